Context: an optimization exercise on an open-source flow, tuned for small area and a short achievable clock period. The choices shown serve that exercise and are no tape-out recipe.
At most, simulation tests tie the RTL to the original design; equivalence was not proved.
The runs stand in the order in which they began. Some may have run side by side, so a run need not build on the results above it, and the first need not be the original design.
Some runs may be left out. An edit can pass the tests and still lose a function that they never use.
Only the layout flow was run in runs 1, 3, 4, 7, 8 and 13; the RTL was not checked for function there.

[flow/config.mk]
export PLATFORM = sky130hd
export DESIGN_NAME = mac
export DESIGN_NICKNAME = mac
export VERILOG_FILES = /design/flow/design.v
export SDC_FILE = /design/flow/constraint.sdc
export NUM_CORES = 4
export LEC_CHECK = 0
export CAP_MARGIN = 20
export CORE_MARGIN = 2
export CORE_UTILIZATION = 40
export SLEW_MARGIN = 20
[flow/constraint.sdc]
create_clock -name core_clock -period 16.5 [get_ports {clk}]
set_input_delay 3.3000 -clock core_clock [delete_from_list [all_inputs] [get_ports {clk}]]
set_output_delay 3.3000 -clock core_clock [all_outputs]
set_load 0.01 [all_outputs]
[flow/design.v]
`timescale 1ns/1ps
module mac #(
    parameter N = 32
  )(
    input  wire                clk,
    input  wire                arst_n,
    input  wire                ce,
    input  wire                sload,
    input  wire signed [N-1:0] A,
    input  wire signed [N-1:0] B,
    output wire                pvalid,
    output wire signed [N-1:0] P
  );
  reg signed [N-1:0]   a_reg;
  reg signed [N-1:0]   b_reg;
  reg signed [N-1:0]   p_reg;
  reg signed [2*N-1:0] mult_reg;
  reg signed [2*N-1:0] acc_reg;
  reg                  sload_reg;
  reg                  qpvalid;
  always @(posedge clk or negedge arst_n) begin : init
    if (arst_n == 1'b0) begin
      sload_reg <= 1'b1;
      a_reg    <= {N{1'b0}};
      b_reg    <= {N{1'b0}};
    end else if (ce == 1'b1) begin
      sload_reg <= sload;
      a_reg <= A;
      b_reg <= B;
    end
  end
  always @(negedge clk or negedge arst_n) begin : mult
    if (arst_n == 1'b0) begin
      mult_reg <= {2*N{1'b0}};
    end else if (ce == 1'b1) begin
      mult_reg <= a_reg * b_reg;
    end
  end
  always @(posedge clk or negedge arst_n) begin : accum
    if (arst_n == 1'b0) begin
      acc_reg  <= {2*N{1'b0}};
    end else if (ce == 1'b1) begin
      if (sload_reg == 1'b0) begin
        acc_reg <= acc_reg + mult_reg;
      end else begin
        acc_reg[2*N-1:N] <= {N{1'b0}};
      end
    end
  end
  always @(negedge clk or negedge arst_n) begin : result_extract
    if (arst_n == 1'b0) begin
      qpvalid <= 1'b0;
      p_reg   <= {N{1'b0}};
    end else if (ce == 1'b1) begin
      if (sload_reg == 1'b0) begin
        qpvalid <= 1'b0;
        p_reg   <= {N{1'b0}};
      end else begin
        qpvalid <= 1'b1;
        p_reg   <= acc_reg[2*N-1:N];
      end
    end
  end
  assign P = p_reg;
  assign pvalid = qpvalid;
endmodule
[flow/run.sh]
#!/bin/bash
# synth_recipe.tcl (not shown) runs the flow's synth.tcl, then flattens the netlist and writes it again
# the make line also repeats each setting of config.mk as NAME=value (left out here)
make -C /OpenROAD-flow-scripts/flow DESIGN_CONFIG=/design/flow/config.mk WORK_HOME=/design/flow/orfs CLKGATE_MAP_FILE= SYNTH_SCRIPT=/design/flow/synth_recipe.tcl finish
==> results.yml, run 1 <==
status:
  status: "timing/DRC/antenna clean"
global_routing:
  grt_max_degree: 165
  antenna_found_initial: 1
  grt_pass1_wl_um: 208000
  grt_overflow_total: 0
  grt_pass1_vias: 38425
  grtUsageTotal_pct: 21.5
logic_synthesis:
  synth.distinct_cells: 80
  synth_top_cell_by_area: "fa_1"
  post_synth.cell_area_avg_um2: 9.53
  ys_ff_latch: 226
  synth-async-reset-ratio_pct: 100
  synthCells: 5055
  ys.flop_type: "dfrtp_1"
  synth_edf_count: 0
  ys_seq_area_share_pct: 11.7
  syn-cell-area_mm2: 0.0482
  synth_top_area_share_pct: 45.0
  synthTopCellsByArea: "fa_1 (45%), inv_1 (8.0%), and2_1 (6.8%)"
  yosysWarnings: 1
sta:
  slew_viol_final: 0
  hold_violations: 0
  worst_pin_slew_ps: 921
  setup_tns_ps: 0
  slew_headroom_pct: 38.6
  finalWorstSetupSlack_ps: 371
  finalSetupViolations: 0
  skew_ps: 58.6
  rsz0062_at_grt: "no"
run:
  max_cap_viol_count: 0
clocking:
  hold_buffers: 0
  cts_tree: "yes"
  cts_setup_buffers: 0
  cts_root_buffer: "clkbuf_16"
  clkSlewWorstSetupHoldPaths_ps: 50
  clockBufferDepth: 3
  worstSkewPairLatency_ps: 620
  cts_resized: 0
  cts_sinks: 226
  cts_buffers: 34
  htreeDepth: 2
critical_path:
  cp_top_family: "adder cells"
  path_class: "flop to flop"
  worstPathCellList: "buf_4, nand2_1, fa_1, inv_1, fa_1, fa_1, fa_1, fa_1, fa_1, fa_1, inv_1, fa_1, inv_1, ha_1, nand4_1, nor3_1, buf_4, o31ai_2, o21ai_1, a211oi_2, o31ai_1, xnor2_1, mux2_2"
  crit_top_cell: "fa_1"
  cp.buffers_inverters: 5
  cp_slowest_cell: "dfrtp_1"
  crit_fanout: 23
  path_depth: 23
  cp-start-kind: "flop"
  arrival_ps: 8330
  r2r_cells: 23
  max_stage_delay_ps: 620
  crit_required_ps: 8700
  timing.reg2reg.setup_slack_ps: 370
  cp-end-kind: "flop"
cells_and_area:
  fill_cells: 11555
  syn_to_final_growth_pct: 10.5
  seq_area_mm2: 0.00569
  multi_input_area_mm2: 0.0377
  finalNonFillerCells: 6758
  nets: 6518
  drive_gt1_share_pct: 8.26
  insertedDiodeCount: 0
die:
  fp.dieW_um: 351
  fp-row-count: 127
  start_util_pct: 40.3
  fp.dieArea_mm2: 0.123
  coreArea_mm2: 0.120
  ios: 101
  die_h_um: 351
drt:
  wirelength_um: 124000
  vias: 34210
  remaining_drc_errors: 0
  first_pass_iters: 6
  antenna_left: 0
  wl_per_cell_um: 18.4
  drt-initial-drc-count: 1931
  via_per_inst: 5.06
place:
  port_buffers: 100
  post-dp-hpwl_um: 105000
  place_inst: 6696
  dp_slack_ps: 146
  globalplace.congestion: 0.883
min_path:
  hp-class: "flop to flop"
  whs_path_depth: 1
worst paths after layout:
kind | to | start
hold / removal | p_reg[31] | p_reg[31]
hold reg to reg | p_reg[31] | p_reg[31]
min in group asynchronous | b_reg[12] | arst_n
setup reg to reg | mult_reg[60] | b_reg[23]
setup / recovery | mult_reg[60] | b_reg[23]
max in group asynchronous | mult_reg[11] | arst_n
synthesized netlist by cell type, types with 73 or more instances:
master / count
o21ai_0: 139
and2_1: 521
a21oi_1: 139
a21o_1: 73
mux2_2: 110
inv_1: 1021
nor2_1: 111
dfrtp_1: 128
ha_1: 247
fa_1: 1083
clkbuf_1: 264
dfrtn_1: 97
xnor2_1: 74
nand2_1: 622
cell families (layout without fill, tap and decap cells):
group | after synthesis | after routing | synth area share, %
and+or+nand+nor | 1423 | 1423 | 14.5
xor gates and xnor gates | 119 | 119 | 2.16
muxes | 115 | 115 | 2.68
buffers and inverters | 1299 | 1390 | 10.1
AOI/OAI and AO/OA | 543 | 543 | 7.31
adders and majority gates | 1330 | 1330 | 51.4
DFF | 226 | 226 | 11.7
area by class of cell:
cell class              count  share of cell area [%]
multi-input cells        3530                    70.8
repair buffers            305                    5.30
inverters                1023                    7.22
well taps                1612                    3.79
clock buffers              51                    1.85
flip-flops and latches    226                    10.7
clock inverters            11                   0.383
metrics by stage:
stage	util (%)	hold WS, ps	area, um^2
6_report	44.5	441	53200
5_1_grt	44.5	477	53200
4_1_cts	44.4	440	53200
3_5_place_dp	43.4	439	52000
3_3_place_gp	43.4	435	52000
2_1_floorplan	-	418	48200
placed cells by master (no fill, tap or decap), types with 34 or more instances in the layout:
cell / Yosys / layout
nand3_1: 60 / 60
xnor2_1: 74 / 74
buf_4: 0 / 183
a21oi_1: 139 / 138
o21ai_0: 139 / 139
clkbuf_16: 0 / 34
nand2_1: 622 / 622
fa_1: 1083 / 1082
mux2_2: 110 / 110
ha_1: 247 / 247
nor2_1: 111 / 110
clkdlybuf4s50_1: 0 / 98
inv_1: 1021 / 1019
dfrtp_1: 128 / 103
a21o_1: 73 / 73
and2_1: 521 / 521
dfrtn_1: 97 / 97
xor2_1: 45 / 45
metal layers:
metal	up-vias	GRT usage [%]	wire [um]
li1	15427	-	-
met3	203	1.93	3470
met5	-	0	0
met1	17982	26.0	50200
met4	0	6.82	4250
met2	598	40.2	66400
Power of run 1 is not shown: default switching activity piles up to over one toggle a cycle in this logic, so the estimate is an artifact.
==> run 2: too many edits to list; what changed since run 1 <==
flow/design.v: 66 -> 2250 lines; modules unchanged: 0
  mac: edited, 65 -> 2249 lines, shown in part
==> module mac, changes in run 2, first 63 of 2282 lines <==
@@ -12,16 +12,16 @@
   );
-  reg signed [N-1:0]   a_reg;
-  reg signed [N-1:0]   b_reg;
-  reg signed [N-1:0]   p_reg;
-  reg signed [2*N-1:0] mult_reg;
-  reg signed [2*N-1:0] acc_reg;
-  reg                  sload_reg;
-  reg                  qpvalid;
-  always @(posedge clk or negedge arst_n) begin : init
-    if (arst_n == 1'b0) begin
-      sload_reg <= 1'b1;
-      a_reg    <= {N{1'b0}};
-      b_reg    <= {N{1'b0}};
-    end else if (ce == 1'b1) begin
-      sload_reg <= sload;
+  reg  [31:0] a_reg;
+  reg  [31:0] b_reg;
+  reg  [31:0] acc_hi;
+  reg  [31:0] acc_lo;
+  reg         sl;
+  reg         hz;
+  reg         pv;
+  reg         v;
+  wire [63:0] acc_in = {acc_hi & {32{~hz}}, acc_lo};
+  wire [63:0] row0;
+  wire [63:0] row1;
+  wire [63:0] sum = row0 + row1;
+  always @(posedge clk) begin
+    if (ce) begin
       a_reg <= A;
@@ -30,36 +30,2220 @@
   end
-  always @(negedge clk or negedge arst_n) begin : mult
-    if (arst_n == 1'b0) begin
-      mult_reg <= {2*N{1'b0}};
-    end else if (ce == 1'b1) begin
-      mult_reg <= a_reg * b_reg;
-    end
+  always @(posedge clk) begin
+    if (ce && !sl)
+      acc_hi <= sum[63:32];
   end
-  always @(posedge clk or negedge arst_n) begin : accum
-    if (arst_n == 1'b0) begin
-      acc_reg  <= {2*N{1'b0}};
-    end else if (ce == 1'b1) begin
-      if (sload_reg == 1'b0) begin
-        acc_reg <= acc_reg + mult_reg;
-      end else begin
-        acc_reg[2*N-1:N] <= {N{1'b0}};
-      end
-    end
+  always @(posedge clk or negedge arst_n) begin
+    if (!arst_n)
+      acc_lo <= 32'd0;
+    else if (ce && !sl)
+      acc_lo <= sum[31:0];
   end
-  always @(negedge clk or negedge arst_n) begin : result_extract
-    if (arst_n == 1'b0) begin
-      qpvalid <= 1'b0;
-      p_reg   <= {N{1'b0}};
==> results.yml, run 2 <==
die:
  ios: 101
  fp.dieW_um: 316
  fp.dieArea_mm2: 0.100
  start_util_pct: 40.3
  coreArea_mm2: 0.0967
  fp-row-count: 114
  die_h_um: 316
drt:
  antenna_left: 0
  vias: 40167
  drt-initial-drc-count: 6630
  via_per_inst: 6.48
  wirelength_um: 173000
  wl_per_cell_um: 27.9
  first_pass_iters: 10
  remaining_drc_errors: 0
sta:
  finalSetupViolations: 0
  hold_violations: 0
  skew_ps: 28.2
  fin_crit_sh_pct: 58.9
  setup_tns_ps: 0
  fmax_mhz: 103
  min_period_ps: 9730
  worst_pin_slew_ps: 1170
  slew_headroom_pct: 21.4
  holdWs_ps: 490
  rsz0062_at_grt: "no"
  slew_viol_final: 0
logic_synthesis:
  ys_ff_latch: 132
  synthCells: 5315
  synth-async-reset-ratio_pct: 27.3
  ys_seq_area_share_pct: 9.71
  synth_edf_count: 96
  synth_top_cell_by_area: "fa_1"
  syn-cell-area_mm2: 0.0390
  ys.flop_type: "edfxtp_1"
  yosysMostFrequentCell: "nand2_1"
  synth_commonest_cells: "nand2_1 (737), clkbuf_1 (535), inv_1 (533)"
  synth_top_area_share_pct: 24.7
  post_synth.cell_area_avg_um2: 7.34
  synthTopCellsByArea: "fa_1 (25%), edfxtp_1 (7.4%), nand2_1 (7.1%)"
  synth.distinct_cells: 71
  yosysWarnings: 1
global_routing:
  grt_pass1_vias: 36146
  grtUsageTotal_pct: 34.2
  grt_max_degree: 120
  grt_overflow_total: 0
  antenna_found_initial: 7
  grt_pass1_wl_um: 253000
place:
  port_buffers: 100
  globalplace.congestion: 1.06
  post-dp-hpwl_um: 122000
  place_area_mm2: 0.0402
clocking:
  cts_setup_buffers: 0
  worstSkewPairLatency_ps: 520
  cts_buffers: 17
  clkSlewWorstSetupHoldPaths_ps: 70
  htreeDepth: 4
  clockBufferDepth: 2
  cts_root_buffer: "clkbuf_16"
  hold_buffers: 0
  cts_tree: "yes"
  cts_sinks: 132
  cts_resized: 0
cells_and_area:
  final_util_pct: 42.2
  fill_cells: 9970
  drive_gt1_share_pct: 4.14
  mostFrequentLayoutCells: "nand2_1 (736), inv_1 (532), a21oi_1 (516)"
  final_common_cell: "nand2_1"
  seq_area_mm2: 0.00379
  design_area_mm2: 0.0408
  nets: 5585
  syn_to_final_growth_pct: 4.54
  multi_input_area_mm2: 0.0308
critical_path:
  crit_fanout: 25
  cp-start-kind: "flop"
  max_stage_delay_ps: 1080
  crit_required_ps: 16760
  cp-end-kind: "flop"
  crit_top_cell: "fa_1"
  cp_slowest_cell: "nor2_1"
  arrival_ps: 9990
  timing.reg2reg.setup_slack_ps: 6770
  path_class: "flop to flop"
min_path:
  hp-class: "flop to flop"
status:
  status: "timing/DRC/antenna clean"
run:
  max_cap_viol_count: 0
## run 2: routing by layer
| layer | part of all wire, % | track usage, % |
|---|---|---|
| met1 | 39 | 46.3 |
| met2 | 40 | 48.5 |
| met3 | 15 | 11.6 |
| met4 | 6.1 | 17.0 |
| met5 | 0.12 | 0.900 |
## run 2: final timing paths
check / startpoint / to / depth (start not counted)
setup reg to reg: b_reg[16] / acc_hi[31] / 25
hold / removal: acc_lo[27] / acc_lo[27] / 2
min in group asynchronous: arst_n / v / 2
max in group asynchronous: arst_n / acc_lo[11] / 2
hold reg to reg: acc_lo[27] / acc_lo[27] / 2
setup / recovery: b_reg[16] / acc_hi[31] / 25
## run 2: area by class of cell
| type | count | area share, % |
|---|---|---|
| clock inverter | 12 | 0.295 |
| tap | 1276 | 3.91 |
| timing repair buffer | 234 | 4.93 |
| multi-input combinational | 3984 | 75.5 |
| antenna | 1 | 0.00614 |
| sequential | 132 | 9.28 |
| clock buffer | 20 | 1.10 |
| inverter | 541 | 4.98 |
## run 2: worst max-delay path, delay by kind of cell (launching register included)
| family | cells | cell delay [ps] |
|---|---|---|
| flip-flops | 1 | 1010 |
| adder cells (fa/ha/maj) | 8 | 3090 |
| XOR/XNOR | 1 | 110 |
| buffers and inverters | 6 | 1170 |
| AO/OA/AOI/OAI | 5 | 1980 |
| AND/OR/NAND/NOR | 5 | 2090 |
## run 2: stage by stage
stage | worst slack (ps) | std cells
3_5_place_dp | 7180 | 6167
2_1_floorplan | 8900 | 5315
4_1_cts | 7110 | 6199
3_3_place_gp | 7210 | 6167
6_report | 6770 | 6200
5_1_grt | 6310 | 6199
## run 2: logic make-up after synthesis
kind of cell | count (synthesis) | synth area share (%)
flip-flops | 132 | 9.71
adder cells (fa/ha/maj) | 744 | 32.2
buffers and inverters | 1199 | 11.6
AO/OA/AOI/OAI | 1823 | 29.8
AND/OR/NAND/NOR | 1293 | 13.9
multiplexers | 4 | 0.112
XOR/XNOR | 120 | 2.69
Power of run 2 is left out for the same reason.
--- run 3: outline of the changes from run 2 ---
flow/design.v: 2250 -> 2973 lines; modules unchanged: 0
  mac: edited, 2249 -> 2246 lines, shown in part
  mac_bsel: new, 12 lines
  mac_aoi22: new, 9 lines
  mac_xnor: new, 7 lines
  mac_bsel32: new, 8 lines
  mac_fa: new, 9 lines
  mac_fa1: new, 9 lines
  mac_ha: new, 8 lines
  mac_cpa: new, 648 lines
  mac_ga: new, 8 lines
  mac_gb: new, 8 lines
==> module mac, changes in run 3, first 50 of 2454 lines <==
@@ -23,3 +23,4 @@
   wire [63:0] row1;
-  wire [63:0] sum = row0 + row1;
+  wire [63:0] sum;
+  mac_cpa u_cpa (.x(row0), .y(row1), .s(sum));
   always @(posedge clk) begin
@@ -57,17 +58,556 @@
   wire [32:0] bx = {b_reg, 1'b0};
-  wire [32:0] ax = {a_reg[31], a_reg};
-  wire [15:0] neg;
-  genvar j;
+  wire [15:0] one, two, nz, neg;
+  genvar j, i;
   generate
-    for (j = 0; j < 16; j = j + 1) begin : booth
-      wire b2 = bx[2*j+2];
-      wire b1 = bx[2*j+1];
-      wire b0 = bx[2*j];
-      wire one = b1 ^ b0;
-      wire two = (b2 & ~b1 & ~b0) | (~b2 & b1 & b0);
-      assign neg[j] = b2;
-      wire [32:0] sel = ({33{one}} & ax) | ({33{two}} & {ax[31:0], 1'b0});
-      wire [32:0] pp = sel ^ {33{b2}};
+    for (j = 0; j < 16; j = j + 1) begin : enc
+      assign one[j] = bx[2*j+1] ^ bx[2*j];
+      assign two[j] = (bx[2*j+2] & ~bx[2*j+1] & ~bx[2*j]) | (~bx[2*j+2] & bx[2*j+1] & bx[2*j]);
+      assign nz[j]  = one[j] | two[j];
+      assign neg[j] = bx[2*j+2];
     end
   endgenerate
+  wire [32:0] pp0;
+  wire [32:0] pp1;
+  wire [32:0] pp2;
+  wire [32:0] pp3;
+  wire [32:0] pp4;
+  wire [32:0] pp5;
+  wire [32:0] pp6;
+  wire [32:0] pp7;
+  wire [32:0] pp8;
+  wire [32:0] pp9;
+  wire [32:0] pp10;
+  wire [32:0] pp11;
+  wire [32:0] pp12;
+  wire [32:0] pp13;
+  wire [32:0] pp14;
+  wire [32:0] pp15;
+  mac_bsel u_bs0_0 (.a1(a_reg[0]), .a0(1'b0), .one(one[0]), .two(two[0]), .neg(neg[0]), .pp(pp0[0]));
+  mac_bsel u_bs0_1 (.a1(a_reg[1]), .a0(a_reg[0]), .one(one[0]), .two(two[0]), .neg(neg[0]), .pp(pp0[1]));
+  mac_bsel u_bs0_2 (.a1(a_reg[2]), .a0(a_reg[1]), .one(one[0]), .two(two[0]), .neg(neg[0]), .pp(pp0[2]));
+  mac_bsel u_bs0_3 (.a1(a_reg[3]), .a0(a_reg[2]), .one(one[0]), .two(two[0]), .neg(neg[0]), .pp(pp0[3]));
==> module mac_bsel as of run 3 <==
module mac_bsel (
    input  wire a1,
    input  wire a0,
    input  wire one,
    input  wire two,
    input  wire neg,
    output wire pp
  );
  wire n;
  mac_aoi22 u_ao (.a1(a1), .a0(a0), .one(one), .two(two), .y(n));
  mac_xnor u_x (.a(n), .b(neg), .y(pp));
endmodule
==> module mac_aoi22 as of run 3 <==
module mac_aoi22 (
    input  wire a1,
    input  wire a0,
    input  wire one,
    input  wire two,
    output wire y
  );
  assign y = ~((one & a1) | (two & a0));
endmodule
==> module mac_xnor as of run 3 <==
module mac_xnor (
    input  wire a,
    input  wire b,
    output wire y
  );
  assign y = ~(a ^ b);
endmodule
==> module mac_bsel32 as of run 3 <==
module mac_bsel32 (
    input  wire a,
    input  wire nz,
    input  wire neg,
    output wire ppn
  );
  assign ppn = ~((nz & a) ^ neg);
endmodule
==> module mac_fa as of run 3 <==
module mac_fa (
    input  wire x,
    input  wire y,
    input  wire z,
    output wire s,
    output wire c
  );
  assign {c, s} = x + y + z;
endmodule
==> module mac_fa1 as of run 3 <==
module mac_fa1 (
    input  wire x,
    input  wire y,
    output wire s,
    output wire c
  );
  assign s = ~(x ^ y);
  assign c = x | y;
endmodule
==> module mac_ha as of run 3 <==
module mac_ha (
    input  wire x,
    input  wire y,
    output wire s,
    output wire c
  );
  assign {c, s} = x + y;
endmodule
==> module mac_cpa as of run 3 <==
module mac_cpa (
    input  wire [63:0] x,
    input  wire [63:0] y,
    output wire [63:0] s
  );
  wire p0_0;
  wire g0_0;
  wire p0_1;
  wire g0_1;
  wire p0_2;
  wire g0_2;
  wire p0_3;
  wire g0_3;
  wire p0_4;
  wire g0_4;
  wire p0_5;
  wire g0_5;
  wire p0_6;
  wire g0_6;
  wire p0_7;
  wire g0_7;
  wire p0_8;
  wire g0_8;
  wire p0_9;
  wire g0_9;
  wire p0_10;
  wire g0_10;
  wire p0_11;
  wire g0_11;
  wire p0_12;
  wire g0_12;
  wire p0_13;
  wire g0_13;
  wire p0_14;
  wire g0_14;
  wire p0_15;
  wire g0_15;
  wire p0_16;
  wire g0_16;
  wire p0_17;
  wire g0_17;
  wire p0_18;
  wire g0_18;
  wire p0_19;
  wire g0_19;
  wire p0_20;
  wire g0_20;
  wire p0_21;
  wire g0_21;
  wire p0_22;
  wire g0_22;
  wire p0_23;
  wire g0_23;
  wire p0_24;
  wire g0_24;
  wire p0_25;
  wire g0_25;
  wire p0_26;
  wire g0_26;
  wire p0_27;
  wire g0_27;
  wire p0_28;
  wire g0_28;
  wire p0_29;
  wire g0_29;
  wire p0_30;
  wire g0_30;
  wire p0_31;
  wire g0_31;
  wire p0_32;
  wire g0_32;
  wire p0_33;
  wire g0_33;
  wire p0_34;
  wire g0_34;
  wire p0_35;
  wire g0_35;
  wire p0_36;
  wire g0_36;
  wire p0_37;
  wire g0_37;
  wire p0_38;
  wire g0_38;
  wire p0_39;
  wire g0_39;
  wire p0_40;
  wire g0_40;
  wire p0_41;
  wire g0_41;
  wire p0_42;
  wire g0_42;
  wire p0_43;
  wire g0_43;
  wire p0_44;
  wire g0_44;
  wire p0_45;
  wire g0_45;
  wire p0_46;
  wire g0_46;
  wire p0_47;
  wire g0_47;
  wire p0_48;
  wire g0_48;
  wire p0_49;
  wire g0_49;
  wire p0_50;
  wire g0_50;
  wire p0_51;
  wire g0_51;
  wire p0_52;
  wire g0_52;
  wire p0_53;
  wire g0_53;
  wire p0_54;
  wire g0_54;
  wire p0_55;
  wire g0_55;
  wire p0_56;
  wire g0_56;
  wire p0_57;
  wire g0_57;
  wire p0_58;
  wire g0_58;
  wire p0_59;
  wire g0_59;
  wire p0_60;
  wire g0_60;
  wire p0_61;
  wire g0_61;
  wire p0_62;
  wire g0_62;
  wire p0_63;
  wire g0_63;
  wire g1_1;
  wire g1_3;
  wire p1_3;
  wire g1_5;
  wire p1_5;
  wire g1_7;
  wire p1_7;
  wire g1_9;
  wire p1_9;
  wire g1_11;
  wire p1_11;
  wire g1_13;
  wire p1_13;
  wire g1_15;
  wire p1_15;
  wire g1_17;
  wire p1_17;
  wire g1_19;
  wire p1_19;
  wire g1_21;
  wire p1_21;
  wire g1_23;
  wire p1_23;
  wire g1_25;
  wire p1_25;
  wire g1_27;
  wire p1_27;
  wire g1_29;
  wire p1_29;
  wire g1_31;
  wire p1_31;
  wire g1_33;
  wire p1_33;
  wire g1_35;
  wire p1_35;
  wire g1_37;
  wire p1_37;
  wire g1_39;
  wire p1_39;
  wire g1_41;
  wire p1_41;
  wire g1_43;
  wire p1_43;
  wire g1_45;
  wire p1_45;
  wire g1_47;
  wire p1_47;
  wire g1_49;
  wire p1_49;
  wire g1_51;
  wire p1_51;
  wire g1_53;
  wire p1_53;
  wire g1_55;
  wire p1_55;
  wire g1_57;
  wire p1_57;
  wire g1_59;
  wire p1_59;
  wire g1_61;
  wire p1_61;
  wire g1_63;
  wire p1_63;
  wire g2_3;
  wire g2_7;
  wire p2_7;
  wire g2_11;
  wire p2_11;
  wire g2_15;
  wire p2_15;
  wire g2_19;
  wire p2_19;
  wire g2_23;
  wire p2_23;
  wire g2_27;
  wire p2_27;
  wire g2_31;
  wire p2_31;
  wire g2_35;
  wire p2_35;
  wire g2_39;
  wire p2_39;
  wire g2_43;
  wire p2_43;
  wire g2_47;
  wire p2_47;
  wire g2_51;
  wire p2_51;
  wire g2_55;
  wire p2_55;
  wire g2_59;
  wire p2_59;
  wire g2_63;
  wire p2_63;
  wire g3_7;
  wire g3_15;
  wire p3_15;
  wire g3_23;
  wire p3_23;
  wire g3_31;
  wire p3_31;
  wire g3_39;
  wire p3_39;
  wire g3_47;
  wire p3_47;
  wire g3_55;
  wire p3_55;
  wire g3_63;
  wire p3_63;
  wire g4_15;
  wire g4_31;
  wire p4_31;
  wire g4_47;
  wire p4_47;
  wire g4_63;
  wire p4_63;
  wire g5_31;
  wire g5_63;
  wire p5_63;
  wire g6_63;
  wire ni0;
  wire g7_47;
  wire ni1;
  wire g8_23;
  wire g8_39;
  wire g8_55;
  wire ni2;
  wire g9_11;
  wire g9_19;
  wire g9_27;
  wire g9_35;
  wire g9_43;
  wire ni3;
  wire g9_51;
  wire g9_59;
  wire ni4;
  wire g10_5;
  wire g10_9;
  wire g10_13;
  wire g10_17;
  wire g10_21;
  wire ni5;
  wire g10_25;
  wire g10_29;
  wire g10_33;
  wire g10_37;
  wire ni6;
  wire g10_41;
  wire g10_45;
  wire g10_49;
  wire g10_53;
  wire ni7;
  wire g10_57;
  wire g10_61;
  wire ni8;
  wire g11_2;
  wire g11_4;
  wire g11_6;
  wire g11_8;
  wire g11_10;
  wire ni9;
  wire g11_12;
  wire g11_14;
  wire g11_16;
  wire g11_18;
  wire ni10;
  wire g11_20;
  wire g11_22;
  wire g11_24;
  wire g11_26;
  wire ni11;
  wire g11_28;
  wire g11_30;
  wire g11_32;
  wire g11_34;
  wire ni12;
  wire g11_36;
  wire g11_38;
  wire g11_40;
  wire g11_42;
  wire ni13;
  wire g11_44;
  wire g11_46;
  wire g11_48;
  wire g11_50;
  wire ni14;
  wire g11_52;
  wire g11_54;
  wire g11_56;
  wire g11_58;
  wire ni15;
  wire g11_60;
  wire g11_62;
  mac_ha u_pg0 (.x(x[0]), .y(y[0]), .s(p0_0), .c(g0_0));
  mac_ha u_pg1 (.x(x[1]), .y(y[1]), .s(p0_1), .c(g0_1));
  mac_ha u_pg2 (.x(x[2]), .y(y[2]), .s(p0_2), .c(g0_2));
  mac_ha u_pg3 (.x(x[3]), .y(y[3]), .s(p0_3), .c(g0_3));
  mac_ha u_pg4 (.x(x[4]), .y(y[4]), .s(p0_4), .c(g0_4));
  mac_ha u_pg5 (.x(x[5]), .y(y[5]), .s(p0_5), .c(g0_5));
  mac_ha u_pg6 (.x(x[6]), .y(y[6]), .s(p0_6), .c(g0_6));
  mac_ha u_pg7 (.x(x[7]), .y(y[7]), .s(p0_7), .c(g0_7));
  mac_ha u_pg8 (.x(x[8]), .y(y[8]), .s(p0_8), .c(g0_8));
  mac_ha u_pg9 (.x(x[9]), .y(y[9]), .s(p0_9), .c(g0_9));
  mac_ha u_pg10 (.x(x[10]), .y(y[10]), .s(p0_10), .c(g0_10));
  mac_ha u_pg11 (.x(x[11]), .y(y[11]), .s(p0_11), .c(g0_11));
  mac_ha u_pg12 (.x(x[12]), .y(y[12]), .s(p0_12), .c(g0_12));
  mac_ha u_pg13 (.x(x[13]), .y(y[13]), .s(p0_13), .c(g0_13));
  mac_ha u_pg14 (.x(x[14]), .y(y[14]), .s(p0_14), .c(g0_14));
  mac_ha u_pg15 (.x(x[15]), .y(y[15]), .s(p0_15), .c(g0_15));
  mac_ha u_pg16 (.x(x[16]), .y(y[16]), .s(p0_16), .c(g0_16));
  mac_ha u_pg17 (.x(x[17]), .y(y[17]), .s(p0_17), .c(g0_17));
  mac_ha u_pg18 (.x(x[18]), .y(y[18]), .s(p0_18), .c(g0_18));
  mac_ha u_pg19 (.x(x[19]), .y(y[19]), .s(p0_19), .c(g0_19));
  mac_ha u_pg20 (.x(x[20]), .y(y[20]), .s(p0_20), .c(g0_20));
  mac_ha u_pg21 (.x(x[21]), .y(y[21]), .s(p0_21), .c(g0_21));
  mac_ha u_pg22 (.x(x[22]), .y(y[22]), .s(p0_22), .c(g0_22));
  mac_ha u_pg23 (.x(x[23]), .y(y[23]), .s(p0_23), .c(g0_23));
  mac_ha u_pg24 (.x(x[24]), .y(y[24]), .s(p0_24), .c(g0_24));
  mac_ha u_pg25 (.x(x[25]), .y(y[25]), .s(p0_25), .c(g0_25));
  mac_ha u_pg26 (.x(x[26]), .y(y[26]), .s(p0_26), .c(g0_26));
  mac_ha u_pg27 (.x(x[27]), .y(y[27]), .s(p0_27), .c(g0_27));
  mac_ha u_pg28 (.x(x[28]), .y(y[28]), .s(p0_28), .c(g0_28));
  mac_ha u_pg29 (.x(x[29]), .y(y[29]), .s(p0_29), .c(g0_29));
  mac_ha u_pg30 (.x(x[30]), .y(y[30]), .s(p0_30), .c(g0_30));
  mac_ha u_pg31 (.x(x[31]), .y(y[31]), .s(p0_31), .c(g0_31));
  mac_ha u_pg32 (.x(x[32]), .y(y[32]), .s(p0_32), .c(g0_32));
  mac_ha u_pg33 (.x(x[33]), .y(y[33]), .s(p0_33), .c(g0_33));
  mac_ha u_pg34 (.x(x[34]), .y(y[34]), .s(p0_34), .c(g0_34));
  mac_ha u_pg35 (.x(x[35]), .y(y[35]), .s(p0_35), .c(g0_35));
  mac_ha u_pg36 (.x(x[36]), .y(y[36]), .s(p0_36), .c(g0_36));
  mac_ha u_pg37 (.x(x[37]), .y(y[37]), .s(p0_37), .c(g0_37));
  mac_ha u_pg38 (.x(x[38]), .y(y[38]), .s(p0_38), .c(g0_38));
  mac_ha u_pg39 (.x(x[39]), .y(y[39]), .s(p0_39), .c(g0_39));
  mac_ha u_pg40 (.x(x[40]), .y(y[40]), .s(p0_40), .c(g0_40));
  mac_ha u_pg41 (.x(x[41]), .y(y[41]), .s(p0_41), .c(g0_41));
  mac_ha u_pg42 (.x(x[42]), .y(y[42]), .s(p0_42), .c(g0_42));
  mac_ha u_pg43 (.x(x[43]), .y(y[43]), .s(p0_43), .c(g0_43));
  mac_ha u_pg44 (.x(x[44]), .y(y[44]), .s(p0_44), .c(g0_44));
  mac_ha u_pg45 (.x(x[45]), .y(y[45]), .s(p0_45), .c(g0_45));
  mac_ha u_pg46 (.x(x[46]), .y(y[46]), .s(p0_46), .c(g0_46));
  mac_ha u_pg47 (.x(x[47]), .y(y[47]), .s(p0_47), .c(g0_47));
  mac_ha u_pg48 (.x(x[48]), .y(y[48]), .s(p0_48), .c(g0_48));
  mac_ha u_pg49 (.x(x[49]), .y(y[49]), .s(p0_49), .c(g0_49));
  mac_ha u_pg50 (.x(x[50]), .y(y[50]), .s(p0_50), .c(g0_50));
  mac_ha u_pg51 (.x(x[51]), .y(y[51]), .s(p0_51), .c(g0_51));
  mac_ha u_pg52 (.x(x[52]), .y(y[52]), .s(p0_52), .c(g0_52));
  mac_ha u_pg53 (.x(x[53]), .y(y[53]), .s(p0_53), .c(g0_53));
  mac_ha u_pg54 (.x(x[54]), .y(y[54]), .s(p0_54), .c(g0_54));
  mac_ha u_pg55 (.x(x[55]), .y(y[55]), .s(p0_55), .c(g0_55));
  mac_ha u_pg56 (.x(x[56]), .y(y[56]), .s(p0_56), .c(g0_56));
  mac_ha u_pg57 (.x(x[57]), .y(y[57]), .s(p0_57), .c(g0_57));
  mac_ha u_pg58 (.x(x[58]), .y(y[58]), .s(p0_58), .c(g0_58));
  mac_ha u_pg59 (.x(x[59]), .y(y[59]), .s(p0_59), .c(g0_59));
  mac_ha u_pg60 (.x(x[60]), .y(y[60]), .s(p0_60), .c(g0_60));
  mac_ha u_pg61 (.x(x[61]), .y(y[61]), .s(p0_61), .c(g0_61));
  mac_ha u_pg62 (.x(x[62]), .y(y[62]), .s(p0_62), .c(g0_62));
  mac_ha u_pg63 (.x(x[63]), .y(y[63]), .s(p0_63), .c(g0_63));
  mac_ga u_g1_1 (.gh(g0_1), .ph(p0_1), .gl(g0_0), .gn(g1_1));
  mac_ga u_g1_3 (.gh(g0_3), .ph(p0_3), .gl(g0_2), .gn(g1_3));
  assign p1_3 = ~(p0_3 & p0_2);
  mac_ga u_g1_5 (.gh(g0_5), .ph(p0_5), .gl(g0_4), .gn(g1_5));
  assign p1_5 = ~(p0_5 & p0_4);
  mac_ga u_g1_7 (.gh(g0_7), .ph(p0_7), .gl(g0_6), .gn(g1_7));
  assign p1_7 = ~(p0_7 & p0_6);
  mac_ga u_g1_9 (.gh(g0_9), .ph(p0_9), .gl(g0_8), .gn(g1_9));
  assign p1_9 = ~(p0_9 & p0_8);
  mac_ga u_g1_11 (.gh(g0_11), .ph(p0_11), .gl(g0_10), .gn(g1_11));
  assign p1_11 = ~(p0_11 & p0_10);
  mac_ga u_g1_13 (.gh(g0_13), .ph(p0_13), .gl(g0_12), .gn(g1_13));
  assign p1_13 = ~(p0_13 & p0_12);
  mac_ga u_g1_15 (.gh(g0_15), .ph(p0_15), .gl(g0_14), .gn(g1_15));
  assign p1_15 = ~(p0_15 & p0_14);
  mac_ga u_g1_17 (.gh(g0_17), .ph(p0_17), .gl(g0_16), .gn(g1_17));
  assign p1_17 = ~(p0_17 & p0_16);
  mac_ga u_g1_19 (.gh(g0_19), .ph(p0_19), .gl(g0_18), .gn(g1_19));
  assign p1_19 = ~(p0_19 & p0_18);
  mac_ga u_g1_21 (.gh(g0_21), .ph(p0_21), .gl(g0_20), .gn(g1_21));
  assign p1_21 = ~(p0_21 & p0_20);
  mac_ga u_g1_23 (.gh(g0_23), .ph(p0_23), .gl(g0_22), .gn(g1_23));
  assign p1_23 = ~(p0_23 & p0_22);
  mac_ga u_g1_25 (.gh(g0_25), .ph(p0_25), .gl(g0_24), .gn(g1_25));
  assign p1_25 = ~(p0_25 & p0_24);
  mac_ga u_g1_27 (.gh(g0_27), .ph(p0_27), .gl(g0_26), .gn(g1_27));
  assign p1_27 = ~(p0_27 & p0_26);
  mac_ga u_g1_29 (.gh(g0_29), .ph(p0_29), .gl(g0_28), .gn(g1_29));
  assign p1_29 = ~(p0_29 & p0_28);
  mac_ga u_g1_31 (.gh(g0_31), .ph(p0_31), .gl(g0_30), .gn(g1_31));
  assign p1_31 = ~(p0_31 & p0_30);
  mac_ga u_g1_33 (.gh(g0_33), .ph(p0_33), .gl(g0_32), .gn(g1_33));
  assign p1_33 = ~(p0_33 & p0_32);
  mac_ga u_g1_35 (.gh(g0_35), .ph(p0_35), .gl(g0_34), .gn(g1_35));
  assign p1_35 = ~(p0_35 & p0_34);
  mac_ga u_g1_37 (.gh(g0_37), .ph(p0_37), .gl(g0_36), .gn(g1_37));
  assign p1_37 = ~(p0_37 & p0_36);
  mac_ga u_g1_39 (.gh(g0_39), .ph(p0_39), .gl(g0_38), .gn(g1_39));
  assign p1_39 = ~(p0_39 & p0_38);
  mac_ga u_g1_41 (.gh(g0_41), .ph(p0_41), .gl(g0_40), .gn(g1_41));
  assign p1_41 = ~(p0_41 & p0_40);
  mac_ga u_g1_43 (.gh(g0_43), .ph(p0_43), .gl(g0_42), .gn(g1_43));
  assign p1_43 = ~(p0_43 & p0_42);
  mac_ga u_g1_45 (.gh(g0_45), .ph(p0_45), .gl(g0_44), .gn(g1_45));
  assign p1_45 = ~(p0_45 & p0_44);
  mac_ga u_g1_47 (.gh(g0_47), .ph(p0_47), .gl(g0_46), .gn(g1_47));
  assign p1_47 = ~(p0_47 & p0_46);
  mac_ga u_g1_49 (.gh(g0_49), .ph(p0_49), .gl(g0_48), .gn(g1_49));
  assign p1_49 = ~(p0_49 & p0_48);
  mac_ga u_g1_51 (.gh(g0_51), .ph(p0_51), .gl(g0_50), .gn(g1_51));
  assign p1_51 = ~(p0_51 & p0_50);
  mac_ga u_g1_53 (.gh(g0_53), .ph(p0_53), .gl(g0_52), .gn(g1_53));
  assign p1_53 = ~(p0_53 & p0_52);
  mac_ga u_g1_55 (.gh(g0_55), .ph(p0_55), .gl(g0_54), .gn(g1_55));
  assign p1_55 = ~(p0_55 & p0_54);
  mac_ga u_g1_57 (.gh(g0_57), .ph(p0_57), .gl(g0_56), .gn(g1_57));
  assign p1_57 = ~(p0_57 & p0_56);
  mac_ga u_g1_59 (.gh(g0_59), .ph(p0_59), .gl(g0_58), .gn(g1_59));
  assign p1_59 = ~(p0_59 & p0_58);
  mac_ga u_g1_61 (.gh(g0_61), .ph(p0_61), .gl(g0_60), .gn(g1_61));
  assign p1_61 = ~(p0_61 & p0_60);
  mac_ga u_g1_63 (.gh(g0_63), .ph(p0_63), .gl(g0_62), .gn(g1_63));
  assign p1_63 = ~(p0_63 & p0_62);
  mac_gb u_g2_3 (.gnh(g1_3), .pnh(p1_3), .gnl(g1_1), .g(g2_3));
  mac_gb u_g2_7 (.gnh(g1_7), .pnh(p1_7), .gnl(g1_5), .g(g2_7));
  assign p2_7 = ~(p1_7 | p1_5);
  mac_gb u_g2_11 (.gnh(g1_11), .pnh(p1_11), .gnl(g1_9), .g(g2_11));
  assign p2_11 = ~(p1_11 | p1_9);
  mac_gb u_g2_15 (.gnh(g1_15), .pnh(p1_15), .gnl(g1_13), .g(g2_15));
  assign p2_15 = ~(p1_15 | p1_13);
  mac_gb u_g2_19 (.gnh(g1_19), .pnh(p1_19), .gnl(g1_17), .g(g2_19));
  assign p2_19 = ~(p1_19 | p1_17);
  mac_gb u_g2_23 (.gnh(g1_23), .pnh(p1_23), .gnl(g1_21), .g(g2_23));
  assign p2_23 = ~(p1_23 | p1_21);
  mac_gb u_g2_27 (.gnh(g1_27), .pnh(p1_27), .gnl(g1_25), .g(g2_27));
  assign p2_27 = ~(p1_27 | p1_25);
  mac_gb u_g2_31 (.gnh(g1_31), .pnh(p1_31), .gnl(g1_29), .g(g2_31));
  assign p2_31 = ~(p1_31 | p1_29);
  mac_gb u_g2_35 (.gnh(g1_35), .pnh(p1_35), .gnl(g1_33), .g(g2_35));
  assign p2_35 = ~(p1_35 | p1_33);
  mac_gb u_g2_39 (.gnh(g1_39), .pnh(p1_39), .gnl(g1_37), .g(g2_39));
  assign p2_39 = ~(p1_39 | p1_37);
  mac_gb u_g2_43 (.gnh(g1_43), .pnh(p1_43), .gnl(g1_41), .g(g2_43));
  assign p2_43 = ~(p1_43 | p1_41);
  mac_gb u_g2_47 (.gnh(g1_47), .pnh(p1_47), .gnl(g1_45), .g(g2_47));
  assign p2_47 = ~(p1_47 | p1_45);
  mac_gb u_g2_51 (.gnh(g1_51), .pnh(p1_51), .gnl(g1_49), .g(g2_51));
  assign p2_51 = ~(p1_51 | p1_49);
  mac_gb u_g2_55 (.gnh(g1_55), .pnh(p1_55), .gnl(g1_53), .g(g2_55));
  assign p2_55 = ~(p1_55 | p1_53);
  mac_gb u_g2_59 (.gnh(g1_59), .pnh(p1_59), .gnl(g1_57), .g(g2_59));
  assign p2_59 = ~(p1_59 | p1_57);
  mac_gb u_g2_63 (.gnh(g1_63), .pnh(p1_63), .gnl(g1_61), .g(g2_63));
  assign p2_63 = ~(p1_63 | p1_61);
  mac_ga u_g3_7 (.gh(g2_7), .ph(p2_7), .gl(g2_3), .gn(g3_7));
  mac_ga u_g3_15 (.gh(g2_15), .ph(p2_15), .gl(g2_11), .gn(g3_15));
  assign p3_15 = ~(p2_15 & p2_11);
  mac_ga u_g3_23 (.gh(g2_23), .ph(p2_23), .gl(g2_19), .gn(g3_23));
  assign p3_23 = ~(p2_23 & p2_19);
  mac_ga u_g3_31 (.gh(g2_31), .ph(p2_31), .gl(g2_27), .gn(g3_31));
  assign p3_31 = ~(p2_31 & p2_27);
  mac_ga u_g3_39 (.gh(g2_39), .ph(p2_39), .gl(g2_35), .gn(g3_39));
  assign p3_39 = ~(p2_39 & p2_35);
  mac_ga u_g3_47 (.gh(g2_47), .ph(p2_47), .gl(g2_43), .gn(g3_47));
  assign p3_47 = ~(p2_47 & p2_43);
  mac_ga u_g3_55 (.gh(g2_55), .ph(p2_55), .gl(g2_51), .gn(g3_55));
  assign p3_55 = ~(p2_55 & p2_51);
  mac_ga u_g3_63 (.gh(g2_63), .ph(p2_63), .gl(g2_59), .gn(g3_63));
  assign p3_63 = ~(p2_63 & p2_59);
  mac_gb u_g4_15 (.gnh(g3_15), .pnh(p3_15), .gnl(g3_7), .g(g4_15));
  mac_gb u_g4_31 (.gnh(g3_31), .pnh(p3_31), .gnl(g3_23), .g(g4_31));
  assign p4_31 = ~(p3_31 | p3_23);
  mac_gb u_g4_47 (.gnh(g3_47), .pnh(p3_47), .gnl(g3_39), .g(g4_47));
  assign p4_47 = ~(p3_47 | p3_39);
  mac_gb u_g4_63 (.gnh(g3_63), .pnh(p3_63), .gnl(g3_55), .g(g4_63));
  assign p4_63 = ~(p3_63 | p3_55);
  mac_ga u_g5_31 (.gh(g4_31), .ph(p4_31), .gl(g4_15), .gn(g5_31));
  mac_ga u_g5_63 (.gh(g4_63), .ph(p4_63), .gl(g4_47), .gn(g5_63));
  assign p5_63 = ~(p4_63 & p4_47);
  mac_gb u_g6_63 (.gnh(g5_63), .pnh(p5_63), .gnl(g5_31), .g(g6_63));
  assign ni0 = ~g5_31;
  mac_ga u_g7_47 (.gh(g4_47), .ph(p4_47), .gl(ni0), .gn(g7_47));
  assign ni1 = ~g4_15;
  mac_gb u_g8_23 (.gnh(g3_23), .pnh(p3_23), .gnl(ni1), .g(g8_23));
  mac_gb u_g8_39 (.gnh(g3_39), .pnh(p3_39), .gnl(g5_31), .g(g8_39));
  mac_gb u_g8_55 (.gnh(g3_55), .pnh(p3_55), .gnl(g7_47), .g(g8_55));
  assign ni2 = ~g3_7;
  mac_ga u_g9_11 (.gh(g2_11), .ph(p2_11), .gl(ni2), .gn(g9_11));
  mac_ga u_g9_19 (.gh(g2_19), .ph(p2_19), .gl(g4_15), .gn(g9_19));
  mac_ga u_g9_27 (.gh(g2_27), .ph(p2_27), .gl(g8_23), .gn(g9_27));
  mac_ga u_g9_35 (.gh(g2_35), .ph(p2_35), .gl(ni0), .gn(g9_35));
  mac_ga u_g9_43 (.gh(g2_43), .ph(p2_43), .gl(g8_39), .gn(g9_43));
  assign ni3 = ~g7_47;
  mac_ga u_g9_51 (.gh(g2_51), .ph(p2_51), .gl(ni3), .gn(g9_51));
  mac_ga u_g9_59 (.gh(g2_59), .ph(p2_59), .gl(g8_55), .gn(g9_59));
  assign ni4 = ~g2_3;
  mac_gb u_g10_5 (.gnh(g1_5), .pnh(p1_5), .gnl(ni4), .g(g10_5));
  mac_gb u_g10_9 (.gnh(g1_9), .pnh(p1_9), .gnl(g3_7), .g(g10_9));
  mac_gb u_g10_13 (.gnh(g1_13), .pnh(p1_13), .gnl(g9_11), .g(g10_13));
  mac_gb u_g10_17 (.gnh(g1_17), .pnh(p1_17), .gnl(ni1), .g(g10_17));
  mac_gb u_g10_21 (.gnh(g1_21), .pnh(p1_21), .gnl(g9_19), .g(g10_21));
  assign ni5 = ~g8_23;
  mac_gb u_g10_25 (.gnh(g1_25), .pnh(p1_25), .gnl(ni5), .g(g10_25));
  mac_gb u_g10_29 (.gnh(g1_29), .pnh(p1_29), .gnl(g9_27), .g(g10_29));
  mac_gb u_g10_33 (.gnh(g1_33), .pnh(p1_33), .gnl(g5_31), .g(g10_33));
  mac_gb u_g10_37 (.gnh(g1_37), .pnh(p1_37), .gnl(g9_35), .g(g10_37));
  assign ni6 = ~g8_39;
  mac_gb u_g10_41 (.gnh(g1_41), .pnh(p1_41), .gnl(ni6), .g(g10_41));
  mac_gb u_g10_45 (.gnh(g1_45), .pnh(p1_45), .gnl(g9_43), .g(g10_45));
  mac_gb u_g10_49 (.gnh(g1_49), .pnh(p1_49), .gnl(g7_47), .g(g10_49));
  mac_gb u_g10_53 (.gnh(g1_53), .pnh(p1_53), .gnl(g9_51), .g(g10_53));
  assign ni7 = ~g8_55;
  mac_gb u_g10_57 (.gnh(g1_57), .pnh(p1_57), .gnl(ni7), .g(g10_57));
  mac_gb u_g10_61 (.gnh(g1_61), .pnh(p1_61), .gnl(g9_59), .g(g10_61));
  assign ni8 = ~g1_1;
  mac_ga u_g11_2 (.gh(g0_2), .ph(p0_2), .gl(ni8), .gn(g11_2));
  mac_ga u_g11_4 (.gh(g0_4), .ph(p0_4), .gl(g2_3), .gn(g11_4));
  mac_ga u_g11_6 (.gh(g0_6), .ph(p0_6), .gl(g10_5), .gn(g11_6));
  mac_ga u_g11_8 (.gh(g0_8), .ph(p0_8), .gl(ni2), .gn(g11_8));
  mac_ga u_g11_10 (.gh(g0_10), .ph(p0_10), .gl(g10_9), .gn(g11_10));
  assign ni9 = ~g9_11;
  mac_ga u_g11_12 (.gh(g0_12), .ph(p0_12), .gl(ni9), .gn(g11_12));
  mac_ga u_g11_14 (.gh(g0_14), .ph(p0_14), .gl(g10_13), .gn(g11_14));
  mac_ga u_g11_16 (.gh(g0_16), .ph(p0_16), .gl(g4_15), .gn(g11_16));
  mac_ga u_g11_18 (.gh(g0_18), .ph(p0_18), .gl(g10_17), .gn(g11_18));
  assign ni10 = ~g9_19;
  mac_ga u_g11_20 (.gh(g0_20), .ph(p0_20), .gl(ni10), .gn(g11_20));
  mac_ga u_g11_22 (.gh(g0_22), .ph(p0_22), .gl(g10_21), .gn(g11_22));
  mac_ga u_g11_24 (.gh(g0_24), .ph(p0_24), .gl(g8_23), .gn(g11_24));
  mac_ga u_g11_26 (.gh(g0_26), .ph(p0_26), .gl(g10_25), .gn(g11_26));
  assign ni11 = ~g9_27;
  mac_ga u_g11_28 (.gh(g0_28), .ph(p0_28), .gl(ni11), .gn(g11_28));
  mac_ga u_g11_30 (.gh(g0_30), .ph(p0_30), .gl(g10_29), .gn(g11_30));
  mac_ga u_g11_32 (.gh(g0_32), .ph(p0_32), .gl(ni0), .gn(g11_32));
  mac_ga u_g11_34 (.gh(g0_34), .ph(p0_34), .gl(g10_33), .gn(g11_34));
  assign ni12 = ~g9_35;
  mac_ga u_g11_36 (.gh(g0_36), .ph(p0_36), .gl(ni12), .gn(g11_36));
  mac_ga u_g11_38 (.gh(g0_38), .ph(p0_38), .gl(g10_37), .gn(g11_38));
  mac_ga u_g11_40 (.gh(g0_40), .ph(p0_40), .gl(g8_39), .gn(g11_40));
  mac_ga u_g11_42 (.gh(g0_42), .ph(p0_42), .gl(g10_41), .gn(g11_42));
  assign ni13 = ~g9_43;
  mac_ga u_g11_44 (.gh(g0_44), .ph(p0_44), .gl(ni13), .gn(g11_44));
  mac_ga u_g11_46 (.gh(g0_46), .ph(p0_46), .gl(g10_45), .gn(g11_46));
  mac_ga u_g11_48 (.gh(g0_48), .ph(p0_48), .gl(ni3), .gn(g11_48));
  mac_ga u_g11_50 (.gh(g0_50), .ph(p0_50), .gl(g10_49), .gn(g11_50));
  assign ni14 = ~g9_51;
  mac_ga u_g11_52 (.gh(g0_52), .ph(p0_52), .gl(ni14), .gn(g11_52));
  mac_ga u_g11_54 (.gh(g0_54), .ph(p0_54), .gl(g10_53), .gn(g11_54));
  mac_ga u_g11_56 (.gh(g0_56), .ph(p0_56), .gl(g8_55), .gn(g11_56));
  mac_ga u_g11_58 (.gh(g0_58), .ph(p0_58), .gl(g10_57), .gn(g11_58));
  assign ni15 = ~g9_59;
  mac_ga u_g11_60 (.gh(g0_60), .ph(p0_60), .gl(ni15), .gn(g11_60));
  mac_ga u_g11_62 (.gh(g0_62), .ph(p0_62), .gl(g10_61), .gn(g11_62));
  assign s[0] = p0_0;
  assign s[1] = p0_1 ^ g0_0;
  assign s[2] = ~(p0_2 ^ g1_1);
  assign s[3] = ~(p0_3 ^ g11_2);
  assign s[4] = p0_4 ^ g2_3;
  assign s[5] = ~(p0_5 ^ g11_4);
  assign s[6] = p0_6 ^ g10_5;
  assign s[7] = ~(p0_7 ^ g11_6);
  assign s[8] = ~(p0_8 ^ g3_7);
  assign s[9] = ~(p0_9 ^ g11_8);
  assign s[10] = p0_10 ^ g10_9;
  assign s[11] = ~(p0_11 ^ g11_10);
  assign s[12] = ~(p0_12 ^ g9_11);
  assign s[13] = ~(p0_13 ^ g11_12);
  assign s[14] = p0_14 ^ g10_13;
  assign s[15] = ~(p0_15 ^ g11_14);
  assign s[16] = p0_16 ^ g4_15;
  assign s[17] = ~(p0_17 ^ g11_16);
  assign s[18] = p0_18 ^ g10_17;
  assign s[19] = ~(p0_19 ^ g11_18);
  assign s[20] = ~(p0_20 ^ g9_19);
  assign s[21] = ~(p0_21 ^ g11_20);
  assign s[22] = p0_22 ^ g10_21;
  assign s[23] = ~(p0_23 ^ g11_22);
  assign s[24] = p0_24 ^ g8_23;
  assign s[25] = ~(p0_25 ^ g11_24);
  assign s[26] = p0_26 ^ g10_25;
  assign s[27] = ~(p0_27 ^ g11_26);
  assign s[28] = ~(p0_28 ^ g9_27);
  assign s[29] = ~(p0_29 ^ g11_28);
  assign s[30] = p0_30 ^ g10_29;
  assign s[31] = ~(p0_31 ^ g11_30);
  assign s[32] = ~(p0_32 ^ g5_31);
  assign s[33] = ~(p0_33 ^ g11_32);
  assign s[34] = p0_34 ^ g10_33;
  assign s[35] = ~(p0_35 ^ g11_34);
  assign s[36] = ~(p0_36 ^ g9_35);
  assign s[37] = ~(p0_37 ^ g11_36);
  assign s[38] = p0_38 ^ g10_37;
  assign s[39] = ~(p0_39 ^ g11_38);
  assign s[40] = p0_40 ^ g8_39;
  assign s[41] = ~(p0_41 ^ g11_40);
  assign s[42] = p0_42 ^ g10_41;
  assign s[43] = ~(p0_43 ^ g11_42);
  assign s[44] = ~(p0_44 ^ g9_43);
  assign s[45] = ~(p0_45 ^ g11_44);
  assign s[46] = p0_46 ^ g10_45;
  assign s[47] = ~(p0_47 ^ g11_46);
  assign s[48] = ~(p0_48 ^ g7_47);
  assign s[49] = ~(p0_49 ^ g11_48);
  assign s[50] = p0_50 ^ g10_49;
  assign s[51] = ~(p0_51 ^ g11_50);
  assign s[52] = ~(p0_52 ^ g9_51);
  assign s[53] = ~(p0_53 ^ g11_52);
  assign s[54] = p0_54 ^ g10_53;
  assign s[55] = ~(p0_55 ^ g11_54);
  assign s[56] = p0_56 ^ g8_55;
  assign s[57] = ~(p0_57 ^ g11_56);
  assign s[58] = p0_58 ^ g10_57;
  assign s[59] = ~(p0_59 ^ g11_58);
  assign s[60] = ~(p0_60 ^ g9_59);
  assign s[61] = ~(p0_61 ^ g11_60);
  assign s[62] = p0_62 ^ g10_61;
  assign s[63] = ~(p0_63 ^ g11_62);
endmodule
==> module mac_ga as of run 3 <==
module mac_ga (
    input  wire gh,
    input  wire ph,
    input  wire gl,
    output wire gn
  );
  assign gn = ~(gh | (ph & gl));
endmodule
==> module mac_gb as of run 3 <==
module mac_gb (
    input  wire gnh,
    input  wire pnh,
    input  wire gnl,
    output wire g
  );
  assign g = ~(gnh & (pnh | gnl));
endmodule
--- a/flow/config.mk
+++ b/flow/config.mk
@@ -7,5 +7,7 @@
 export LEC_CHECK = 0
-export CAP_MARGIN = 20
+export CAP_MARGIN = 60
 export CORE_MARGIN = 2
 export CORE_UTILIZATION = 40
-export SLEW_MARGIN = 20
+export SETUP_SLACK_MARGIN = 5
+export SLEW_MARGIN = 60
+export SYNTH_HIERARCHICAL = 1
==> results.yml, run 3 <==
status:
  status: "timing/DRC/antenna clean"
sta:
  slew_headroom_pct: 59.5
  slew_viol_final: 0
  setup_tns_ps: 0
  hold_violations: 0
  fin_crit_sh_pct: 51.4
  finalSetupViolations: 0
  min_period_ps: 8470
  fmax_mhz: 118
  worst_pin_slew_ps: 608
  holdWs_ps: 489
  finalWorstSetupSlack_ps: 8030
  skew_ps: 18.5
  rsz0062_at_grt: "no"
drt:
  wirelength_um: 104000
  wl_per_cell_um: 29.0
  remaining_drc_errors: 0
  via_per_inst: 6.16
  first_pass_iters: 5
  antenna_left: 0
  drt-initial-drc-count: 1947
  vias: 22068
logic_synthesis:
  synthCells: 2387
  yosysWarnings: 7
  synthTopCellsByArea: "fa_1 (32%), a22oi_2 (21%), xnor2_1 (16%)"
  ys_seq_area_share_pct: 12.5
  post_synth.cell_area_avg_um2: 12.7
  synth_top_area_share_pct: 31.8
  ys_ff_latch: 132
  synth.distinct_cells: 36
  synth-async-reset-ratio_pct: 27.3
  synth_top_cell_by_area: "fa_1"
  ys.flop_type: "edfxtp_1"
  synth_edf_count: 96
  yosysMostFrequentCell: "xnor2_1"
  syn-cell-area_mm2: 0.0303
  synth_commonest_cells: "xnor2_1 (554), a22oi_2 (512), fa_1 (480)"
global_routing:
  grt_overflow_total: 0
  grt_pass1_vias: 24838
  grtUsageTotal_pct: 27.2
  grt_pass1_wl_um: 158000
  antenna_found_initial: 0
  grt_max_degree: 69
critical_path:
  r2r-start: "b_reg[11]"
  cp-end-kind: "flop"
  cp-startpoint: "b_reg[11]"
  crit_required_ps: 16760
  crit_fanout: 36
  path_class: "flop to flop"
  cp-start-kind: "flop"
  arrival_ps: 8730
clocking:
  clockBufferDepth: 2
  cts_tree: "yes"
  htreeDepth: 4
  cts_setup_buffers: 0
  worstSkewPairLatency_ps: 500
  cts_buffers: 17
  hold_buffers: 0
  cts_resized: 0
  cts_root_buffer: "clkbuf_16"
  cts_sinks: 132
  clkSlewWorstSetupHoldPaths_ps: 80
place:
  post-dp-hpwl_um: 67500
  port_buffers: 100
  dp_slack_ps: 8010
  globalplace.congestion: 0.903
cells_and_area:
  fill_cells: 6737
  syn_to_final_growth_pct: 14.4
  mostFrequentLayoutCells: "xnor2_1 (554), a22oi_2 (512), fa_1 (480)"
  final_util_pct: 46.3
  nets: 3272
  drive_gt1_share_pct: 32.4
  final_common_cell: "xnor2_1"
die:
  die_h_um: 279
  fp.dieW_um: 279
  fp.dieArea_mm2: 0.0778
  start_util_pct: 40.5
  coreArea_mm2: 0.0747
  ios: 101
  fp-row-count: 100
run:
  max_cap_viol_count: 0
min_path:
  hp-start: "v"
  hp-class: "flop to flop"
[run 3: cell count changes after synthesis, sizes merged, moves of 109 or more]
| cell | before | now |
|---|---|---|
| a22oi | 283 | 512 |
| maj3 | 137 | 0 |
| clkbuf | 537 | 24 |
| o21ai | 394 | 52 |
| xnor2 | 58 | 554 |
| a21oi | 517 | 78 |
| buf | 121 | 12 |
| a221oi | 118 | 0 |
| a211oi | 120 | 0 |
| nor2 | 321 | 17 |
| inv | 534 | 81 |
| o22ai | 137 | 0 |
| nand2 | 738 | 56 |
[run 3: final timing paths]
kind	endpoint	slack, ps	depth (start not counted)
setup / recovery	acc_hi[31]	8030	23
hold / removal	v	490	2
setup reg to reg	acc_hi[31]	8030	23
hold reg to reg	v	490	2
max in group asynchronous	acc_lo[30]	13030	2
min in group asynchronous	acc_lo[3]	2740	1
[run 3: metrics by stage]
step                cells  cell area (um^2)
floorplan            2402             30300
global placement     3531             33500
detailed placement   3543             33900
CTS                  3575             34500
global route         3579             34600
finish               3580             34600
[run 3: cell type report]
type                       count  area (um^2)  area share, %
tap                          969         1210           3.50
clock inverter                15          183          0.528
antenna                        1         2.50        0.00723
inverter                      81          304          0.879
sequential                   132         3790           10.9
multi-input combinational   2153        26500           76.5
timing repair buffer         212         2220           6.41
clock buffer                  17          425           1.23
[run 3: per-layer routing]
metal | global-route usage [%] | share of wire (%) | vias to the layer above
met4 | 11.9 | 3.9 | 0
met3 | 4.60 | 7.3 | 248
li1 | - | - | 9073
met2 | 45.1 | 48 | 1133
met5 | 0 | 0 | -
met1 | 35.0 | 41 | 11614
[run 3: Yosys stat by module (local to each module, per instance), a selection]
| module | cells inside | flip-flops and latches | copies in the design |
|---|---|---|---|
| mac_ha | 1 | 0 | 111 |
| mac_xnor | 1 | 0 | 512 |
| mac | 414 | 132 | 1 |
| mac_fa1 | 5 | 0 | 16 |
| mac_fa | 1 | 0 | 480 |
| mac_ga | 1 | 0 | 78 |
| mac_aoi22 | 1 | 0 | 512 |
| mac_bsel32 | 2 | 0 | 16 |
| mac_gb | 1 | 0 | 36 |
| mac_cpa | 132 | 0 | 1 |
[run 3: logic make-up after synthesis]
family / after synthesis / synth area share (%)
compound gates: 674 / 25.2
other cells: 1 / 0.0124
buf+inv: 117 / 1.75
fa+ha+maj: 607 / 37.0
simple gates: 216 / 4.31
mux: 34 / 1.63
flops: 132 / 12.5
xor+xnor: 606 / 17.5
[run 3: worst max-delay path, cell delays in order (launching register included)]
cell      delay [ps]
edfxtp_1         520
buf_6            520
xor2_4           400
buf_4            520
a22oi_2          180
xnor2_1          310
fa_1             470
fa_1             510
fa_1             430
fa_1             430
fa_1             550
fa_1             430
ha_1             320
ha_1             370
and4_4           210
and4_1           210
a21oi_2          360
inv_1            170
a21oi_2          440
o21ai_2          210
a21oi_2          240
o21ai_1          150
a21oi_2          160
xnor2_1           80
Power of run 3 is left out for the same reason.
## Run 4: large edit since run 3, in outline
flow/design.v: 2973 -> 3354 lines; modules unchanged: 5
  mac: edited, 2246 -> 2258 lines, shown in part
  mac_mux: new, 8 lines
  mac_bsel: edited, 12 -> 10 lines
  mac_bsel0: new, 8 lines
  mac_bsel32: edited, 8 -> 9 lines
  mac_cpa: edited, 648 -> 1018 lines, not shown
  removed: mac_aoi22, mac_xnor
==> module mac, changes in run 4, first 62 of 1128 lines <==
@@ -12,4 +12,6 @@
   );
-  reg  [31:0] a_reg;
-  reg  [31:0] b_reg;
+  reg  [31:0] a_n;
+  reg  [15:0] one_n;
+  reg  [15:0] two_n;
+  reg  [15:0] neg;
   reg  [31:0] acc_hi;
@@ -24,11 +26,25 @@
   wire [63:0] sum;
-  mac_cpa u_cpa (.x(row0), .y(row1), .s(sum));
+  wire [32:0] bx = {B, 1'b0};
+  wire [15:0] b_one;
+  wire [15:0] b_two;
+  genvar j;
+  generate
+    for (j = 0; j < 16; j = j + 1) begin : enc
+      assign b_one[j] = bx[2*j+1] ^ bx[2*j];
+      assign b_two[j] = (bx[2*j+2] & ~bx[2*j+1] & ~bx[2*j]) | (~bx[2*j+2] & bx[2*j+1] & bx[2*j]);
+    end
+  endgenerate
+  wire ld_ab = ce & ~sload;
   always @(posedge clk) begin
-    if (ce) begin
-      a_reg <= A;
-      b_reg <= B;
+    if (ld_ab) begin
+      a_n   <= ~A;
+      one_n <= ~b_one;
+      two_n <= ~b_two;
+      neg   <= {B[31], B[29], B[27], B[25], B[23], B[21], B[19], B[17],
+                B[15], B[13], B[11], B[9], B[7], B[5], B[3], B[1]};
     end
   end
+  wire ld_acc = ce & ~sl;
   always @(posedge clk) begin
-    if (ce && !sl)
+    if (ld_acc)
       acc_hi <= sum[63:32];
@@ -38,3 +54,3 @@
       acc_lo <= 32'd0;
-    else if (ce && !sl)
+    else if (ld_acc)
       acc_lo <= sum[31:0];
@@ -54,16 +70,12 @@
   end
-  wire pshow = ce ? (sl & ~hz) : pv;
-  assign P      = acc_hi & {32{pshow}};
-  assign pvalid = ce ? (sl & arst_n) : v;
-  wire [32:0] bx = {b_reg, 1'b0};
-  wire [15:0] one, two, nz, neg;
-  genvar j, i;
+  wire       show = sl & ~hz;
+  wire [3:0] pshow;
   generate
-    for (j = 0; j < 16; j = j + 1) begin : enc
-      assign one[j] = bx[2*j+1] ^ bx[2*j];
-      assign two[j] = (bx[2*j+2] & ~bx[2*j+1] & ~bx[2*j]) | (~bx[2*j+2] & bx[2*j+1] & bx[2*j]);
-      assign nz[j]  = one[j] | two[j];
-      assign neg[j] = bx[2*j+2];
+    for (j = 0; j < 4; j = j + 1) begin : psel
==> module mac_mux as of run 4 <==
module mac_mux (
    input  wire s,
    input  wire a1,
    input  wire a0,
    output wire y
  );
  assign y = s ? a1 : a0;
endmodule
==> module mac_bsel as of run 4 <==
module mac_bsel (
    input  wire a1n,
    input  wire a0n,
    input  wire onen,
    input  wire twon,
    input  wire neg,
    output wire pp
  );
  assign pp = ~((onen | a1n) & (twon | a0n)) ^ neg;
endmodule
==> module mac_bsel0 as of run 4 <==
module mac_bsel0 (
    input  wire a1n,
    input  wire onen,
    input  wire neg,
    output wire pp
  );
  assign pp = ~(onen | a1n) ^ neg;
endmodule
==> module mac_bsel32 as of run 4 <==
module mac_bsel32 (
    input  wire a31n,
    input  wire onen,
    input  wire twon,
    input  wire neg,
    output wire ppn
  );
  assign ppn = ~(~((onen & twon) | a31n) ^ neg);
endmodule
==> results.yml, run 4 <==
status:
  status: "timing/DRC/antenna clean"
place:
  port_buffers: 100
  post-dp-hpwl_um: 67700
  globalplace.congestion: 0.893
  place_area_mm2: 0.0343
logic_synthesis:
  synth_simple_gate_area_share_pct: 4.20
  synth_top_cell_by_area: "fa_1"
  post_synth.cell_area_avg_um2: 12.4
  synth_xor_area_share_pct: 17.1
  synthMuxAreaShare_pct: 1.78
  syn-cell-area_mm2: 0.0310
  synth_compound_area_share_pct: 25.0
  synth-async-reset-ratio_pct: 24.3
  yosysMostFrequentCell: "xor2_1"
  synthCells: 2506
  ys_ff_latch: 148
  synth_top_family_by_area: "adder cells"
  synthAdderAreaFrac_pct: 36.1
  yosysWarnings: 7
  ys_seq_area_share_pct: 13.7
  synthTopCellsByArea: "fa_1 (31%), o22ai_2 (20%), xor2_1 (15%)"
  synth.distinct_cells: 40
  synth_top_area_share_pct: 31.0
  synth_edf_count: 112
  ys.flop_type: "edfxtp_1"
  synth_commonest_cells: "xor2_1 (543), o22ai_2 (496), fa_1 (480)"
drt:
  wirelength_um: 107000
  dr_wl_met2_um: 51600
  drt-initial-drc-count: 1883
  vias: 22882
  top_layer_used: "met4"
  remaining_drc_errors: 0
  met3_wirelength_um: 8780
  drt-met1-wl_um: 42000
  via_per_inst: 6.06
  antenna_left: 0
  wl_per_cell_um: 28.4
  first_pass_iters: 5
critical_path:
  cp_slowest_cell: "clkdlybuf4s50_1"
  cp-start-kind: "input port"
  crit_required_ps: 13200
  timing.reg2reg.setup_slack_ps: 9340
  r2r_cells: 21
  cp-endpoint: "P[14]"
  arrival_ps: 4640
  timing.rr.end: "acc_hi[28]"
  path_depth: 4
  crit_fanout: 12
  path_class: "input port to primary output"
  r2r-start: "a_n[22]"
  cp-end-kind: "primary output"
  cp.buffers_inverters: 2
  worstPathCellList: "buf_2, mux2_4, and2_1, clkdlybuf4s50_1"
  cp-startpoint: "ce"
  max_stage_delay_ps: 480
  cp_top_family: "buffers and inverters"
global_routing:
  antenna_found_initial: 0
  grt_pass1_wl_um: 160000
  grt_pass1_vias: 25175
  grtUsageTotal_pct: 27.1
  grt_overflow_total: 0
  grt_max_degree: 78
sta:
  slew_viol_final: 0
  min_period_ps: 7940
  slew_headroom_pct: 58.5
  rsz0062_at_grt: "no"
  fin_crit_sh_pct: 48.1
  worst_pin_slew_ps: 623
  fmax_mhz: 126
  hold_violations: 0
  finalSetupViolations: 0
  setup_tns_ps: 0
  skew_ps: 28.1
die:
  fp.dieW_um: 283
  fp-row-count: 102
  ios: 101
  coreArea_mm2: 0.0771
  start_util_pct: 40.3
  fp.dieArea_mm2: 0.0798
  die_h_um: 283
run:
  max_cap_viol_count: 0
clocking:
  cts_setup_buffers: 0
  htreeDepth: 4
  clockBufferDepth: 2
  hold_buffers: 0
  cts_tree: "yes"
  cts_root_buffer: "clkbuf_16"
  worstSkewPairLatency_ps: 520
  cts_sinks: 148
  cts_resized: 0
  clkSlewWorstSetupHoldPaths_ps: 90
  cts_buffers: 17
cells_and_area:
  mostFrequentLayoutCells: "xor2_1 (543), o22ai_2 (496), fa_1 (480)"
  final_common_cell: "xor2_1"
  syn_to_final_growth_pct: 12.5
  nets: 3396
  final_util_pct: 45.3
  design_area_mm2: 0.0349
  insertedDiodeCount: 0
  drive_gt1_share_pct: 29.7
min_path:
  hp-class: "flop to flop"
## run 4: cell types whose count changed in the layout (fill, tap and decap cells not counted), moves of 47 or more
cell and change:
a21oi_2 +47, a22oi_2 -512, inv_1 +55, o22ai_2 +496, xnor2_1 -491, xor2_1 +506
## run 4: layout make-up
class	instances	area, um^2
tap	1040	1300
timing repair buffer	207	2090
clock inverter	15	185
fill	7091	42100
sequential	148	4270
multi-input combinational	2208	26100
inverter	139	529
clock buffer	17	425
## run 4: per-layer routing
metal	vias up	global-route usage [%]
li1	9411	-
met1	11891	33.9
met2	1253	45.3
met3	327	5.76
met4	0	11.6
met5	-	0
## run 4: worst min-delay path by stage
stage / to / start / slack [ps] / depth (start not counted)
global placement: v / v / 480 / 2
global route: acc_lo[1] / acc_lo[1] / 540 / 1
floorplan: v / v / 440 / 2
detailed placement: v / v / 500 / 2
finish: v / v / 510 / 2
CTS: v / v / 520 / 2
## run 4: stage by stage
step           hold WS, ps  worst slack, ps  std cells
2_1_floorplan          442             9000       2506
5_1_grt                543             8500       3774
4_1_cts                523             7970       3773
3_3_place_gp           477             7990       3738
3_5_place_dp           503             7980       3741
6_report               508             8560       3774
## run 4: tightest hold or removal path: stages (launching register included)
cell and delay, ps:
dfrtp_1 340, nand2b_1 70, nand2_1 70
## run 4: cell families (layout without fill, tap and decap cells)
family	Yosys count	after routing
buf+inv	150	378
mux	38	38
compound gates	714	714
fa+ha+maj	607	607
flops	148	148
xor+xnor	606	606
simple gates	243	243
## run 4: modules after synthesis, one instance, submodules excluded
module      flip-flops and latches  cells inside  area, um^2  copies in the design
mac_gb                           0             1        5.00                    77
mac_cpa                          0           231        1340                     1
mac                            148           358        5830                     1
mac_bsel0                        0             2        12.5                    16
mac_fa1                          0             5        27.5                    16
mac_bsel32                       0             2        17.5                    16
mac_bsel                         0             2        21.3                   496
mac_mux                          0             1        15.0                     4
mac_ha                           0             1        12.5                   111
mac_ga                           0             1        8.76                   109
mac_fa                           0             1        20.0                   480
Power of run 4 is left out for the same reason.
==> run 5, diff against run 4 <==
--- a/flow/design.v
+++ b/flow/design.v
@@ -2516,317 +2516,132 @@
   wire p1_63;
-  wire ni0;
-  wire g2_2;
   wire g2_3;
-  wire ni1;
-  wire ni2;
-  wire g2_6;
-  wire p2_6;
   wire g2_7;
   wire p2_7;
-  wire ni3;
-  wire ni4;
-  wire g2_10;
-  wire p2_10;
   wire g2_11;
   wire p2_11;
-  wire ni5;
-  wire ni6;
-  wire g2_14;
-  wire p2_14;
   wire g2_15;
   wire p2_15;
-  wire ni7;
-  wire ni8;
-  wire g2_18;
-  wire p2_18;
   wire g2_19;
   wire p2_19;
-  wire ni9;
-  wire ni10;
-  wire g2_22;
-  wire p2_22;
   wire g2_23;
   wire p2_23;
-  wire ni11;
-  wire ni12;
-  wire g2_26;
-  wire p2_26;
   wire g2_27;
   wire p2_27;
-  wire ni13;
-  wire ni14;
-  wire g2_30;
-  wire p2_30;
   wire g2_31;
   wire p2_31;
-  wire ni15;
-  wire ni16;
-  wire g2_34;
-  wire p2_34;
   wire g2_35;
   wire p2_35;
-  wire ni17;
-  wire ni18;
-  wire g2_38;
-  wire p2_38;
   wire g2_39;
   wire p2_39;
-  wire ni19;
-  wire ni20;
-  wire g2_42;
-  wire p2_42;
   wire g2_43;
   wire p2_43;
-  wire ni21;
-  wire ni22;
-  wire g2_46;
-  wire p2_46;
   wire g2_47;
   wire p2_47;
-  wire ni23;
-  wire ni24;
-  wire g2_50;
-  wire p2_50;
   wire g2_51;
   wire p2_51;
-  wire ni25;
-  wire ni26;
-  wire g2_54;
-  wire p2_54;
   wire g2_55;
   wire p2_55;
-  wire ni27;
-  wire ni28;
-  wire g2_58;
-  wire p2_58;
   wire g2_59;
   wire p2_59;
-  wire ni29;
-  wire ni30;
-  wire g2_62;
-  wire p2_62;
   wire g2_63;
   wire p2_63;
-  wire g3_4;
-  wire ni31;
-  wire g3_5;
-  wire g3_6;
   wire g3_7;
-  wire g3_12;
-  wire p3_12;
-  wire ni32;
-  wire ni33;
-  wire g3_13;
-  wire p3_13;
-  wire g3_14;
-  wire p3_14;
   wire g3_15;
   wire p3_15;
-  wire g3_20;
-  wire p3_20;
-  wire ni34;
-  wire ni35;
-  wire g3_21;
-  wire p3_21;
-  wire g3_22;
-  wire p3_22;
   wire g3_23;
   wire p3_23;
-  wire g3_28;
-  wire p3_28;
-  wire ni36;
-  wire ni37;
-  wire g3_29;
-  wire p3_29;
-  wire g3_30;
-  wire p3_30;
   wire g3_31;
   wire p3_31;
-  wire g3_36;
-  wire p3_36;
-  wire ni38;
-  wire ni39;
-  wire g3_37;
-  wire p3_37;
-  wire g3_38;
-  wire p3_38;
   wire g3_39;
   wire p3_39;
-  wire g3_44;
-  wire p3_44;
-  wire ni40;
-  wire ni41;
-  wire g3_45;
-  wire p3_45;
-  wire g3_46;
-  wire p3_46;
   wire g3_47;
   wire p3_47;
-  wire g3_52;
-  wire p3_52;
-  wire ni42;
-  wire ni43;
-  wire g3_53;
-  wire p3_53;
-  wire g3_54;
-  wire p3_54;
   wire g3_55;
   wire p3_55;
-  wire g3_60;
-  wire p3_60;
-  wire ni44;
-  wire ni45;
-  wire g3_61;
-  wire p3_61;
-  wire g3_62;
-  wire p3_62;
   wire g3_63;
   wire p3_63;
-  wire ni46;
-  wire g4_8;
-  wire g4_9;
-  wire g4_10;
-  wire g4_11;
-  wire g4_12;
-  wire g4_13;
-  wire g4_14;
   wire g4_15;
-  wire ni47;
-  wire ni48;
-  wire g4_24;
-  wire p4_24;
-  wire g4_25;
-  wire p4_25;
-  wire g4_26;
-  wire p4_26;
-  wire g4_27;
-  wire p4_27;
-  wire g4_28;
-  wire p4_28;
-  wire g4_29;
-  wire p4_29;
-  wire g4_30;
-  wire p4_30;
   wire g4_31;
   wire p4_31;
-  wire ni49;
-  wire ni50;
-  wire g4_40;
-  wire p4_40;
-  wire g4_41;
-  wire p4_41;
-  wire g4_42;
-  wire p4_42;
-  wire g4_43;
-  wire p4_43;
-  wire g4_44;
-  wire p4_44;
-  wire g4_45;
-  wire p4_45;
-  wire g4_46;
-  wire p4_46;
   wire g4_47;
   wire p4_47;
-  wire ni51;
-  wire ni52;
-  wire g4_56;
-  wire p4_56;
-  wire g4_57;
-  wire p4_57;
-  wire g4_58;
-  wire p4_58;
-  wire g4_59;
-  wire p4_59;
-  wire g4_60;
-  wire p4_60;
-  wire g4_61;
-  wire p4_61;
-  wire g4_62;
-  wire p4_62;
   wire g4_63;
   wire p4_63;
-  wire g5_16;
-  wire ni53;
-  wire g5_17;
-  wire g5_18;
-  wire g5_19;
-  wire g5_20;
-  wire g5_21;
-  wire g5_22;
-  wire g5_23;
-  wire g5_24;
-  wire g5_25;
-  wire g5_26;
-  wire g5_27;
-  wire g5_28;
-  wire g5_29;
-  wire g5_30;
   wire g5_31;
-  wire g5_48;
-  wire p5_48;
-  wire ni54;
-  wire ni55;
-  wire g5_49;
-  wire p5_49;
-  wire g5_50;
-  wire p5_50;
-  wire g5_51;
-  wire p5_51;
-  wire g5_52;
-  wire p5_52;
-  wire g5_53;
-  wire p5_53;
-  wire g5_54;
-  wire p5_54;
-  wire g5_55;
-  wire p5_55;
-  wire g5_56;
-  wire p5_56;
-  wire g5_57;
-  wire p5_57;
-  wire g5_58;
-  wire p5_58;
-  wire g5_59;
-  wire p5_59;
-  wire g5_60;
-  wire p5_60;
-  wire g5_61;
-  wire p5_61;
-  wire g5_62;
-  wire p5_62;
   wire g5_63;
   wire p5_63;
-  wire ni56;
-  wire g6_32;
-  wire g6_33;
-  wire g6_34;
-  wire g6_35;
-  wire g6_36;
-  wire g6_37;
-  wire g6_38;
-  wire g6_39;
-  wire g6_40;
-  wire g6_41;
-  wire g6_42;
-  wire g6_43;
-  wire g6_44;
-  wire g6_45;
-  wire g6_46;
-  wire g6_47;
-  wire g6_48;
-  wire g6_49;
-  wire g6_50;
-  wire g6_51;
-  wire g6_52;
-  wire g6_53;
-  wire g6_54;
-  wire g6_55;
-  wire g6_56;
-  wire g6_57;
-  wire g6_58;
-  wire g6_59;
-  wire g6_60;
-  wire g6_61;
-  wire g6_62;
   wire g6_63;
+  wire ni0;
+  wire g7_47;
+  wire ni1;
+  wire g8_23;
+  wire g8_39;
+  wire g8_55;
+  wire ni2;
+  wire g9_11;
+  wire g9_19;
+  wire g9_27;
+  wire g9_35;
+  wire g9_43;
+  wire ni3;
+  wire g9_51;
+  wire g9_59;
+  wire ni4;
+  wire g10_5;
+  wire g10_9;
+  wire g10_13;
+  wire g10_17;
+  wire g10_21;
+  wire ni5;
+  wire g10_25;
+  wire g10_29;
+  wire g10_33;
+  wire g10_37;
+  wire ni6;
+  wire g10_41;
+  wire g10_45;
+  wire g10_49;
+  wire g10_53;
+  wire ni7;
+  wire g10_57;
+  wire g10_61;
+  wire ni8;
+  wire g11_2;
+  wire g11_4;
+  wire g11_6;
+  wire g11_8;
+  wire g11_10;
+  wire ni9;
+  wire g11_12;
+  wire g11_14;
+  wire g11_16;
+  wire g11_18;
+  wire ni10;
+  wire g11_20;
+  wire g11_22;
+  wire g11_24;
+  wire g11_26;
+  wire ni11;
+  wire g11_28;
+  wire g11_30;
+  wire g11_32;
+  wire g11_34;
+  wire ni12;
+  wire g11_36;
+  wire g11_38;
+  wire g11_40;
+  wire g11_42;
+  wire ni13;
+  wire g11_44;
+  wire g11_46;
+  wire g11_48;
+  wire g11_50;
+  wire ni14;
+  wire g11_52;
+  wire g11_54;
+  wire g11_56;
+  wire g11_58;
+  wire ni15;
+  wire g11_60;
+  wire g11_62;
   mac_ha u_pg0 (.x(x[0]), .y(y[0]), .s(p0_0), .c(g0_0));
@@ -2958,317 +2773,132 @@
   assign p1_63 = ~(p0_63 & p0_62);
-  assign ni0 = ~g1_1;
-  mac_ga u_g2_2 (.gh(g0_2), .ph(p0_2), .gl(ni0), .gn(g2_2));
   mac_gb u_g2_3 (.gnh(g1_3), .pnh(p1_3), .gnl(g1_1), .g(g2_3));
-  assign ni1 = ~g1_5;
-  assign ni2 = ~p1_5;
-  mac_ga u_g2_6 (.gh(g0_6), .ph(p0_6), .gl(ni1), .gn(g2_6));
-  assign p2_6 = ~(p0_6 & ni2);
   mac_gb u_g2_7 (.gnh(g1_7), .pnh(p1_7), .gnl(g1_5), .g(g2_7));
   assign p2_7 = ~(p1_7 | p1_5);
-  assign ni3 = ~g1_9;
-  assign ni4 = ~p1_9;
-  mac_ga u_g2_10 (.gh(g0_10), .ph(p0_10), .gl(ni3), .gn(g2_10));
-  assign p2_10 = ~(p0_10 & ni4);
   mac_gb u_g2_11 (.gnh(g1_11), .pnh(p1_11), .gnl(g1_9), .g(g2_11));
   assign p2_11 = ~(p1_11 | p1_9);
-  assign ni5 = ~g1_13;
-  assign ni6 = ~p1_13;
-  mac_ga u_g2_14 (.gh(g0_14), .ph(p0_14), .gl(ni5), .gn(g2_14));
-  assign p2_14 = ~(p0_14 & ni6);
   mac_gb u_g2_15 (.gnh(g1_15), .pnh(p1_15), .gnl(g1_13), .g(g2_15));
   assign p2_15 = ~(p1_15 | p1_13);
-  assign ni7 = ~g1_17;
-  assign ni8 = ~p1_17;
-  mac_ga u_g2_18 (.gh(g0_18), .ph(p0_18), .gl(ni7), .gn(g2_18));
-  assign p2_18 = ~(p0_18 & ni8);
   mac_gb u_g2_19 (.gnh(g1_19), .pnh(p1_19), .gnl(g1_17), .g(g2_19));
   assign p2_19 = ~(p1_19 | p1_17);
-  assign ni9 = ~g1_21;
-  assign ni10 = ~p1_21;
-  mac_ga u_g2_22 (.gh(g0_22), .ph(p0_22), .gl(ni9), .gn(g2_22));
-  assign p2_22 = ~(p0_22 & ni10);
   mac_gb u_g2_23 (.gnh(g1_23), .pnh(p1_23), .gnl(g1_21), .g(g2_23));
   assign p2_23 = ~(p1_23 | p1_21);
-  assign ni11 = ~g1_25;
-  assign ni12 = ~p1_25;
-  mac_ga u_g2_26 (.gh(g0_26), .ph(p0_26), .gl(ni11), .gn(g2_26));
-  assign p2_26 = ~(p0_26 & ni12);
   mac_gb u_g2_27 (.gnh(g1_27), .pnh(p1_27), .gnl(g1_25), .g(g2_27));
   assign p2_27 = ~(p1_27 | p1_25);
-  assign ni13 = ~g1_29;
-  assign ni14 = ~p1_29;
-  mac_ga u_g2_30 (.gh(g0_30), .ph(p0_30), .gl(ni13), .gn(g2_30));
-  assign p2_30 = ~(p0_30 & ni14);
   mac_gb u_g2_31 (.gnh(g1_31), .pnh(p1_31), .gnl(g1_29), .g(g2_31));
   assign p2_31 = ~(p1_31 | p1_29);
-  assign ni15 = ~g1_33;
-  assign ni16 = ~p1_33;
-  mac_ga u_g2_34 (.gh(g0_34), .ph(p0_34), .gl(ni15), .gn(g2_34));
-  assign p2_34 = ~(p0_34 & ni16);
   mac_gb u_g2_35 (.gnh(g1_35), .pnh(p1_35), .gnl(g1_33), .g(g2_35));
   assign p2_35 = ~(p1_35 | p1_33);
-  assign ni17 = ~g1_37;
-  assign ni18 = ~p1_37;
-  mac_ga u_g2_38 (.gh(g0_38), .ph(p0_38), .gl(ni17), .gn(g2_38));
-  assign p2_38 = ~(p0_38 & ni18);
   mac_gb u_g2_39 (.gnh(g1_39), .pnh(p1_39), .gnl(g1_37), .g(g2_39));
   assign p2_39 = ~(p1_39 | p1_37);
-  assign ni19 = ~g1_41;
-  assign ni20 = ~p1_41;
-  mac_ga u_g2_42 (.gh(g0_42), .ph(p0_42), .gl(ni19), .gn(g2_42));
-  assign p2_42 = ~(p0_42 & ni20);
   mac_gb u_g2_43 (.gnh(g1_43), .pnh(p1_43), .gnl(g1_41), .g(g2_43));
   assign p2_43 = ~(p1_43 | p1_41);
-  assign ni21 = ~g1_45;
-  assign ni22 = ~p1_45;
-  mac_ga u_g2_46 (.gh(g0_46), .ph(p0_46), .gl(ni21), .gn(g2_46));
-  assign p2_46 = ~(p0_46 & ni22);
   mac_gb u_g2_47 (.gnh(g1_47), .pnh(p1_47), .gnl(g1_45), .g(g2_47));
   assign p2_47 = ~(p1_47 | p1_45);
-  assign ni23 = ~g1_49;
-  assign ni24 = ~p1_49;
-  mac_ga u_g2_50 (.gh(g0_50), .ph(p0_50), .gl(ni23), .gn(g2_50));
-  assign p2_50 = ~(p0_50 & ni24);
   mac_gb u_g2_51 (.gnh(g1_51), .pnh(p1_51), .gnl(g1_49), .g(g2_51));
   assign p2_51 = ~(p1_51 | p1_49);
-  assign ni25 = ~g1_53;
-  assign ni26 = ~p1_53;
-  mac_ga u_g2_54 (.gh(g0_54), .ph(p0_54), .gl(ni25), .gn(g2_54));
-  assign p2_54 = ~(p0_54 & ni26);
   mac_gb u_g2_55 (.gnh(g1_55), .pnh(p1_55), .gnl(g1_53), .g(g2_55));
   assign p2_55 = ~(p1_55 | p1_53);
-  assign ni27 = ~g1_57;
-  assign ni28 = ~p1_57;
-  mac_ga u_g2_58 (.gh(g0_58), .ph(p0_58), .gl(ni27), .gn(g2_58));
-  assign p2_58 = ~(p0_58 & ni28);
   mac_gb u_g2_59 (.gnh(g1_59), .pnh(p1_59), .gnl(g1_57), .g(g2_59));
   assign p2_59 = ~(p1_59 | p1_57);
-  assign ni29 = ~g1_61;
-  assign ni30 = ~p1_61;
-  mac_ga u_g2_62 (.gh(g0_62), .ph(p0_62), .gl(ni29), .gn(g2_62));
-  assign p2_62 = ~(p0_62 & ni30);
   mac_gb u_g2_63 (.gnh(g1_63), .pnh(p1_63), .gnl(g1_61), .g(g2_63));
   assign p2_63 = ~(p1_63 | p1_61);
-  mac_ga u_g3_4 (.gh(g0_4), .ph(p0_4), .gl(g2_3), .gn(g3_4));
-  assign ni31 = ~g2_3;
-  mac_gb u_g3_5 (.gnh(g1_5), .pnh(p1_5), .gnl(ni31), .g(g3_5));
-  mac_gb u_g3_6 (.gnh(g2_6), .pnh(p2_6), .gnl(ni31), .g(g3_6));
   mac_ga u_g3_7 (.gh(g2_7), .ph(p2_7), .gl(g2_3), .gn(g3_7));
-  mac_ga u_g3_12 (.gh(g0_12), .ph(p0_12), .gl(g2_11), .gn(g3_12));
-  assign p3_12 = ~(p0_12 & p2_11);
-  assign ni32 = ~g2_11;
-  assign ni33 = ~p2_11;
-  mac_gb u_g3_13 (.gnh(g1_13), .pnh(p1_13), .gnl(ni32), .g(g3_13));
-  assign p3_13 = ~(p1_13 | ni33);
-  mac_gb u_g3_14 (.gnh(g2_14), .pnh(p2_14), .gnl(ni32), .g(g3_14));
-  assign p3_14 = ~(p2_14 | ni33);
   mac_ga u_g3_15 (.gh(g2_15), .ph(p2_15), .gl(g2_11), .gn(g3_15));
   assign p3_15 = ~(p2_15 & p2_11);
-  mac_ga u_g3_20 (.gh(g0_20), .ph(p0_20), .gl(g2_19), .gn(g3_20));
-  assign p3_20 = ~(p0_20 & p2_19);
-  assign ni34 = ~g2_19;
-  assign ni35 = ~p2_19;
-  mac_gb u_g3_21 (.gnh(g1_21), .pnh(p1_21), .gnl(ni34), .g(g3_21));
-  assign p3_21 = ~(p1_21 | ni35);
-  mac_gb u_g3_22 (.gnh(g2_22), .pnh(p2_22), .gnl(ni34), .g(g3_22));
-  assign p3_22 = ~(p2_22 | ni35);
   mac_ga u_g3_23 (.gh(g2_23), .ph(p2_23), .gl(g2_19), .gn(g3_23));
   assign p3_23 = ~(p2_23 & p2_19);
-  mac_ga u_g3_28 (.gh(g0_28), .ph(p0_28), .gl(g2_27), .gn(g3_28));
-  assign p3_28 = ~(p0_28 & p2_27);
-  assign ni36 = ~g2_27;
-  assign ni37 = ~p2_27;
-  mac_gb u_g3_29 (.gnh(g1_29), .pnh(p1_29), .gnl(ni36), .g(g3_29));
-  assign p3_29 = ~(p1_29 | ni37);
-  mac_gb u_g3_30 (.gnh(g2_30), .pnh(p2_30), .gnl(ni36), .g(g3_30));
-  assign p3_30 = ~(p2_30 | ni37);
   mac_ga u_g3_31 (.gh(g2_31), .ph(p2_31), .gl(g2_27), .gn(g3_31));
   assign p3_31 = ~(p2_31 & p2_27);
-  mac_ga u_g3_36 (.gh(g0_36), .ph(p0_36), .gl(g2_35), .gn(g3_36));
-  assign p3_36 = ~(p0_36 & p2_35);
-  assign ni38 = ~g2_35;
-  assign ni39 = ~p2_35;
-  mac_gb u_g3_37 (.gnh(g1_37), .pnh(p1_37), .gnl(ni38), .g(g3_37));
-  assign p3_37 = ~(p1_37 | ni39);
-  mac_gb u_g3_38 (.gnh(g2_38), .pnh(p2_38), .gnl(ni38), .g(g3_38));
-  assign p3_38 = ~(p2_38 | ni39);
   mac_ga u_g3_39 (.gh(g2_39), .ph(p2_39), .gl(g2_35), .gn(g3_39));
   assign p3_39 = ~(p2_39 & p2_35);
-  mac_ga u_g3_44 (.gh(g0_44), .ph(p0_44), .gl(g2_43), .gn(g3_44));
-  assign p3_44 = ~(p0_44 & p2_43);
-  assign ni40 = ~g2_43;
-  assign ni41 = ~p2_43;
-  mac_gb u_g3_45 (.gnh(g1_45), .pnh(p1_45), .gnl(ni40), .g(g3_45));
-  assign p3_45 = ~(p1_45 | ni41);
-  mac_gb u_g3_46 (.gnh(g2_46), .pnh(p2_46), .gnl(ni40), .g(g3_46));
-  assign p3_46 = ~(p2_46 | ni41);
   mac_ga u_g3_47 (.gh(g2_47), .ph(p2_47), .gl(g2_43), .gn(g3_47));
   assign p3_47 = ~(p2_47 & p2_43);
-  mac_ga u_g3_52 (.gh(g0_52), .ph(p0_52), .gl(g2_51), .gn(g3_52));
-  assign p3_52 = ~(p0_52 & p2_51);
-  assign ni42 = ~g2_51;
-  assign ni43 = ~p2_51;
-  mac_gb u_g3_53 (.gnh(g1_53), .pnh(p1_53), .gnl(ni42), .g(g3_53));
-  assign p3_53 = ~(p1_53 | ni43);
-  mac_gb u_g3_54 (.gnh(g2_54), .pnh(p2_54), .gnl(ni42), .g(g3_54));
-  assign p3_54 = ~(p2_54 | ni43);
   mac_ga u_g3_55 (.gh(g2_55), .ph(p2_55), .gl(g2_51), .gn(g3_55));
   assign p3_55 = ~(p2_55 & p2_51);
-  mac_ga u_g3_60 (.gh(g0_60), .ph(p0_60), .gl(g2_59), .gn(g3_60));
-  assign p3_60 = ~(p0_60 & p2_59);
-  assign ni44 = ~g2_59;
-  assign ni45 = ~p2_59;
-  mac_gb u_g3_61 (.gnh(g1_61), .pnh(p1_61), .gnl(ni44), .g(g3_61));
-  assign p3_61 = ~(p1_61 | ni45);
-  mac_gb u_g3_62 (.gnh(g2_62), .pnh(p2_62), .gnl(ni44), .g(g3_62));
-  assign p3_62 = ~(p2_62 | ni45);
   mac_ga u_g3_63 (.gh(g2_63), .ph(p2_63), .gl(g2_59), .gn(g3_63));
   assign p3_63 = ~(p2_63 & p2_59);
-  assign ni46 = ~g3_7;
-  mac_ga u_g4_8 (.gh(g0_8), .ph(p0_8), .gl(ni46), .gn(g4_8));
-  mac_gb u_g4_9 (.gnh(g1_9), .pnh(p1_9), .gnl(g3_7), .g(g4_9));
-  mac_gb u_g4_10 (.gnh(g2_10), .pnh(p2_10), .gnl(g3_7), .g(g4_10));
-  mac_ga u_g4_11 (.gh(g2_11), .ph(p2_11), .gl(ni46), .gn(g4_11));
-  mac_gb u_g4_12 (.gnh(g3_12), .pnh(p3_12), .gnl(g3_7), .g(g4_12));
-  mac_ga u_g4_13 (.gh(g3_13), .ph(p3_13), .gl(ni46), .gn(g4_13));
-  mac_ga u_g4_14 (.gh(g3_14), .ph(p3_14), .gl(ni46), .gn(g4_14));
   mac_gb u_g4_15 (.gnh(g3_15), .pnh(p3_15), .gnl(g3_7), .g(g4_15));
-  assign ni47 = ~g3_23;
-  assign ni48 = ~p3_23;
-  mac_ga u_g4_24 (.gh(g0_24), .ph(p0_24), .gl(ni47), .gn(g4_24));
-  assign p4_24 = ~(p0_24 & ni48);
-  mac_gb u_g4_25 (.gnh(g1_25), .pnh(p1_25), .gnl(g3_23), .g(g4_25));
-  assign p4_25 = ~(p1_25 | p3_23);
-  mac_gb u_g4_26 (.gnh(g2_26), .pnh(p2_26), .gnl(g3_23), .g(g4_26));
-  assign p4_26 = ~(p2_26 | p3_23);
-  mac_ga u_g4_27 (.gh(g2_27), .ph(p2_27), .gl(ni47), .gn(g4_27));
-  assign p4_27 = ~(p2_27 & ni48);
-  mac_gb u_g4_28 (.gnh(g3_28), .pnh(p3_28), .gnl(g3_23), .g(g4_28));
-  assign p4_28 = ~(p3_28 | p3_23);
-  mac_ga u_g4_29 (.gh(g3_29), .ph(p3_29), .gl(ni47), .gn(g4_29));
-  assign p4_29 = ~(p3_29 & ni48);
-  mac_ga u_g4_30 (.gh(g3_30), .ph(p3_30), .gl(ni47), .gn(g4_30));
-  assign p4_30 = ~(p3_30 & ni48);
   mac_gb u_g4_31 (.gnh(g3_31), .pnh(p3_31), .gnl(g3_23), .g(g4_31));
   assign p4_31 = ~(p3_31 | p3_23);
-  assign ni49 = ~g3_39;
-  assign ni50 = ~p3_39;
-  mac_ga u_g4_40 (.gh(g0_40), .ph(p0_40), .gl(ni49), .gn(g4_40));
-  assign p4_40 = ~(p0_40 & ni50);
-  mac_gb u_g4_41 (.gnh(g1_41), .pnh(p1_41), .gnl(g3_39), .g(g4_41));
-  assign p4_41 = ~(p1_41 | p3_39);
-  mac_gb u_g4_42 (.gnh(g2_42), .pnh(p2_42), .gnl(g3_39), .g(g4_42));
-  assign p4_42 = ~(p2_42 | p3_39);
-  mac_ga u_g4_43 (.gh(g2_43), .ph(p2_43), .gl(ni49), .gn(g4_43));
-  assign p4_43 = ~(p2_43 & ni50);
-  mac_gb u_g4_44 (.gnh(g3_44), .pnh(p3_44), .gnl(g3_39), .g(g4_44));
-  assign p4_44 = ~(p3_44 | p3_39);
-  mac_ga u_g4_45 (.gh(g3_45), .ph(p3_45), .gl(ni49), .gn(g4_45));
-  assign p4_45 = ~(p3_45 & ni50);
-  mac_ga u_g4_46 (.gh(g3_46), .ph(p3_46), .gl(ni49), .gn(g4_46));
-  assign p4_46 = ~(p3_46 & ni50);
   mac_gb u_g4_47 (.gnh(g3_47), .pnh(p3_47), .gnl(g3_39), .g(g4_47));
   assign p4_47 = ~(p3_47 | p3_39);
-  assign ni51 = ~g3_55;
-  assign ni52 = ~p3_55;
-  mac_ga u_g4_56 (.gh(g0_56), .ph(p0_56), .gl(ni51), .gn(g4_56));
-  assign p4_56 = ~(p0_56 & ni52);
-  mac_gb u_g4_57 (.gnh(g1_57), .pnh(p1_57), .gnl(g3_55), .g(g4_57));
-  assign p4_57 = ~(p1_57 | p3_55);
-  mac_gb u_g4_58 (.gnh(g2_58), .pnh(p2_58), .gnl(g3_55), .g(g4_58));
-  assign p4_58 = ~(p2_58 | p3_55);
-  mac_ga u_g4_59 (.gh(g2_59), .ph(p2_59), .gl(ni51), .gn(g4_59));
-  assign p4_59 = ~(p2_59 & ni52);
-  mac_gb u_g4_60 (.gnh(g3_60), .pnh(p3_60), .gnl(g3_55), .g(g4_60));
-  assign p4_60 = ~(p3_60 | p3_55);
-  mac_ga u_g4_61 (.gh(g3_61), .ph(p3_61), .gl(ni51), .gn(g4_61));
-  assign p4_61 = ~(p3_61 & ni52);
-  mac_ga u_g4_62 (.gh(g3_62), .ph(p3_62), .gl(ni51), .gn(g4_62));
-  assign p4_62 = ~(p3_62 & ni52);
   mac_gb u_g4_63 (.gnh(g3_63), .pnh(p3_63), .gnl(g3_55), .g(g4_63));
   assign p4_63 = ~(p3_63 | p3_55);
-  mac_ga u_g5_16 (.gh(g0_16), .ph(p0_16), .gl(g4_15), .gn(g5_16));
-  assign ni53 = ~g4_15;
-  mac_gb u_g5_17 (.gnh(g1_17), .pnh(p1_17), .gnl(ni53), .g(g5_17));
-  mac_gb u_g5_18 (.gnh(g2_18), .pnh(p2_18), .gnl(ni53), .g(g5_18));
-  mac_ga u_g5_19 (.gh(g2_19), .ph(p2_19), .gl(g4_15), .gn(g5_19));
-  mac_gb u_g5_20 (.gnh(g3_20), .pnh(p3_20), .gnl(ni53), .g(g5_20));
-  mac_ga u_g5_21 (.gh(g3_21), .ph(p3_21), .gl(g4_15), .gn(g5_21));
-  mac_ga u_g5_22 (.gh(g3_22), .ph(p3_22), .gl(g4_15), .gn(g5_22));
-  mac_gb u_g5_23 (.gnh(g3_23), .pnh(p3_23), .gnl(ni53), .g(g5_23));
-  mac_gb u_g5_24 (.gnh(g4_24), .pnh(p4_24), .gnl(ni53), .g(g5_24));
-  mac_ga u_g5_25 (.gh(g4_25), .ph(p4_25), .gl(g4_15), .gn(g5_25));
-  mac_ga u_g5_26 (.gh(g4_26), .ph(p4_26), .gl(g4_15), .gn(g5_26));
-  mac_gb u_g5_27 (.gnh(g4_27), .pnh(p4_27), .gnl(ni53), .g(g5_27));
-  mac_ga u_g5_28 (.gh(g4_28), .ph(p4_28), .gl(g4_15), .gn(g5_28));
-  mac_gb u_g5_29 (.gnh(g4_29), .pnh(p4_29), .gnl(ni53), .g(g5_29));
-  mac_gb u_g5_30 (.gnh(g4_30), .pnh(p4_30), .gnl(ni53), .g(g5_30));
   mac_ga u_g5_31 (.gh(g4_31), .ph(p4_31), .gl(g4_15), .gn(g5_31));
-  mac_ga u_g5_48 (.gh(g0_48), .ph(p0_48), .gl(g4_47), .gn(g5_48));
-  assign p5_48 = ~(p0_48 & p4_47);
-  assign ni54 = ~g4_47;
-  assign ni55 = ~p4_47;
-  mac_gb u_g5_49 (.gnh(g1_49), .pnh(p1_49), .gnl(ni54), .g(g5_49));
-  assign p5_49 = ~(p1_49 | ni55);
-  mac_gb u_g5_50 (.gnh(g2_50), .pnh(p2_50), .gnl(ni54), .g(g5_50));
-  assign p5_50 = ~(p2_50 | ni55);
-  mac_ga u_g5_51 (.gh(g2_51), .ph(p2_51), .gl(g4_47), .gn(g5_51));
-  assign p5_51 = ~(p2_51 & p4_47);
-  mac_gb u_g5_52 (.gnh(g3_52), .pnh(p3_52), .gnl(ni54), .g(g5_52));
-  assign p5_52 = ~(p3_52 | ni55);
-  mac_ga u_g5_53 (.gh(g3_53), .ph(p3_53), .gl(g4_47), .gn(g5_53));
-  assign p5_53 = ~(p3_53 & p4_47);
-  mac_ga u_g5_54 (.gh(g3_54), .ph(p3_54), .gl(g4_47), .gn(g5_54));
-  assign p5_54 = ~(p3_54 & p4_47);
-  mac_gb u_g5_55 (.gnh(g3_55), .pnh(p3_55), .gnl(ni54), .g(g5_55));
-  assign p5_55 = ~(p3_55 | ni55);
-  mac_gb u_g5_56 (.gnh(g4_56), .pnh(p4_56), .gnl(ni54), .g(g5_56));
-  assign p5_56 = ~(p4_56 | ni55);
-  mac_ga u_g5_57 (.gh(g4_57), .ph(p4_57), .gl(g4_47), .gn(g5_57));
-  assign p5_57 = ~(p4_57 & p4_47);
-  mac_ga u_g5_58 (.gh(g4_58), .ph(p4_58), .gl(g4_47), .gn(g5_58));
-  assign p5_58 = ~(p4_58 & p4_47);
-  mac_gb u_g5_59 (.gnh(g4_59), .pnh(p4_59), .gnl(ni54), .g(g5_59));
-  assign p5_59 = ~(p4_59 | ni55);
-  mac_ga u_g5_60 (.gh(g4_60), .ph(p4_60), .gl(g4_47), .gn(g5_60));
-  assign p5_60 = ~(p4_60 & p4_47);
-  mac_gb u_g5_61 (.gnh(g4_61), .pnh(p4_61), .gnl(ni54), .g(g5_61));
-  assign p5_61 = ~(p4_61 | ni55);
-  mac_gb u_g5_62 (.gnh(g4_62), .pnh(p4_62), .gnl(ni54), .g(g5_62));
-  assign p5_62 = ~(p4_62 | ni55);
   mac_ga u_g5_63 (.gh(g4_63), .ph(p4_63), .gl(g4_47), .gn(g5_63));
   assign p5_63 = ~(p4_63 & p4_47);
-  assign ni56 = ~g5_31;
-  mac_ga u_g6_32 (.gh(g0_32), .ph(p0_32), .gl(ni56), .gn(g6_32));
-  mac_gb u_g6_33 (.gnh(g1_33), .pnh(p1_33), .gnl(g5_31), .g(g6_33));
-  mac_gb u_g6_34 (.gnh(g2_34), .pnh(p2_34), .gnl(g5_31), .g(g6_34));
-  mac_ga u_g6_35 (.gh(g2_35), .ph(p2_35), .gl(ni56), .gn(g6_35));
-  mac_gb u_g6_36 (.gnh(g3_36), .pnh(p3_36), .gnl(g5_31), .g(g6_36));
-  mac_ga u_g6_37 (.gh(g3_37), .ph(p3_37), .gl(ni56), .gn(g6_37));
-  mac_ga u_g6_38 (.gh(g3_38), .ph(p3_38), .gl(ni56), .gn(g6_38));
-  mac_gb u_g6_39 (.gnh(g3_39), .pnh(p3_39), .gnl(g5_31), .g(g6_39));
-  mac_gb u_g6_40 (.gnh(g4_40), .pnh(p4_40), .gnl(g5_31), .g(g6_40));
-  mac_ga u_g6_41 (.gh(g4_41), .ph(p4_41), .gl(ni56), .gn(g6_41));
-  mac_ga u_g6_42 (.gh(g4_42), .ph(p4_42), .gl(ni56), .gn(g6_42));
-  mac_gb u_g6_43 (.gnh(g4_43), .pnh(p4_43), .gnl(g5_31), .g(g6_43));
-  mac_ga u_g6_44 (.gh(g4_44), .ph(p4_44), .gl(ni56), .gn(g6_44));
-  mac_gb u_g6_45 (.gnh(g4_45), .pnh(p4_45), .gnl(g5_31), .g(g6_45));
-  mac_gb u_g6_46 (.gnh(g4_46), .pnh(p4_46), .gnl(g5_31), .g(g6_46));
-  mac_ga u_g6_47 (.gh(g4_47), .ph(p4_47), .gl(ni56), .gn(g6_47));
-  mac_gb u_g6_48 (.gnh(g5_48), .pnh(p5_48), .gnl(g5_31), .g(g6_48));
-  mac_ga u_g6_49 (.gh(g5_49), .ph(p5_49), .gl(ni56), .gn(g6_49));
-  mac_ga u_g6_50 (.gh(g5_50), .ph(p5_50), .gl(ni56), .gn(g6_50));
-  mac_gb u_g6_51 (.gnh(g5_51), .pnh(p5_51), .gnl(g5_31), .g(g6_51));
-  mac_ga u_g6_52 (.gh(g5_52), .ph(p5_52), .gl(ni56), .gn(g6_52));
-  mac_gb u_g6_53 (.gnh(g5_53), .pnh(p5_53), .gnl(g5_31), .g(g6_53));
-  mac_gb u_g6_54 (.gnh(g5_54), .pnh(p5_54), .gnl(g5_31), .g(g6_54));
-  mac_ga u_g6_55 (.gh(g5_55), .ph(p5_55), .gl(ni56), .gn(g6_55));
-  mac_ga u_g6_56 (.gh(g5_56), .ph(p5_56), .gl(ni56), .gn(g6_56));
-  mac_gb u_g6_57 (.gnh(g5_57), .pnh(p5_57), .gnl(g5_31), .g(g6_57));
-  mac_gb u_g6_58 (.gnh(g5_58), .pnh(p5_58), .gnl(g5_31), .g(g6_58));
-  mac_ga u_g6_59 (.gh(g5_59), .ph(p5_59), .gl(ni56), .gn(g6_59));
-  mac_gb u_g6_60 (.gnh(g5_60), .pnh(p5_60), .gnl(g5_31), .g(g6_60));
-  mac_ga u_g6_61 (.gh(g5_61), .ph(p5_61), .gl(ni56), .gn(g6_61));
-  mac_ga u_g6_62 (.gh(g5_62), .ph(p5_62), .gl(ni56), .gn(g6_62));
   mac_gb u_g6_63 (.gnh(g5_63), .pnh(p5_63), .gnl(g5_31), .g(g6_63));
+  assign ni0 = ~g5_31;
+  mac_ga u_g7_47 (.gh(g4_47), .ph(p4_47), .gl(ni0), .gn(g7_47));
+  assign ni1 = ~g4_15;
+  mac_gb u_g8_23 (.gnh(g3_23), .pnh(p3_23), .gnl(ni1), .g(g8_23));
+  mac_gb u_g8_39 (.gnh(g3_39), .pnh(p3_39), .gnl(g5_31), .g(g8_39));
+  mac_gb u_g8_55 (.gnh(g3_55), .pnh(p3_55), .gnl(g7_47), .g(g8_55));
+  assign ni2 = ~g3_7;
+  mac_ga u_g9_11 (.gh(g2_11), .ph(p2_11), .gl(ni2), .gn(g9_11));
+  mac_ga u_g9_19 (.gh(g2_19), .ph(p2_19), .gl(g4_15), .gn(g9_19));
+  mac_ga u_g9_27 (.gh(g2_27), .ph(p2_27), .gl(g8_23), .gn(g9_27));
+  mac_ga u_g9_35 (.gh(g2_35), .ph(p2_35), .gl(ni0), .gn(g9_35));
+  mac_ga u_g9_43 (.gh(g2_43), .ph(p2_43), .gl(g8_39), .gn(g9_43));
+  assign ni3 = ~g7_47;
+  mac_ga u_g9_51 (.gh(g2_51), .ph(p2_51), .gl(ni3), .gn(g9_51));
+  mac_ga u_g9_59 (.gh(g2_59), .ph(p2_59), .gl(g8_55), .gn(g9_59));
+  assign ni4 = ~g2_3;
+  mac_gb u_g10_5 (.gnh(g1_5), .pnh(p1_5), .gnl(ni4), .g(g10_5));
+  mac_gb u_g10_9 (.gnh(g1_9), .pnh(p1_9), .gnl(g3_7), .g(g10_9));
+  mac_gb u_g10_13 (.gnh(g1_13), .pnh(p1_13), .gnl(g9_11), .g(g10_13));
+  mac_gb u_g10_17 (.gnh(g1_17), .pnh(p1_17), .gnl(ni1), .g(g10_17));
+  mac_gb u_g10_21 (.gnh(g1_21), .pnh(p1_21), .gnl(g9_19), .g(g10_21));
+  assign ni5 = ~g8_23;
+  mac_gb u_g10_25 (.gnh(g1_25), .pnh(p1_25), .gnl(ni5), .g(g10_25));
+  mac_gb u_g10_29 (.gnh(g1_29), .pnh(p1_29), .gnl(g9_27), .g(g10_29));
+  mac_gb u_g10_33 (.gnh(g1_33), .pnh(p1_33), .gnl(g5_31), .g(g10_33));
+  mac_gb u_g10_37 (.gnh(g1_37), .pnh(p1_37), .gnl(g9_35), .g(g10_37));
+  assign ni6 = ~g8_39;
+  mac_gb u_g10_41 (.gnh(g1_41), .pnh(p1_41), .gnl(ni6), .g(g10_41));
+  mac_gb u_g10_45 (.gnh(g1_45), .pnh(p1_45), .gnl(g9_43), .g(g10_45));
+  mac_gb u_g10_49 (.gnh(g1_49), .pnh(p1_49), .gnl(g7_47), .g(g10_49));
+  mac_gb u_g10_53 (.gnh(g1_53), .pnh(p1_53), .gnl(g9_51), .g(g10_53));
+  assign ni7 = ~g8_55;
+  mac_gb u_g10_57 (.gnh(g1_57), .pnh(p1_57), .gnl(ni7), .g(g10_57));
+  mac_gb u_g10_61 (.gnh(g1_61), .pnh(p1_61), .gnl(g9_59), .g(g10_61));
+  assign ni8 = ~g1_1;
+  mac_ga u_g11_2 (.gh(g0_2), .ph(p0_2), .gl(ni8), .gn(g11_2));
+  mac_ga u_g11_4 (.gh(g0_4), .ph(p0_4), .gl(g2_3), .gn(g11_4));
+  mac_ga u_g11_6 (.gh(g0_6), .ph(p0_6), .gl(g10_5), .gn(g11_6));
+  mac_ga u_g11_8 (.gh(g0_8), .ph(p0_8), .gl(ni2), .gn(g11_8));
+  mac_ga u_g11_10 (.gh(g0_10), .ph(p0_10), .gl(g10_9), .gn(g11_10));
+  assign ni9 = ~g9_11;
+  mac_ga u_g11_12 (.gh(g0_12), .ph(p0_12), .gl(ni9), .gn(g11_12));
+  mac_ga u_g11_14 (.gh(g0_14), .ph(p0_14), .gl(g10_13), .gn(g11_14));
+  mac_ga u_g11_16 (.gh(g0_16), .ph(p0_16), .gl(g4_15), .gn(g11_16));
+  mac_ga u_g11_18 (.gh(g0_18), .ph(p0_18), .gl(g10_17), .gn(g11_18));
+  assign ni10 = ~g9_19;
+  mac_ga u_g11_20 (.gh(g0_20), .ph(p0_20), .gl(ni10), .gn(g11_20));
+  mac_ga u_g11_22 (.gh(g0_22), .ph(p0_22), .gl(g10_21), .gn(g11_22));
+  mac_ga u_g11_24 (.gh(g0_24), .ph(p0_24), .gl(g8_23), .gn(g11_24));
+  mac_ga u_g11_26 (.gh(g0_26), .ph(p0_26), .gl(g10_25), .gn(g11_26));
+  assign ni11 = ~g9_27;
+  mac_ga u_g11_28 (.gh(g0_28), .ph(p0_28), .gl(ni11), .gn(g11_28));
+  mac_ga u_g11_30 (.gh(g0_30), .ph(p0_30), .gl(g10_29), .gn(g11_30));
+  mac_ga u_g11_32 (.gh(g0_32), .ph(p0_32), .gl(ni0), .gn(g11_32));
+  mac_ga u_g11_34 (.gh(g0_34), .ph(p0_34), .gl(g10_33), .gn(g11_34));
+  assign ni12 = ~g9_35;
+  mac_ga u_g11_36 (.gh(g0_36), .ph(p0_36), .gl(ni12), .gn(g11_36));
+  mac_ga u_g11_38 (.gh(g0_38), .ph(p0_38), .gl(g10_37), .gn(g11_38));
+  mac_ga u_g11_40 (.gh(g0_40), .ph(p0_40), .gl(g8_39), .gn(g11_40));
+  mac_ga u_g11_42 (.gh(g0_42), .ph(p0_42), .gl(g10_41), .gn(g11_42));
+  assign ni13 = ~g9_43;
+  mac_ga u_g11_44 (.gh(g0_44), .ph(p0_44), .gl(ni13), .gn(g11_44));
+  mac_ga u_g11_46 (.gh(g0_46), .ph(p0_46), .gl(g10_45), .gn(g11_46));
+  mac_ga u_g11_48 (.gh(g0_48), .ph(p0_48), .gl(ni3), .gn(g11_48));
+  mac_ga u_g11_50 (.gh(g0_50), .ph(p0_50), .gl(g10_49), .gn(g11_50));
+  assign ni14 = ~g9_51;
+  mac_ga u_g11_52 (.gh(g0_52), .ph(p0_52), .gl(ni14), .gn(g11_52));
+  mac_ga u_g11_54 (.gh(g0_54), .ph(p0_54), .gl(g10_53), .gn(g11_54));
+  mac_ga u_g11_56 (.gh(g0_56), .ph(p0_56), .gl(g8_55), .gn(g11_56));
+  mac_ga u_g11_58 (.gh(g0_58), .ph(p0_58), .gl(g10_57), .gn(g11_58));
+  assign ni15 = ~g9_59;
+  mac_ga u_g11_60 (.gh(g0_60), .ph(p0_60), .gl(ni15), .gn(g11_60));
+  mac_ga u_g11_62 (.gh(g0_62), .ph(p0_62), .gl(g10_61), .gn(g11_62));
   assign s[0] = p0_0;
@@ -3276,63 +2906,63 @@
   assign s[2] = ~(p0_2 ^ g1_1);
-  assign s[3] = ~(p0_3 ^ g2_2);
+  assign s[3] = ~(p0_3 ^ g11_2);
   assign s[4] = p0_4 ^ g2_3;
-  assign s[5] = ~(p0_5 ^ g3_4);
-  assign s[6] = p0_6 ^ g3_5;
-  assign s[7] = p0_7 ^ g3_6;
+  assign s[5] = ~(p0_5 ^ g11_4);
+  assign s[6] = p0_6 ^ g10_5;
+  assign s[7] = ~(p0_7 ^ g11_6);
   assign s[8] = ~(p0_8 ^ g3_7);
-  assign s[9] = ~(p0_9 ^ g4_8);
-  assign s[10] = p0_10 ^ g4_9;
-  assign s[11] = p0_11 ^ g4_10;
-  assign s[12] = ~(p0_12 ^ g4_11);
-  assign s[13] = p0_13 ^ g4_12;
-  assign s[14] = ~(p0_14 ^ g4_13);
-  assign s[15] = ~(p0_15 ^ g4_14);
+  assign s[9] = ~(p0_9 ^ g11_8);
+  assign s[10] = p0_10 ^ g10_9;
+  assign s[11] = ~(p0_11 ^ g11_10);
+  assign s[12] = ~(p0_12 ^ g9_11);
+  assign s[13] = ~(p0_13 ^ g11_12);
+  assign s[14] = p0_14 ^ g10_13;
+  assign s[15] = ~(p0_15 ^ g11_14);
   assign s[16] = p0_16 ^ g4_15;
-  assign s[17] = ~(p0_17 ^ g5_16);
-  assign s[18] = p0_18 ^ g5_17;
-  assign s[19] = p0_19 ^ g5_18;
-  assign s[20] = ~(p0_20 ^ g5_19);
-  assign s[21] = p0_21 ^ g5_20;
-  assign s[22] = ~(p0_22 ^ g5_21);
-  assign s[23] = ~(p0_23 ^ g5_22);
-  assign s[24] = p0_24 ^ g5_23;
-  assign s[25] = p0_25 ^ g5_24;
-  assign s[26] = ~(p0_26 ^ g5_25);
-  assign s[27] = ~(p0_27 ^ g5_26);
-  assign s[28] = p0_28 ^ g5_27;
-  assign s[29] = ~(p0_29 ^ g5_28);
-  assign s[30] = p0_30 ^ g5_29;
-  assign s[31] = p0_31 ^ g5_30;
+  assign s[17] = ~(p0_17 ^ g11_16);
+  assign s[18] = p0_18 ^ g10_17;
+  assign s[19] = ~(p0_19 ^ g11_18);
+  assign s[20] = ~(p0_20 ^ g9_19);
+  assign s[21] = ~(p0_21 ^ g11_20);
+  assign s[22] = p0_22 ^ g10_21;
+  assign s[23] = ~(p0_23 ^ g11_22);
+  assign s[24] = p0_24 ^ g8_23;
+  assign s[25] = ~(p0_25 ^ g11_24);
+  assign s[26] = p0_26 ^ g10_25;
+  assign s[27] = ~(p0_27 ^ g11_26);
+  assign s[28] = ~(p0_28 ^ g9_27);
+  assign s[29] = ~(p0_29 ^ g11_28);
+  assign s[30] = p0_30 ^ g10_29;
+  assign s[31] = ~(p0_31 ^ g11_30);
   assign s[32] = ~(p0_32 ^ g5_31);
-  assign s[33] = ~(p0_33 ^ g6_32);
-  assign s[34] = p0_34 ^ g6_33;
-  assign s[35] = p0_35 ^ g6_34;
-  assign s[36] = ~(p0_36 ^ g6_35);
-  assign s[37] = p0_37 ^ g6_36;
-  assign s[38] = ~(p0_38 ^ g6_37);
-  assign s[39] = ~(p0_39 ^ g6_38);
-  assign s[40] = p0_40 ^ g6_39;
-  assign s[41] = p0_41 ^ g6_40;
-  assign s[42] = ~(p0_42 ^ g6_41);
-  assign s[43] = ~(p0_43 ^ g6_42);
-  assign s[44] = p0_44 ^ g6_43;
-  assign s[45] = ~(p0_45 ^ g6_44);
-  assign s[46] = p0_46 ^ g6_45;
-  assign s[47] = p0_47 ^ g6_46;
-  assign s[48] = ~(p0_48 ^ g6_47);
-  assign s[49] = p0_49 ^ g6_48;
-  assign s[50] = ~(p0_50 ^ g6_49);
-  assign s[51] = ~(p0_51 ^ g6_50);
-  assign s[52] = p0_52 ^ g6_51;
-  assign s[53] = ~(p0_53 ^ g6_52);
-  assign s[54] = p0_54 ^ g6_53;
-  assign s[55] = p0_55 ^ g6_54;
-  assign s[56] = ~(p0_56 ^ g6_55);
-  assign s[57] = ~(p0_57 ^ g6_56);
-  assign s[58] = p0_58 ^ g6_57;
-  assign s[59] = p0_59 ^ g6_58;
-  assign s[60] = ~(p0_60 ^ g6_59);
-  assign s[61] = p0_61 ^ g6_60;
-  assign s[62] = ~(p0_62 ^ g6_61);
-  assign s[63] = ~(p0_63 ^ g6_62);
+  assign s[33] = ~(p0_33 ^ g11_32);
+  assign s[34] = p0_34 ^ g10_33;
+  assign s[35] = ~(p0_35 ^ g11_34);
+  assign s[36] = ~(p0_36 ^ g9_35);
+  assign s[37] = ~(p0_37 ^ g11_36);
+  assign s[38] = p0_38 ^ g10_37;
+  assign s[39] = ~(p0_39 ^ g11_38);
+  assign s[40] = p0_40 ^ g8_39;
+  assign s[41] = ~(p0_41 ^ g11_40);
+  assign s[42] = p0_42 ^ g10_41;
+  assign s[43] = ~(p0_43 ^ g11_42);
+  assign s[44] = ~(p0_44 ^ g9_43);
+  assign s[45] = ~(p0_45 ^ g11_44);
+  assign s[46] = p0_46 ^ g10_45;
+  assign s[47] = ~(p0_47 ^ g11_46);
+  assign s[48] = ~(p0_48 ^ g7_47);
+  assign s[49] = ~(p0_49 ^ g11_48);
+  assign s[50] = p0_50 ^ g10_49;
+  assign s[51] = ~(p0_51 ^ g11_50);
+  assign s[52] = ~(p0_52 ^ g9_51);
+  assign s[53] = ~(p0_53 ^ g11_52);
+  assign s[54] = p0_54 ^ g10_53;
+  assign s[55] = ~(p0_55 ^ g11_54);
+  assign s[56] = p0_56 ^ g8_55;
+  assign s[57] = ~(p0_57 ^ g11_56);
+  assign s[58] = p0_58 ^ g10_57;
+  assign s[59] = ~(p0_59 ^ g11_58);
+  assign s[60] = ~(p0_60 ^ g9_59);
+  assign s[61] = ~(p0_61 ^ g11_60);
+  assign s[62] = p0_62 ^ g10_61;
+  assign s[63] = ~(p0_63 ^ g11_62);
 endmodule
==> results.yml, run 5 <==
clocking:
  htreeDepth: 4
  clkSlewWorstSetupHoldPaths_ps: 80
  cts_tree: "yes"
  clockBufferDepth: 2
  cts_resized: 0
  cts_sinks: 148
  worstSkewPairLatency_ps: 520
  cts_root_buffer: "clkbuf_16"
  hold_buffers: 0
  cts_setup_buffers: 0
  cts_buffers: 17
sta:
  setup_tns_ps: 0
  worst_pin_slew_ps: 636
  skew_ps: 32.3
  fmax_mhz: 126
  slew_viol_final: 0
  hold_violations: 0
  min_period_ps: 7910
  fin_crit_sh_pct: 48.0
  rsz0062_at_grt: "no"
  finalSetupViolations: 0
  slew_headroom_pct: 57.6
cells_and_area:
  nets: 3225
  final_common_cell: "xor2_1"
  insertedDiodeCount: 0
  drive_gt1_share_pct: 30.4
  syn_to_final_growth_pct: 12.8
  mostFrequentLayoutCells: "xor2_1 (533), o22ai_2 (496), fa_1 (480)"
place:
  port_buffers: 100
  post-dp-hpwl_um: 64800
  globalplace.congestion: 0.876
critical_path:
  cp_slowest_cell: "edfxtp_1"
  crit_top_cell: "fa_1"
  cp-start-kind: "flop"
  cp-end-kind: "flop"
  arrival_ps: 8170
  worstPathCellList: "buf_4, o22ai_2, xor2_1, fa_1, fa_1, fa_1, fa_1, fa_1, fa_1, ha_1, ha_1, a21oi_2, o21ai_1, a21oi_2, o21ai_1, a21oi_4, inv_1, a21oi_2, o21ai_1, a21oi_2, o21ai_1, a21oi_2, xnor2_1"
  crit_fanout: 23
  crit_required_ps: 16760
  path_class: "flop to flop"
  max_stage_delay_ps: 710
logic_synthesis:
  synth.distinct_cells: 30
  synthCells: 2335
  synthTopCellsByArea: "fa_1 (32%), o22ai_2 (21%), xor2_1 (15%)"
  synth-async-reset-ratio_pct: 24.3
  ys_ff_latch: 148
  syn-cell-area_mm2: 0.0301
  ys.flop_type: "edfxtp_1"
  ys_seq_area_share_pct: 14.2
  yosysMostFrequentCell: "xor2_1"
  synth_edf_count: 112
  synth_top_area_share_pct: 31.9
  synth_commonest_cells: "xor2_1 (533), o22ai_2 (496), fa_1 (480)"
  yosysWarnings: 7
  post_synth.cell_area_avg_um2: 12.9
  synth_top_cell_by_area: "fa_1"
min_path:
  hp-class: "flop to flop"
drt:
  antenna_left: 0
  first_pass_iters: 5
  remaining_drc_errors: 0
  via_per_inst: 6.20
  wl_per_cell_um: 30.0
  wirelength_um: 106000
  vias: 21881
  drt-initial-drc-count: 1886
global_routing:
  grt_pass1_vias: 24401
  grt_overflow_total: 0
  grt_pass1_wl_um: 159000
  grtUsageTotal_pct: 27.6
  grt_max_degree: 54
  antenna_found_initial: 0
die:
  fp-row-count: 100
  start_util_pct: 40.5
  fp.dieW_um: 278
  fp.dieArea_mm2: 0.0775
  die_h_um: 278
  ios: 101
  coreArea_mm2: 0.0744
run:
  max_cap_viol_count: 0
status:
  status: "timing/DRC/antenna clean"
## run 5: cell count changes after synthesis, sizes merged, moves of 4 or more
| cell | previous run | this run |
|---|---|---|
| nor3 | 6 | 0 |
| nand2 | 56 | 41 |
| and4 | 6 | 14 |
| and2 | 36 | 32 |
| xor2 | 543 | 533 |
| o21ai | 78 | 37 |
| xnor2 | 63 | 73 |
| nand4 | 5 | 0 |
| or3 | 6 | 0 |
| nand3 | 17 | 1 |
| and3 | 7 | 0 |
| inv | 139 | 114 |
| nor2 | 53 | 32 |
| a21oi | 140 | 109 |
## run 5: final timing paths
check	slack (ps)	from	cells past startpoint	to
setup / recovery	8590	a_n[26]	23	acc_hi[31]
hold / removal	480	v	2	v
setup reg to reg	8590	a_n[26]	23	acc_hi[31]
hold reg to reg	480	v	2	v
max in group asynchronous	13340	arst_n	2	hz
min in group asynchronous	2810	arst_n	2	acc_lo[5]
## run 5: routing by layer
metal	wire length [um]	vias up	track usage (%)	share of wire [%]
met2	50000	1219	45.1	47
met1	41200	11447	34.8	39
met5	0	-	0	0
li1	-	8814	-	-
met3	8630	401	5.10	8.1
met4	6280	0	15.0	5.9
## run 5: cells by family after synthesis
kind of cell | after synthesis | synth area share [%]
AOI/OAI and AO/OA | 642 | 24.2
adders and majority gates | 607 | 37.2
xor gates and xnor gates | 606 | 17.6
and+or+nand+nor | 171 | 3.25
DFF | 148 | 14.2
buffers and inverters | 123 | 1.76
muxes | 38 | 1.83
## run 5: layout make-up
type / instances / area, um^2
inverters: 114 / 428
well taps: 969 / 1210
clock inverters: 14 / 166
flip-flops and latches: 148 / 4270
clock buffers: 18 / 429
fillers: 6612 / 40500
repair buffers: 205 / 2110
multi-input cells: 2064 / 25400
## run 5: critical path, delay by kind of cell, from the launching register on
family	cells	cell delay [ps]
buf+inv	2	770
flops	1	710
xor+xnor	2	280
fa+ha+maj	8	3580
compound gates	11	2290
## run 5: through the flow
step	util, %	hold WS, ps	worst slack, ps	area (um^2)	std cells
2_1_floorplan	-	442	9000	30100	2335
3_3_place_gp	44.3	468	7980	33000	3490
3_5_place_dp	44.7	465	8570	33300	3498
6_report	45.6	479	8590	34000	3532
4_1_cts	45.5	482	8560	33900	3530
5_1_grt	45.6	540	8290	34000	3532
## run 5: modules after synthesis (local to each module, per instance), excerpt
module / cell area [um^2] / cells inside
mac_bsel: 21.3 / 2
mac_bsel0: 12.5 / 2
mac_bsel32: 17.5 / 2
mac_cpa: 900 / 132
mac_fa1: 27.5 / 5
mac_gb: 5.00 / 1
mac_ha: 12.5 / 1
mac_mux: 15.0 / 1
Power of run 5 is left out for the same reason.
==> run 6, diff against run 5 <==
==> flow/flow/run.sh (new file) <==
#!/bin/bash
# Layout flow: the standard flow (standard.sh) with two changes.
#  1. After the standard synthesis, combinational cells that ABC upsized but
#     that drive only a few loads get their smallest size back
#     (flow/downsize.tcl); nothing else in the netlist changes.
#  2. Ports are buffered with buf_2 cells instead of clkdlybuf4s50_1, the
#     delay cell that buffer_ports picks by default.
# Each step's output goes to its own log here; ORFS's own logs are under orfs/logs.
set -euo pipefail
bash standard.sh synth > synth.log 2>&1
SYNTH_ODB=$PWD/orfs/results/sky130hd/mac/base/1_synth.odb \
  openroad -no_init -exit flow/downsize.tcl > downsize.log 2>&1
BUFFER_PORTS_ARGS="-buffer_cell sky130_fd_sc_hd__buf_2" \
  bash standard.sh finish > layout.log 2>&1
==> flow/flow/downsize.tcl (new file) <==
# Give combinational cells that synthesis upsized, but that drive at most
# MAX_FANOUT loads, their smallest drive strength again. Registers, buffers
# and inverters are left alone; repair_design later fixes any slew or
# capacitance this breaks.
set max_fanout 3
set odb_file $::env(SYNTH_ODB)
read_db $odb_file
set db [ord::get_db]
set block [ord::get_db_block]
set count 0
foreach inst [$block getInsts] {
  set m [[$inst getMaster] getName]
  if {![regexp {^(sky130_fd_sc_hd__([a-z0-9]+))_([0-9]+)$} $m -> base kind size]} { continue }
  if {$size == 1 || $size == 0} { continue }
  if {[regexp {^(df|edf|sdf|dl|buf|clkbuf|inv|clkinv|dly|clkdly|conb|tap|fill|decap)} $kind]} { continue }
  set small [$db findMaster ${base}_1]
  if {$small eq "NULL"} { continue }
  set fanout 0
  foreach it [$inst getITerms] {
    if {![$it isOutputSignal]} { continue }
    set net [$it getNet]
    if {$net eq "NULL"} { continue }
    incr fanout [expr {[llength [$net getITerms]] - 1 + [llength [$net getBTerms]]}]
  }
  if {$fanout > $max_fanout} { continue }
  if {[$inst swapMaster $small]} { incr count }
}
puts "downsize: $count instances set to their smallest size"
write_db $odb_file
==> flow/standard.sh (new file) <==
#!/bin/bash
# synth_recipe.tcl (not shown) runs the flow's synth.tcl, then flattens the netlist and writes it again
# the make line also repeats each setting of config.mk as NAME=value (left out here)
make -C /OpenROAD-flow-scripts/flow DESIGN_CONFIG=/design/flow/config.mk WORK_HOME=/design/flow/orfs CLKGATE_MAP_FILE= SYNTH_SCRIPT=/design/flow/synth_recipe.tcl "${@:-finish}"
removed: flow/run.sh
==> results.yml, run 6 <==
clocking:
  clkSlewWorstSetupHoldPaths_ps: 70
  htreeDepth: 4
  cts_buffers: 17
  cts_resized: 0
  cts_setup_buffers: 0
  cts_tree: "yes"
  hold_buffers: 0
  cts_sinks: 148
  worstSkewPairLatency_ps: 500
  clockBufferDepth: 2
  cts_root_buffer: "clkbuf_16"
die:
  coreArea_mm2: 0.0657
  fp.dieW_um: 262
  fp.dieArea_mm2: 0.0684
  ios: 101
  die_h_um: 262
  fp-row-count: 94
  start_util_pct: 40.4
drt:
  vias: 22253
  antenna_left: 0
  via_per_inst: 6.53
  drt-initial-drc-count: 2727
  wl_per_cell_um: 28.2
  first_pass_iters: 6
  wirelength_um: 96200
  remaining_drc_errors: 0
global_routing:
  antenna_found_initial: 0
  grtUsageTotal_pct: 28.7
  grt_overflow_total: 0
  grt_pass1_vias: 24856
  grt_max_degree: 78
  grt_pass1_wl_um: 147000
sta:
  fin_crit_sh_pct: 45.9
  slew_headroom_pct: 58.4
  finalWorstSetupSlack_ps: 8930
  finalSetupViolations: 0
  slew_viol_final: 0
  worst_pin_slew_ps: 625
  holdWs_ps: 489
  hold_violations: 0
  min_period_ps: 7570
  rsz0062_at_grt: "no"
  fmax_mhz: 132
  setup_tns_ps: 0
  skew_ps: 15.4
critical_path:
  cp-start-kind: "flop"
  timing.reg2reg.setup_slack_ps: 8930
  timing.rr.end: "acc_hi[31]"
  arrival_ps: 7820
  r2r_cells: 23
  cp-startpoint: "a_n[16]"
  crit_fanout: 32
  path_class: "flop to flop"
  crit_required_ps: 16740
  r2r-start: "a_n[16]"
  cp-end-kind: "flop"
min_path:
  hp-start: "v"
  hold_path_end: "v"
  whs_path_depth: 2
  hp-class: "flop to flop"
logic_synthesis:
  post_synth.cell_area_avg_um2: 11.4
  yosysWarnings: 7
  syn-cell-area_mm2: 0.0265
  synthCells: 2335
cells_and_area:
  final_common_cell: "xor2_1"
  mostFrequentLayoutCells: "xor2_1 (533), o22ai_1 (496), fa_1 (480)"
  nets: 3209
  fill_cells: 6036
  insertedDiodeCount: 0
  drive_gt1_share_pct: 9.11
  syn_to_final_growth_pct: 10.9
  final_util_pct: 44.8
place:
  post-dp-hpwl_um: 57300
  globalplace.congestion: 0.864
  port_buffers: 100
  dp_slack_ps: 8870
run:
  max_cap_viol_count: 0
status:
  status: "timing/DRC/antenna clean"
## run 6: worst max-delay path, stage by stage (launching register included)
cell and delay [ps]:
edfxtp_1 330, buf_4 500, o22ai_1 220, xor2_1 210
fa_1 600, fa_1 460, fa_1 440, fa_1 440
fa_1 550, fa_1 420, ha_1 330, ha_1 360
a21oi_1 190, o21ai_1 100, a21oi_1 120, o21ai_1 110
a21oi_4 340, inv_1 180, a21oi_2 360, o21ai_1 240
a21oi_1 340, o21ai_1 170, a21oi_1 180, xnor2_1 90
## run 6: per-layer routing
metal / GRT usage, % / wire length [um]
met5: 0.278 / 0
met4: 17.7 / 6150
met3: 7.71 / 11000
met2: 46.2 / 44600
met1: 34.3 / 34400
## run 6: area by class of cell
type | count | area [um^2] | share of cell area (%)
Clock inverter | 14 | 149 | 0.506
Tap cell | 864 | 1080 | 3.67
Inverter | 114 | 428 | 1.45
Timing Repair Buffer | 189 | 1300 | 4.43
Clock buffer | 17 | 425 | 1.45
Sequential cell | 148 | 4270 | 14.5
Multi-Input combinational cell | 2064 | 21800 | 74.0
## run 6: how the worst max path moves through the flow
| stage | to | slack (ps) | cells after the start |
|---|---|---|---|
| floorplan | a_n[0] | 9000 | 2 |
| global placement | P[9] | 8960 | 4 |
| detailed placement | acc_hi[31] | 8870 | 23 |
| CTS | acc_hi[31] | 8840 | 23 |
| global route | acc_hi[31] | 8540 | 23 |
| finish | acc_hi[31] | 8930 | 23 |
## run 6: metrics by stage
| step | instances | cell area (um^2) |
|---|---|---|
| finish | 3410 | 29400 |
| global route | 3410 | 29400 |
| CTS | 3408 | 29400 |
| detailed placement | 3377 | 28800 |
| global placement | 3376 | 28700 |
| floorplan | 2335 | 26500 |
Power of run 6 is left out for the same reason.
==> run 7, diff against run 6 <==
==> flow/design.v: back to that of run 4 <==
==> results.yml, run 7 <==
clocking:
  hold_buffers: 0
  cts_setup_buffers: 0
  cts_root_buffer: "clkbuf_16"
  cts_sinks: 148
  cts_tree: "yes"
  cts_buffers: 17
  worstSkewPairLatency_ps: 510
  htreeDepth: 4
  clockBufferDepth: 2
  cts_resized: 0
  clkSlewWorstSetupHoldPaths_ps: 70
place:
  post-dp-hpwl_um: 61300
  place_inst: 3561
  globalplace.congestion: 0.925
  port_buffers: 100
cells_and_area:
  finalNonFillerCells: 3595
  multi_input_area_mm2: 0.0225
  drive_gt1_share_pct: 8.93
  nets: 3382
  syn_to_final_growth_pct: 10.6
  fill_cells: 6266
  final_common_cell: "xor2_1"
  seq_area_mm2: 0.00427
  mostFrequentLayoutCells: "xor2_1 (543), o22ai_1 (496), fa_1 (480)"
sta:
  min_period_ps: 7570
  slew_viol_final: 0
  finalSetupViolations: 0
  fmax_mhz: 132
  setup_tns_ps: 0
  rsz0062_at_grt: "no"
  fin_crit_sh_pct: 45.9
  slew_headroom_pct: 57.1
  hold_violations: 0
  worst_pin_slew_ps: 643
  skew_ps: 23.5
die:
  start_util_pct: 40.6
  fp.dieArea_mm2: 0.0705
  fp-row-count: 95
  coreArea_mm2: 0.0674
  ios: 101
  die_h_um: 266
  fp.dieW_um: 266
drt:
  wl_per_cell_um: 27.9
  vias: 23452
  wirelength_um: 100000
  antenna_left: 0
  via_per_inst: 6.52
  drt-initial-drc-count: 3023
  remaining_drc_errors: 0
  first_pass_iters: 6
global_routing:
  antenna_found_initial: 3
  grtUsageTotal_pct: 28.9
  grt_pass1_wl_um: 154000
  grt_max_degree: 65
  grt_pass1_vias: 25565
  grt_overflow_total: 0
logic_synthesis:
  yosysWarnings: 7
  synthCells: 2506
  syn-cell-area_mm2: 0.0274
  post_synth.cell_area_avg_um2: 10.9
critical_path:
  crit_fanout: 12
  path_class: "input port to primary output"
  cp-end-kind: "primary output"
  cp-start-kind: "input port"
  arrival_ps: 4270
  crit_required_ps: 13200
min_path:
  hp-class: "flop to flop"
run:
  max_cap_viol_count: 0
status:
  status: "timing/DRC/antenna clean"
-- run 7: changes by cell type in the layout (fill, tap and decap cells not counted), moves of 9 or more --
cell / change
a21oi_1: +29
and4_1: -9
inv_1: +22
nand2_1: +15
nand3_1: +16
nor2_1: +21
o21ai_1: +43
xnor2_1: -10
xor2_1: +10
-- run 7: path summary, 6_finish.rpt --
check / slack, ps / cells after the start / start / to
hold / removal: 480 / 2 / v / v
min in group asynchronous: 2770 / 2 / arst_n / acc_lo[19]
setup reg to reg: 9380 / 20 / a_n[21] / acc_hi[31]
hold reg to reg: 480 / 2 / v / v
max in group asynchronous: 13020 / 3 / arst_n / acc_lo[31]
setup / recovery: 8930 / 4 / ce / P[6]
-- run 7: metal layers --
metal | GRT usage, % | part of all wire, % | vias up
met5 | 0.139 | 0.011 | -
met4 | 15.1 | 5.9 | 2
met3 | 7.66 | 12 | 505
met2 | 46.6 | 46 | 1832
met1 | 35.5 | 36 | 11697
li1 | - | - | 9416
-- run 7: area by class of cell --
cell class | instances | area share [%]
repair buffers | 193 | 4.29
diodes | 2 | 0.0165
multi-input cells | 2208 | 74.2
inverters | 139 | 1.74
flip-flops and latches | 148 | 14.1
clock inverters | 14 | 0.591
well taps | 873 | 3.61
clock buffers | 18 | 1.42
-- run 7: worst max-delay path, stage by stage --
cell,delay [ps]
buf_2,260
mux2_4,410
and2_1,160
buf_2,130
-- run 7: through the flow --
stage | hold WS, ps | setup WS, ps | utilization [%] | instance area [um^2]
after floorplan | 442 | 9000 | - | 27400
after global placement | 466 | 8930 | 43.8 | 29500
after detailed placement | 473 | 8940 | 44.0 | 29600
after CTS | 491 | 8930 | 44.9 | 30300
after global routing | 517 | 8900 | 44.9 | 30300
final | 480 | 8930 | 44.9 | 30300
Power of run 7 is left out for the same reason.
==> run 8, diff against run 7 <==
--- a/flow/flow/run.sh
+++ b/flow/flow/run.sh
@@ -1,3 +1,3 @@
 #!/bin/bash
-# Layout flow: the standard flow (standard.sh) with two changes.
+# Layout flow: the standard flow (standard.sh) with three changes.
 #  1. After the standard synthesis, combinational cells that ABC upsized but
@@ -7,2 +7,4 @@
 #     delay cell that buffer_ports picks by default.
+#  3. Timing repair aims at 9.3 ns of setup slack (a 7.2 ns period) instead
+#     of config.mk's SETUP_SLACK_MARGIN; the clock and constraints are the same.
 # Each step's output goes to its own log here; ORFS's own logs are under orfs/logs.
@@ -13,2 +15,2 @@
 BUFFER_PORTS_ARGS="-buffer_cell sky130_fd_sc_hd__buf_2" \
-  bash standard.sh finish > layout.log 2>&1
+  bash standard.sh SETUP_SLACK_MARGIN=9.3 finish > layout.log 2>&1
==> results.yml, run 8 <==
status:
  status: "timing/DRC/antenna clean"
sta:
  finalSetupViolations: 0
  skew_ps: 27.6
  hold_violations: 0
  fin_crit_sh_pct: 44.8
  fmax_mhz: 135
  setup_tns_ps: 0
  slew_viol_final: 0
  rsz0062_at_grt: "yes"
  worst_pin_slew_ps: 620
  min_period_ps: 7380
  slew_headroom_pct: 58.7
drt:
  top_layer_used: "met5"
  wirelength_um: 99800
  vias: 23427
  met3_wirelength_um: 12100
  remaining_drc_errors: 0
  antenna_left: 0
  dr_wl_met2_um: 45500
  drt-initial-drc-count: 2749
  drt-met1-wl_um: 36200
  first_pass_iters: 8
  wl_per_cell_um: 27.8
  via_per_inst: 6.51
global_routing:
  grt_pass1_wl_um: 152000
  antenna_found_initial: 4
  grtUsageTotal_pct: 28.6
  grt_max_degree: 79
  grt_overflow_total: 0
  grt_pass1_vias: 25658
logic_synthesis:
  synthCells: 2506
  post_synth.cell_area_avg_um2: 10.9
  syn-cell-area_mm2: 0.0274
  yosysWarnings: 7
clocking:
  htreeDepth: 4
  cts_sinks: 148
  cts_tree: "yes"
  clkSlewWorstSetupHoldPaths_ps: 80
  worstSkewPairLatency_ps: 510
  cts_root_buffer: "clkbuf_16"
  clockBufferDepth: 2
  cts_buffers: 17
critical_path:
  arrival_ps: 4080
  timing.rr.end: "acc_hi[25]"
  max_stage_delay_ps: 380
  r2r_cells: 20
  cp-start-kind: "input port"
  cp-endpoint: "P[1]"
  crit_fanout: 8
  timing.reg2reg.setup_slack_ps: 9500
  r2r-start: "a_n[26]"
  path_class: "input port to primary output"
  cp-end-kind: "primary output"
  crit_required_ps: 13200
  cp-startpoint: "ce"
  worstPathCellList: "buf_12, mux2_4, and2_4, buf_2"
  cp_slowest_cell: "mux2_4"
place:
  post-dp-hpwl_um: 61200
  port_buffers: 100
  globalplace.congestion: 0.910
cells_and_area:
  final_util_pct: 45.4
  syn_to_final_growth_pct: 11.9
  final_common_cell: "xor2_1"
  mostFrequentLayoutCells: "xor2_1 (543), o22ai_1 (496), fa_1 (480)"
  drive_gt1_share_pct: 10.1
  fill_cells: 6233
  nets: 3384
run:
  max_cap_viol_count: 0
die:
  coreArea_mm2: 0.0674
  fp-row-count: 95
  fp.dieArea_mm2: 0.0705
  fp.dieW_um: 266
  ios: 101
  die_h_um: 266
  start_util_pct: 40.6
min_path:
  hp-class: "flop to flop"
## run 8: critical path, delay by kind of cell
kind	cells	cell delay [ps]
buf+inv	2	240
simple gates	1	160
mux	1	380
## run 8: cell type report
class	count	area, um^2	share of cell area [%]
Antenna cell	1	2.50	0.00817
Tap cell	873	1090	3.57
Clock inverter	15	210	0.686
Timing Repair Buffer	195	1550	5.06
Sequential cell	148	4270	13.9
Multi-Input combinational cell	2208	22600	73.6
Inverter	139	527	1.72
Clock buffer	17	425	1.39
## run 8: worst min path at each step
| stage | startpoint | cells after the start | slack, ps | to |
|---|---|---|---|---|
| final | acc_lo[1] | 1 | 500 | acc_lo[1] |
| after floorplan | v | 2 | 440 | v |
| after global routing | acc_lo[0] | 1 | 530 | acc_lo[0] |
| after CTS | acc_lo[1] | 1 | 500 | acc_lo[1] |
| after detailed placement | v | 2 | 480 | v |
| after global placement | v | 2 | 470 | v |
## run 8: through the flow
step	instances	setup WS, ps	hold slack, ps	area [um^2]
floorplan	2506	9410	442	27400
global placement	3559	8940	468	29500
detailed placement	3560	8930	483	29600
CTS	3594	9100	503	30400
global route	3595	9100	529	30600
finish	3596	9120	503	30600
## run 8: layer usage
metal | up-vias | GRT usage [%]
li1 | 9422 | -
met1 | 11706 | 34.8
met2 | 1822 | 45.6
met3 | 475 | 8.22
met4 | 2 | 15.9
met5 | - | 0
## run 8: repair_timing
item                                    CTS  global route
hold buffers                              0             0
pin swaps                                 2             1
cloned                                    0             0
buffers inserted                          2             0
endpoints found under the setup margin   33            43
resized for setup                        33            45
Power of run 8 is left out for the same reason.
==> run 9, diff against run 8 <==
--- a/flow/design.v
+++ b/flow/design.v
@@ -2309,4 +2309,18 @@
   );
-  assign s = ~(x ^ y);
-  assign c = x | y;
+  mac_xnor2 u_s (.a(x), .b(y), .y(s));
+  mac_or2   u_c (.a(x), .b(y), .y(c));
+endmodule
+module mac_xnor2 (
+    input  wire a,
+    input  wire b,
+    output wire y
+  );
+  assign y = ~(a ^ b);
+endmodule
+module mac_or2 (
+    input  wire a,
+    input  wire b,
+    output wire y
+  );
+  assign y = a | b;
 endmodule
@@ -2516,317 +2530,132 @@
   wire p1_63;
-  wire ni0;
-  wire g2_2;
   wire g2_3;
-  wire ni1;
-  wire ni2;
-  wire g2_6;
-  wire p2_6;
   wire g2_7;
   wire p2_7;
-  wire ni3;
-  wire ni4;
-  wire g2_10;
-  wire p2_10;
   wire g2_11;
   wire p2_11;
-  wire ni5;
-  wire ni6;
-  wire g2_14;
-  wire p2_14;
   wire g2_15;
   wire p2_15;
-  wire ni7;
-  wire ni8;
-  wire g2_18;
-  wire p2_18;
   wire g2_19;
   wire p2_19;
-  wire ni9;
-  wire ni10;
-  wire g2_22;
-  wire p2_22;
   wire g2_23;
   wire p2_23;
-  wire ni11;
-  wire ni12;
-  wire g2_26;
-  wire p2_26;
   wire g2_27;
   wire p2_27;
-  wire ni13;
-  wire ni14;
-  wire g2_30;
-  wire p2_30;
   wire g2_31;
   wire p2_31;
-  wire ni15;
-  wire ni16;
-  wire g2_34;
-  wire p2_34;
   wire g2_35;
   wire p2_35;
-  wire ni17;
-  wire ni18;
-  wire g2_38;
-  wire p2_38;
   wire g2_39;
   wire p2_39;
-  wire ni19;
-  wire ni20;
-  wire g2_42;
-  wire p2_42;
   wire g2_43;
   wire p2_43;
-  wire ni21;
-  wire ni22;
-  wire g2_46;
-  wire p2_46;
   wire g2_47;
   wire p2_47;
-  wire ni23;
-  wire ni24;
-  wire g2_50;
-  wire p2_50;
   wire g2_51;
   wire p2_51;
-  wire ni25;
-  wire ni26;
-  wire g2_54;
-  wire p2_54;
   wire g2_55;
   wire p2_55;
-  wire ni27;
-  wire ni28;
-  wire g2_58;
-  wire p2_58;
   wire g2_59;
   wire p2_59;
-  wire ni29;
-  wire ni30;
-  wire g2_62;
-  wire p2_62;
   wire g2_63;
   wire p2_63;
-  wire g3_4;
-  wire ni31;
-  wire g3_5;
-  wire g3_6;
   wire g3_7;
-  wire g3_12;
-  wire p3_12;
-  wire ni32;
-  wire ni33;
-  wire g3_13;
-  wire p3_13;
-  wire g3_14;
-  wire p3_14;
   wire g3_15;
   wire p3_15;
-  wire g3_20;
-  wire p3_20;
-  wire ni34;
-  wire ni35;
-  wire g3_21;
-  wire p3_21;
-  wire g3_22;
-  wire p3_22;
   wire g3_23;
   wire p3_23;
-  wire g3_28;
-  wire p3_28;
-  wire ni36;
-  wire ni37;
-  wire g3_29;
-  wire p3_29;
-  wire g3_30;
-  wire p3_30;
   wire g3_31;
   wire p3_31;
-  wire g3_36;
-  wire p3_36;
-  wire ni38;
-  wire ni39;
-  wire g3_37;
-  wire p3_37;
-  wire g3_38;
-  wire p3_38;
   wire g3_39;
   wire p3_39;
-  wire g3_44;
-  wire p3_44;
-  wire ni40;
-  wire ni41;
-  wire g3_45;
-  wire p3_45;
-  wire g3_46;
-  wire p3_46;
   wire g3_47;
   wire p3_47;
-  wire g3_52;
-  wire p3_52;
-  wire ni42;
-  wire ni43;
-  wire g3_53;
-  wire p3_53;
-  wire g3_54;
-  wire p3_54;
   wire g3_55;
   wire p3_55;
-  wire g3_60;
-  wire p3_60;
-  wire ni44;
-  wire ni45;
-  wire g3_61;
-  wire p3_61;
-  wire g3_62;
-  wire p3_62;
   wire g3_63;
   wire p3_63;
-  wire ni46;
-  wire g4_8;
-  wire g4_9;
-  wire g4_10;
-  wire g4_11;
-  wire g4_12;
-  wire g4_13;
-  wire g4_14;
   wire g4_15;
-  wire ni47;
-  wire ni48;
-  wire g4_24;
-  wire p4_24;
-  wire g4_25;
-  wire p4_25;
-  wire g4_26;
-  wire p4_26;
-  wire g4_27;
-  wire p4_27;
-  wire g4_28;
-  wire p4_28;
-  wire g4_29;
-  wire p4_29;
-  wire g4_30;
-  wire p4_30;
   wire g4_31;
   wire p4_31;
-  wire ni49;
-  wire ni50;
-  wire g4_40;
-  wire p4_40;
-  wire g4_41;
-  wire p4_41;
-  wire g4_42;
-  wire p4_42;
-  wire g4_43;
-  wire p4_43;
-  wire g4_44;
-  wire p4_44;
-  wire g4_45;
-  wire p4_45;
-  wire g4_46;
-  wire p4_46;
   wire g4_47;
   wire p4_47;
-  wire ni51;
-  wire ni52;
-  wire g4_56;
-  wire p4_56;
-  wire g4_57;
-  wire p4_57;
-  wire g4_58;
-  wire p4_58;
-  wire g4_59;
-  wire p4_59;
-  wire g4_60;
-  wire p4_60;
-  wire g4_61;
-  wire p4_61;
-  wire g4_62;
-  wire p4_62;
   wire g4_63;
   wire p4_63;
-  wire g5_16;
-  wire ni53;
-  wire g5_17;
-  wire g5_18;
-  wire g5_19;
-  wire g5_20;
-  wire g5_21;
-  wire g5_22;
-  wire g5_23;
-  wire g5_24;
-  wire g5_25;
-  wire g5_26;
-  wire g5_27;
-  wire g5_28;
-  wire g5_29;
-  wire g5_30;
   wire g5_31;
-  wire g5_48;
-  wire p5_48;
-  wire ni54;
-  wire ni55;
-  wire g5_49;
-  wire p5_49;
-  wire g5_50;
-  wire p5_50;
-  wire g5_51;
-  wire p5_51;
-  wire g5_52;
-  wire p5_52;
-  wire g5_53;
-  wire p5_53;
-  wire g5_54;
-  wire p5_54;
-  wire g5_55;
-  wire p5_55;
-  wire g5_56;
-  wire p5_56;
-  wire g5_57;
-  wire p5_57;
-  wire g5_58;
-  wire p5_58;
-  wire g5_59;
-  wire p5_59;
-  wire g5_60;
-  wire p5_60;
-  wire g5_61;
-  wire p5_61;
-  wire g5_62;
-  wire p5_62;
   wire g5_63;
   wire p5_63;
-  wire ni56;
-  wire g6_32;
-  wire g6_33;
-  wire g6_34;
-  wire g6_35;
-  wire g6_36;
-  wire g6_37;
-  wire g6_38;
-  wire g6_39;
-  wire g6_40;
-  wire g6_41;
-  wire g6_42;
-  wire g6_43;
-  wire g6_44;
-  wire g6_45;
-  wire g6_46;
-  wire g6_47;
-  wire g6_48;
-  wire g6_49;
-  wire g6_50;
-  wire g6_51;
-  wire g6_52;
-  wire g6_53;
-  wire g6_54;
-  wire g6_55;
-  wire g6_56;
-  wire g6_57;
-  wire g6_58;
-  wire g6_59;
-  wire g6_60;
-  wire g6_61;
-  wire g6_62;
   wire g6_63;
+  wire ni0;
+  wire g7_47;
+  wire ni1;
+  wire g8_23;
+  wire g8_39;
+  wire g8_55;
+  wire ni2;
+  wire g9_11;
+  wire g9_19;
+  wire g9_27;
+  wire g9_35;
+  wire g9_43;
+  wire ni3;
+  wire g9_51;
+  wire g9_59;
+  wire ni4;
+  wire g10_5;
+  wire g10_9;
+  wire g10_13;
+  wire g10_17;
+  wire g10_21;
+  wire ni5;
+  wire g10_25;
+  wire g10_29;
+  wire g10_33;
+  wire g10_37;
+  wire ni6;
+  wire g10_41;
+  wire g10_45;
+  wire g10_49;
+  wire g10_53;
+  wire ni7;
+  wire g10_57;
+  wire g10_61;
+  wire ni8;
+  wire g11_2;
+  wire g11_4;
+  wire g11_6;
+  wire g11_8;
+  wire g11_10;
+  wire ni9;
+  wire g11_12;
+  wire g11_14;
+  wire g11_16;
+  wire g11_18;
+  wire ni10;
+  wire g11_20;
+  wire g11_22;
+  wire g11_24;
+  wire g11_26;
+  wire ni11;
+  wire g11_28;
+  wire g11_30;
+  wire g11_32;
+  wire g11_34;
+  wire ni12;
+  wire g11_36;
+  wire g11_38;
+  wire g11_40;
+  wire g11_42;
+  wire ni13;
+  wire g11_44;
+  wire g11_46;
+  wire g11_48;
+  wire g11_50;
+  wire ni14;
+  wire g11_52;
+  wire g11_54;
+  wire g11_56;
+  wire g11_58;
+  wire ni15;
+  wire g11_60;
+  wire g11_62;
   mac_ha u_pg0 (.x(x[0]), .y(y[0]), .s(p0_0), .c(g0_0));
@@ -2958,317 +2787,132 @@
   assign p1_63 = ~(p0_63 & p0_62);
-  assign ni0 = ~g1_1;
-  mac_ga u_g2_2 (.gh(g0_2), .ph(p0_2), .gl(ni0), .gn(g2_2));
   mac_gb u_g2_3 (.gnh(g1_3), .pnh(p1_3), .gnl(g1_1), .g(g2_3));
-  assign ni1 = ~g1_5;
-  assign ni2 = ~p1_5;
-  mac_ga u_g2_6 (.gh(g0_6), .ph(p0_6), .gl(ni1), .gn(g2_6));
-  assign p2_6 = ~(p0_6 & ni2);
   mac_gb u_g2_7 (.gnh(g1_7), .pnh(p1_7), .gnl(g1_5), .g(g2_7));
   assign p2_7 = ~(p1_7 | p1_5);
-  assign ni3 = ~g1_9;
-  assign ni4 = ~p1_9;
-  mac_ga u_g2_10 (.gh(g0_10), .ph(p0_10), .gl(ni3), .gn(g2_10));
-  assign p2_10 = ~(p0_10 & ni4);
   mac_gb u_g2_11 (.gnh(g1_11), .pnh(p1_11), .gnl(g1_9), .g(g2_11));
   assign p2_11 = ~(p1_11 | p1_9);
-  assign ni5 = ~g1_13;
-  assign ni6 = ~p1_13;
-  mac_ga u_g2_14 (.gh(g0_14), .ph(p0_14), .gl(ni5), .gn(g2_14));
-  assign p2_14 = ~(p0_14 & ni6);
   mac_gb u_g2_15 (.gnh(g1_15), .pnh(p1_15), .gnl(g1_13), .g(g2_15));
   assign p2_15 = ~(p1_15 | p1_13);
-  assign ni7 = ~g1_17;
-  assign ni8 = ~p1_17;
-  mac_ga u_g2_18 (.gh(g0_18), .ph(p0_18), .gl(ni7), .gn(g2_18));
-  assign p2_18 = ~(p0_18 & ni8);
   mac_gb u_g2_19 (.gnh(g1_19), .pnh(p1_19), .gnl(g1_17), .g(g2_19));
   assign p2_19 = ~(p1_19 | p1_17);
-  assign ni9 = ~g1_21;
-  assign ni10 = ~p1_21;
-  mac_ga u_g2_22 (.gh(g0_22), .ph(p0_22), .gl(ni9), .gn(g2_22));
-  assign p2_22 = ~(p0_22 & ni10);
   mac_gb u_g2_23 (.gnh(g1_23), .pnh(p1_23), .gnl(g1_21), .g(g2_23));
   assign p2_23 = ~(p1_23 | p1_21);
-  assign ni11 = ~g1_25;
-  assign ni12 = ~p1_25;
-  mac_ga u_g2_26 (.gh(g0_26), .ph(p0_26), .gl(ni11), .gn(g2_26));
-  assign p2_26 = ~(p0_26 & ni12);
   mac_gb u_g2_27 (.gnh(g1_27), .pnh(p1_27), .gnl(g1_25), .g(g2_27));
   assign p2_27 = ~(p1_27 | p1_25);
-  assign ni13 = ~g1_29;
-  assign ni14 = ~p1_29;
-  mac_ga u_g2_30 (.gh(g0_30), .ph(p0_30), .gl(ni13), .gn(g2_30));
-  assign p2_30 = ~(p0_30 & ni14);
   mac_gb u_g2_31 (.gnh(g1_31), .pnh(p1_31), .gnl(g1_29), .g(g2_31));
   assign p2_31 = ~(p1_31 | p1_29);
-  assign ni15 = ~g1_33;
-  assign ni16 = ~p1_33;
-  mac_ga u_g2_34 (.gh(g0_34), .ph(p0_34), .gl(ni15), .gn(g2_34));
-  assign p2_34 = ~(p0_34 & ni16);
   mac_gb u_g2_35 (.gnh(g1_35), .pnh(p1_35), .gnl(g1_33), .g(g2_35));
   assign p2_35 = ~(p1_35 | p1_33);
-  assign ni17 = ~g1_37;
-  assign ni18 = ~p1_37;
-  mac_ga u_g2_38 (.gh(g0_38), .ph(p0_38), .gl(ni17), .gn(g2_38));
-  assign p2_38 = ~(p0_38 & ni18);
   mac_gb u_g2_39 (.gnh(g1_39), .pnh(p1_39), .gnl(g1_37), .g(g2_39));
   assign p2_39 = ~(p1_39 | p1_37);
-  assign ni19 = ~g1_41;
-  assign ni20 = ~p1_41;
-  mac_ga u_g2_42 (.gh(g0_42), .ph(p0_42), .gl(ni19), .gn(g2_42));
-  assign p2_42 = ~(p0_42 & ni20);
   mac_gb u_g2_43 (.gnh(g1_43), .pnh(p1_43), .gnl(g1_41), .g(g2_43));
   assign p2_43 = ~(p1_43 | p1_41);
-  assign ni21 = ~g1_45;
-  assign ni22 = ~p1_45;
-  mac_ga u_g2_46 (.gh(g0_46), .ph(p0_46), .gl(ni21), .gn(g2_46));
-  assign p2_46 = ~(p0_46 & ni22);
   mac_gb u_g2_47 (.gnh(g1_47), .pnh(p1_47), .gnl(g1_45), .g(g2_47));
   assign p2_47 = ~(p1_47 | p1_45);
-  assign ni23 = ~g1_49;
-  assign ni24 = ~p1_49;
-  mac_ga u_g2_50 (.gh(g0_50), .ph(p0_50), .gl(ni23), .gn(g2_50));
-  assign p2_50 = ~(p0_50 & ni24);
   mac_gb u_g2_51 (.gnh(g1_51), .pnh(p1_51), .gnl(g1_49), .g(g2_51));
   assign p2_51 = ~(p1_51 | p1_49);
-  assign ni25 = ~g1_53;
-  assign ni26 = ~p1_53;
-  mac_ga u_g2_54 (.gh(g0_54), .ph(p0_54), .gl(ni25), .gn(g2_54));
-  assign p2_54 = ~(p0_54 & ni26);
   mac_gb u_g2_55 (.gnh(g1_55), .pnh(p1_55), .gnl(g1_53), .g(g2_55));
   assign p2_55 = ~(p1_55 | p1_53);
-  assign ni27 = ~g1_57;
-  assign ni28 = ~p1_57;
-  mac_ga u_g2_58 (.gh(g0_58), .ph(p0_58), .gl(ni27), .gn(g2_58));
-  assign p2_58 = ~(p0_58 & ni28);
   mac_gb u_g2_59 (.gnh(g1_59), .pnh(p1_59), .gnl(g1_57), .g(g2_59));
   assign p2_59 = ~(p1_59 | p1_57);
-  assign ni29 = ~g1_61;
-  assign ni30 = ~p1_61;
-  mac_ga u_g2_62 (.gh(g0_62), .ph(p0_62), .gl(ni29), .gn(g2_62));
-  assign p2_62 = ~(p0_62 & ni30);
   mac_gb u_g2_63 (.gnh(g1_63), .pnh(p1_63), .gnl(g1_61), .g(g2_63));
   assign p2_63 = ~(p1_63 | p1_61);
-  mac_ga u_g3_4 (.gh(g0_4), .ph(p0_4), .gl(g2_3), .gn(g3_4));
-  assign ni31 = ~g2_3;
-  mac_gb u_g3_5 (.gnh(g1_5), .pnh(p1_5), .gnl(ni31), .g(g3_5));
-  mac_gb u_g3_6 (.gnh(g2_6), .pnh(p2_6), .gnl(ni31), .g(g3_6));
   mac_ga u_g3_7 (.gh(g2_7), .ph(p2_7), .gl(g2_3), .gn(g3_7));
-  mac_ga u_g3_12 (.gh(g0_12), .ph(p0_12), .gl(g2_11), .gn(g3_12));
-  assign p3_12 = ~(p0_12 & p2_11);
-  assign ni32 = ~g2_11;
-  assign ni33 = ~p2_11;
-  mac_gb u_g3_13 (.gnh(g1_13), .pnh(p1_13), .gnl(ni32), .g(g3_13));
-  assign p3_13 = ~(p1_13 | ni33);
-  mac_gb u_g3_14 (.gnh(g2_14), .pnh(p2_14), .gnl(ni32), .g(g3_14));
-  assign p3_14 = ~(p2_14 | ni33);
   mac_ga u_g3_15 (.gh(g2_15), .ph(p2_15), .gl(g2_11), .gn(g3_15));
   assign p3_15 = ~(p2_15 & p2_11);
-  mac_ga u_g3_20 (.gh(g0_20), .ph(p0_20), .gl(g2_19), .gn(g3_20));
-  assign p3_20 = ~(p0_20 & p2_19);
-  assign ni34 = ~g2_19;
-  assign ni35 = ~p2_19;
-  mac_gb u_g3_21 (.gnh(g1_21), .pnh(p1_21), .gnl(ni34), .g(g3_21));
-  assign p3_21 = ~(p1_21 | ni35);
-  mac_gb u_g3_22 (.gnh(g2_22), .pnh(p2_22), .gnl(ni34), .g(g3_22));
-  assign p3_22 = ~(p2_22 | ni35);
   mac_ga u_g3_23 (.gh(g2_23), .ph(p2_23), .gl(g2_19), .gn(g3_23));
   assign p3_23 = ~(p2_23 & p2_19);
-  mac_ga u_g3_28 (.gh(g0_28), .ph(p0_28), .gl(g2_27), .gn(g3_28));
-  assign p3_28 = ~(p0_28 & p2_27);
-  assign ni36 = ~g2_27;
-  assign ni37 = ~p2_27;
-  mac_gb u_g3_29 (.gnh(g1_29), .pnh(p1_29), .gnl(ni36), .g(g3_29));
-  assign p3_29 = ~(p1_29 | ni37);
-  mac_gb u_g3_30 (.gnh(g2_30), .pnh(p2_30), .gnl(ni36), .g(g3_30));
-  assign p3_30 = ~(p2_30 | ni37);
   mac_ga u_g3_31 (.gh(g2_31), .ph(p2_31), .gl(g2_27), .gn(g3_31));
   assign p3_31 = ~(p2_31 & p2_27);
-  mac_ga u_g3_36 (.gh(g0_36), .ph(p0_36), .gl(g2_35), .gn(g3_36));
-  assign p3_36 = ~(p0_36 & p2_35);
-  assign ni38 = ~g2_35;
-  assign ni39 = ~p2_35;
-  mac_gb u_g3_37 (.gnh(g1_37), .pnh(p1_37), .gnl(ni38), .g(g3_37));
-  assign p3_37 = ~(p1_37 | ni39);
-  mac_gb u_g3_38 (.gnh(g2_38), .pnh(p2_38), .gnl(ni38), .g(g3_38));
-  assign p3_38 = ~(p2_38 | ni39);
   mac_ga u_g3_39 (.gh(g2_39), .ph(p2_39), .gl(g2_35), .gn(g3_39));
   assign p3_39 = ~(p2_39 & p2_35);
-  mac_ga u_g3_44 (.gh(g0_44), .ph(p0_44), .gl(g2_43), .gn(g3_44));
-  assign p3_44 = ~(p0_44 & p2_43);
-  assign ni40 = ~g2_43;
-  assign ni41 = ~p2_43;
-  mac_gb u_g3_45 (.gnh(g1_45), .pnh(p1_45), .gnl(ni40), .g(g3_45));
-  assign p3_45 = ~(p1_45 | ni41);
-  mac_gb u_g3_46 (.gnh(g2_46), .pnh(p2_46), .gnl(ni40), .g(g3_46));
-  assign p3_46 = ~(p2_46 | ni41);
   mac_ga u_g3_47 (.gh(g2_47), .ph(p2_47), .gl(g2_43), .gn(g3_47));
   assign p3_47 = ~(p2_47 & p2_43);
-  mac_ga u_g3_52 (.gh(g0_52), .ph(p0_52), .gl(g2_51), .gn(g3_52));
-  assign p3_52 = ~(p0_52 & p2_51);
-  assign ni42 = ~g2_51;
-  assign ni43 = ~p2_51;
-  mac_gb u_g3_53 (.gnh(g1_53), .pnh(p1_53), .gnl(ni42), .g(g3_53));
-  assign p3_53 = ~(p1_53 | ni43);
-  mac_gb u_g3_54 (.gnh(g2_54), .pnh(p2_54), .gnl(ni42), .g(g3_54));
-  assign p3_54 = ~(p2_54 | ni43);
   mac_ga u_g3_55 (.gh(g2_55), .ph(p2_55), .gl(g2_51), .gn(g3_55));
   assign p3_55 = ~(p2_55 & p2_51);
-  mac_ga u_g3_60 (.gh(g0_60), .ph(p0_60), .gl(g2_59), .gn(g3_60));
-  assign p3_60 = ~(p0_60 & p2_59);
-  assign ni44 = ~g2_59;
-  assign ni45 = ~p2_59;
-  mac_gb u_g3_61 (.gnh(g1_61), .pnh(p1_61), .gnl(ni44), .g(g3_61));
-  assign p3_61 = ~(p1_61 | ni45);
-  mac_gb u_g3_62 (.gnh(g2_62), .pnh(p2_62), .gnl(ni44), .g(g3_62));
-  assign p3_62 = ~(p2_62 | ni45);
   mac_ga u_g3_63 (.gh(g2_63), .ph(p2_63), .gl(g2_59), .gn(g3_63));
   assign p3_63 = ~(p2_63 & p2_59);
-  assign ni46 = ~g3_7;
-  mac_ga u_g4_8 (.gh(g0_8), .ph(p0_8), .gl(ni46), .gn(g4_8));
-  mac_gb u_g4_9 (.gnh(g1_9), .pnh(p1_9), .gnl(g3_7), .g(g4_9));
-  mac_gb u_g4_10 (.gnh(g2_10), .pnh(p2_10), .gnl(g3_7), .g(g4_10));
-  mac_ga u_g4_11 (.gh(g2_11), .ph(p2_11), .gl(ni46), .gn(g4_11));
-  mac_gb u_g4_12 (.gnh(g3_12), .pnh(p3_12), .gnl(g3_7), .g(g4_12));
-  mac_ga u_g4_13 (.gh(g3_13), .ph(p3_13), .gl(ni46), .gn(g4_13));
-  mac_ga u_g4_14 (.gh(g3_14), .ph(p3_14), .gl(ni46), .gn(g4_14));
   mac_gb u_g4_15 (.gnh(g3_15), .pnh(p3_15), .gnl(g3_7), .g(g4_15));
-  assign ni47 = ~g3_23;
-  assign ni48 = ~p3_23;
-  mac_ga u_g4_24 (.gh(g0_24), .ph(p0_24), .gl(ni47), .gn(g4_24));
-  assign p4_24 = ~(p0_24 & ni48);
-  mac_gb u_g4_25 (.gnh(g1_25), .pnh(p1_25), .gnl(g3_23), .g(g4_25));
-  assign p4_25 = ~(p1_25 | p3_23);
-  mac_gb u_g4_26 (.gnh(g2_26), .pnh(p2_26), .gnl(g3_23), .g(g4_26));
-  assign p4_26 = ~(p2_26 | p3_23);
-  mac_ga u_g4_27 (.gh(g2_27), .ph(p2_27), .gl(ni47), .gn(g4_27));
-  assign p4_27 = ~(p2_27 & ni48);
-  mac_gb u_g4_28 (.gnh(g3_28), .pnh(p3_28), .gnl(g3_23), .g(g4_28));
-  assign p4_28 = ~(p3_28 | p3_23);
-  mac_ga u_g4_29 (.gh(g3_29), .ph(p3_29), .gl(ni47), .gn(g4_29));
-  assign p4_29 = ~(p3_29 & ni48);
-  mac_ga u_g4_30 (.gh(g3_30), .ph(p3_30), .gl(ni47), .gn(g4_30));
-  assign p4_30 = ~(p3_30 & ni48);
   mac_gb u_g4_31 (.gnh(g3_31), .pnh(p3_31), .gnl(g3_23), .g(g4_31));
   assign p4_31 = ~(p3_31 | p3_23);
-  assign ni49 = ~g3_39;
-  assign ni50 = ~p3_39;
-  mac_ga u_g4_40 (.gh(g0_40), .ph(p0_40), .gl(ni49), .gn(g4_40));
-  assign p4_40 = ~(p0_40 & ni50);
-  mac_gb u_g4_41 (.gnh(g1_41), .pnh(p1_41), .gnl(g3_39), .g(g4_41));
-  assign p4_41 = ~(p1_41 | p3_39);
-  mac_gb u_g4_42 (.gnh(g2_42), .pnh(p2_42), .gnl(g3_39), .g(g4_42));
-  assign p4_42 = ~(p2_42 | p3_39);
-  mac_ga u_g4_43 (.gh(g2_43), .ph(p2_43), .gl(ni49), .gn(g4_43));
-  assign p4_43 = ~(p2_43 & ni50);
-  mac_gb u_g4_44 (.gnh(g3_44), .pnh(p3_44), .gnl(g3_39), .g(g4_44));
-  assign p4_44 = ~(p3_44 | p3_39);
-  mac_ga u_g4_45 (.gh(g3_45), .ph(p3_45), .gl(ni49), .gn(g4_45));
-  assign p4_45 = ~(p3_45 & ni50);
-  mac_ga u_g4_46 (.gh(g3_46), .ph(p3_46), .gl(ni49), .gn(g4_46));
-  assign p4_46 = ~(p3_46 & ni50);
   mac_gb u_g4_47 (.gnh(g3_47), .pnh(p3_47), .gnl(g3_39), .g(g4_47));
   assign p4_47 = ~(p3_47 | p3_39);
-  assign ni51 = ~g3_55;
-  assign ni52 = ~p3_55;
-  mac_ga u_g4_56 (.gh(g0_56), .ph(p0_56), .gl(ni51), .gn(g4_56));
-  assign p4_56 = ~(p0_56 & ni52);
-  mac_gb u_g4_57 (.gnh(g1_57), .pnh(p1_57), .gnl(g3_55), .g(g4_57));
-  assign p4_57 = ~(p1_57 | p3_55);
-  mac_gb u_g4_58 (.gnh(g2_58), .pnh(p2_58), .gnl(g3_55), .g(g4_58));
-  assign p4_58 = ~(p2_58 | p3_55);
-  mac_ga u_g4_59 (.gh(g2_59), .ph(p2_59), .gl(ni51), .gn(g4_59));
-  assign p4_59 = ~(p2_59 & ni52);
-  mac_gb u_g4_60 (.gnh(g3_60), .pnh(p3_60), .gnl(g3_55), .g(g4_60));
-  assign p4_60 = ~(p3_60 | p3_55);
-  mac_ga u_g4_61 (.gh(g3_61), .ph(p3_61), .gl(ni51), .gn(g4_61));
-  assign p4_61 = ~(p3_61 & ni52);
-  mac_ga u_g4_62 (.gh(g3_62), .ph(p3_62), .gl(ni51), .gn(g4_62));
-  assign p4_62 = ~(p3_62 & ni52);
   mac_gb u_g4_63 (.gnh(g3_63), .pnh(p3_63), .gnl(g3_55), .g(g4_63));
   assign p4_63 = ~(p3_63 | p3_55);
-  mac_ga u_g5_16 (.gh(g0_16), .ph(p0_16), .gl(g4_15), .gn(g5_16));
-  assign ni53 = ~g4_15;
-  mac_gb u_g5_17 (.gnh(g1_17), .pnh(p1_17), .gnl(ni53), .g(g5_17));
-  mac_gb u_g5_18 (.gnh(g2_18), .pnh(p2_18), .gnl(ni53), .g(g5_18));
-  mac_ga u_g5_19 (.gh(g2_19), .ph(p2_19), .gl(g4_15), .gn(g5_19));
-  mac_gb u_g5_20 (.gnh(g3_20), .pnh(p3_20), .gnl(ni53), .g(g5_20));
-  mac_ga u_g5_21 (.gh(g3_21), .ph(p3_21), .gl(g4_15), .gn(g5_21));
-  mac_ga u_g5_22 (.gh(g3_22), .ph(p3_22), .gl(g4_15), .gn(g5_22));
-  mac_gb u_g5_23 (.gnh(g3_23), .pnh(p3_23), .gnl(ni53), .g(g5_23));
-  mac_gb u_g5_24 (.gnh(g4_24), .pnh(p4_24), .gnl(ni53), .g(g5_24));
-  mac_ga u_g5_25 (.gh(g4_25), .ph(p4_25), .gl(g4_15), .gn(g5_25));
-  mac_ga u_g5_26 (.gh(g4_26), .ph(p4_26), .gl(g4_15), .gn(g5_26));
-  mac_gb u_g5_27 (.gnh(g4_27), .pnh(p4_27), .gnl(ni53), .g(g5_27));
-  mac_ga u_g5_28 (.gh(g4_28), .ph(p4_28), .gl(g4_15), .gn(g5_28));
-  mac_gb u_g5_29 (.gnh(g4_29), .pnh(p4_29), .gnl(ni53), .g(g5_29));
-  mac_gb u_g5_30 (.gnh(g4_30), .pnh(p4_30), .gnl(ni53), .g(g5_30));
   mac_ga u_g5_31 (.gh(g4_31), .ph(p4_31), .gl(g4_15), .gn(g5_31));
-  mac_ga u_g5_48 (.gh(g0_48), .ph(p0_48), .gl(g4_47), .gn(g5_48));
-  assign p5_48 = ~(p0_48 & p4_47);
-  assign ni54 = ~g4_47;
-  assign ni55 = ~p4_47;
-  mac_gb u_g5_49 (.gnh(g1_49), .pnh(p1_49), .gnl(ni54), .g(g5_49));
-  assign p5_49 = ~(p1_49 | ni55);
-  mac_gb u_g5_50 (.gnh(g2_50), .pnh(p2_50), .gnl(ni54), .g(g5_50));
-  assign p5_50 = ~(p2_50 | ni55);
-  mac_ga u_g5_51 (.gh(g2_51), .ph(p2_51), .gl(g4_47), .gn(g5_51));
-  assign p5_51 = ~(p2_51 & p4_47);
-  mac_gb u_g5_52 (.gnh(g3_52), .pnh(p3_52), .gnl(ni54), .g(g5_52));
-  assign p5_52 = ~(p3_52 | ni55);
-  mac_ga u_g5_53 (.gh(g3_53), .ph(p3_53), .gl(g4_47), .gn(g5_53));
-  assign p5_53 = ~(p3_53 & p4_47);
-  mac_ga u_g5_54 (.gh(g3_54), .ph(p3_54), .gl(g4_47), .gn(g5_54));
-  assign p5_54 = ~(p3_54 & p4_47);
-  mac_gb u_g5_55 (.gnh(g3_55), .pnh(p3_55), .gnl(ni54), .g(g5_55));
-  assign p5_55 = ~(p3_55 | ni55);
-  mac_gb u_g5_56 (.gnh(g4_56), .pnh(p4_56), .gnl(ni54), .g(g5_56));
-  assign p5_56 = ~(p4_56 | ni55);
-  mac_ga u_g5_57 (.gh(g4_57), .ph(p4_57), .gl(g4_47), .gn(g5_57));
-  assign p5_57 = ~(p4_57 & p4_47);
-  mac_ga u_g5_58 (.gh(g4_58), .ph(p4_58), .gl(g4_47), .gn(g5_58));
-  assign p5_58 = ~(p4_58 & p4_47);
-  mac_gb u_g5_59 (.gnh(g4_59), .pnh(p4_59), .gnl(ni54), .g(g5_59));
-  assign p5_59 = ~(p4_59 | ni55);
-  mac_ga u_g5_60 (.gh(g4_60), .ph(p4_60), .gl(g4_47), .gn(g5_60));
-  assign p5_60 = ~(p4_60 & p4_47);
-  mac_gb u_g5_61 (.gnh(g4_61), .pnh(p4_61), .gnl(ni54), .g(g5_61));
-  assign p5_61 = ~(p4_61 | ni55);
-  mac_gb u_g5_62 (.gnh(g4_62), .pnh(p4_62), .gnl(ni54), .g(g5_62));
-  assign p5_62 = ~(p4_62 | ni55);
   mac_ga u_g5_63 (.gh(g4_63), .ph(p4_63), .gl(g4_47), .gn(g5_63));
   assign p5_63 = ~(p4_63 & p4_47);
-  assign ni56 = ~g5_31;
-  mac_ga u_g6_32 (.gh(g0_32), .ph(p0_32), .gl(ni56), .gn(g6_32));
-  mac_gb u_g6_33 (.gnh(g1_33), .pnh(p1_33), .gnl(g5_31), .g(g6_33));
-  mac_gb u_g6_34 (.gnh(g2_34), .pnh(p2_34), .gnl(g5_31), .g(g6_34));
-  mac_ga u_g6_35 (.gh(g2_35), .ph(p2_35), .gl(ni56), .gn(g6_35));
-  mac_gb u_g6_36 (.gnh(g3_36), .pnh(p3_36), .gnl(g5_31), .g(g6_36));
-  mac_ga u_g6_37 (.gh(g3_37), .ph(p3_37), .gl(ni56), .gn(g6_37));
-  mac_ga u_g6_38 (.gh(g3_38), .ph(p3_38), .gl(ni56), .gn(g6_38));
-  mac_gb u_g6_39 (.gnh(g3_39), .pnh(p3_39), .gnl(g5_31), .g(g6_39));
-  mac_gb u_g6_40 (.gnh(g4_40), .pnh(p4_40), .gnl(g5_31), .g(g6_40));
-  mac_ga u_g6_41 (.gh(g4_41), .ph(p4_41), .gl(ni56), .gn(g6_41));
-  mac_ga u_g6_42 (.gh(g4_42), .ph(p4_42), .gl(ni56), .gn(g6_42));
-  mac_gb u_g6_43 (.gnh(g4_43), .pnh(p4_43), .gnl(g5_31), .g(g6_43));
-  mac_ga u_g6_44 (.gh(g4_44), .ph(p4_44), .gl(ni56), .gn(g6_44));
-  mac_gb u_g6_45 (.gnh(g4_45), .pnh(p4_45), .gnl(g5_31), .g(g6_45));
-  mac_gb u_g6_46 (.gnh(g4_46), .pnh(p4_46), .gnl(g5_31), .g(g6_46));
-  mac_ga u_g6_47 (.gh(g4_47), .ph(p4_47), .gl(ni56), .gn(g6_47));
-  mac_gb u_g6_48 (.gnh(g5_48), .pnh(p5_48), .gnl(g5_31), .g(g6_48));
-  mac_ga u_g6_49 (.gh(g5_49), .ph(p5_49), .gl(ni56), .gn(g6_49));
-  mac_ga u_g6_50 (.gh(g5_50), .ph(p5_50), .gl(ni56), .gn(g6_50));
-  mac_gb u_g6_51 (.gnh(g5_51), .pnh(p5_51), .gnl(g5_31), .g(g6_51));
-  mac_ga u_g6_52 (.gh(g5_52), .ph(p5_52), .gl(ni56), .gn(g6_52));
-  mac_gb u_g6_53 (.gnh(g5_53), .pnh(p5_53), .gnl(g5_31), .g(g6_53));
-  mac_gb u_g6_54 (.gnh(g5_54), .pnh(p5_54), .gnl(g5_31), .g(g6_54));
-  mac_ga u_g6_55 (.gh(g5_55), .ph(p5_55), .gl(ni56), .gn(g6_55));
-  mac_ga u_g6_56 (.gh(g5_56), .ph(p5_56), .gl(ni56), .gn(g6_56));
-  mac_gb u_g6_57 (.gnh(g5_57), .pnh(p5_57), .gnl(g5_31), .g(g6_57));
-  mac_gb u_g6_58 (.gnh(g5_58), .pnh(p5_58), .gnl(g5_31), .g(g6_58));
-  mac_ga u_g6_59 (.gh(g5_59), .ph(p5_59), .gl(ni56), .gn(g6_59));
-  mac_gb u_g6_60 (.gnh(g5_60), .pnh(p5_60), .gnl(g5_31), .g(g6_60));
-  mac_ga u_g6_61 (.gh(g5_61), .ph(p5_61), .gl(ni56), .gn(g6_61));
-  mac_ga u_g6_62 (.gh(g5_62), .ph(p5_62), .gl(ni56), .gn(g6_62));
   mac_gb u_g6_63 (.gnh(g5_63), .pnh(p5_63), .gnl(g5_31), .g(g6_63));
+  assign ni0 = ~g5_31;
+  mac_ga u_g7_47 (.gh(g4_47), .ph(p4_47), .gl(ni0), .gn(g7_47));
+  assign ni1 = ~g4_15;
+  mac_gb u_g8_23 (.gnh(g3_23), .pnh(p3_23), .gnl(ni1), .g(g8_23));
+  mac_gb u_g8_39 (.gnh(g3_39), .pnh(p3_39), .gnl(g5_31), .g(g8_39));
+  mac_gb u_g8_55 (.gnh(g3_55), .pnh(p3_55), .gnl(g7_47), .g(g8_55));
+  assign ni2 = ~g3_7;
+  mac_ga u_g9_11 (.gh(g2_11), .ph(p2_11), .gl(ni2), .gn(g9_11));
+  mac_ga u_g9_19 (.gh(g2_19), .ph(p2_19), .gl(g4_15), .gn(g9_19));
+  mac_ga u_g9_27 (.gh(g2_27), .ph(p2_27), .gl(g8_23), .gn(g9_27));
+  mac_ga u_g9_35 (.gh(g2_35), .ph(p2_35), .gl(ni0), .gn(g9_35));
+  mac_ga u_g9_43 (.gh(g2_43), .ph(p2_43), .gl(g8_39), .gn(g9_43));
+  assign ni3 = ~g7_47;
+  mac_ga u_g9_51 (.gh(g2_51), .ph(p2_51), .gl(ni3), .gn(g9_51));
+  mac_ga u_g9_59 (.gh(g2_59), .ph(p2_59), .gl(g8_55), .gn(g9_59));
+  assign ni4 = ~g2_3;
+  mac_gb u_g10_5 (.gnh(g1_5), .pnh(p1_5), .gnl(ni4), .g(g10_5));
+  mac_gb u_g10_9 (.gnh(g1_9), .pnh(p1_9), .gnl(g3_7), .g(g10_9));
+  mac_gb u_g10_13 (.gnh(g1_13), .pnh(p1_13), .gnl(g9_11), .g(g10_13));
+  mac_gb u_g10_17 (.gnh(g1_17), .pnh(p1_17), .gnl(ni1), .g(g10_17));
+  mac_gb u_g10_21 (.gnh(g1_21), .pnh(p1_21), .gnl(g9_19), .g(g10_21));
+  assign ni5 = ~g8_23;
+  mac_gb u_g10_25 (.gnh(g1_25), .pnh(p1_25), .gnl(ni5), .g(g10_25));
+  mac_gb u_g10_29 (.gnh(g1_29), .pnh(p1_29), .gnl(g9_27), .g(g10_29));
+  mac_gb u_g10_33 (.gnh(g1_33), .pnh(p1_33), .gnl(g5_31), .g(g10_33));
+  mac_gb u_g10_37 (.gnh(g1_37), .pnh(p1_37), .gnl(g9_35), .g(g10_37));
+  assign ni6 = ~g8_39;
+  mac_gb u_g10_41 (.gnh(g1_41), .pnh(p1_41), .gnl(ni6), .g(g10_41));
+  mac_gb u_g10_45 (.gnh(g1_45), .pnh(p1_45), .gnl(g9_43), .g(g10_45));
+  mac_gb u_g10_49 (.gnh(g1_49), .pnh(p1_49), .gnl(g7_47), .g(g10_49));
+  mac_gb u_g10_53 (.gnh(g1_53), .pnh(p1_53), .gnl(g9_51), .g(g10_53));
+  assign ni7 = ~g8_55;
+  mac_gb u_g10_57 (.gnh(g1_57), .pnh(p1_57), .gnl(ni7), .g(g10_57));
+  mac_gb u_g10_61 (.gnh(g1_61), .pnh(p1_61), .gnl(g9_59), .g(g10_61));
+  assign ni8 = ~g1_1;
+  mac_ga u_g11_2 (.gh(g0_2), .ph(p0_2), .gl(ni8), .gn(g11_2));
+  mac_ga u_g11_4 (.gh(g0_4), .ph(p0_4), .gl(g2_3), .gn(g11_4));
+  mac_ga u_g11_6 (.gh(g0_6), .ph(p0_6), .gl(g10_5), .gn(g11_6));
+  mac_ga u_g11_8 (.gh(g0_8), .ph(p0_8), .gl(ni2), .gn(g11_8));
+  mac_ga u_g11_10 (.gh(g0_10), .ph(p0_10), .gl(g10_9), .gn(g11_10));
+  assign ni9 = ~g9_11;
+  mac_ga u_g11_12 (.gh(g0_12), .ph(p0_12), .gl(ni9), .gn(g11_12));
+  mac_ga u_g11_14 (.gh(g0_14), .ph(p0_14), .gl(g10_13), .gn(g11_14));
+  mac_ga u_g11_16 (.gh(g0_16), .ph(p0_16), .gl(g4_15), .gn(g11_16));
+  mac_ga u_g11_18 (.gh(g0_18), .ph(p0_18), .gl(g10_17), .gn(g11_18));
+  assign ni10 = ~g9_19;
+  mac_ga u_g11_20 (.gh(g0_20), .ph(p0_20), .gl(ni10), .gn(g11_20));
+  mac_ga u_g11_22 (.gh(g0_22), .ph(p0_22), .gl(g10_21), .gn(g11_22));
+  mac_ga u_g11_24 (.gh(g0_24), .ph(p0_24), .gl(g8_23), .gn(g11_24));
+  mac_ga u_g11_26 (.gh(g0_26), .ph(p0_26), .gl(g10_25), .gn(g11_26));
+  assign ni11 = ~g9_27;
+  mac_ga u_g11_28 (.gh(g0_28), .ph(p0_28), .gl(ni11), .gn(g11_28));
+  mac_ga u_g11_30 (.gh(g0_30), .ph(p0_30), .gl(g10_29), .gn(g11_30));
+  mac_ga u_g11_32 (.gh(g0_32), .ph(p0_32), .gl(ni0), .gn(g11_32));
+  mac_ga u_g11_34 (.gh(g0_34), .ph(p0_34), .gl(g10_33), .gn(g11_34));
+  assign ni12 = ~g9_35;
+  mac_ga u_g11_36 (.gh(g0_36), .ph(p0_36), .gl(ni12), .gn(g11_36));
+  mac_ga u_g11_38 (.gh(g0_38), .ph(p0_38), .gl(g10_37), .gn(g11_38));
+  mac_ga u_g11_40 (.gh(g0_40), .ph(p0_40), .gl(g8_39), .gn(g11_40));
+  mac_ga u_g11_42 (.gh(g0_42), .ph(p0_42), .gl(g10_41), .gn(g11_42));
+  assign ni13 = ~g9_43;
+  mac_ga u_g11_44 (.gh(g0_44), .ph(p0_44), .gl(ni13), .gn(g11_44));
+  mac_ga u_g11_46 (.gh(g0_46), .ph(p0_46), .gl(g10_45), .gn(g11_46));
+  mac_ga u_g11_48 (.gh(g0_48), .ph(p0_48), .gl(ni3), .gn(g11_48));
+  mac_ga u_g11_50 (.gh(g0_50), .ph(p0_50), .gl(g10_49), .gn(g11_50));
+  assign ni14 = ~g9_51;
+  mac_ga u_g11_52 (.gh(g0_52), .ph(p0_52), .gl(ni14), .gn(g11_52));
+  mac_ga u_g11_54 (.gh(g0_54), .ph(p0_54), .gl(g10_53), .gn(g11_54));
+  mac_ga u_g11_56 (.gh(g0_56), .ph(p0_56), .gl(g8_55), .gn(g11_56));
+  mac_ga u_g11_58 (.gh(g0_58), .ph(p0_58), .gl(g10_57), .gn(g11_58));
+  assign ni15 = ~g9_59;
+  mac_ga u_g11_60 (.gh(g0_60), .ph(p0_60), .gl(ni15), .gn(g11_60));
+  mac_ga u_g11_62 (.gh(g0_62), .ph(p0_62), .gl(g10_61), .gn(g11_62));
   assign s[0] = p0_0;
@@ -3276,63 +2920,63 @@
   assign s[2] = ~(p0_2 ^ g1_1);
-  assign s[3] = ~(p0_3 ^ g2_2);
+  assign s[3] = ~(p0_3 ^ g11_2);
   assign s[4] = p0_4 ^ g2_3;
-  assign s[5] = ~(p0_5 ^ g3_4);
-  assign s[6] = p0_6 ^ g3_5;
-  assign s[7] = p0_7 ^ g3_6;
+  assign s[5] = ~(p0_5 ^ g11_4);
+  assign s[6] = p0_6 ^ g10_5;
+  assign s[7] = ~(p0_7 ^ g11_6);
   assign s[8] = ~(p0_8 ^ g3_7);
-  assign s[9] = ~(p0_9 ^ g4_8);
-  assign s[10] = p0_10 ^ g4_9;
-  assign s[11] = p0_11 ^ g4_10;
-  assign s[12] = ~(p0_12 ^ g4_11);
-  assign s[13] = p0_13 ^ g4_12;
-  assign s[14] = ~(p0_14 ^ g4_13);
-  assign s[15] = ~(p0_15 ^ g4_14);
+  assign s[9] = ~(p0_9 ^ g11_8);
+  assign s[10] = p0_10 ^ g10_9;
+  assign s[11] = ~(p0_11 ^ g11_10);
+  assign s[12] = ~(p0_12 ^ g9_11);
+  assign s[13] = ~(p0_13 ^ g11_12);
+  assign s[14] = p0_14 ^ g10_13;
+  assign s[15] = ~(p0_15 ^ g11_14);
   assign s[16] = p0_16 ^ g4_15;
-  assign s[17] = ~(p0_17 ^ g5_16);
-  assign s[18] = p0_18 ^ g5_17;
-  assign s[19] = p0_19 ^ g5_18;
-  assign s[20] = ~(p0_20 ^ g5_19);
-  assign s[21] = p0_21 ^ g5_20;
-  assign s[22] = ~(p0_22 ^ g5_21);
-  assign s[23] = ~(p0_23 ^ g5_22);
-  assign s[24] = p0_24 ^ g5_23;
-  assign s[25] = p0_25 ^ g5_24;
-  assign s[26] = ~(p0_26 ^ g5_25);
-  assign s[27] = ~(p0_27 ^ g5_26);
-  assign s[28] = p0_28 ^ g5_27;
-  assign s[29] = ~(p0_29 ^ g5_28);
-  assign s[30] = p0_30 ^ g5_29;
-  assign s[31] = p0_31 ^ g5_30;
+  assign s[17] = ~(p0_17 ^ g11_16);
+  assign s[18] = p0_18 ^ g10_17;
+  assign s[19] = ~(p0_19 ^ g11_18);
+  assign s[20] = ~(p0_20 ^ g9_19);
+  assign s[21] = ~(p0_21 ^ g11_20);
+  assign s[22] = p0_22 ^ g10_21;
+  assign s[23] = ~(p0_23 ^ g11_22);
+  assign s[24] = p0_24 ^ g8_23;
+  assign s[25] = ~(p0_25 ^ g11_24);
+  assign s[26] = p0_26 ^ g10_25;
+  assign s[27] = ~(p0_27 ^ g11_26);
+  assign s[28] = ~(p0_28 ^ g9_27);
+  assign s[29] = ~(p0_29 ^ g11_28);
+  assign s[30] = p0_30 ^ g10_29;
+  assign s[31] = ~(p0_31 ^ g11_30);
   assign s[32] = ~(p0_32 ^ g5_31);
-  assign s[33] = ~(p0_33 ^ g6_32);
-  assign s[34] = p0_34 ^ g6_33;
-  assign s[35] = p0_35 ^ g6_34;
-  assign s[36] = ~(p0_36 ^ g6_35);
-  assign s[37] = p0_37 ^ g6_36;
-  assign s[38] = ~(p0_38 ^ g6_37);
-  assign s[39] = ~(p0_39 ^ g6_38);
-  assign s[40] = p0_40 ^ g6_39;
-  assign s[41] = p0_41 ^ g6_40;
-  assign s[42] = ~(p0_42 ^ g6_41);
-  assign s[43] = ~(p0_43 ^ g6_42);
-  assign s[44] = p0_44 ^ g6_43;
-  assign s[45] = ~(p0_45 ^ g6_44);
-  assign s[46] = p0_46 ^ g6_45;
-  assign s[47] = p0_47 ^ g6_46;
-  assign s[48] = ~(p0_48 ^ g6_47);
-  assign s[49] = p0_49 ^ g6_48;
-  assign s[50] = ~(p0_50 ^ g6_49);
-  assign s[51] = ~(p0_51 ^ g6_50);
-  assign s[52] = p0_52 ^ g6_51;
-  assign s[53] = ~(p0_53 ^ g6_52);
-  assign s[54] = p0_54 ^ g6_53;
-  assign s[55] = p0_55 ^ g6_54;
-  assign s[56] = ~(p0_56 ^ g6_55);
-  assign s[57] = ~(p0_57 ^ g6_56);
-  assign s[58] = p0_58 ^ g6_57;
-  assign s[59] = p0_59 ^ g6_58;
-  assign s[60] = ~(p0_60 ^ g6_59);
-  assign s[61] = p0_61 ^ g6_60;
-  assign s[62] = ~(p0_62 ^ g6_61);
-  assign s[63] = ~(p0_63 ^ g6_62);
+  assign s[33] = ~(p0_33 ^ g11_32);
+  assign s[34] = p0_34 ^ g10_33;
+  assign s[35] = ~(p0_35 ^ g11_34);
+  assign s[36] = ~(p0_36 ^ g9_35);
+  assign s[37] = ~(p0_37 ^ g11_36);
+  assign s[38] = p0_38 ^ g10_37;
+  assign s[39] = ~(p0_39 ^ g11_38);
+  assign s[40] = p0_40 ^ g8_39;
+  assign s[41] = ~(p0_41 ^ g11_40);
+  assign s[42] = p0_42 ^ g10_41;
+  assign s[43] = ~(p0_43 ^ g11_42);
+  assign s[44] = ~(p0_44 ^ g9_43);
+  assign s[45] = ~(p0_45 ^ g11_44);
+  assign s[46] = p0_46 ^ g10_45;
+  assign s[47] = ~(p0_47 ^ g11_46);
+  assign s[48] = ~(p0_48 ^ g7_47);
+  assign s[49] = ~(p0_49 ^ g11_48);
+  assign s[50] = p0_50 ^ g10_49;
+  assign s[51] = ~(p0_51 ^ g11_50);
+  assign s[52] = ~(p0_52 ^ g9_51);
+  assign s[53] = ~(p0_53 ^ g11_52);
+  assign s[54] = p0_54 ^ g10_53;
+  assign s[55] = ~(p0_55 ^ g11_54);
+  assign s[56] = p0_56 ^ g8_55;
+  assign s[57] = ~(p0_57 ^ g11_56);
+  assign s[58] = p0_58 ^ g10_57;
+  assign s[59] = ~(p0_59 ^ g11_58);
+  assign s[60] = ~(p0_60 ^ g9_59);
+  assign s[61] = ~(p0_61 ^ g11_60);
+  assign s[62] = p0_62 ^ g10_61;
+  assign s[63] = ~(p0_63 ^ g11_62);
 endmodule
==> flow/flow/run.sh (replaced) <==
#!/bin/bash
# Layout flow: the standard flow (standard.sh) with two changes.
#  1. After the standard synthesis, combinational cells that ABC upsized but
#     that drive only a few loads get their smallest size back
#     (flow/downsize.tcl); nothing else in the netlist changes.
#  2. Ports are buffered with buf_2 cells instead of clkdlybuf4s50_1, the
#     delay cell that buffer_ports picks by default.
# Each step's output goes to its own log here; ORFS's own logs are under orfs/logs.
set -euo pipefail
bash standard.sh synth > synth.log 2>&1
SYNTH_ODB=$PWD/orfs/results/sky130hd/mac/base/1_synth.odb \
  openroad -no_init -exit flow/downsize.tcl > downsize.log 2>&1
BUFFER_PORTS_ARGS="-buffer_cell sky130_fd_sc_hd__buf_2" \
  bash standard.sh finish > layout.log 2>&1
--- a/flow/config.mk
+++ b/flow/config.mk
@@ -7,7 +7,7 @@
 export LEC_CHECK = 0
-export CAP_MARGIN = 60
+export CAP_MARGIN = 20
 export CORE_MARGIN = 2
-export CORE_UTILIZATION = 40
+export CORE_UTILIZATION = 60
 export SETUP_SLACK_MARGIN = 5
-export SLEW_MARGIN = 60
+export SLEW_MARGIN = 20
 export SYNTH_HIERARCHICAL = 1
==> results.yml, run 9 <==
cells_and_area:
  drive_gt1_share_pct: 9.14
  multi_input_area_mm2: 0.0218
  seq_area_mm2: 0.00427
  syn_to_final_growth_pct: 9.15
  mostFrequentLayoutCells: "xor2_1 (533), o22ai_1 (496), fa_1 (480)"
  insertedDiodeCount: 0
  final_common_cell: "xor2_1"
  fill_cells: 3415
  nets: 3141
clocking:
  cts_setup_buffers: 0
  cts_resized: 0
  clockBufferDepth: 2
  clkSlewWorstSetupHoldPaths_ps: 70
  cts_buffers: 17
  htreeDepth: 4
  cts_root_buffer: "clkbuf_16"
  cts_sinks: 148
  hold_buffers: 0
  worstSkewPairLatency_ps: 520
  cts_tree: "yes"
die:
  fp-row-count: 76
  start_util_pct: 61.0
  coreArea_mm2: 0.0432
  fp.dieW_um: 214
  die_h_um: 214
  ios: 101
  fp.dieArea_mm2: 0.0456
sta:
  min_period_ps: 7630
  slew_headroom_pct: 20.7
  fmax_mhz: 131
  rsz0062_at_grt: "no"
  hold_violations: 0
  slew_viol_final: 0
  fin_crit_sh_pct: 46.3
  setup_tns_ps: 0
  worst_pin_slew_ps: 1180
  finalSetupViolations: 0
  skew_ps: 34.2
drt:
  antenna_left: 0
  wl_per_cell_um: 31.2
  remaining_drc_errors: 0
  wirelength_um: 96200
  vias: 22132
  first_pass_iters: 7
  via_per_inst: 7.19
  drt-initial-drc-count: 3049
critical_path:
  path_class: "input port to primary output"
  crit_fanout: 12
  crit_required_ps: 13200
  timing.rr.end: "acc_hi[31]"
  cp-end-kind: "primary output"
  r2r_cells: 21
  cp-start-kind: "input port"
  cp-startpoint: "ce"
  arrival_ps: 4330
  r2r-start: "one_n[3]"
  timing.reg2reg.setup_slack_ps: 8940
  cp-endpoint: "P[8]"
logic_synthesis:
  yosysWarnings: 7
  post_synth.cell_area_avg_um2: 11.5
  syn-cell-area_mm2: 0.0263
  synthCells: 2287
status:
  status: "timing/DRC/antenna clean"
global_routing:
  grt_pass1_wl_um: 148000
  grt_overflow_total: 0
  antenna_found_initial: 3
  grt_pass1_vias: 24472
  grt_max_degree: 67
  grtUsageTotal_pct: 44.6
place:
  port_buffers: 100
  globalplace.congestion: 0.930
  post-dp-hpwl_um: 55900
run:
  max_cap_viol_count: 0
min_path:
  hp-start: "acc_lo[0]"
  hp-class: "flop to flop"
-- run 9: worst max-delay path: stages --
cell and delay [ps]:
buf_2 250, mux2_4 420, and2_1 210, buf_2 150
-- run 9: worst min-delay path by stage --
stage / to / cells after the start
floorplan: v / 2
global placement: v / 2
detailed placement: v / 2
CTS: v / 2
global route: acc_lo[0] / 1
finish: acc_lo[0] / 1
-- run 9: per-stage QoR --
stage / std cells / hold slack, ps / utilization (%) / instance area [um^2] / setup slack [ps]
5_1_grt: 3080 / 516 / 66.6 / 28800 / 8570
6_report: 3080 / 496 / 66.6 / 28800 / 8870
3_3_place_gp: 3048 / 456 / 65.2 / 28100 / 8870
4_1_cts: 3080 / 501 / 66.6 / 28800 / 8860
2_1_floorplan: 2287 / 442 / - / 26300 / 9000
3_5_place_dp: 3048 / 479 / 65.2 / 28100 / 8860
-- run 9: layout make-up --
cell class / instances / area share, %
Clock buffer: 17 / 1.48
Clock inverter: 15 / 0.700
Multi-Input combinational cell: 2080 / 75.8
Sequential cell: 148 / 14.8
Tap cell: 585 / 2.55
Inverter: 50 / 0.653
Timing Repair Buffer: 185 / 3.96
-- run 9: routing by layer --
metal / track usage, % / wire (um)
met5: 0 / 31
met4: 29.1 / 7500
met3: 16.4 / 14000
met2: 66.8 / 42100
met1: 54.4 / 32600
Power of run 9 is left out for the same reason.
==> run 10, diff against run 9 <==
--- a/flow/config.mk
+++ b/flow/config.mk
@@ -7,3 +7,3 @@
 export LEC_CHECK = 0
-export CAP_MARGIN = 20
+export CAP_MARGIN = 60
 export CORE_MARGIN = 2
@@ -11,3 +11,3 @@
 export SETUP_SLACK_MARGIN = 5
-export SLEW_MARGIN = 20
+export SLEW_MARGIN = 60
 export SYNTH_HIERARCHICAL = 1
==> results.yml, run 10 <==
status:
  status: "timing/DRC/antenna clean"
clocking:
  clkSlewWorstSetupHoldPaths_ps: 90
  hold_buffers: 0
  cts_tree: "yes"
  cts_sinks: 148
  htreeDepth: 4
  cts_root_buffer: "clkbuf_16"
  cts_resized: 0
  cts_buffers: 17
  worstSkewPairLatency_ps: 510
  clockBufferDepth: 2
  cts_setup_buffers: 0
place:
  post-dp-hpwl_um: 56200
  dp_slack_ps: 8860
  port_buffers: 100
  globalplace.congestion: 0.930
critical_path:
  timing.reg2reg.setup_slack_ps: 8910
  crit_fanout: 12
  r2r_cells: 22
  worstPathCellList: "buf_2, mux2_4, and2_1, buf_2"
  arrival_ps: 4350
  crit_required_ps: 13200
  max_stage_delay_ps: 420
  cp_slowest_cell: "mux2_4"
  path_class: "input port to primary output"
  timing.rr.end: "acc_hi[31]"
  cp-end-kind: "primary output"
  cp-start-kind: "input port"
  r2r-start: "one_n[3]"
  crit_top_cell: "buf_2"
die:
  start_util_pct: 61.0
  fp-row-count: 76
  fp.dieArea_mm2: 0.0456
  die_h_um: 214
  coreArea_mm2: 0.0432
  fp.dieW_um: 214
  ios: 101
sta:
  finalWorstSetupSlack_ps: 8850
  fmax_mhz: 131
  slew_viol_final: 0
  finalSetupViolations: 0
  setup_tns_ps: 0
  hold_violations: 0
  worst_pin_slew_ps: 666
  min_period_ps: 7650
  rsz0062_at_grt: "no"
  slew_headroom_pct: 55.6
  skew_ps: 26.2
  fin_crit_sh_pct: 46.3
global_routing:
  grt_max_degree: 67
  grt_overflow_total: 0
  grt_pass1_wl_um: 148000
  grtUsageTotal_pct: 44.5
  antenna_found_initial: 3
  grt_pass1_vias: 24592
min_path:
  hp-class: "flop to flop"
  whs_path_depth: 2
  hold_path_end: "v"
  hp-start: "v"
drt:
  remaining_drc_errors: 0
  first_pass_iters: 12
  antenna_left: 0
  vias: 22297
  wl_per_cell_um: 31.1
  via_per_inst: 7.23
  wirelength_um: 96100
  drt-initial-drc-count: 3124
logic_synthesis:
  yosysWarnings: 7
  synthCells: 2287
  post_synth.cell_area_avg_um2: 11.5
  syn-cell-area_mm2: 0.0263
cells_and_area:
  drive_gt1_share_pct: 9.48
  mostFrequentLayoutCells: "xor2_1 (533), o22ai_1 (496), fa_1 (480)"
  final_common_cell: "xor2_1"
  final_util_pct: 67.0
  nets: 3146
  syn_to_final_growth_pct: 9.86
run:
  max_cap_viol_count: 0
==> run 10: cell type report <==
type / count / area, um^2
antenna: 1 / 2.50
clock buffer: 17 / 425
clock inverter: 15 / 194
fill: 3462 / 14200
inverter: 50 / 188
multi-input combinational: 2080 / 21800
sequential: 148 / 4270
tap: 585 / 732
timing repair buffer: 190 / 1310
==> run 10: routing by layer <==
metal,routed length (um),global-route usage [%]
met2,42400,66.7
met5,15,0.323
met4,7310,29.4
met1,32900,55.1
met3,13400,15.0
==> run 10: worst max-delay path by stage <==
stage | start | slack, ps | depth (start not counted) | end
2_1_floorplan | ce | 9000 | 2 | a_n[0]
3_3_place_gp | ce | 8870 | 4 | P[8]
3_5_place_dp | ce | 8860 | 4 | P[8]
4_1_cts | ce | 8860 | 4 | P[8]
5_1_grt | one_n[3] | 8610 | 23 | acc_hi[31]
6_report | ce | 8850 | 4 | P[8]
==> run 10: critical path: cells and delay by family <==
kind | cells | cell delay, ps
and+or+nand+nor | 1 | 210
buffers and inverters | 2 | 400
muxes | 1 | 420
==> run 10: stage by stage <==
step	cells	hold slack [ps]	area [um^2]
after floorplan	2287	442	26300
after global placement	3048	456	28100
after global routing	3085	520	28900
after detailed placement	3050	476	28200
final	3086	497	28900
after CTS	3082	498	28900
Power of run 10 is left out for the same reason.
==> run 11, diff against run 10 <==
--- a/flow/flow/run.sh
+++ b/flow/flow/run.sh
@@ -1,3 +1,3 @@
 #!/bin/bash
-# Layout flow: the standard flow (standard.sh) with two changes.
+# Layout flow: the standard flow (standard.sh) with three changes.
 #  1. After the standard synthesis, combinational cells that ABC upsized but
@@ -7,2 +7,4 @@
 #     delay cell that buffer_ports picks by default.
+#  3. Timing repair aims at 9.3 ns of setup slack (a 7.2 ns period) instead
+#     of config.mk's SETUP_SLACK_MARGIN; the clock and constraints are the same.
 # Each step's output goes to its own log here; ORFS's own logs are under orfs/logs.
@@ -13,2 +15,2 @@
 BUFFER_PORTS_ARGS="-buffer_cell sky130_fd_sc_hd__buf_2" \
-  bash standard.sh finish > layout.log 2>&1
+  bash standard.sh SETUP_SLACK_MARGIN=9.3 finish > layout.log 2>&1
--- a/flow/config.mk
+++ b/flow/config.mk
@@ -7,3 +7,3 @@
 export LEC_CHECK = 0
-export CAP_MARGIN = 60
+export CAP_MARGIN = 20
 export CORE_MARGIN = 2
@@ -11,3 +11,3 @@
 export SETUP_SLACK_MARGIN = 5
-export SLEW_MARGIN = 60
+export SLEW_MARGIN = 20
 export SYNTH_HIERARCHICAL = 1
==> results.yml, run 11 <==
status:
  status: "timing/DRC/antenna clean"
cells_and_area:
  syn_to_final_growth_pct: 11.5
  final_common_cell: "xor2_1"
  design_area_mm2: 0.0294
  mostFrequentLayoutCells: "xor2_1 (533), o22ai_1 (494), fa_1 (480)"
  drive_gt1_share_pct: 11.2
  insertedDiodeCount: 0
  nets: 3154
global_routing:
  grt_max_degree: 66
  antenna_found_initial: 0
  grtUsageTotal_pct: 44.2
  grt_overflow_total: 0
  grt_pass1_wl_um: 146000
  grt_pass1_vias: 24261
drt:
  via_per_inst: 7.21
  wirelength_um: 95800
  vias: 22312
  antenna_left: 0
  wl_per_cell_um: 31.0
  first_pass_iters: 8
  remaining_drc_errors: 0
  drt-initial-drc-count: 3299
die:
  start_util_pct: 61.0
  coreArea_mm2: 0.0432
  die_h_um: 214
  fp-row-count: 76
  ios: 101
  fp.dieArea_mm2: 0.0456
  fp.dieW_um: 214
logic_synthesis:
  synthCells: 2287
  yosysWarnings: 7
  post_synth.cell_area_avg_um2: 11.5
  syn-cell-area_mm2: 0.0263
clocking:
  clkSlewWorstSetupHoldPaths_ps: 70
  clockBufferDepth: 2
  worstSkewPairLatency_ps: 510
  cts_buffers: 17
  htreeDepth: 4
  cts_tree: "yes"
  cts_sinks: 148
  hold_buffers: 0
  cts_root_buffer: "clkbuf_16"
sta:
  setup_tns_ps: 0
  worst_pin_slew_ps: 1050
  finalSetupViolations: 0
  fmax_mhz: 135
  fin_crit_sh_pct: 45.1
  slew_headroom_pct: 30.0
  min_period_ps: 7430
  rsz0062_at_grt: "yes"
  skew_ps: 19.3
  slew_viol_final: 0
  hold_violations: 0
critical_path:
  cp-start-kind: "input port"
  arrival_ps: 4130
  path_class: "input port to primary output"
  crit_fanout: 8
  cp-end-kind: "primary output"
  crit_required_ps: 13200
run:
  max_cap_viol_count: 0
place:
  place_area_mm2: 0.0281
  port_buffers: 100
  globalplace.congestion: 0.955
  post-dp-hpwl_um: 56000
min_path:
  hp-class: "flop to flop"
-- run 11: final timing paths --
check                             endpoint  depth (start not counted)  slack (ps)  startpoint
worst min register to register   acc_lo[1]                          1         500   acc_lo[1]
worst max-delay path                  P[5]                          4        9070          ce
worst min-delay path             acc_lo[1]                          1         500   acc_lo[1]
max in group asynchronous               sl                          2       13230      arst_n
worst max register to register  acc_hi[31]                         22        9390    one_n[2]
min in group asynchronous       acc_lo[21]                          1        2630      arst_n
-- run 11: what timing repair did --
| action | in CTS | in global routing |
|---|---|---|
| pin swaps | 4 | 3 |
| resized for setup | 50 | 91 |
| endpoints found under the setup margin | 42 | 52 |
| buffers inserted | 3 | 10 |
-- run 11: critical path, cell delays in order --
cell and delay [ps]:
buf_12 110, mux2_4 410, and2_4 180, buf_2 130
-- run 11: per-stage QoR --
| step | hold WS, ps | std cells | setup WS [ps] | util (%) |
|---|---|---|---|---|
| final | 496 | 3093 | 9070 | 68.0 |
| after global routing | 526 | 3093 | 9070 | 68.0 |
| after CTS | 500 | 3083 | 9050 | 67.1 |
| after detailed placement | 478 | 3048 | 8870 | 65.2 |
| after global placement | 459 | 3048 | 8870 | 65.2 |
| after floorplan | 442 | 2287 | 9410 | - |
-- run 11: cell type report --
class	count	area (um^2)
Multi-Input combinational cell	2080	21900
Fill cell	3367	13800
Sequential cell	148	4270
Timing Repair Buffer	198	1620
Tap cell	585	732
Clock buffer	17	425
Clock inverter	15	196
Inverter	50	188
-- run 11: per-layer routing --
metal	vias to the layer above	GRT usage [%]	wire, um
li1	8735	-	-
met5	-	0	0
met1	10922	54.3	32700
met2	2035	66.2	42100
met4	0	29.2	7330
met3	620	15.5	13700
Power of run 11 is left out for the same reason.
==> run 12, diff against run 11 <==
--- a/flow/flow/run.sh
+++ b/flow/flow/run.sh
@@ -1,3 +1,3 @@
 #!/bin/bash
-# Layout flow: the standard flow (standard.sh) with three changes.
+# Layout flow: the standard flow (standard.sh) with four changes.
 #  1. After the standard synthesis, combinational cells that ABC upsized but
@@ -9,2 +9,4 @@
 #     of config.mk's SETUP_SLACK_MARGIN; the clock and constraints are the same.
+#  4. The pin placer keeps ce, arst_n, sload, pvalid and P on one edge
+#     (flow/pins.tcl), so the paths from ce and arst_n to the outputs stay short.
 # Each step's output goes to its own log here; ORFS's own logs are under orfs/logs.
@@ -14,2 +16,3 @@
   openroad -no_init -exit flow/downsize.tcl > downsize.log 2>&1
+PRE_IO_PLACEMENT_TCL=$PWD/flow/pins.tcl \
 BUFFER_PORTS_ARGS="-buffer_cell sky130_fd_sc_hd__buf_2" \
==> flow/flow/pins.tcl (new file) <==
# Keep the ports whose paths cross the design in one cycle (ce, arst_n ->
# P, pvalid) together on the top edge; the operands go on the other edges.
set_io_pin_constraint -pin_names {ce arst_n sload pvalid P[*]} -region top:*
set_io_pin_constraint -pin_names {A[*]} -region left:*
set_io_pin_constraint -pin_names {B[*]} -region right:*
--- a/flow/config.mk
+++ b/flow/config.mk
@@ -9,3 +9,3 @@
 export CORE_MARGIN = 2
-export CORE_UTILIZATION = 60
+export CORE_UTILIZATION = 70
 export SETUP_SLACK_MARGIN = 5
==> results.yml, run 12 <==
cells_and_area:
  fill_cells: 2396
  syn_to_final_growth_pct: 11.2
  final_common_cell: "xor2_1"
  seq_area_mm2: 0.00427
  multi_input_area_mm2: 0.0219
  nets: 3147
  mostFrequentLayoutCells: "xor2_1 (533), o22ai_1 (495), fa_1 (480)"
  drive_gt1_share_pct: 10.8
clocking:
  cts_tree: "yes"
  worstSkewPairLatency_ps: 510
  htreeDepth: 4
  cts_sinks: 148
  cts_root_buffer: "clkbuf_16"
  clockBufferDepth: 2
  clkSlewWorstSetupHoldPaths_ps: 70
  cts_buffers: 17
critical_path:
  path_class: "input port to primary output"
  crit_fanout: 8
  timing.reg2reg.setup_slack_ps: 9410
  cp-end-kind: "primary output"
  r2r_cells: 21
  arrival_ps: 4070
  crit_required_ps: 13200
  cp-start-kind: "input port"
  r2r-start: "a_n[26]"
  timing.rr.end: "acc_hi[15]"
drt:
  via_per_inst: 7.63
  drt-initial-drc-count: 3251
  remaining_drc_errors: 0
  vias: 22991
  wl_per_cell_um: 32.3
  wirelength_um: 97300
  first_pass_iters: 14
  antenna_left: 0
die:
  start_util_pct: 70.4
  die_h_um: 198
  coreArea_mm2: 0.0374
  ios: 101
  fp.dieArea_mm2: 0.0392
  fp.dieW_um: 198
  fp-row-count: 71
logic_synthesis:
  synthCells: 2287
  yosysWarnings: 7
  syn-cell-area_mm2: 0.0263
  post_synth.cell_area_avg_um2: 11.5
min_path:
  hp-start: "acc_lo[0]"
  hold_path_end: "acc_lo[0]"
  whs_path_depth: 1
  hp-class: "flop to flop"
global_routing:
  grt_overflow_total: 0
  grtUsageTotal_pct: 51.9
  grt_pass1_wl_um: 147000
  grt_max_degree: 77
  antenna_found_initial: 2
  grt_pass1_vias: 25298
sta:
  fin_crit_sh_pct: 44.7
  slew_headroom_pct: 31.8
  slew_viol_final: 0
  worst_pin_slew_ps: 1020
  skew_ps: 13.3
  min_period_ps: 7370
  setup_tns_ps: 0
  hold_violations: 0
  fmax_mhz: 136
  finalSetupViolations: 0
  rsz0062_at_grt: "yes"
run:
  max_cap_viol_count: 0
place:
  globalplace.congestion: 0.981
  port_buffers: 100
  post-dp-hpwl_um: 56400
status:
  status: "timing/DRC/antenna clean"
run 12: per-stage QoR:
step	cell area (um^2)	utilization, %	setup slack, ps	hold WS [ps]	instances
floorplan	26300	-	9410	442	2287
global placement	28000	74.9	8990	464	2973
detailed placement	28000	74.9	8960	471	2973
CTS	29100	77.8	9150	487	3008
global route	29300	78.3	9120	525	3012
finish	29300	78.3	9130	504	3013
run 12: worst max path at each step:
stage | start | to | slack [ps] | cells after the start
final | ce | P[23] | 9130 | 4
after global routing | ce | P[8] | 9120 | 4
after CTS | ce | P[22] | 9150 | 4
after detailed placement | one_n[2] | acc_hi[31] | 8960 | 23
after global placement | arst_n | pvalid | 8990 | 5
after floorplan | ce | P[27] | 9410 | 2
run 12: cell type report:
type,count,share of cell area (%)
Antenna cell,1,0.00854
Clock buffer,17,1.45
Clock inverter,15,0.555
Inverter,50,0.641
Multi-Input combinational cell,2080,74.9
Sequential cell,148,14.6
Tap cell,511,2.18
Timing Repair Buffer,191,5.72
run 12: what timing repair did:
item / in CTS / in global routing
hold buffers: 0 / 0
pin swaps: 2 / 3
cloned: 1 / 0
setup endpoints to repair: 40 / 48
endpoints found under the hold margin: 0 / 0
gates resized for setup: 104 / 44
setup buffers: 2 / 4
run 12: routing by layer:
| layer | up-vias | GRT usage, % | share of wire [%] |
|---|---|---|---|
| met4 | 6 | 37.2 | 8.6 |
| met2 | 2424 | 74.4 | 43 |
| met3 | 793 | 24.3 | 17 |
| met5 | - | 0.511 | 0.059 |
| met1 | 11047 | 61.6 | 32 |
| li1 | 8721 | - | - |
run 12: worst max-delay path, stage by stage:
cell and delay (ps):
buf_12 110, mux2_4 360, and2_4 160, buf_2 140
Power of run 12 is left out for the same reason.
==> run 13, diff against run 12 <==
--- a/flow/design.v
+++ b/flow/design.v
@@ -72,7 +72,10 @@
   wire       show = sl & ~hz;
-  wire [3:0] pshow;
+  wire [7:0] pshow;
   generate
-    for (j = 0; j < 4; j = j + 1) begin : psel
-      mac_mux u_m (.s(ce), .a1(show), .a0(pv), .y(pshow[j]));
-      assign P[8*j+7:8*j] = acc_hi[8*j+7:8*j] & {8{pshow[j]}};
+    for (j = 0; j < 8; j = j + 1) begin : psel
+      wire n1, n0;
+      mac_nand2  u_n1 (.a(ce), .b(show), .y(n1));
+      mac_nand2b u_n0 (.an(ce), .b(pv), .y(n0));
+      mac_nand2  u_o  (.a(n1), .b(n0), .y(pshow[j]));
+      assign P[4*j+3:4*j] = acc_hi[4*j+3:4*j] & {4{pshow[j]}};
     end
@@ -2259,9 +2262,15 @@
 endmodule
-module mac_mux (
-    input  wire s,
-    input  wire a1,
-    input  wire a0,
+module mac_nand2 (
+    input  wire a,
+    input  wire b,
     output wire y
   );
-  assign y = s ? a1 : a0;
+  assign y = ~(a & b);
+endmodule
+module mac_nand2b (
+    input  wire an,
+    input  wire b,
+    output wire y
+  );
+  assign y = ~(~an & b);
 endmodule
==> results.yml, run 13 <==
status:
  status: "timing/DRC/antenna clean"
drt:
  vias: 23529
  antenna_left: 0
  remaining_drc_errors: 0
  drt-initial-drc-count: 3991
  via_per_inst: 7.76
  first_pass_iters: 8
  wirelength_um: 98600
  wl_per_cell_um: 32.5
clocking:
  htreeDepth: 4
  worstSkewPairLatency_ps: 520
  cts_tree: "yes"
  cts_buffers: 17
  clockBufferDepth: 2
  cts_root_buffer: "clkbuf_16"
  cts_sinks: 148
  clkSlewWorstSetupHoldPaths_ps: 70
critical_path:
  timing.reg2reg.setup_slack_ps: 9270
  crit_required_ps: 13200
  cp-start-kind: "input port"
  r2r-start: "one_n[3]"
  max_stage_delay_ps: 160
  r2r_cells: 22
  cp-end-kind: "primary output"
  crit_fanout: 6
  arrival_ps: 3950
  timing.rr.end: "acc_hi[23]"
  cp_slowest_cell: "and2_4"
  worstPathCellList: "buf_12, nand2b_4, nand2_4, and2_4, buf_6"
  path_class: "input port to primary output"
  cp-endpoint: "P[18]"
  cp-startpoint: "ce"
die:
  fp.dieW_um: 198
  start_util_pct: 70.6
  coreArea_mm2: 0.0374
  fp.dieArea_mm2: 0.0393
  die_h_um: 198
  fp-row-count: 71
  ios: 101
place:
  globalplace.congestion: 0.958
  port_buffers: 100
  place_inst: 2993
  post-dp-hpwl_um: 56100
sta:
  fin_crit_sh_pct: 43.9
  slew_viol_final: 0
  finalSetupViolations: 0
  rsz0062_at_grt: "yes"
  hold_violations: 0
  slew_headroom_pct: 29.0
  holdWs_ps: 481
  setup_tns_ps: 0
  worst_pin_slew_ps: 1060
  min_period_ps: 7250
  skew_ps: 22.1
  fmax_mhz: 138
cells_and_area:
  drive_gt1_share_pct: 11.0
  nets: 3167
  syn_to_final_growth_pct: 11.4
  finalNonFillerCells: 3033
  final_common_cell: "xor2_1"
  mostFrequentLayoutCells: "xor2_1 (533), o22ai_1 (495), fa_1 (480)"
logic_synthesis:
  synthCells: 2307
  syn-cell-area_mm2: 0.0264
  post_synth.cell_area_avg_um2: 11.4
  yosysWarnings: 7
global_routing:
  grt_util_met1_pct: 63.0
  grt_max_degree: 80
  grtUsageTotal_pct: 51.8
  antenna_found_initial: 1
  grt_overflow_total: 0
  busiest_layer: "met2"
  use_met3_pct: 22.7
  grt_use_met2_pct: 74.9
  grt_pass1_wl_um: 147000
  grt_pass1_vias: 25297
min_path:
  hp-class: "flop to flop"
run:
  max_cap_viol_count: 0
-- run 13: repair_timing --
| item | in CTS | in global routing |
|---|---|---|
| hold buffers | 0 | 0 |
| resized for setup | 79 | 77 |
| gates cloned | 2 | 1 |
| pin swaps | 3 | 9 |
| setup buffers | 1 | 3 |
| endpoints found under the setup margin | 43 | 40 |
-- run 13: through the flow --
stage | utilization [%] | area (um^2) | setup WS, ps
global route | 78.6 | 29400 | 9240
finish | 78.6 | 29400 | 9250
floorplan | - | 26400 | 9540
detailed placement | 75.1 | 28100 | 8940
CTS | 77.6 | 29000 | 9280
global placement | 75.1 | 28100 | 8940
-- run 13: worst min path at each step --
stage          startpoint  to  slack (ps)  cells past startpoint
6_report                v   v         480                      2
5_1_grt                 v   v         510                      2
4_1_cts                 v   v         480                      2
3_5_place_dp            v   v         460                      2
3_3_place_gp            v   v         470                      2
2_1_floorplan           v   v         440                      2
-- run 13: worst max-delay path: cells and delay by family --
kind,cells,cell delay (ps)
simple gates,3,430
buf+inv,2,220
-- run 13: metal layers --
metal  up-vias  routed length [um]
met3       843               16500
met5         -                   0
li1       8797                   -
met4         0                8690
met1     11286               32000
met2      2603               41400
-- run 13: final cells by class --
class                           instances  area, um^2
Fill cell                            2405        8000
Tap cell                              511         639
Clock buffer                           18         429
Sequential cell                       148        4270
Inverter                               50         188
Antenna cell                            1        2.50
Clock inverter                         14         133
Multi-Input combinational cell       2100       22100
Timing Repair Buffer                  191        1680
Power of run 13 is left out for the same reason.
==> run 14, diff against run 13 <==
--- a/flow/design.v
+++ b/flow/design.v
@@ -2669,66 +2669,130 @@
   wire g11_62;
-  mac_ha u_pg0 (.x(x[0]), .y(y[0]), .s(p0_0), .c(g0_0));
-  mac_ha u_pg1 (.x(x[1]), .y(y[1]), .s(p0_1), .c(g0_1));
-  mac_ha u_pg2 (.x(x[2]), .y(y[2]), .s(p0_2), .c(g0_2));
-  mac_ha u_pg3 (.x(x[3]), .y(y[3]), .s(p0_3), .c(g0_3));
-  mac_ha u_pg4 (.x(x[4]), .y(y[4]), .s(p0_4), .c(g0_4));
-  mac_ha u_pg5 (.x(x[5]), .y(y[5]), .s(p0_5), .c(g0_5));
-  mac_ha u_pg6 (.x(x[6]), .y(y[6]), .s(p0_6), .c(g0_6));
-  mac_ha u_pg7 (.x(x[7]), .y(y[7]), .s(p0_7), .c(g0_7));
-  mac_ha u_pg8 (.x(x[8]), .y(y[8]), .s(p0_8), .c(g0_8));
-  mac_ha u_pg9 (.x(x[9]), .y(y[9]), .s(p0_9), .c(g0_9));
-  mac_ha u_pg10 (.x(x[10]), .y(y[10]), .s(p0_10), .c(g0_10));
-  mac_ha u_pg11 (.x(x[11]), .y(y[11]), .s(p0_11), .c(g0_11));
-  mac_ha u_pg12 (.x(x[12]), .y(y[12]), .s(p0_12), .c(g0_12));
-  mac_ha u_pg13 (.x(x[13]), .y(y[13]), .s(p0_13), .c(g0_13));
-  mac_ha u_pg14 (.x(x[14]), .y(y[14]), .s(p0_14), .c(g0_14));
-  mac_ha u_pg15 (.x(x[15]), .y(y[15]), .s(p0_15), .c(g0_15));
-  mac_ha u_pg16 (.x(x[16]), .y(y[16]), .s(p0_16), .c(g0_16));
-  mac_ha u_pg17 (.x(x[17]), .y(y[17]), .s(p0_17), .c(g0_17));
-  mac_ha u_pg18 (.x(x[18]), .y(y[18]), .s(p0_18), .c(g0_18));
-  mac_ha u_pg19 (.x(x[19]), .y(y[19]), .s(p0_19), .c(g0_19));
-  mac_ha u_pg20 (.x(x[20]), .y(y[20]), .s(p0_20), .c(g0_20));
-  mac_ha u_pg21 (.x(x[21]), .y(y[21]), .s(p0_21), .c(g0_21));
-  mac_ha u_pg22 (.x(x[22]), .y(y[22]), .s(p0_22), .c(g0_22));
-  mac_ha u_pg23 (.x(x[23]), .y(y[23]), .s(p0_23), .c(g0_23));
-  mac_ha u_pg24 (.x(x[24]), .y(y[24]), .s(p0_24), .c(g0_24));
-  mac_ha u_pg25 (.x(x[25]), .y(y[25]), .s(p0_25), .c(g0_25));
-  mac_ha u_pg26 (.x(x[26]), .y(y[26]), .s(p0_26), .c(g0_26));
-  mac_ha u_pg27 (.x(x[27]), .y(y[27]), .s(p0_27), .c(g0_27));
-  mac_ha u_pg28 (.x(x[28]), .y(y[28]), .s(p0_28), .c(g0_28));
-  mac_ha u_pg29 (.x(x[29]), .y(y[29]), .s(p0_29), .c(g0_29));
-  mac_ha u_pg30 (.x(x[30]), .y(y[30]), .s(p0_30), .c(g0_30));
-  mac_ha u_pg31 (.x(x[31]), .y(y[31]), .s(p0_31), .c(g0_31));
-  mac_ha u_pg32 (.x(x[32]), .y(y[32]), .s(p0_32), .c(g0_32));
-  mac_ha u_pg33 (.x(x[33]), .y(y[33]), .s(p0_33), .c(g0_33));
-  mac_ha u_pg34 (.x(x[34]), .y(y[34]), .s(p0_34), .c(g0_34));
-  mac_ha u_pg35 (.x(x[35]), .y(y[35]), .s(p0_35), .c(g0_35));
-  mac_ha u_pg36 (.x(x[36]), .y(y[36]), .s(p0_36), .c(g0_36));
-  mac_ha u_pg37 (.x(x[37]), .y(y[37]), .s(p0_37), .c(g0_37));
-  mac_ha u_pg38 (.x(x[38]), .y(y[38]), .s(p0_38), .c(g0_38));
-  mac_ha u_pg39 (.x(x[39]), .y(y[39]), .s(p0_39), .c(g0_39));
-  mac_ha u_pg40 (.x(x[40]), .y(y[40]), .s(p0_40), .c(g0_40));
-  mac_ha u_pg41 (.x(x[41]), .y(y[41]), .s(p0_41), .c(g0_41));
-  mac_ha u_pg42 (.x(x[42]), .y(y[42]), .s(p0_42), .c(g0_42));
-  mac_ha u_pg43 (.x(x[43]), .y(y[43]), .s(p0_43), .c(g0_43));
-  mac_ha u_pg44 (.x(x[44]), .y(y[44]), .s(p0_44), .c(g0_44));
-  mac_ha u_pg45 (.x(x[45]), .y(y[45]), .s(p0_45), .c(g0_45));
-  mac_ha u_pg46 (.x(x[46]), .y(y[46]), .s(p0_46), .c(g0_46));
-  mac_ha u_pg47 (.x(x[47]), .y(y[47]), .s(p0_47), .c(g0_47));
-  mac_ha u_pg48 (.x(x[48]), .y(y[48]), .s(p0_48), .c(g0_48));
-  mac_ha u_pg49 (.x(x[49]), .y(y[49]), .s(p0_49), .c(g0_49));
-  mac_ha u_pg50 (.x(x[50]), .y(y[50]), .s(p0_50), .c(g0_50));
-  mac_ha u_pg51 (.x(x[51]), .y(y[51]), .s(p0_51), .c(g0_51));
-  mac_ha u_pg52 (.x(x[52]), .y(y[52]), .s(p0_52), .c(g0_52));
-  mac_ha u_pg53 (.x(x[53]), .y(y[53]), .s(p0_53), .c(g0_53));
-  mac_ha u_pg54 (.x(x[54]), .y(y[54]), .s(p0_54), .c(g0_54));
-  mac_ha u_pg55 (.x(x[55]), .y(y[55]), .s(p0_55), .c(g0_55));
-  mac_ha u_pg56 (.x(x[56]), .y(y[56]), .s(p0_56), .c(g0_56));
-  mac_ha u_pg57 (.x(x[57]), .y(y[57]), .s(p0_57), .c(g0_57));
-  mac_ha u_pg58 (.x(x[58]), .y(y[58]), .s(p0_58), .c(g0_58));
-  mac_ha u_pg59 (.x(x[59]), .y(y[59]), .s(p0_59), .c(g0_59));
-  mac_ha u_pg60 (.x(x[60]), .y(y[60]), .s(p0_60), .c(g0_60));
-  mac_ha u_pg61 (.x(x[61]), .y(y[61]), .s(p0_61), .c(g0_61));
-  mac_ha u_pg62 (.x(x[62]), .y(y[62]), .s(p0_62), .c(g0_62));
-  mac_ha u_pg63 (.x(x[63]), .y(y[63]), .s(p0_63), .c(g0_63));
+  mac_xor2 u_p0 (.a(x[0]), .b(y[0]), .y(p0_0));
+  mac_and2 u_g0 (.a(x[0]), .b(y[0]), .y(g0_0));
+  mac_xor2 u_p1 (.a(x[1]), .b(y[1]), .y(p0_1));
+  mac_and2 u_g1 (.a(x[1]), .b(y[1]), .y(g0_1));
+  mac_xor2 u_p2 (.a(x[2]), .b(y[2]), .y(p0_2));
+  mac_and2 u_g2 (.a(x[2]), .b(y[2]), .y(g0_2));
+  mac_xor2 u_p3 (.a(x[3]), .b(y[3]), .y(p0_3));
+  mac_and2 u_g3 (.a(x[3]), .b(y[3]), .y(g0_3));
+  mac_xor2 u_p4 (.a(x[4]), .b(y[4]), .y(p0_4));
+  mac_and2 u_g4 (.a(x[4]), .b(y[4]), .y(g0_4));
+  mac_xor2 u_p5 (.a(x[5]), .b(y[5]), .y(p0_5));
+  mac_and2 u_g5 (.a(x[5]), .b(y[5]), .y(g0_5));
+  mac_xor2 u_p6 (.a(x[6]), .b(y[6]), .y(p0_6));
+  mac_and2 u_g6 (.a(x[6]), .b(y[6]), .y(g0_6));
+  mac_xor2 u_p7 (.a(x[7]), .b(y[7]), .y(p0_7));
+  mac_and2 u_g7 (.a(x[7]), .b(y[7]), .y(g0_7));
+  mac_xor2 u_p8 (.a(x[8]), .b(y[8]), .y(p0_8));
+  mac_and2 u_g8 (.a(x[8]), .b(y[8]), .y(g0_8));
+  mac_xor2 u_p9 (.a(x[9]), .b(y[9]), .y(p0_9));
+  mac_and2 u_g9 (.a(x[9]), .b(y[9]), .y(g0_9));
+  mac_xor2 u_p10 (.a(x[10]), .b(y[10]), .y(p0_10));
+  mac_and2 u_g10 (.a(x[10]), .b(y[10]), .y(g0_10));
+  mac_xor2 u_p11 (.a(x[11]), .b(y[11]), .y(p0_11));
+  mac_and2 u_g11 (.a(x[11]), .b(y[11]), .y(g0_11));
+  mac_xor2 u_p12 (.a(x[12]), .b(y[12]), .y(p0_12));
+  mac_and2 u_g12 (.a(x[12]), .b(y[12]), .y(g0_12));
+  mac_xor2 u_p13 (.a(x[13]), .b(y[13]), .y(p0_13));
+  mac_and2 u_g13 (.a(x[13]), .b(y[13]), .y(g0_13));
+  mac_xor2 u_p14 (.a(x[14]), .b(y[14]), .y(p0_14));
+  mac_and2 u_g14 (.a(x[14]), .b(y[14]), .y(g0_14));
+  mac_xor2 u_p15 (.a(x[15]), .b(y[15]), .y(p0_15));
+  mac_and2 u_g15 (.a(x[15]), .b(y[15]), .y(g0_15));
+  mac_xor2 u_p16 (.a(x[16]), .b(y[16]), .y(p0_16));
+  mac_and2 u_g16 (.a(x[16]), .b(y[16]), .y(g0_16));
+  mac_xor2 u_p17 (.a(x[17]), .b(y[17]), .y(p0_17));
+  mac_and2 u_g17 (.a(x[17]), .b(y[17]), .y(g0_17));
+  mac_xor2 u_p18 (.a(x[18]), .b(y[18]), .y(p0_18));
+  mac_and2 u_g18 (.a(x[18]), .b(y[18]), .y(g0_18));
+  mac_xor2 u_p19 (.a(x[19]), .b(y[19]), .y(p0_19));
+  mac_and2 u_g19 (.a(x[19]), .b(y[19]), .y(g0_19));
+  mac_xor2 u_p20 (.a(x[20]), .b(y[20]), .y(p0_20));
+  mac_and2 u_g20 (.a(x[20]), .b(y[20]), .y(g0_20));
+  mac_xor2 u_p21 (.a(x[21]), .b(y[21]), .y(p0_21));
+  mac_and2 u_g21 (.a(x[21]), .b(y[21]), .y(g0_21));
+  mac_xor2 u_p22 (.a(x[22]), .b(y[22]), .y(p0_22));
+  mac_and2 u_g22 (.a(x[22]), .b(y[22]), .y(g0_22));
+  mac_xor2 u_p23 (.a(x[23]), .b(y[23]), .y(p0_23));
+  mac_and2 u_g23 (.a(x[23]), .b(y[23]), .y(g0_23));
+  mac_xor2 u_p24 (.a(x[24]), .b(y[24]), .y(p0_24));
+  mac_and2 u_g24 (.a(x[24]), .b(y[24]), .y(g0_24));
+  mac_xor2 u_p25 (.a(x[25]), .b(y[25]), .y(p0_25));
+  mac_and2 u_g25 (.a(x[25]), .b(y[25]), .y(g0_25));
+  mac_xor2 u_p26 (.a(x[26]), .b(y[26]), .y(p0_26));
+  mac_and2 u_g26 (.a(x[26]), .b(y[26]), .y(g0_26));
+  mac_xor2 u_p27 (.a(x[27]), .b(y[27]), .y(p0_27));
+  mac_and2 u_g27 (.a(x[27]), .b(y[27]), .y(g0_27));
+  mac_xor2 u_p28 (.a(x[28]), .b(y[28]), .y(p0_28));
+  mac_and2 u_g28 (.a(x[28]), .b(y[28]), .y(g0_28));
+  mac_xor2 u_p29 (.a(x[29]), .b(y[29]), .y(p0_29));
+  mac_and2 u_g29 (.a(x[29]), .b(y[29]), .y(g0_29));
+  mac_xor2 u_p30 (.a(x[30]), .b(y[30]), .y(p0_30));
+  mac_and2 u_g30 (.a(x[30]), .b(y[30]), .y(g0_30));
+  mac_xor2 u_p31 (.a(x[31]), .b(y[31]), .y(p0_31));
+  mac_and2 u_g31 (.a(x[31]), .b(y[31]), .y(g0_31));
+  mac_xor2 u_p32 (.a(x[32]), .b(y[32]), .y(p0_32));
+  mac_and2 u_g32 (.a(x[32]), .b(y[32]), .y(g0_32));
+  mac_xor2 u_p33 (.a(x[33]), .b(y[33]), .y(p0_33));
+  mac_and2 u_g33 (.a(x[33]), .b(y[33]), .y(g0_33));
+  mac_xor2 u_p34 (.a(x[34]), .b(y[34]), .y(p0_34));
+  mac_and2 u_g34 (.a(x[34]), .b(y[34]), .y(g0_34));
+  mac_xor2 u_p35 (.a(x[35]), .b(y[35]), .y(p0_35));
+  mac_and2 u_g35 (.a(x[35]), .b(y[35]), .y(g0_35));
+  mac_xor2 u_p36 (.a(x[36]), .b(y[36]), .y(p0_36));
+  mac_and2 u_g36 (.a(x[36]), .b(y[36]), .y(g0_36));
+  mac_xor2 u_p37 (.a(x[37]), .b(y[37]), .y(p0_37));
+  mac_and2 u_g37 (.a(x[37]), .b(y[37]), .y(g0_37));
+  mac_xor2 u_p38 (.a(x[38]), .b(y[38]), .y(p0_38));
+  mac_and2 u_g38 (.a(x[38]), .b(y[38]), .y(g0_38));
+  mac_xor2 u_p39 (.a(x[39]), .b(y[39]), .y(p0_39));
+  mac_and2 u_g39 (.a(x[39]), .b(y[39]), .y(g0_39));
+  mac_xor2 u_p40 (.a(x[40]), .b(y[40]), .y(p0_40));
+  mac_and2 u_g40 (.a(x[40]), .b(y[40]), .y(g0_40));
+  mac_xor2 u_p41 (.a(x[41]), .b(y[41]), .y(p0_41));
+  mac_and2 u_g41 (.a(x[41]), .b(y[41]), .y(g0_41));
+  mac_xor2 u_p42 (.a(x[42]), .b(y[42]), .y(p0_42));
+  mac_and2 u_g42 (.a(x[42]), .b(y[42]), .y(g0_42));
+  mac_xor2 u_p43 (.a(x[43]), .b(y[43]), .y(p0_43));
+  mac_and2 u_g43 (.a(x[43]), .b(y[43]), .y(g0_43));
+  mac_xor2 u_p44 (.a(x[44]), .b(y[44]), .y(p0_44));
+  mac_and2 u_g44 (.a(x[44]), .b(y[44]), .y(g0_44));
+  mac_xor2 u_p45 (.a(x[45]), .b(y[45]), .y(p0_45));
+  mac_and2 u_g45 (.a(x[45]), .b(y[45]), .y(g0_45));
+  mac_xor2 u_p46 (.a(x[46]), .b(y[46]), .y(p0_46));
+  mac_and2 u_g46 (.a(x[46]), .b(y[46]), .y(g0_46));
+  mac_xor2 u_p47 (.a(x[47]), .b(y[47]), .y(p0_47));
+  mac_and2 u_g47 (.a(x[47]), .b(y[47]), .y(g0_47));
+  mac_xor2 u_p48 (.a(x[48]), .b(y[48]), .y(p0_48));
+  mac_and2 u_g48 (.a(x[48]), .b(y[48]), .y(g0_48));
+  mac_xor2 u_p49 (.a(x[49]), .b(y[49]), .y(p0_49));
+  mac_and2 u_g49 (.a(x[49]), .b(y[49]), .y(g0_49));
+  mac_xor2 u_p50 (.a(x[50]), .b(y[50]), .y(p0_50));
+  mac_and2 u_g50 (.a(x[50]), .b(y[50]), .y(g0_50));
+  mac_xor2 u_p51 (.a(x[51]), .b(y[51]), .y(p0_51));
+  mac_and2 u_g51 (.a(x[51]), .b(y[51]), .y(g0_51));
+  mac_xor2 u_p52 (.a(x[52]), .b(y[52]), .y(p0_52));
+  mac_and2 u_g52 (.a(x[52]), .b(y[52]), .y(g0_52));
+  mac_xor2 u_p53 (.a(x[53]), .b(y[53]), .y(p0_53));
+  mac_and2 u_g53 (.a(x[53]), .b(y[53]), .y(g0_53));
+  mac_xor2 u_p54 (.a(x[54]), .b(y[54]), .y(p0_54));
+  mac_and2 u_g54 (.a(x[54]), .b(y[54]), .y(g0_54));
+  mac_xor2 u_p55 (.a(x[55]), .b(y[55]), .y(p0_55));
+  mac_and2 u_g55 (.a(x[55]), .b(y[55]), .y(g0_55));
+  mac_xor2 u_p56 (.a(x[56]), .b(y[56]), .y(p0_56));
+  mac_and2 u_g56 (.a(x[56]), .b(y[56]), .y(g0_56));
+  mac_xor2 u_p57 (.a(x[57]), .b(y[57]), .y(p0_57));
+  mac_and2 u_g57 (.a(x[57]), .b(y[57]), .y(g0_57));
+  mac_xor2 u_p58 (.a(x[58]), .b(y[58]), .y(p0_58));
+  mac_and2 u_g58 (.a(x[58]), .b(y[58]), .y(g0_58));
+  mac_xor2 u_p59 (.a(x[59]), .b(y[59]), .y(p0_59));
+  mac_and2 u_g59 (.a(x[59]), .b(y[59]), .y(g0_59));
+  mac_xor2 u_p60 (.a(x[60]), .b(y[60]), .y(p0_60));
+  mac_and2 u_g60 (.a(x[60]), .b(y[60]), .y(g0_60));
+  mac_xor2 u_p61 (.a(x[61]), .b(y[61]), .y(p0_61));
+  mac_and2 u_g61 (.a(x[61]), .b(y[61]), .y(g0_61));
+  mac_xor2 u_p62 (.a(x[62]), .b(y[62]), .y(p0_62));
+  mac_and2 u_g62 (.a(x[62]), .b(y[62]), .y(g0_62));
+  mac_xor2 u_p63 (.a(x[63]), .b(y[63]), .y(p0_63));
+  mac_and2 u_g63 (.a(x[63]), .b(y[63]), .y(g0_63));
   mac_ga u_g1_1 (.gh(g0_1), .ph(p0_1), .gl(g0_0), .gn(g1_1));
@@ -2991,2 +3055,16 @@
 endmodule
+module mac_xor2 (
+    input  wire a,
+    input  wire b,
+    output wire y
+  );
+  assign y = a ^ b;
+endmodule
+module mac_and2 (
+    input  wire a,
+    input  wire b,
+    output wire y
+  );
+  assign y = a & b;
+endmodule
 module mac_ga (
--- a/flow/config.mk
+++ b/flow/config.mk
@@ -9,3 +9,3 @@
 export CORE_MARGIN = 2
-export CORE_UTILIZATION = 70
+export CORE_UTILIZATION = 60
 export SETUP_SLACK_MARGIN = 5
==> results.yml, run 14 <==
global_routing:
  grt_overflow_total: 0
  antenna_found_initial: 3
  grt_pass1_vias: 24883
  grtUsageTotal_pct: 44.3
  grt_pass1_wl_um: 151000
  grt_max_degree: 72
status:
  status: "timing/DRC/antenna clean"
sta:
  rsz0062_at_grt: "yes"
  hold_violations: 0
  slew_headroom_pct: 30.9
  min_period_ps: 7230
  slew_viol_final: 0
  fin_crit_sh_pct: 43.8
  fmax_mhz: 138
  skew_ps: 20.6
  finalWorstSetupSlack_ps: 9270
  finalSetupViolations: 0
  worst_pin_slew_ps: 1040
  setup_tns_ps: 0
critical_path:
  timing.rr.end: "acc_hi[15]"
  timing.reg2reg.setup_slack_ps: 9480
  r2r-start: "one_n[12]"
  r2r_cells: 20
  path_class: "input port to primary output"
  crit_fanout: 6
  arrival_ps: 3930
  cp-end-kind: "primary output"
  cp-start-kind: "input port"
  crit_required_ps: 13200
  cp-endpoint: "P[19]"
  cp-startpoint: "ce"
place:
  port_buffers: 100
  globalplace.congestion: 0.931
  dp_slack_ps: 8900
  post-dp-hpwl_um: 57900
min_path:
  hp-class: "flop to flop"
  whs_path_depth: 2
drt:
  antenna_left: 0
  remaining_drc_errors: 0
  first_pass_iters: 6
  via_per_inst: 7.25
  vias: 23058
  wirelength_um: 99200
  wl_per_cell_um: 31.2
  drt-initial-drc-count: 3222
die:
  fp.dieArea_mm2: 0.0460
  fp.dieW_um: 214
  fp-row-count: 77
  coreArea_mm2: 0.0439
  ios: 101
  start_util_pct: 60.4
  die_h_um: 214
cells_and_area:
  final_common_cell: "xor2_1"
  nets: 3166
  drive_gt1_share_pct: 10.6
  fill_cells: 3470
  mostFrequentLayoutCells: "xor2_1 (595), o22ai_1 (495), fa_1 (479)"
  syn_to_final_growth_pct: 11.7
logic_synthesis:
  post_synth.cell_area_avg_um2: 11.2
  syn-cell-area_mm2: 0.0266
  yosysWarnings: 7
  synthCells: 2370
clocking:
  hold_buffers: 0
  cts_root_buffer: "clkbuf_16"
  cts_tree: "yes"
  clkSlewWorstSetupHoldPaths_ps: 70
  cts_buffers: 17
  worstSkewPairLatency_ps: 510
  clockBufferDepth: 2
  htreeDepth: 4
  cts_sinks: 148
run:
  max_cap_viol_count: 0
-- run 14: cell types whose count changed in the layout (fill, tap and decap cells not counted), moves of 3 or more --
cell,before,now
xor2_1,533,595
buf_4,23,19
diode_2,1,4
buf_6,87,80
and2_4,26,19
buf_2,74,83
clkinv_4,3,0
ha_1,111,47
and2_1,6,76
-- run 14: critical path, stage by stage --
cell       delay, ps
clkbuf_16        130
nand2b_4         140
nand2_4           90
and2_1           130
buf_2            130
-- run 14: layout make-up --
type | instances | area [um^2] | share of cell area (%)
inverter | 50 | 188 | 0.633
multi-input combinational | 2163 | 22200 | 74.9
clock inverter | 15 | 158 | 0.531
clock buffer | 17 | 425 | 1.43
tap | 592 | 741 | 2.50
antenna | 4 | 10.0 | 0.0337
timing repair buffer | 191 | 1650 | 5.55
sequential | 148 | 4270 | 14.4
-- run 14: worst min-delay path by stage --
stage               slack, ps  from  to
global route              510     v   v
detailed placement        470     v   v
floorplan                 440     v   v
global placement          480     v   v
finish                    480     v   v
CTS                       490     v   v
-- run 14: metal layers --
layer  GRT usage (%)  part of all wire [%]  vias up
li1                -                     -     8917
met1            55.8                    35    11407
met2            67.0                    44     2104
met3            13.0                    14      630
met4            28.9                   7.6        0
met5               0                     0        -
-- run 14: stage by stage --
step	hold slack [ps]	utilization (%)	cells	instance area, um^2
floorplan	442	-	2370	26600
global placement	475	64.5	3136	28300
detailed placement	473	64.5	3136	28300
CTS	489	66.8	3170	29400
global route	508	67.5	3177	29700
finish	482	67.5	3180	29700
-- run 14: repair_timing --
item,4_1_cts,5_1_grt
hold endpoints to repair,0,0
setup endpoints to repair,41,41
resized for setup,97,52
gates cloned,2,1
buffers inserted,0,5
pin swaps,13,9
Power of run 14 is left out for the same reason.
==> run 15, diff against run 14 <==
--- a/flow/config.mk
+++ b/flow/config.mk
@@ -10,2 +10,5 @@
 export CORE_UTILIZATION = 60
+export CTS_BUF_LIST = sky130_fd_sc_hd__clkbuf_8
+export CTS_CLUSTER_DIAMETER = 40
+export CTS_CLUSTER_SIZE = 10
 export SETUP_SLACK_MARGIN = 5
==> results.yml, run 15 <==
min_path:
  hp-class: "flop to flop"
drt:
  remaining_drc_errors: 0
  first_pass_iters: 6
  via_per_inst: 7.19
  antenna_left: 0
  drt-initial-drc-count: 3212
  vias: 22873
  wl_per_cell_um: 31.3
  wirelength_um: 99700
logic_synthesis:
  synthCells: 2370
  post_synth.cell_area_avg_um2: 11.2
  yosysWarnings: 7
  syn-cell-area_mm2: 0.0266
critical_path:
  cp_slowest_cell: "clkbuf_16"
  arrival_ps: 3910
  crit_required_ps: 13200
  cp-start-kind: "input port"
  path_class: "input port to primary output"
  crit_fanout: 6
  max_stage_delay_ps: 140
  worstPathCellList: "clkbuf_16, nand2b_4, nand2_4, and2_1, buf_2"
  cp-end-kind: "primary output"
global_routing:
  grtUsageTotal_pct: 44.3
  grt_max_degree: 72
  grt_pass1_vias: 24864
  antenna_found_initial: 3
  grt_overflow_total: 0
  grt_pass1_wl_um: 151000
cells_and_area:
  final_common_cell: "xor2_1"
  syn_to_final_growth_pct: 11.3
  drive_gt1_share_pct: 10.9
  nets: 3169
  mostFrequentLayoutCells: "xor2_1 (591), o22ai_1 (495), fa_1 (479)"
sta:
  slew_viol_final: 0
  finalSetupViolations: 0
  fin_crit_sh_pct: 43.7
  rsz0062_at_grt: "yes"
  slew_headroom_pct: 29.5
  skew_ps: 31.7
  hold_violations: 0
  fmax_mhz: 139
  worst_pin_slew_ps: 1060
  setup_tns_ps: 0
  min_period_ps: 7210
clocking:
  clkSlewWorstSetupHoldPaths_ps: 90
  clockBufferDepth: 2
  cts_buffers: 17
  htreeDepth: 4
  cts_sinks: 148
  worstSkewPairLatency_ps: 610
  cts_tree: "yes"
  cts_root_buffer: "clkbuf_8"
  hold_buffers: 0
die:
  coreArea_mm2: 0.0439
  start_util_pct: 60.4
  die_h_um: 214
  ios: 101
  fp.dieArea_mm2: 0.0460
  fp-row-count: 77
  fp.dieW_um: 214
place:
  globalplace.congestion: 0.931
  post-dp-hpwl_um: 57900
  port_buffers: 100
run:
  max_cap_viol_count: 0
status:
  status: "timing/DRC/antenna clean"
-- run 15: changes by cell type in the layout (fill, tap and decap cells not counted), sizes merged --
cell    delta
clkbuf     +3
diode      -1
-- run 15: metal layers --
metal  wire [um]  global-route usage (%)  up-vias
met5          13                       0        -
met4        7200                    28.5        2
met3       13600                    13.9      556
met2       43800                    66.9     2028
met1       35100                    55.5    11369
li1            -                       -     8918
-- run 15: timing repair --
item | in CTS | in global routing
buffers inserted | 0 | 8
setup endpoints to repair | 41 | 41
pin swaps | 13 | 12
resized for setup | 99 | 61
gates cloned | 2 | 1
-- run 15: layout make-up --
cell class | instances | area [um^2]
timing repair buffer | 194 | 1690
multi-input combinational | 2163 | 22300
fill | 3480 | 14400
clock buffer | 17 | 234
sequential | 148 | 4270
clock inverter | 15 | 158
tap | 592 | 741
inverter | 50 | 188
antenna | 3 | 7.51
-- run 15: path summary, 6_finish.rpt --
check / from / endpoint / slack [ps] / cells after the start
min in group asynchronous: arst_n / pv / 2790 / 3
worst max-delay path: ce / P[7] / 9290 / 5
worst max register to register: two_n[12] / acc_hi[31] / 9460 / 24
worst min-delay path: v / v / 490 / 2
worst min register to register: v / v / 490 / 2
max in group asynchronous: arst_n / acc_lo[13] / 13350 / 3
-- run 15: worst max-delay path, delay by kind of cell --
kind          cells  cell delay [ps]
simple gates      3              360
buf+inv           2              260
-- run 15: per-stage QoR --
step / setup WS [ps] / cells / cell area [um^2] / util (%) / hold slack [ps]
6_report: 9290 / 3182 / 29500 / 67.3 / 492
5_1_grt: 9250 / 3180 / 29500 / 67.3 / 515
4_1_cts: 9210 / 3170 / 29200 / 66.4 / 496
3_5_place_dp: 8900 / 3136 / 28300 / 64.5 / 473
3_3_place_gp: 8900 / 3136 / 28300 / 64.5 / 475
2_1_floorplan: 9540 / 2370 / 26600 / - / 442
Power of run 15 is left out for the same reason.
==> run 16, diff against run 15 <==
--- a/flow/config.mk
+++ b/flow/config.mk
@@ -11,4 +11,4 @@
 export CTS_BUF_LIST = sky130_fd_sc_hd__clkbuf_8
-export CTS_CLUSTER_DIAMETER = 40
-export CTS_CLUSTER_SIZE = 10
+export CTS_CLUSTER_DIAMETER = 30
+export CTS_CLUSTER_SIZE = 8
 export SETUP_SLACK_MARGIN = 5
==> results.yml, run 16 <==
sta:
  slew_viol_final: 0
  fmax_mhz: 139
  setup_tns_ps: 0
  min_period_ps: 7210
  fin_crit_sh_pct: 43.7
  rsz0062_at_grt: "yes"
  slew_headroom_pct: 29.5
  hold_violations: 0
  worst_pin_slew_ps: 1060
  skew_ps: 31.7
  finalSetupViolations: 0
cells_and_area:
  mostFrequentLayoutCells: "xor2_1 (591), o22ai_1 (495), fa_1 (479)"
  nets: 3169
  syn_to_final_growth_pct: 11.3
  final_util_pct: 67.3
  fill_cells: 3480
  drive_gt1_share_pct: 10.9
  final_common_cell: "xor2_1"
global_routing:
  grtUsageTotal_pct: 44.3
  antenna_found_initial: 3
  grt_overflow_total: 0
  grt_pass1_vias: 24864
  grt_max_degree: 72
  grt_pass1_wl_um: 151000
logic_synthesis:
  synthCells: 2370
  yosysWarnings: 7
  syn-cell-area_mm2: 0.0266
  post_synth.cell_area_avg_um2: 11.2
critical_path:
  cp-end-kind: "primary output"
  r2r-start: "two_n[12]"
  r2r_cells: 24
  cp-start-kind: "input port"
  crit_required_ps: 13200
  timing.reg2reg.setup_slack_ps: 9460
  crit_fanout: 6
  timing.rr.end: "acc_hi[31]"
  cp-startpoint: "ce"
  path_class: "input port to primary output"
  arrival_ps: 3910
die:
  fp.dieArea_mm2: 0.0460
  ios: 101
  fp.dieW_um: 214
  die_h_um: 214
  fp-row-count: 77
  start_util_pct: 60.4
  coreArea_mm2: 0.0439
clocking:
  clkSlewWorstSetupHoldPaths_ps: 90
  cts_root_buffer: "clkbuf_8"
  clockBufferDepth: 2
  cts_tree: "yes"
  worstSkewPairLatency_ps: 610
  cts_buffers: 17
  hold_buffers: 0
  cts_sinks: 148
  htreeDepth: 4
drt:
  drt-initial-drc-count: 3212
  wirelength_um: 99700
  remaining_drc_errors: 0
  via_per_inst: 7.19
  wl_per_cell_um: 31.3
  vias: 22873
  antenna_left: 0
  first_pass_iters: 6
run:
  max_cap_viol_count: 0
place:
  port_buffers: 100
  globalplace.congestion: 0.931
  post-dp-hpwl_um: 57900
min_path:
  whs_path_depth: 2
  hp-class: "flop to flop"
  hp-start: "v"
  hold_path_end: "v"
status:
  status: "timing/DRC/antenna clean"
-- run 16: layout make-up --
class	instances	area [um^2]	area share (%)
Clock buffer	17	234	0.792
Tap cell	592	741	2.51
Clock inverter	15	158	0.534
Antenna cell	3	7.51	0.0254
Sequential cell	148	4270	14.4
Inverter	50	188	0.635
Timing Repair Buffer	194	1690	5.71
Multi-Input combinational cell	2163	22300	75.4
-- run 16: per-layer routing --
layer	vias to the layer above	track usage [%]	wire length [um]
li1	8918	-	-
met1	11369	55.5	35100
met2	2028	66.9	43800
met3	556	13.9	13600
met4	2	28.5	7200
met5	-	0	13
-- run 16: timing repair --
item                       4_1_cts  5_1_grt
setup buffers                    0        8
cloned                           2        1
pin swaps                       13       12
setup endpoints to repair       41       41
resized for setup               99       61
-- run 16: worst max-delay path, cell delays in order --
cell and delay [ps]:
clkbuf_16 140, nand2b_4 140, nand2_4 100, and2_1 120, buf_2 120
-- run 16: per-stage QoR --
stage	instances	hold WS (ps)	worst slack, ps	area (um^2)
final	3182	492	9290	29500
after global routing	3180	515	9250	29500
after CTS	3170	496	9210	29200
after detailed placement	3136	473	8900	28300
after global placement	3136	475	8900	28300
after floorplan	2370	442	9540	26600
-- run 16: how the worst max path moves through the flow --
stage / cells after the start / slack [ps] / end
after floorplan: 3 / 9540 / P[28]
after global placement: 5 / 8900 / pvalid
after detailed placement: 5 / 8900 / pvalid
after CTS: 5 / 9210 / pvalid
after global routing: 5 / 9250 / P[30]
final: 5 / 9290 / P[7]
Power of run 16 is left out for the same reason.
==> run 17, diff against run 16 <==
--- a/flow/design.v
+++ b/flow/design.v
@@ -71,5 +71,8 @@
   end
-  wire       show = sl & ~hz;
-  wire [7:0] pshow;
+  wire        show = sl & ~hz;
+  wire [31:0] acc_hi_n;
   generate
+    for (j = 0; j < 32; j = j + 1) begin : pinv
+      mac_inv u_i (.a(acc_hi[j]), .y(acc_hi_n[j]));
+    end
     for (j = 0; j < 8; j = j + 1) begin : psel
@@ -78,4 +81,6 @@
       mac_nand2b u_n0 (.an(ce), .b(pv), .y(n0));
-      mac_nand2  u_o  (.a(n1), .b(n0), .y(pshow[j]));
-      assign P[4*j+3:4*j] = acc_hi[4*j+3:4*j] & {4{pshow[j]}};
+      mac_a21oi  u_p0 (.a1(n1), .a2(n0), .b(acc_hi_n[4*j]),   .y(P[4*j]));
+      mac_a21oi  u_p1 (.a1(n1), .a2(n0), .b(acc_hi_n[4*j+1]), .y(P[4*j+1]));
+      mac_a21oi  u_p2 (.a1(n1), .a2(n0), .b(acc_hi_n[4*j+2]), .y(P[4*j+2]));
+      mac_a21oi  u_p3 (.a1(n1), .a2(n0), .b(acc_hi_n[4*j+3]), .y(P[4*j+3]));
     end
@@ -2269,2 +2274,16 @@
 endmodule
+module mac_inv (
+    input  wire a,
+    output wire y
+  );
+  assign y = ~a;
+endmodule
+module mac_a21oi (
+    input  wire a1,
+    input  wire a2,
+    input  wire b,
+    output wire y
+  );
+  assign y = ~((a1 & a2) | b);
+endmodule
 module mac_nand2b (
--- a/flow/flow/run.sh
+++ b/flow/flow/run.sh
@@ -7,3 +7,3 @@
 #     delay cell that buffer_ports picks by default.
-#  3. Timing repair aims at 9.3 ns of setup slack (a 7.2 ns period) instead
+#  3. Timing repair aims at 9.4 ns of setup slack (a 7.1 ns period) instead
 #     of config.mk's SETUP_SLACK_MARGIN; the clock and constraints are the same.
@@ -18,2 +18,2 @@
 BUFFER_PORTS_ARGS="-buffer_cell sky130_fd_sc_hd__buf_2" \
-  bash standard.sh SETUP_SLACK_MARGIN=9.3 finish > layout.log 2>&1
+  bash standard.sh SETUP_SLACK_MARGIN=9.4 finish > layout.log 2>&1
--- a/flow/config.mk
+++ b/flow/config.mk
@@ -10,5 +10,2 @@
 export CORE_UTILIZATION = 60
-export CTS_BUF_LIST = sky130_fd_sc_hd__clkbuf_8
-export CTS_CLUSTER_DIAMETER = 30
-export CTS_CLUSTER_SIZE = 8
 export SETUP_SLACK_MARGIN = 5
==> results.yml, run 17 <==
status:
  status: "timing/DRC/antenna clean"
die:
  ios: 101
  fp-row-count: 77
  coreArea_mm2: 0.0440
  fp.dieW_um: 215
  die_h_um: 215
  start_util_pct: 60.4
  fp.dieArea_mm2: 0.0460
clocking:
  cts_sinks: 148
  clkSlewWorstSetupHoldPaths_ps: 70
  worstSkewPairLatency_ps: 520
  hold_buffers: 0
  htreeDepth: 4
  cts_root_buffer: "clkbuf_16"
  cts_tree: "yes"
  cts_buffers: 17
  clockBufferDepth: 2
min_path:
  hp-class: "flop to flop"
  hp-start: "acc_lo[1]"
  whs_path_depth: 1
global_routing:
  grt_max_degree: 65
  antenna_found_initial: 0
  grt_pass1_vias: 24697
  grtUsageTotal_pct: 43.9
  grt_overflow_total: 0
  grt_pass1_wl_um: 150000
cells_and_area:
  design_area_mm2: 0.0296
  final_util_pct: 67.3
  syn_to_final_growth_pct: 11.3
  drive_gt1_share_pct: 10.8
  nets: 3188
  final_common_cell: "xor2_1"
  mostFrequentLayoutCells: "xor2_1 (596), o22ai_1 (496), fa_1 (480)"
  fill_cells: 3470
logic_synthesis:
  post_synth.cell_area_avg_um2: 11.1
  syn-cell-area_mm2: 0.0266
  yosysWarnings: 7
  synthCells: 2394
sta:
  holdWs_ps: 507
  finalSetupViolations: 0
  fmax_mhz: 139
  min_period_ps: 7210
  hold_violations: 0
  slew_headroom_pct: 32.6
  worst_pin_slew_ps: 1010
  skew_ps: 30.3
  fin_crit_sh_pct: 43.7
  setup_tns_ps: 0
  rsz0062_at_grt: "yes"
  slew_viol_final: 0
critical_path:
  cp-end-kind: "primary output"
  r2r_cells: 23
  r2r-start: "two_n[10]"
  cp-start-kind: "input port"
  crit_required_ps: 13200
  arrival_ps: 3910
  crit_fanout: 6
  cp-startpoint: "ce"
  path_class: "input port to primary output"
place:
  post-dp-hpwl_um: 58400
  port_buffers: 100
  globalplace.congestion: 0.948
  place_area_mm2: 0.0284
run:
  max_cap_viol_count: 0
drt:
  first_pass_iters: 6
  antenna_left: 0
  wl_per_cell_um: 30.6
  drt-initial-drc-count: 2900
  via_per_inst: 7.15
  wirelength_um: 97800
  remaining_drc_errors: 0
  vias: 22857
run 17: routing by layer:
metal	up-vias	GRT usage [%]	part of all wire, %
li1	8985	-	-
met5	-	0	0
met2	1976	65.6	44
met3	490	15.0	14
met1	11406	56.0	36
met4	0	25.1	6.0
run 17: path summary, 6_finish.rpt:
kind | endpoint | slack, ps
max | P[17] | 9290
min | acc_lo[1] | 510
max reg2reg | acc_hi[31] | 9520
min reg2reg | acc_lo[1] | 510
max in group asynchronous | sl | 13280
min in group asynchronous | acc_lo[16] | 2840
run 17: critical path: stages:
cell and delay, ps:
buf_16 120, nand2b_4 170, a21oi_2 160, buf_2 160
run 17: what timing repair did:
| item | 4_1_cts | 5_1_grt |
|---|---|---|
| hold endpoints to repair | 0 | 0 |
| gates cloned | 3 | 0 |
| setup buffers | 1 | 2 |
| endpoints found under the setup margin | 39 | 41 |
| gates resized for setup | 117 | 24 |
| pin swaps | 29 | 24 |
run 17: cell type report:
| class | count | area [um^2] | share of cell area [%] |
|---|---|---|---|
| repair buffers | 189 | 1530 | 5.18 |
| clock inverters | 15 | 136 | 0.460 |
| flip-flops and latches | 148 | 4270 | 14.4 |
| well taps | 592 | 741 | 2.50 |
| clock buffers | 17 | 425 | 1.44 |
| diodes | 1 | 2.50 | 0.00845 |
| inverters | 82 | 308 | 1.04 |
| multi-input cells | 2155 | 22200 | 75.0 |
run 17: stage by stage:
stage,setup slack (ps),std cells
floorplan,9510,2394
global placement,8930,3160
detailed placement,8960,3160
CTS,9320,3196
global route,9260,3198
finish,9290,3199
Power of run 17 is left out for the same reason.

-- port drivers added, routing unchanged --
The results above use ideal ports. As a check the final layouts listed here were re-extracted and re-timed, cells and wires unchanged. Step 1: set_driving_cell puts a clkbuf_16 on clk and a buf_2 on each other input, an assumption about the parent block. Step 2 also shifts input and output timing later by t, the mid clock arrival at the registers, as if the neighbouring blocks saw the same clock. a / b / c = ideal / step 1 / step 2; a / b = the first two.
| run | t (ns) | setup WS [ns] | worst hold slack (ns) | slew at the worst register clock pin (ns) | worst data-port slew with drivers (ns) |
|---|---|---|---|---|---|
| run 2 | 0.577 | 6.774 / 6.774 / 6.774 | 0.490 / 0.490 / 0.490 | 0.09 / 0.09 | 0.05 |
| run 3 | 0.565 | 8.026 / 8.026 / 8.026 | 0.489 / 0.489 / 0.489 | 0.08 / 0.08 | 0.05 |
| run 4 | 0.572 | 8.559 / 8.540 / 8.540 | 0.508 / 0.508 / 0.508 | 0.10 / 0.10 | 0.05 |
| run 5 | 0.567 | 8.586 / 8.567 / 8.567 | 0.479 / 0.479 / 0.479 | 0.09 / 0.09 | 0.05 |
| run 6 | 0.550 | 8.928 / 8.921 / 8.921 | 0.489 / 0.489 / 0.489 | 0.08 / 0.08 | 0.04 |
| run 7 | 0.556 | 8.928 / 8.900 / 8.900 | 0.480 / 0.480 / 0.480 | 0.09 / 0.09 | 0.05 |
| run 8 | 0.560 | 9.115 / 9.064 / 9.064 | 0.503 / 0.503 / 0.503 | 0.09 / 0.09 | 0.07 |
| run 9 | 0.562 | 8.869 / 8.845 / 8.845 | 0.496 / 0.496 / 0.496 | 0.10 / 0.10 | 0.04 |
| run 10 | 0.556 | 8.855 / 8.832 / 8.832 | 0.497 / 0.497 / 0.497 | 0.10 / 0.10 | 0.04 |
| run 11 | 0.558 | 9.066 / 9.016 / 9.016 | 0.496 / 0.496 / 0.496 | 0.09 / 0.09 | 0.06 |
| run 12 | 0.568 | 9.126 / 9.073 / 9.073 | 0.504 / 0.504 / 0.504 | 0.08 / 0.08 | 0.07 |
| run 13 | 0.565 | 9.249 / 9.044 / 9.044 | 0.481 / 0.481 / 0.481 | 0.08 / 0.08 | 0.23 |
| run 14 | 0.565 | 9.267 / 9.091 / 9.091 | 0.482 / 0.482 / 0.482 | 0.09 / 0.09 | 0.19 |
| run 15 | 0.654 | 9.287 / 9.088 / 9.088 | 0.492 / 0.492 / 0.492 | 0.13 / 0.13 | 0.19 |
| run 16 | 0.654 | 9.287 / 9.088 / 9.088 | 0.492 / 0.492 / 0.492 | 0.13 / 0.13 | 0.19 |
| run 17 | 0.572 | 9.294 / 9.043 / 9.043 | 0.507 / 0.508 / 0.508 | 0.09 / 0.09 | 0.29 |
After both steps every run listed still meets setup and hold. For run 17, which loses most, drivers alone change the setup slack by -0.251 ns; drivers and shift together by -0.251 ns.
